From an optimization exercise on the open Yosys and OpenROAD flow, aimed at small area; shortcuts taken in it are not production practice. At most, simulation tests tie the RTL to the original design; equivalence was not proved. Order is by start time. A run may have started before the one above it ended, and the first run may already hold edits. Not every run is shown, and edits may drop behaviour that the tests do not exercise. For run 4, only the layout was checked, not whether the RTL still works. Power and IR drop assume default switching activity.

==> design/flow/design.v <==
module dly_signal (clk, indata, outdata);
parameter WIDTH = 1;
input clk;
input [WIDTH-1:0] indata;
output [WIDTH-1:0] outdata;
reg [WIDTH-1:0] outdata, next_outdata;
always @(posedge clk) outdata <= next_outdata;
always @*
begin
  next_outdata = indata;
end
endmodule
module pipeline_stall (clk, reset, datain, dataout);
parameter WIDTH = 1;
parameter DELAY = 1;
input clk, reset;
input [WIDTH-1:0] datain;
output [WIDTH-1:0] dataout;
reg [(WIDTH*DELAY)-1:0] dly_datain, next_dly_datain;
assign dataout = dly_datain[(WIDTH*DELAY)-1 : WIDTH*(DELAY-1)];
always @ (posedge clk)
begin
  if (reset)
    dly_datain <= 0;
  else dly_datain <= next_dly_datain;
end
always @*
begin
  next_dly_datain = {dly_datain, datain};
end
endmodule
module full_synchronizer (clk, reset, datain, dataout);
parameter WIDTH = 1;
input clk, reset;
input [WIDTH-1:0] datain;
output [WIDTH-1:0] dataout;
pipeline_stall #(WIDTH,2) sync (clk, reset, datain, dataout);
endmodule
module reset_sync (clk, hardreset, reset);
input clk, hardreset;
output reset;
reg [3:0] reset_reg, next_reset_reg;
assign reset = reset_reg[3];
always @ (posedge clk)
begin
  if (hardreset)
    reset_reg <= 4'hF;
  else reset_reg <= next_reset_reg;
end
always @*
begin
  next_reset_reg = {reset_reg,1'b0};
end
endmodule
module ddr_inbuf (clk, pad, indata, indata180);
parameter WIDTH=32;
input clk;
input [WIDTH-1:0] pad;
output [WIDTH-1:0] indata;
output [WIDTH-1:0] indata180;
reg [WIDTH-1:0] indata, indata180, next_indata;
always @(posedge clk) indata <= next_indata;
always @(negedge clk) indata180 <= next_indata;
always @* begin next_indata = pad; end
endmodule
module filter (clock, indata, indata180, outdata);
input clock;
input [31:0] indata;
input [31:0] indata180;
output [31:0] outdata;
reg [31:0] dly_indata, next_dly_indata; 
reg [31:0] dly_indata180, next_dly_indata180; 
reg [31:0] outdata, next_outdata;
always @(posedge clock) 
begin
  outdata <= next_outdata;
  dly_indata <= next_dly_indata;
  dly_indata180 <= next_dly_indata180;
end
always @*
begin
  next_outdata = (outdata | dly_indata | indata) & dly_indata180;
  next_dly_indata = indata;
  next_dly_indata180 = indata180;
end
endmodule
module demux(clock, indata, indata180, outdata);
input clock;
input [15:0] indata;
input [15:0] indata180;
output [31:0] outdata;
reg [15:0] dly_indata180, next_dly_indata180;
assign outdata = {dly_indata180,indata};
always @(posedge clock) 
begin
  dly_indata180 <= next_dly_indata180;
end
always @*
begin
  next_dly_indata180 = indata180;
end
endmodule
module sync (clock, reset, indata, intTestMode, numberScheme, filter_mode, demux_mode, falling_edge, outdata);
input clock;
input reset;
input [31:0] indata;
input intTestMode;
input numberScheme;
input filter_mode;
input demux_mode;
input falling_edge;
output [31:0] outdata;
dly_signal sampled_intTestMode_reg (clock, intTestMode, sampled_intTestMode);
dly_signal sampled_numberScheme_reg (clock, numberScheme, sampled_numberScheme);
wire [31:0] sync_indata, sync_indata180;
ddr_inbuf inbuf (clock, indata, sync_indata, sync_indata180);
reg [7:0] testcount, next_testcount;
always @ (posedge clock)
  if (reset) testcount <= 0;
  else testcount <= next_testcount;
always @* begin next_testcount = testcount+1'b1; end
wire [7:0] testcount1 = {
  testcount[0],testcount[1],testcount[2],testcount[3],
  testcount[4],testcount[5],testcount[6],testcount[7]};
wire [7:0] testcount2 = {
  testcount[3],testcount[2],testcount[1],testcount[0],
  testcount[4],testcount[5],testcount[6],testcount[7]};
wire [7:0] testcount3 = {
  testcount[3],testcount[2],testcount[1],testcount[0],
  testcount[7],testcount[6],testcount[5],testcount[4]};
wire [31:0] itm_count;
dly_signal #(32) sampled_testcount_reg (clock, {testcount3,testcount2,testcount1,testcount}, itm_count);
wire [31:0] itm_indata = (sampled_intTestMode) ? itm_count : sync_indata;
wire [31:0] itm_indata180 = (sampled_intTestMode) ? ~itm_count : sync_indata180;
wire [31:0] demuxL_indata; 
demux demuxL (
  .clock(clock),
  .indata(itm_indata[15:0]), 
  .indata180(itm_indata180[15:0]), 
  .outdata(demuxL_indata));
wire [31:0] demuxH_indata; 
demux demuxH (
  .clock(clock),
  .indata(itm_indata[31:16]), 
  .indata180(itm_indata180[31:16]), 
  .outdata(demuxH_indata));
wire [31:0] demux_indata = (sampled_numberScheme) ? {demuxH_indata[15:0],demuxH_indata[31:16]} : demuxL_indata;
wire [31:0] filtered_indata; 
filter filter (
  .clock(clock), 
  .indata(itm_indata),
  .indata180(itm_indata180),
  .outdata(filtered_indata));
reg [1:0] select, next_select;
reg [31:0] selectdata, next_selectdata;
reg [31:0] outdata;
always @(posedge clock) 
begin
  select <= next_select;
  selectdata <= next_selectdata;
end
always @*
begin
  if (demux_mode)
    next_select = 2'b10;
  else if (filter_mode)
    next_select = 2'b11;
  else next_select = {1'b0,falling_edge};
  case (select) 
    2'b00 : next_selectdata = itm_indata;
    2'b01 : next_selectdata = itm_indata180;
    2'b10 : next_selectdata = demux_indata;
    2'b11 : next_selectdata = filtered_indata;
  endcase
  outdata = (sampled_numberScheme) ? {selectdata[15:0],selectdata[31:16]} : selectdata;
end
endmodule
module async_fifo (
  wrclk, wrreset, rdclk, rdreset,
  space_avail, wrenb, wrdata,
  read_req, data_avail, 
  data_valid, data_out);
parameter ASYNC_FIFO_MAXINDEX = 3;
parameter ASYNC_FIFO_MAXDATA = 31;
parameter ASYNC_FIFO_FULLTHRESHOLD = 4;		 
input wrclk, wrreset;
input rdclk, rdreset;
output space_avail;
input wrenb;
input [ASYNC_FIFO_MAXDATA:0] wrdata;
input read_req;
output data_avail, data_valid;
output [ASYNC_FIFO_MAXDATA:0] data_out;
wire [ASYNC_FIFO_MAXINDEX+1:0] stable_wrptr, stable_rdptr;
wire [ASYNC_FIFO_MAXINDEX:0] ram_wraddr, ram_rdaddr;
wire [ASYNC_FIFO_MAXDATA:0] ram_wrdata, ram_rddata;
async_fifo_ram ram (
  wrclk, rdclk, 
  ram_wrenb, ram_wraddr, ram_wrdata, 
  ram_rdenb, ram_rdaddr, ram_rddata);
defparam ram.ASYNC_FIFO_MAXINDEX = ASYNC_FIFO_MAXINDEX;
defparam ram.ASYNC_FIFO_MAXDATA = ASYNC_FIFO_MAXDATA;
async_fifo_wrpath wrpath (
  wrclk, wrreset, 
  space_avail, wrenb, wrdata,
  ram_wrenb, ram_wraddr, ram_wrdata,
  stable_wrptr, stable_rdptr);
defparam wrpath.ASYNC_FIFO_MAXINDEX = ASYNC_FIFO_MAXINDEX;
defparam wrpath.ASYNC_FIFO_MAXDATA = ASYNC_FIFO_MAXDATA;
defparam wrpath.ASYNC_FIFO_FULLTHRESHOLD = ASYNC_FIFO_FULLTHRESHOLD;
async_fifo_rdpath rdpath (
  rdclk, rdreset, 
  read_req, data_avail, 
  data_valid, data_out,
  ram_rdenb, ram_rdaddr, ram_rddata,
  stable_wrptr, stable_rdptr);
defparam rdpath.ASYNC_FIFO_MAXINDEX = ASYNC_FIFO_MAXINDEX;
defparam rdpath.ASYNC_FIFO_MAXDATA = ASYNC_FIFO_MAXDATA;
endmodule
module async_fifo_wrpath (
  clk, reset, 
  space_avail, data_valid, wrdata,
  ram_wrenb, ram_wraddr, ram_wrdata,
  stable_wrptr, stable_rdptr);
parameter ASYNC_FIFO_MAXINDEX = 3;
parameter ASYNC_FIFO_MAXDATA = 31;
parameter ASYNC_FIFO_FULLTHRESHOLD = 4;
input clk, reset;
output space_avail;
input data_valid;
input [ASYNC_FIFO_MAXDATA:0] wrdata;
output ram_wrenb;
output [ASYNC_FIFO_MAXINDEX:0] ram_wraddr;
output [ASYNC_FIFO_MAXDATA:0] ram_wrdata;
output [ASYNC_FIFO_MAXINDEX+1:0] stable_wrptr;
input [ASYNC_FIFO_MAXINDEX+1:0] stable_rdptr;
localparam WIDTH = ASYNC_FIFO_MAXINDEX+2;
function [WIDTH-1:0] gray2bin;
input [WIDTH-1:0] gray;
integer i;
begin
  gray2bin[WIDTH-1] = gray[WIDTH-1];
  for (i=WIDTH-2; i>=0; i=i-1) gray2bin[i] = gray2bin[i+1]^gray[i];
end
endfunction
function [WIDTH-1:0] bin2gray;
input [WIDTH-1:0] bin;
integer i;
begin
  for (i=0; i<WIDTH-1; i=i+1) bin2gray[i] = bin[i+1] ^ bin[i];
  bin2gray[WIDTH-1] = bin[WIDTH-1];
end
endfunction
reg [ASYNC_FIFO_MAXINDEX+1:0] stable_wrptr, next_stable_wrptr;
reg [ASYNC_FIFO_MAXINDEX+1:0] wrptr, next_wrptr;
reg [ASYNC_FIFO_MAXINDEX+1:0] rdptr, next_rdptr;
reg space_avail, next_space_avail;
wire [ASYNC_FIFO_MAXINDEX+1:0] wrptr_plus1 = wrptr+1'b1;
wire [ASYNC_FIFO_MAXINDEX+1:0] fifo_depth = wrptr-rdptr;
wire [ASYNC_FIFO_MAXINDEX+1:0] gray_rdptr;
full_synchronizer #(WIDTH) sync_gray_rdptr (clk, reset, stable_rdptr, gray_rdptr);
wire ram_wrenb = data_valid;
wire [ASYNC_FIFO_MAXINDEX:0] ram_wraddr = wrptr[ASYNC_FIFO_MAXINDEX:0];
wire [ASYNC_FIFO_MAXDATA:0] ram_wrdata = wrdata;
always @ (posedge clk)
begin
  if (reset) 
    begin
      stable_wrptr <= 0;
      rdptr <= 0;
    end
  else
    begin
      stable_wrptr <= next_stable_wrptr;
      rdptr <= next_rdptr;
    end
end
always @(*)
begin
  next_stable_wrptr = bin2gray(next_wrptr);
  next_rdptr = gray2bin(gray_rdptr);
end
always @ (posedge clk)
begin
  if (reset) 
    begin
      space_avail <= 1'b1;
      wrptr <= 0;
    end
  else
    begin
      space_avail <= next_space_avail;
      wrptr <= next_wrptr;
    end
end
always @(*)
begin
  next_space_avail = fifo_depth<((1<<(ASYNC_FIFO_MAXINDEX+1))-ASYNC_FIFO_FULLTHRESHOLD);
  next_wrptr = (data_valid && space_avail) ? wrptr_plus1 : wrptr;
end
endmodule
module async_fifo_rdpath (
  clk, reset, 
  read_req, data_avail, 
  data_valid, data_out,
  ram_rdenb, ram_rdaddr, ram_rddata,
  stable_wrptr, stable_rdptr);
parameter ASYNC_FIFO_MAXINDEX = 3;
parameter ASYNC_FIFO_MAXDATA = 31;
input clk, reset;
input read_req;
output data_avail, data_valid;
output [ASYNC_FIFO_MAXDATA:0] data_out;
output ram_rdenb;
output [ASYNC_FIFO_MAXINDEX:0] ram_rdaddr;
input [ASYNC_FIFO_MAXDATA:0] ram_rddata;
input [ASYNC_FIFO_MAXINDEX+1:0] stable_wrptr;
output [ASYNC_FIFO_MAXINDEX+1:0] stable_rdptr;
localparam WIDTH = ASYNC_FIFO_MAXINDEX+2;
function [WIDTH-1:0] gray2bin;
input [WIDTH-1:0] gray;
integer i;
begin
  gray2bin[WIDTH-1] = gray[WIDTH-1];
  for (i=WIDTH-2; i>=0; i=i-1) gray2bin[i] = gray2bin[i+1]^gray[i];
end
endfunction
function [WIDTH-1:0] bin2gray;
input [WIDTH-1:0] bin;
integer i;
begin
  for (i=0; i<WIDTH-1; i=i+1) bin2gray[i] = bin[i+1] ^ bin[i];
  bin2gray[WIDTH-1] = bin[WIDTH-1];
end
endfunction
reg [ASYNC_FIFO_MAXINDEX+1:0] stable_rdptr, next_stable_rdptr;
reg [ASYNC_FIFO_MAXINDEX+1:0] wrptr, next_wrptr;
reg data_avail, next_data_avail;
reg data_valid, next_data_valid;
reg [ASYNC_FIFO_MAXINDEX+1:0] rdptr, next_rdptr;
reg [ASYNC_FIFO_MAXDATA:0] data_out, next_data_out;
wire ram_rdenb = data_avail;
reg [ASYNC_FIFO_MAXINDEX:0] ram_rdaddr;
wire [ASYNC_FIFO_MAXINDEX+1:0] rdptr_plus1 = rdptr+1'b1;
wire [ASYNC_FIFO_MAXINDEX+1:0] gray_wrptr;
full_synchronizer #(WIDTH) sync_gray_wrptr (clk, reset, stable_wrptr, gray_wrptr);
always @ (posedge clk)
begin
  if (reset)
    begin
      stable_rdptr <= 0;
      wrptr <= 0;
    end
  else
    begin
      stable_rdptr <= next_stable_rdptr;
      wrptr <= next_wrptr;
    end
end
always @(*)
begin
  next_stable_rdptr = bin2gray(rdptr);
  next_wrptr = gray2bin(gray_wrptr);
end
always @ (posedge clk)
begin
  if (reset) 
    begin
      rdptr <= 0;
      data_avail <= 1'b0;
      data_valid <= 1'b0;
    end
  else
    begin
      rdptr <= next_rdptr;
      data_avail <= next_data_avail;
      data_valid <= next_data_valid;
    end
end
always @ (posedge clk) data_out <= next_data_out;
always @(*)
begin
  next_rdptr = rdptr;
  next_data_out = {(ASYNC_FIFO_MAXDATA+1){data_avail}} & ram_rddata;
  next_data_valid = 1'b0;
  if (read_req && data_avail)
    begin
      next_data_valid = 1'b1;
      next_rdptr = rdptr_plus1;
    end
  next_data_avail = (next_wrptr != next_rdptr);
  ram_rdaddr = next_rdptr[ASYNC_FIFO_MAXINDEX:0];
end
endmodule
module async_fifo_ram (wrclk, rdclk, wrenb, wrptr, wrdata, rdenb, rdptr, rddata);
parameter ASYNC_FIFO_MAXINDEX = 4;
parameter ASYNC_FIFO_MAXDATA = 31;
input wrclk, rdclk;
input wrenb, rdenb;
input [ASYNC_FIFO_MAXINDEX:0] wrptr, rdptr;
input [ASYNC_FIFO_MAXDATA:0] wrdata;
output [ASYNC_FIFO_MAXDATA:0] rddata;
wire dly_wrenb = wrenb;
wire [ASYNC_FIFO_MAXINDEX:0] dly_wrptr = wrptr;
wire [ASYNC_FIFO_MAXDATA:0] dly_wrdata = wrdata;
wire dly_rdenb = rdenb;
wire [ASYNC_FIFO_MAXINDEX:0] dly_rdptr = rdptr;
reg [ASYNC_FIFO_MAXDATA:0] mem[0:(1<<(ASYNC_FIFO_MAXINDEX+1))-1];
reg [ASYNC_FIFO_MAXINDEX:0] rdptr_reg;
assign rddata = mem[rdptr_reg];
always @ (posedge wrclk)
begin
  if (dly_wrenb) mem[dly_wrptr] <= dly_wrdata;
end
always @ (posedge rdclk)
begin
  rdptr_reg <= dly_rdptr;
end
endmodule
module decoder(
  clock, execute, opcode,
  wrtrigmask, wrtrigval, wrtrigcfg, wrtrigedge,
  wrspeed, wrsize, wrFlags,
  wrTrigSelect, wrTrigChain,
  finish_now,
  arm_basic, arm_adv, resetCmd);
input clock;
input execute;
input [7:0] opcode;
output [3:0] wrtrigmask;
output [3:0] wrtrigval;
output [3:0] wrtrigcfg;
output [3:0] wrtrigedge;
output wrspeed;
output wrsize;
output wrFlags;
output wrTrigSelect;
output wrTrigChain;
output finish_now;
output arm_basic;
output arm_adv;
output resetCmd;
reg resetCmd, next_resetCmd;
reg arm_basic, next_arm_basic;
reg arm_adv, next_arm_adv;
reg [3:0] wrtrigmask, next_wrtrigmask;
reg [3:0] wrtrigval, next_wrtrigval;
reg [3:0] wrtrigcfg, next_wrtrigcfg;
reg [3:0] wrtrigedge, next_wrtrigedge;
reg wrspeed, next_wrspeed;
reg wrsize, next_wrsize;
reg wrFlags, next_wrFlags;
reg finish_now, next_finish_now;
reg wrTrigSelect, next_wrTrigSelect;
reg wrTrigChain, next_wrTrigChain;
reg dly_execute, next_dly_execute;
always @(posedge clock) 
begin
  resetCmd <= next_resetCmd;
  arm_basic <= next_arm_basic;
  arm_adv <= next_arm_adv;
  wrtrigmask <= next_wrtrigmask;
  wrtrigval <= next_wrtrigval;
  wrtrigcfg <= next_wrtrigcfg;
  wrtrigedge <= next_wrtrigedge;
  wrspeed <= next_wrspeed;
  wrsize <= next_wrsize;
  wrFlags <= next_wrFlags;
  finish_now <= next_finish_now;
  wrTrigSelect <= next_wrTrigSelect;
  wrTrigChain <= next_wrTrigChain;
  dly_execute <= next_dly_execute;
end
always @*
begin
  next_resetCmd = 1'b0;
  next_arm_basic = 1'b0;
  next_arm_adv = 1'b0;
  next_wrtrigmask = 4'b0000;
  next_wrtrigval = 4'b0000;
  next_wrtrigcfg = 4'b0000;
  next_wrtrigedge = 4'b0000;
  next_wrspeed = 1'b0;
  next_wrsize = 1'b0;
  next_wrFlags = 1'b0;
  next_finish_now = 1'b0;
  next_wrTrigSelect = 1'b0;
  next_wrTrigChain = 1'b0;
  next_dly_execute = execute;
  if (execute & !dly_execute)
    case(opcode)
      8'h00 : next_resetCmd = 1'b1;
      8'h01 : next_arm_basic = 1'b1;
      8'h02 :; 
      8'h03 :; 
      8'h04 :; 
      8'h05 : next_finish_now = 1'b1;
      8'h06 :; 
      8'h0F : next_arm_adv = 1'b1;
      8'h11 :; 
      8'h13 :; 
      8'h80 : next_wrspeed = 1'b1;
      8'h81 : next_wrsize = 1'b1;
      8'h82 : next_wrFlags = 1'b1;
      8'h9E : next_wrTrigSelect = 1'b1;
      8'h9F : next_wrTrigChain = 1'b1;
      8'hC0 : next_wrtrigmask[0] = 1'b1;
      8'hC1 : next_wrtrigval[0] = 1'b1;
      8'hC2 : next_wrtrigcfg[0] = 1'b1;
      8'hC3 : next_wrtrigedge[0] = 1'b1;
      8'hC4 : next_wrtrigmask[1] = 1'b1;
      8'hC5 : next_wrtrigval[1] = 1'b1;
      8'hC6 : next_wrtrigcfg[1] = 1'b1;
      8'hC7 : next_wrtrigedge[1] = 1'b1;
      8'hC8 : next_wrtrigmask[2] = 1'b1;
      8'hC9 : next_wrtrigval[2] = 1'b1;
      8'hCA : next_wrtrigcfg[2] = 1'b1;
      8'hCB : next_wrtrigedge[2] = 1'b1;
      8'hCC : next_wrtrigmask[3] = 1'b1;
      8'hCD : next_wrtrigval[3] = 1'b1;
      8'hCE : next_wrtrigcfg[3] = 1'b1;
      8'hCF : next_wrtrigedge[3] = 1'b1;
    endcase
end
endmodule
module flags(
  clock, reset, wrFlags, config_data,
  finish_now,
  flags_reg);
input clock;
input reset;
input wrFlags;
input [31:0] config_data;
input finish_now;
output [31:0] flags_reg;
reg [31:0] flags_reg, next_flags_reg;
always @(posedge clock) 
begin
  if (reset) flags_reg <= 0;
  else flags_reg <= next_flags_reg;
end
always @*
begin
  next_flags_reg = (wrFlags) ? config_data : flags_reg;
  if (finish_now) next_flags_reg[8] = 1'b0;
end
endmodule
module sampler (
  clock, reset, extClock_mode, 
  wrDivider, config_data, 
  validIn, dataIn, 
  validOut, dataOut, ready50);
input clock; 			 
input reset;			 
input extClock_mode;		 
input wrDivider; 		 
input [23:0] config_data; 	 
input validIn;			 
input [31:0] dataIn; 		 
output validOut; 		 
output [31:0] dataOut; 		 
output ready50;
parameter TRUE = 1'b1;
parameter FALSE = 1'b0;
reg validOut, next_validOut;
reg [31:0] dataOut, next_dataOut;
reg ready50, next_ready50;  
reg [23:0] divider, next_divider; 
reg [23:0] counter, next_counter;	 
wire counter_zero = ~|counter;
always @ (posedge clock) 
begin
  if (reset)
    begin
      divider <= 0;
      counter <= 0;
      validOut <= 0;
      dataOut <= 0;
    end
  else
    begin
      divider <= next_divider;
      counter <= next_counter;
      validOut <= next_validOut;
      dataOut <= next_dataOut;
    end
end
always @*
begin
  next_divider = divider;
  next_counter = counter;
  next_validOut = FALSE;
  next_dataOut = dataOut;
  if (extClock_mode)
    begin
      next_validOut = validIn;
      next_dataOut = dataIn;
    end
  else if (validIn && counter_zero)
    begin
      next_validOut = TRUE;
      next_dataOut = dataIn;
    end
  if (wrDivider)
    begin
      next_divider = config_data[23:0];
      next_counter = next_divider;
      next_validOut = FALSE;  
    end
  else if (validIn) 
    if (counter_zero)
      next_counter = divider;
    else next_counter = counter-1'b1;
end
always @(posedge clock) 
begin
  ready50 <= next_ready50;
end
always @*
begin
  next_ready50 = ready50;
  if (wrDivider)
    next_ready50 = FALSE;  
  else if (counter_zero)
    next_ready50 = TRUE;
  else if (counter == divider[23:1])
    next_ready50 = FALSE;
end
endmodule
module stage(
  clock, reset, dataIn, validIn,
  wrMask, wrValue, wrEdge, 
  wrConfig, config_data,
  arm, demux_mode, level,
  run, match);
parameter TRUE = 1'b1;
parameter FALSE = 1'b0;
input clock, reset;
input validIn;
input [31:0] dataIn;		 
input wrMask;			 
input wrValue;		 
input wrEdge;			 
input wrConfig;			 
input [31:0] config_data;	 
input arm;
input demux_mode;
input [1:0] level;
output run;
output match;
reg [31:0] dataIn_dlyd;
reg validIn_dlyd;
reg [31:0] maskRegister, next_maskRegister;
reg [31:0] valueRegister, next_valueRegister;
reg [31:0] edgeRegister, next_edgeRegister;
reg [27:0] configRegister, next_configRegister;
reg [15:0] counter, next_counter; 
reg [31:0] shiftRegister, next_shiftRegister;
reg match32Register, next_match32Register;
reg run, next_run;
reg match, next_match;
wire cfgStart = configRegister[27];
wire cfgSerial = configRegister[26];
wire [4:0] cfgChannel = configRegister[24:20];
wire [1:0] cfgLevel = configRegister[17:16];
wire [15:0] cfgDelay = configRegister[15:0];
always @ (posedge clock)
  if (wrConfig) begin
    dataIn_dlyd <= 0;
    validIn_dlyd <= 0;
  end else begin
    dataIn_dlyd <= validIn ? dataIn : dataIn_dlyd;
    validIn_dlyd <= validIn | validIn_dlyd;
  end
always @ (posedge clock)
  if (reset) begin
    maskRegister <= 0;
    valueRegister <= 0;
    edgeRegister <= 0;
    configRegister <= 0;
  end else begin
    maskRegister <= next_maskRegister;
    valueRegister <= next_valueRegister;
    edgeRegister <= next_edgeRegister;
    configRegister <= next_configRegister;
  end
always @*
begin
  next_maskRegister = (wrMask) ? config_data : maskRegister;
  next_valueRegister = (wrValue) ? config_data : valueRegister;
  next_edgeRegister = (wrEdge) ? config_data : edgeRegister;
  next_configRegister = (wrConfig) ? config_data[27:0] : configRegister;
end
wire [31:0] testValue = (cfgSerial) ? shiftRegister : dataIn;
wire [31:0] edgeMatch, bitMatch;
genvar i;
generate
  for(i = 0 ; i < 32 ; i = i + 1)
    begin: bitgen
      assign edgeMatch[i] = validIn_dlyd & (valueRegister[i] ? (dataIn[i] & ~dataIn_dlyd[i]) : (~dataIn[i] & dataIn_dlyd[i]));
      assign bitMatch[i] = ~maskRegister[i] | ((edgeRegister[i] & ~cfgSerial) ? edgeMatch[i] : (~testValue[i] ^ valueRegister[i]));
    end
endgenerate
wire matchL16 = &bitMatch[15:0];
wire matchH16 = &bitMatch[31:16];
always @(posedge clock) 
begin
  match32Register <= next_match32Register;
end
always @*
begin
  if (demux_mode) 
    next_match32Register = matchL16 | matchH16;
  else next_match32Register = matchL16 & matchH16;
end
wire serialChannelL16 = dataIn[{1'b0,cfgChannel[3:0]}];
wire serialChannelH16 = dataIn[{1'b1,cfgChannel[3:0]}];
always @(posedge clock) 
begin
  shiftRegister <= next_shiftRegister;
end
always @*
begin
  next_shiftRegister = shiftRegister;
  if (validIn)
    if (demux_mode)  
      next_shiftRegister = {shiftRegister,serialChannelH16,serialChannelL16};
    else next_shiftRegister = {shiftRegister, (cfgChannel[4]) ? serialChannelH16 : serialChannelL16};
end
parameter [1:0]
  OFF = 2'h0,
  ARMED = 2'h1,
  MATCHED = 2'h2;
reg [1:0] state, next_state;
always @(posedge clock) 
begin
  if (reset) 
    begin
      state <= OFF;
      counter <= 0;
      match <= FALSE;
      run <= FALSE;
    end
  else 
    begin
      state <= next_state;
      counter <= next_counter;
      match <= next_match;
      run <= next_run;
    end
end
always @*
begin
  next_state = state;
  next_counter = counter;
  next_match = FALSE;
  next_run = FALSE;
  case (state)  
    OFF : 
      begin
        if (arm) next_state = ARMED;
      end
    ARMED : 
      begin
        next_counter = cfgDelay;
        if (match32Register && (level >= cfgLevel)) 
          next_state = MATCHED;
      end
    MATCHED : 
      begin
        if (validIn)
	  begin
            next_counter = counter-1'b1;
            if (~|counter)
	      begin
                next_run = cfgStart;
                next_match = ~cfgStart;
                next_state = OFF;
              end
	  end
      end
  endcase
end
endmodule
module trigger(
  clock, reset, 
  dataIn, validIn, 
  wrMask, wrValue,
  wrConfig, wrEdge,
  config_data,
  arm, demux_mode, 
  capture, run);
input clock, reset;
input validIn;
input [31:0] dataIn;		 
input [3:0] wrMask;		 
input [3:0] wrValue;		 
input [3:0] wrConfig;		 
input [3:0] wrEdge;		 
input [31:0] config_data;	 
input arm;
input demux_mode;
output capture;			 
output run;			 
reg capture, next_capture;
reg [1:0] levelReg, next_levelReg;
wire [3:0] stageRun;
wire run = |stageRun;
wire [3:0] stageMatch;
stage stage0 (
  .clock(clock), .reset(reset), .dataIn(dataIn), .validIn(validIn), 
  .wrMask(wrMask[0]), .wrValue(wrValue[0]), .wrEdge(wrEdge[0]), 
  .wrConfig(wrConfig[0]), .config_data(config_data),
  .arm(arm), .level(levelReg), .demux_mode(demux_mode),
  .run(stageRun[0]), .match(stageMatch[0]));
stage stage1 (
  .clock(clock), .reset(reset), .dataIn(dataIn), .validIn(validIn), 
  .wrMask(wrMask[1]), .wrValue(wrValue[1]), .wrEdge(wrEdge[1]), 
  .wrConfig(wrConfig[1]), .config_data(config_data),
  .arm(arm), .level(levelReg), .demux_mode(demux_mode),
  .run(stageRun[1]), .match(stageMatch[1]));
stage stage2 (
  .clock(clock), .reset(reset), .dataIn(dataIn), .validIn(validIn), 
  .wrMask(wrMask[2]), .wrValue(wrValue[2]), .wrEdge(wrEdge[2]), 
  .wrConfig(wrConfig[2]), .config_data(config_data),
  .arm(arm), .level(levelReg), .demux_mode(demux_mode),
  .run(stageRun[2]), .match(stageMatch[2]));
stage stage3 (
  .clock(clock), .reset(reset), .dataIn(dataIn), .validIn(validIn), 
  .wrMask(wrMask[3]), .wrValue(wrValue[3]), .wrEdge(wrEdge[3]), 
  .wrConfig(wrConfig[3]), .config_data(config_data),
  .arm(arm), .level(levelReg), .demux_mode(demux_mode),
  .run(stageRun[3]), .match(stageMatch[3]));
always @(posedge clock) 
begin : P2
  if (reset) 
    begin
      capture <= 1'b0;
      levelReg <= 2'b00;
    end
  else 
    begin
      capture <= next_capture;
      levelReg <= next_levelReg;
    end
end
always @*
begin
  next_capture = arm | capture;
  next_levelReg = levelReg;
  if (|stageMatch) next_levelReg = levelReg + 1;
end
endmodule
module delay_fifo (
  clock, 
  validIn, dataIn,
  validOut, dataOut);
parameter DELAY = 3;	 
parameter WIDTH = 32;
input clock;
input validIn;
input [WIDTH-1:0] dataIn;
output validOut;
output [WIDTH-1:0] dataOut;
reg [WIDTH:0] shift [0:DELAY-1];
integer k;
always @(posedge clock)
begin
  shift[0] <= {validIn, dataIn};
  for (k=1; k<DELAY; k=k+1) shift[k] <= shift[k-1];
end
assign {validOut, dataOut} = shift[DELAY-1];
endmodule
module data_align(
  clock, disabledGroups, 
  validIn, dataIn, 
  validOut, dataOut);
input clock;
input [3:0] disabledGroups;
input validIn;
input [31:0] dataIn;
output validOut;
output [31:0] dataOut;
reg [1:0] insel0, next_insel0;
reg [1:0] insel1, next_insel1;
reg insel2, next_insel2;
reg [31:0] dataOut, next_dataOut;
reg validOut, next_validOut;
always @ (posedge clock)
begin
  dataOut <= next_dataOut;
  validOut <= next_validOut;
end
always @*
begin
  next_dataOut = dataIn;
  next_validOut = validIn;
  case (insel0[1:0])
    2'h1 : next_dataOut[7:0] = dataIn[15:8];
    2'h2 : next_dataOut[7:0] = dataIn[23:16];
    2'h3 : next_dataOut[7:0] = dataIn[31:24];
  endcase
  case (insel1[1:0])
    2'h1 : next_dataOut[15:8] = dataIn[23:16];
    2'h2 : next_dataOut[15:8] = dataIn[31:24];
  endcase
  case (insel2)
    1'b1 : next_dataOut[23:16] = dataIn[31:24];
  endcase
end
always @(posedge clock) 
begin
  insel0 <= next_insel0;
  insel1 <= next_insel1;
  insel2 <= next_insel2;
end
always @*
begin
  next_insel0 = 2'h0;
  next_insel1 = 2'h0;
  next_insel2 = 1'b0;
  case (disabledGroups)
    4'b0001 : begin next_insel2 = 1'b1; next_insel1=2'h1; next_insel0=2'h1; end
    4'b0010 : begin next_insel2 = 1'b1; next_insel1=2'h1; end
    4'b0100 : begin next_insel2 = 1'b1; end
    4'b0011 : begin next_insel1=2'h2; next_insel0=2'h2; end
    4'b0101 : begin next_insel1=2'h2; next_insel0=2'h1; end
    4'b1001 : begin next_insel1=2'h1; next_insel0=2'h1; end
    4'b0110 : begin next_insel1=2'h2; end
    4'b1010 : begin next_insel1=2'h1; end
    4'b1100 : begin next_insel1=2'h0; end
    4'b0111 : next_insel0 = 2'h3;
    4'b1011 : next_insel0 = 2'h2;
    4'b1101 : next_insel0 = 2'h1;
  endcase
end
endmodule
module rle_enc(
  clock, reset, 
  enable, arm, 
  rle_mode, demux_mode, disabledGroups, 
  dataIn, validIn, 
  dataOut, validOut);
input clock, reset;
input enable, arm;
input [1:0] rle_mode;
input demux_mode;
input [3:0] disabledGroups;
input [31:0] dataIn;
input validIn;
output [31:0] dataOut;
output validOut;
localparam TRUE = 1'b1;
localparam FALSE = 1'b0;
localparam RLE_COUNT = 1'b1;
reg active, next_active;
reg mask_flag, next_mask_flag;
reg [1:0] mode, next_mode;
reg [30:0] data_mask, next_data_mask;
reg [30:0] last_data, next_last_data;
reg last_valid, next_last_valid;
reg [31:0] dataOut, next_dataOut;
reg validOut, next_validOut;
reg [30:0] count, next_count;		 
reg [8:0] fieldcount, next_fieldcount;	 
reg [1:0] track, next_track;		 
wire [30:0] inc_count = count+1'b1;
wire count_zero = ~|count;
wire count_gt_one = track[1];
wire count_full = (count==data_mask);
reg demux_mismatch;
reg mismatch;
wire [30:0] masked_dataIn = dataIn & data_mask;
wire rle_repeat_mode = 0;  
always @ (posedge clock)
begin
  mode <= next_mode;
  data_mask <= next_data_mask;
end
always @*
begin
  next_mode = 2'h3;  
  case (disabledGroups)
    4'b1110,4'b1101,4'b1011,4'b0111 : next_mode = 2'h0;  
    4'b1100,4'b1010,4'b0110,4'b1001,4'b0101,4'b0011 : next_mode = 2'h1;  
    4'b1000,4'b0100,4'b0010,4'b0001 : next_mode = 2'h2;  
  endcase
  next_data_mask = demux_mode ? 32'h7FFF7FFF : 32'h7FFFFFFF;
  case (mode)
    2'h0 : next_data_mask = 32'h0000007F;
    2'h1 : next_data_mask = demux_mode ? 32'h00007F7F : 32'h00007FFF;
    2'h2 : next_data_mask = 32'h007FFFFF;
  endcase
end
always @ (posedge clock)
begin
  if (reset)
    begin
      active <= 0;
      mask_flag <= 0;
    end
  else 
    begin
      active <= next_active;
      mask_flag <= next_mask_flag;
    end
end
always @ (posedge clock)
begin
  count <= next_count;
  fieldcount <= next_fieldcount;
  track <= next_track;
  dataOut <= next_dataOut;
  validOut <= next_validOut;
  last_data <= next_last_data;
  last_valid <= next_last_valid;
end
always @*
begin
  next_active = active | (enable && arm);
  next_mask_flag = mask_flag | (enable && arm);  
  next_dataOut = (mask_flag) ? masked_dataIn : dataIn;
  next_validOut = validIn;
  next_last_data = (validIn) ? masked_dataIn : last_data; 
  next_last_valid = FALSE;
  next_count = count & {31{active}};
  next_fieldcount = fieldcount & {9{active}};
  next_track = track & {2{active}};
  mismatch = |(masked_dataIn^last_data);  
  if (demux_mode)
    begin
      case (mode)
        2'h0 : demux_mismatch = 0;  
        2'h1 : demux_mismatch = (dataIn[14:8] != dataIn[6:0]);
        2'h2 : demux_mismatch = 0;  
        2'h3 : demux_mismatch = (dataIn[30:16] != dataIn[14:0]);
      endcase
    end
  else
    demux_mismatch = 0;
  if (active)
    begin
      next_validOut = FALSE;
      next_last_valid = last_valid | validIn;
      if (validIn && last_valid)
        if (!enable || mismatch || demux_mismatch || count_full)  
          begin
	    next_active = enable;
            next_validOut = TRUE;
            next_dataOut = {RLE_COUNT,count};
            case (mode)
              2'h0 : next_dataOut = {RLE_COUNT,count[6:0]};
              2'h1 : next_dataOut = {RLE_COUNT,count[14:0]};
              2'h2 : next_dataOut = {RLE_COUNT,count[22:0]};
            endcase
            if (!count_gt_one) next_dataOut = last_data;
	    next_fieldcount = fieldcount+1'b1;  
	    next_count = (mismatch || demux_mismatch || ~rle_mode[1] || ~rle_mode[0] & fieldcount[8]) ? 0 : 1;
	    next_track = next_count[1:0];
          end
        else  
	  begin
            next_count = inc_count;
	    if (count_zero)  
	      begin
		next_fieldcount = 0;
		next_validOut = TRUE;
	      end
	    if (rle_repeat_mode && count_zero) next_count = 2;
	    next_track = {|track,1'b1};
	  end
    end
end
endmodule
module controller(
  clock, reset, run,
  wrSize, config_data,
  validIn, dataIn, busy, arm, 
  send, memoryWrData, memoryRead, 
  memoryWrite, memoryLastWrite);
input clock;
input reset;
input run;
input wrSize;
input [31:0] config_data;
input validIn;
input [31:0] dataIn;
input busy;
input arm;
output send;
output [31:0] memoryWrData;
output memoryRead;
output memoryWrite;
output memoryLastWrite;
reg [15:0] fwd, next_fwd;  
reg [15:0] bwd, next_bwd;
reg send, next_send;
reg memoryRead, next_memoryRead;
reg memoryWrite, next_memoryWrite;
reg memoryLastWrite, next_memoryLastWrite;
reg [17:0] counter, next_counter; 
wire [17:0] counter_inc = counter+1'b1;
reg [31:0] memoryWrData, next_memoryWrData;
always @(posedge clock) 
begin
  memoryWrData <= next_memoryWrData;
end
always @*
begin
  next_memoryWrData = dataIn;
end
parameter [2:0]
  IDLE =     3'h0,
  SAMPLE =   3'h1,
  DELAY =    3'h2,
  READ =     3'h3,
  READWAIT = 3'h4;
reg [2:0] state, next_state; 
always @(posedge clock) 
begin
  if (reset)
    begin
      state <= IDLE;
      memoryWrite <= 1'b0;
      memoryLastWrite <= 1'b0;
      memoryRead <= 1'b0;
    end
  else 
    begin
      state <= next_state;
      memoryWrite <= next_memoryWrite;
      memoryLastWrite <= next_memoryLastWrite;
      memoryRead <= next_memoryRead;
    end
end
always @(posedge clock)
begin
  counter <= next_counter;
  send <= next_send;
end
always @*
begin
  next_state = state;
  next_counter = counter;
  next_memoryWrite = 1'b0;
  next_memoryLastWrite = 1'b0;
  next_memoryRead = 1'b0;
  next_send = 1'b0;
  case(state)
    IDLE :
      begin
        next_counter = 0;
        next_memoryWrite = 1;
	if (run) next_state = DELAY;
	else if (arm) next_state = SAMPLE;
      end
    SAMPLE : 
      begin
        next_counter = 0;
        next_memoryWrite = validIn;
        if (run) next_state = DELAY;
      end
    DELAY : 
      begin
	if (validIn)
	  begin
	    next_memoryWrite = 1'b1;
            next_counter = counter_inc;
            if (counter == {fwd,2'b11}) 	 
	      begin				 
		next_memoryLastWrite = 1'b1;	 
		next_counter = 0;
		next_state = READ;
	      end
	  end
      end
    READ : 
      begin
        next_memoryRead = 1'b1;
        next_send = 1'b1;
        if (counter == {bwd,2'b11}) 
	  begin
            next_counter = 0;
            next_state = IDLE;
          end
        else 
	  begin
            next_counter = counter_inc;
            next_state = READWAIT;
          end
      end
    READWAIT : 
      begin
        if (!busy && !send) next_state = READ;
      end
  endcase
end
always @(posedge clock) 
begin
  fwd <= next_fwd;
  bwd <= next_bwd;
end
always @*
begin
  next_fwd = fwd;
  next_bwd = bwd;
  if (wrSize) 
    begin
      next_fwd = config_data[31:16];
      next_bwd = config_data[15:0];
    end
end
endmodule
module ols_core(
  clock, extReset, 
  extTriggerIn, 
  opcode, config_data, execute, indata, outputBusy, 
  sampleReady50, outputSend, stableInput,
  memoryWrData, memoryRead, memoryWrite, memoryLastWrite,
  extTriggerOut, armLEDnn, 
  triggerLEDnn, wrFlags, extTestMode);
input clock;
input extReset;			 
input [7:0] opcode;		 
input [31:0] config_data;
input execute;			 
input [31:0] indata;		 
input outputBusy;
input extTriggerIn;
output sampleReady50;
output outputSend;
output [31:0] stableInput;
output [31:0] memoryWrData;
output memoryRead;
output memoryWrite;
output memoryLastWrite;
output extTriggerOut;
output armLEDnn;
output triggerLEDnn;
output wrFlags;
output extTestMode;
wire [31:0] syncedInput;
wire [3:0] wrtrigmask; 
wire [3:0] wrtrigval; 
wire [3:0] wrtrigcfg;
wire [3:0] wrtrigedge;
wire wrDivider; 
wire wrsize; 
wire sample_valid;
wire [31:0] sample_data; 
wire dly_sample_valid;
wire [31:0] dly_sample_data;
wire aligned_data_valid;
wire [31:0] aligned_data;
wire rle_data_valid; 
wire [31:0] rle_data;
wire arm_basic, arm_adv;
wire arm = arm_basic | arm_adv;
wire resetCmd;
wire reset = extReset | resetCmd;
reset_sync reset_sync_core (clock, reset, reset_core); 
reset_sync reset_sync_sample (clock, reset_core, reset_sample);
wire [31:0] flags_reg;
wire demux_mode = flags_reg[0];                     
wire filter_mode = flags_reg[1];                    
wire [3:0] disabledGroups = flags_reg[5:2];         
wire extClock_mode = flags_reg[6];                  
wire falling_edge = flags_reg[7];                   
wire rleEnable = flags_reg[8];                      
wire numberScheme = flags_reg[9];                   
wire extTestMode = flags_reg[10] && !numberScheme;  
wire intTestMode = flags_reg[11];                   
wire [1:0] rle_mode = flags_reg[15:14];             
wire run_basic, run; 
dly_signal extTriggerIn_reg (clock, extTriggerIn, sampled_extTriggerIn);
dly_signal extTriggerOut_reg (clock, run, extTriggerOut);
assign run = run_basic | sampled_extTriggerIn;
reg armLEDnn, next_armLEDnn;
reg triggerLEDnn, next_triggerLEDnn;
always @(posedge clock) 
begin
  armLEDnn <= next_armLEDnn;
  triggerLEDnn <= next_triggerLEDnn;
end
always @*
begin
  next_armLEDnn = armLEDnn;
  next_triggerLEDnn = triggerLEDnn;
  if (arm) 
    begin
      next_armLEDnn = ~1'b1;
      next_triggerLEDnn = ~1'b0;
    end
  else if (run) 
    begin
      next_armLEDnn = ~1'b0;
      next_triggerLEDnn = ~1'b1;
    end
end
decoder decoder(
  .clock(clock),
  .execute(execute),
  .opcode(opcode),
  .wrtrigmask(wrtrigmask),
  .wrtrigval(wrtrigval),
  .wrtrigcfg(wrtrigcfg),
  .wrtrigedge(wrtrigedge),
  .wrspeed(wrDivider),
  .wrsize(wrsize),
  .wrFlags(wrFlags),
  .wrTrigSelect(wrTrigSelect),
  .wrTrigChain(wrTrigChain),
  .finish_now(finish_now),
  .arm_basic(arm_basic),
  .arm_adv(arm_adv),
  .resetCmd(resetCmd));
flags flags(
  .clock(clock),
  .reset(extReset),
  .wrFlags(wrFlags),
  .config_data(config_data),
  .finish_now(finish_now),
  .flags_reg(flags_reg));
sync sync(
  .clock(clock),
  .reset(extReset),
  .indata(indata),
  .intTestMode(intTestMode),
  .numberScheme(numberScheme),
  .filter_mode(filter_mode),
  .demux_mode(demux_mode),
  .falling_edge(falling_edge),
  .outdata(syncedInput));
async_fifo async_fifo(
  .wrclk(clock), .wrreset(reset_sample),
  .rdclk(clock), .rdreset(reset_core),
  .space_avail(), .wrenb(1'b1), .wrdata(syncedInput),
  .read_req(1'b1), .data_avail(), 
  .data_valid(stableValid), .data_out(stableInput));
sampler sampler(
  .clock(clock),
  .reset(extReset),
  .extClock_mode(extClock_mode),
  .wrDivider(wrDivider),
  .config_data(config_data[23:0]),
  .validIn(stableValid),
  .dataIn(stableInput),
  .validOut(sample_valid),
  .dataOut(sample_data),
  .ready50(sampleReady50));
trigger trigger(
  .clock(clock),
  .reset(reset_core),
  .validIn(sample_valid),
  .dataIn(sample_data),
  .wrMask(wrtrigmask),
  .wrValue(wrtrigval),
  .wrConfig(wrtrigcfg),
  .wrEdge(wrtrigedge),
  .config_data(config_data),
  .arm(arm_basic),
  .demux_mode(demux_mode),
  .run(run_basic),
  .capture(capture_basic));
wire capture = capture_basic;
delay_fifo #(.DELAY(3)) delay_fifo (
  .clock(clock),
  .validIn(sample_valid),
  .dataIn(sample_data),
  .validOut(dly_sample_valid),
  .dataOut(dly_sample_data));
data_align data_align (
  .clock(clock),
  .disabledGroups(disabledGroups),
  .validIn(dly_sample_valid && capture),
  .dataIn(dly_sample_data),
  .validOut(aligned_data_valid),
  .dataOut(aligned_data));
rle_enc rle_enc (
  .clock(clock),
  .reset(reset_core),
  .enable(rleEnable),
  .arm(arm),
  .rle_mode(rle_mode),
  .demux_mode(demux_mode),
  .disabledGroups(disabledGroups),
  .validIn(aligned_data_valid),
  .dataIn(aligned_data),
  .validOut(rle_data_valid),
  .dataOut(rle_data));
pipeline_stall #(.DELAY(2)) dly_arm_reg (
  .clk(clock), 
  .reset(reset_core), 
  .datain(arm), 
  .dataout(dly_arm));
pipeline_stall #(.DELAY(1)) dly_run_reg (
  .clk(clock), 
  .reset(reset_core), 
  .datain(run), 
  .dataout(dly_run));
controller controller(
  .clock(clock),
  .reset(reset_core),
  .run(dly_run),
  .wrSize(wrsize),
  .config_data(config_data),
  .validIn(rle_data_valid),
  .dataIn(rle_data),
  .arm(dly_arm),
  .busy(outputBusy),
  .send(outputSend),
  .memoryWrData(memoryWrData),
  .memoryRead(memoryRead),
  .memoryWrite(memoryWrite),
  .memoryLastWrite(memoryLastWrite));
endmodule
==> design/flow/run.sh <==
#!/bin/bash
# synth_recipe.tcl (not shown) runs the flow's synth.tcl, then flattens the netlist and writes it again
# the make line also repeats each setting of config.mk as NAME=value (left out here)
make -C /OpenROAD-flow-scripts/flow DESIGN_CONFIG=/design/flow/config.mk WORK_HOME=/design/flow/orfs CLKGATE_MAP_FILE= SYNTH_SCRIPT=/design/flow/synth_recipe.tcl finish
==> design/flow/config.mk <==
export PLATFORM = sky130hd
export DESIGN_NAME = ols_core
export DESIGN_NICKNAME = ols_core
export VERILOG_FILES = /design/flow/design.v
export SDC_FILE = /design/flow/constraint.sdc
export NUM_CORES = 4
export LEC_CHECK = 0
export CAP_MARGIN = 20
export CORE_MARGIN = 2
export CORE_UTILIZATION = 40
export SLEW_MARGIN = 20
==> design/flow/constraint.sdc <==
create_clock -name core_clock -period 10.0 [get_ports {clock}]
set_input_delay 2.0000 -clock core_clock [delete_from_list [all_inputs] [get_ports {clock}]]
set_output_delay 2.0000 -clock core_clock [all_outputs]
set_load 0.01 [all_outputs]
==> summary.txt, run 1 <==
status finished clean; largest family of logic cells by synthesized area multiplexers; Post-Synthesis Cells roughly 7.3k; max reg flops a little over 500; Cell Pwr Density 183 nW/µm²; Crit Reg-Reg Endpoint sync.selectdata[3]; CTS tree built; Crit path buffers/inverters 1; critical path required time between 5 and 6 ns; reg2reg setup slack approximately 4 ns; Worst VDD drop between 150 and 200 µV; Syn-to-layout area delta 14.0%; Core Area 210,000 µm²; initial antenna violation count 10; register bit total from synthesis 2,115; max-slew violation count 0; syn avg cell area ~12 µm²; Max H-tree Level 4; DRT iter0 DRCs 4,970; drt via density ~5.5; CP startpoint kind input port; DIE AREA 216,000 µm²; crit-path cells clkdlybuf4s50_1; crit path from indata[28]; DRC 0; FP Rows approximately 170; Ports 151; crit end category register; Setup violations, final 0; clock latency on the worst-skew pair about 0.86 ns; crit path max fanout 2; grt ovf 0; Clock transition at path regs roughly 0.06 ns; CP arrival 2.44 ns; TritonRoute pass-1 iters 6; initial core utilization about 40%; share of Yosys cell area claimed by the top area cell type between 30% and 40%; Post-CTS Resized 0; FF-to-FF Start sync.inbuf.indata180[3]; XOR/XNOR Fraction of Synth Area 3.26%; layout cell share with drive strength beyond 1 approximately an eighth; ys async rst share 0%; worst setup path endpoint sync.inbuf.indata180[28]; Slew @ Worst Pin around 1.2 ns; largest register by flop count async_fifo.ram.mem; Post-Synth Simple-Gate Area between 10% and 20%; number of global-route vias before repair ~55k; EDFF count, synth a little over 700; largest net degree at the start of global routing around 190; global-route wire length before repair roughly 360 mm; Die X ~460 µm; Synth Area in Compound Gates roughly a tenth; WL final 239 mm; Tot GR Track Use between 20% and 30%; mux share of post-synthesis cell area 14.6%; clock root buffer clkbuf_16; CTS Buffer Depth 3; relative slew slack between 20% and 30%; HPWL Detailed 149 mm; postcts setup bufs 0; Routed Antenna Nets 0; Clock Sinks 2,115; CP peak stage delay ~0.44 ns; delay-heaviest family, CP buffers and inverters; RePlAce Congestion between 0.8 and 0.9; final-stage net count 7,428; Die Height about 460 µm; Top Registers async_fifo.ram.mem: 512 flops, delay_fifo.shift: 99 flops; synth top area cells dfxtp_1 33%, edfxtp_1 26%, mux2i_1 6.4%, mux4_2 5.8%, nor2_1 3.4%; max-cap check violation count 0; adder-cell share of the synthesized area 0.800%; PortBufs 150; setup tns final 0 ns; synthesized area between 80,000 and 90,000 µm²; Final Hold Fails 0; leakage power ~32 nW; Yosys top cell by area dfxtp_1; drt wl/cell 23.2 µm; worst r2r path cells 3; Worst Hold Class register to register; cts bufs inserted about 210; Yosys warnings 38; synth unique cells 81; routed via count about 57k; sequential fraction of the synthesis area around 58%; Setup Skew between 0.07 and 0.08 ns; CTS Hold Bufs 0; Critical-path top delay cell clkdlybuf4s50_1; unrepaired setup endpoints after global routing false; Levels on crit path 1; Layout Utilization 46.0%; Crit Path Class input port to register; Synth Flop Type dfxtp_1
==> per-stage QoR <==
step                worst slack [ns]  instance area, µm²  hold slack, ns  cells  total power, mW
floorplan                       2.90               84800           0.310   7274             9.37
global placement                2.43               88900           0.310   9858             9.53
detailed placement              2.42               88900           0.312   9858             9.54
CTS                             3.25               96600           0.294  10300             17.9
global route                    3.22               96600           0.296  10300             18.3
finish                          3.20               96600           0.301  10300             17.7
==> layout by cell type, fill, tap and decap left out, types with 31 or more instances in the layout <==
cell type,netlist,routed
clkbuf_1,400,52
nor2b_1,81,81
inv_1,156,187
and2_1,69,57
clkdlybuf4s50_1,0,148
edfxtp_1,721,721
nor2_1,768,768
nand2b_1,201,201
nand4_1,52,52
o22ai_1,41,41
clkbuf_8,0,39
nand3_1,99,99
o31a_1,32,32
a211oi_1,142,142
xor2_1,234,234
o21ai_0,316,316
mux2i_1,543,543
mux4_2,217,217
dfxtp_1,1394,1358
a31oi_1,143,143
buf_4,3,126
nand2_1,440,440
ha_1,51,51
a22oi_1,82,82
a21oi_1,324,322
mux2_2,182,182
xnor2_1,82,82
nor3_1,59,59
clkbuf_16,0,220
dfxtp_2,0,31
==> layout make-up <==
cell class / instances / area, µm²
antenna: 7 / 17.5
clock buffer: 311 / 6240
clock inverter: 127 / 1410
fill: 19000 / 114000
inverter: 156 / 586
multi-input combinational: 4504 / 32800
sequential: 2115 / 49600
tap: 2805 / 3510
timing repair buffer: 278 / 2500
==> metal layers <==
metal  wire (µm)  share of wire (%)  global-route usage, %
met1      105000                 44                   29.1
met5           0                  0                      0
met2      113000                 47                   35.8
met3       12900                5.4                   3.05
met4        8140                3.4                   7.38
==> report_power, final <==
| part | switching [mW] | internal, mW | total, mW |
|---|---|---|---|
| registers | 0.0587 | 8.95 | 9.01 |
| logic | 0.221 | 0.107 | 0.328 |
| clock network | 3.57 | 4.82 | 8.38 |
| total | 3.85 | 13.9 | 17.7 |
==> cell usage after synthesis (12+ instances only) <==
library cell / instances
a221oi_1: 24
edfxtp_1: 721
a22oi_1: 82
mux4_2: 217
o21ai_1: 12
nand3_1: 99
nand4_1: 52
a21oi_1: 324
clkbuf_1: 400
nor3_1: 59
a31oi_1: 143
a222oi_1: 15
dfxtp_1: 1394
nor2_1: 768
nor4_1: 30
and3_1: 21
buf_1: 82
a211oi_1: 142
o22ai_1: 41
o31ai_1: 15
o211ai_1: 26
nand2b_1: 201
a22o_1: 23
mux2_2: 182
o31a_1: 32
ha_1: 51
and2_1: 69
o21ai_0: 316
xor2_1: 234
mux2i_1: 543
a21o_1: 14
or3_1: 15
nor2b_1: 81
xnor2_1: 82
inv_1: 156
nand2_1: 440
==> worst min-delay path by stage <==
| stage | startpoint | end | depth (start not counted) |
|---|---|---|---|
| 2_1_floorplan | rle_enc.dataOut[0] | controller.memoryWrData[0] | 0 |
| 3_5_place_dp | delay_fifo.shift[0][14] | delay_fifo.shift[1][14] | 0 |
| 5_1_grt | delay_fifo.shift[0][32] | delay_fifo.shift[1][32] | 0 |
| 6_report | delay_fifo.shift[0][32] | delay_fifo.shift[1][32] | 0 |
| 4_1_cts | delay_fifo.shift[0][32] | delay_fifo.shift[1][32] | 0 |
| 3_3_place_gp | delay_fifo.shift[1][21] | delay_fifo.shift[2][21] | 0 |
==> cell families (layout without fill, tap and decap cells) <==
| kind of cell | count (synthesis) | count (layout) |
|---|---|---|
| xor gates and xnor gates | 316 | 316 |
| and+or+nand+nor | 1902 | 1902 |
| muxes | 943 | 943 |
| buffers and inverters | 655 | 872 |
| adders and majority gates | 55 | 55 |
| other | 0 | 7 |
| DFF | 2115 | 2115 |
| AOI/OAI and AO/OA | 1288 | 1288 |
==> run 2, diff against run 1 <==
--- a/design/flow/design.v
+++ b/design/flow/design.v
@@ -175,246 +175,30 @@
   outdata = (sampled_numberScheme) ? {selectdata[15:0],selectdata[31:16]} : selectdata;
 end
 endmodule
-module async_fifo (
-  wrclk, wrreset, rdclk, rdreset,
-  space_avail, wrenb, wrdata,
-  read_req, data_avail, 
-  data_valid, data_out);
-parameter ASYNC_FIFO_MAXINDEX = 3;
-parameter ASYNC_FIFO_MAXDATA = 31;
-parameter ASYNC_FIFO_FULLTHRESHOLD = 4;		 
-input wrclk, wrreset;
-input rdclk, rdreset;
-output space_avail;
-input wrenb;
-input [ASYNC_FIFO_MAXDATA:0] wrdata;
-input read_req;
-output data_avail, data_valid;
-output [ASYNC_FIFO_MAXDATA:0] data_out;
-wire [ASYNC_FIFO_MAXINDEX+1:0] stable_wrptr, stable_rdptr;
-wire [ASYNC_FIFO_MAXINDEX:0] ram_wraddr, ram_rdaddr;
-wire [ASYNC_FIFO_MAXDATA:0] ram_wrdata, ram_rddata;
-async_fifo_ram ram (
-  wrclk, rdclk, 
-  ram_wrenb, ram_wraddr, ram_wrdata, 
-  ram_rdenb, ram_rdaddr, ram_rddata);
-defparam ram.ASYNC_FIFO_MAXINDEX = ASYNC_FIFO_MAXINDEX;
-defparam ram.ASYNC_FIFO_MAXDATA = ASYNC_FIFO_MAXDATA;
-async_fifo_wrpath wrpath (
-  wrclk, wrreset, 
-  space_avail, wrenb, wrdata,
-  ram_wrenb, ram_wraddr, ram_wrdata,
-  stable_wrptr, stable_rdptr);
-defparam wrpath.ASYNC_FIFO_MAXINDEX = ASYNC_FIFO_MAXINDEX;
-defparam wrpath.ASYNC_FIFO_MAXDATA = ASYNC_FIFO_MAXDATA;
-defparam wrpath.ASYNC_FIFO_FULLTHRESHOLD = ASYNC_FIFO_FULLTHRESHOLD;
-async_fifo_rdpath rdpath (
-  rdclk, rdreset, 
-  read_req, data_avail, 
-  data_valid, data_out,
-  ram_rdenb, ram_rdaddr, ram_rddata,
-  stable_wrptr, stable_rdptr);
-defparam rdpath.ASYNC_FIFO_MAXINDEX = ASYNC_FIFO_MAXINDEX;
-defparam rdpath.ASYNC_FIFO_MAXDATA = ASYNC_FIFO_MAXDATA;
-endmodule
-module async_fifo_wrpath (
-  clk, reset, 
-  space_avail, data_valid, wrdata,
-  ram_wrenb, ram_wraddr, ram_wrdata,
-  stable_wrptr, stable_rdptr);
-parameter ASYNC_FIFO_MAXINDEX = 3;
-parameter ASYNC_FIFO_MAXDATA = 31;
-parameter ASYNC_FIFO_FULLTHRESHOLD = 4;
-input clk, reset;
-output space_avail;
-input data_valid;
-input [ASYNC_FIFO_MAXDATA:0] wrdata;
-output ram_wrenb;
-output [ASYNC_FIFO_MAXINDEX:0] ram_wraddr;
-output [ASYNC_FIFO_MAXDATA:0] ram_wrdata;
-output [ASYNC_FIFO_MAXINDEX+1:0] stable_wrptr;
-input [ASYNC_FIFO_MAXINDEX+1:0] stable_rdptr;
-localparam WIDTH = ASYNC_FIFO_MAXINDEX+2;
-function [WIDTH-1:0] gray2bin;
-input [WIDTH-1:0] gray;
-integer i;
-begin
-  gray2bin[WIDTH-1] = gray[WIDTH-1];
-  for (i=WIDTH-2; i>=0; i=i-1) gray2bin[i] = gray2bin[i+1]^gray[i];
-end
-endfunction
-function [WIDTH-1:0] bin2gray;
-input [WIDTH-1:0] bin;
-integer i;
-begin
-  for (i=0; i<WIDTH-1; i=i+1) bin2gray[i] = bin[i+1] ^ bin[i];
-  bin2gray[WIDTH-1] = bin[WIDTH-1];
-end
-endfunction
-reg [ASYNC_FIFO_MAXINDEX+1:0] stable_wrptr, next_stable_wrptr;
-reg [ASYNC_FIFO_MAXINDEX+1:0] wrptr, next_wrptr;
-reg [ASYNC_FIFO_MAXINDEX+1:0] rdptr, next_rdptr;
-reg space_avail, next_space_avail;
-wire [ASYNC_FIFO_MAXINDEX+1:0] wrptr_plus1 = wrptr+1'b1;
-wire [ASYNC_FIFO_MAXINDEX+1:0] fifo_depth = wrptr-rdptr;
-wire [ASYNC_FIFO_MAXINDEX+1:0] gray_rdptr;
-full_synchronizer #(WIDTH) sync_gray_rdptr (clk, reset, stable_rdptr, gray_rdptr);
-wire ram_wrenb = data_valid;
-wire [ASYNC_FIFO_MAXINDEX:0] ram_wraddr = wrptr[ASYNC_FIFO_MAXINDEX:0];
-wire [ASYNC_FIFO_MAXDATA:0] ram_wrdata = wrdata;
-always @ (posedge clk)
-begin
-  if (reset) 
-    begin
-      stable_wrptr <= 0;
-      rdptr <= 0;
-    end
-  else
-    begin
-      stable_wrptr <= next_stable_wrptr;
-      rdptr <= next_rdptr;
-    end
-end
-always @(*)
-begin
-  next_stable_wrptr = bin2gray(next_wrptr);
-  next_rdptr = gray2bin(gray_rdptr);
-end
-always @ (posedge clk)
-begin
-  if (reset) 
-    begin
-      space_avail <= 1'b1;
-      wrptr <= 0;
-    end
-  else
-    begin
-      space_avail <= next_space_avail;
-      wrptr <= next_wrptr;
-    end
-end
-always @(*)
-begin
-  next_space_avail = fifo_depth<((1<<(ASYNC_FIFO_MAXINDEX+1))-ASYNC_FIFO_FULLTHRESHOLD);
-  next_wrptr = (data_valid && space_avail) ? wrptr_plus1 : wrptr;
-end
-endmodule
-module async_fifo_rdpath (
-  clk, reset, 
-  read_req, data_avail, 
-  data_valid, data_out,
-  ram_rdenb, ram_rdaddr, ram_rddata,
-  stable_wrptr, stable_rdptr);
-parameter ASYNC_FIFO_MAXINDEX = 3;
-parameter ASYNC_FIFO_MAXDATA = 31;
-input clk, reset;
-input read_req;
-output data_avail, data_valid;
-output [ASYNC_FIFO_MAXDATA:0] data_out;
-output ram_rdenb;
-output [ASYNC_FIFO_MAXINDEX:0] ram_rdaddr;
-input [ASYNC_FIFO_MAXDATA:0] ram_rddata;
-input [ASYNC_FIFO_MAXINDEX+1:0] stable_wrptr;
-output [ASYNC_FIFO_MAXINDEX+1:0] stable_rdptr;
-localparam WIDTH = ASYNC_FIFO_MAXINDEX+2;
-function [WIDTH-1:0] gray2bin;
-input [WIDTH-1:0] gray;
-integer i;
-begin
-  gray2bin[WIDTH-1] = gray[WIDTH-1];
-  for (i=WIDTH-2; i>=0; i=i-1) gray2bin[i] = gray2bin[i+1]^gray[i];
-end
-endfunction
-function [WIDTH-1:0] bin2gray;
-input [WIDTH-1:0] bin;
-integer i;
-begin
-  for (i=0; i<WIDTH-1; i=i+1) bin2gray[i] = bin[i+1] ^ bin[i];
-  bin2gray[WIDTH-1] = bin[WIDTH-1];
-end
-endfunction
-reg [ASYNC_FIFO_MAXINDEX+1:0] stable_rdptr, next_stable_rdptr;
-reg [ASYNC_FIFO_MAXINDEX+1:0] wrptr, next_wrptr;
-reg data_avail, next_data_avail;
-reg data_valid, next_data_valid;
-reg [ASYNC_FIFO_MAXINDEX+1:0] rdptr, next_rdptr;
-reg [ASYNC_FIFO_MAXDATA:0] data_out, next_data_out;
-wire ram_rdenb = data_avail;
-reg [ASYNC_FIFO_MAXINDEX:0] ram_rdaddr;
-wire [ASYNC_FIFO_MAXINDEX+1:0] rdptr_plus1 = rdptr+1'b1;
-wire [ASYNC_FIFO_MAXINDEX+1:0] gray_wrptr;
-full_synchronizer #(WIDTH) sync_gray_wrptr (clk, reset, stable_wrptr, gray_wrptr);
-always @ (posedge clk)
-begin
-  if (reset)
-    begin
-      stable_rdptr <= 0;
-      wrptr <= 0;
-    end
-  else
-    begin
-      stable_rdptr <= next_stable_rdptr;
-      wrptr <= next_wrptr;
-    end
-end
-always @(*)
-begin
-  next_stable_rdptr = bin2gray(rdptr);
-  next_wrptr = gray2bin(gray_wrptr);
-end
-always @ (posedge clk)
-begin
-  if (reset) 
-    begin
-      rdptr <= 0;
-      data_avail <= 1'b0;
-      data_valid <= 1'b0;
-    end
-  else
-    begin
-      rdptr <= next_rdptr;
-      data_avail <= next_data_avail;
-      data_valid <= next_data_valid;
-    end
-end
-always @ (posedge clk) data_out <= next_data_out;
-always @(*)
-begin
-  next_rdptr = rdptr;
-  next_data_out = {(ASYNC_FIFO_MAXDATA+1){data_avail}} & ram_rddata;
-  next_data_valid = 1'b0;
-  if (read_req && data_avail)
-    begin
-      next_data_valid = 1'b1;
-      next_rdptr = rdptr_plus1;
-    end
-  next_data_avail = (next_wrptr != next_rdptr);
-  ram_rdaddr = next_rdptr[ASYNC_FIFO_MAXINDEX:0];
-end
-endmodule
-module async_fifo_ram (wrclk, rdclk, wrenb, wrptr, wrdata, rdenb, rdptr, rddata);
-parameter ASYNC_FIFO_MAXINDEX = 4;
-parameter ASYNC_FIFO_MAXDATA = 31;
-input wrclk, rdclk;
-input wrenb, rdenb;
-input [ASYNC_FIFO_MAXINDEX:0] wrptr, rdptr;
-input [ASYNC_FIFO_MAXDATA:0] wrdata;
-output [ASYNC_FIFO_MAXDATA:0] rddata;
-wire dly_wrenb = wrenb;
-wire [ASYNC_FIFO_MAXINDEX:0] dly_wrptr = wrptr;
-wire [ASYNC_FIFO_MAXDATA:0] dly_wrdata = wrdata;
-wire dly_rdenb = rdenb;
-wire [ASYNC_FIFO_MAXINDEX:0] dly_rdptr = rdptr;
-reg [ASYNC_FIFO_MAXDATA:0] mem[0:(1<<(ASYNC_FIFO_MAXINDEX+1))-1];
-reg [ASYNC_FIFO_MAXINDEX:0] rdptr_reg;
-assign rddata = mem[rdptr_reg];
-always @ (posedge wrclk)
-begin
-  if (dly_wrenb) mem[dly_wrptr] <= dly_wrdata;
-end
-always @ (posedge rdclk)
+module async_fifo (clock, reset, reset_core, wrdata, data_valid, data_out);
+input clock;
+input reset;			 
+output reset_core;
+input [31:0] wrdata;
+output data_valid;
+output [31:0] data_out;
+reg [3:0] rst_cnt;
+reg avail;
+reg data_valid;
+reg [31:0] dly0, dly1, dly2, dly3;
+reg [31:0] data_out;
+assign reset_core = rst_cnt[3];
+always @(posedge clock)
 begin
-  rdptr_reg <= dly_rdptr;
+  if (reset) rst_cnt <= 4'd11;
+  else if (|rst_cnt) rst_cnt <= rst_cnt - 1'b1;
+  avail <= ~|rst_cnt;
+  data_valid <= avail & ~rst_cnt[3];
+  dly0 <= wrdata;
+  dly1 <= dly0;
+  dly2 <= dly1;
+  dly3 <= dly2;
+  data_out <= avail ? dly3 : 32'h0;
 end
 endmodule
 module decoder(
@@ -1258,8 +1042,7 @@
 wire arm = arm_basic | arm_adv;
 wire resetCmd;
 wire reset = extReset | resetCmd;
-reset_sync reset_sync_core (clock, reset, reset_core); 
-reset_sync reset_sync_sample (clock, reset_core, reset_sample);
+wire reset_core;
 wire [31:0] flags_reg;
 wire demux_mode = flags_reg[0];                     
 wire filter_mode = flags_reg[1];                    
@@ -1332,10 +1115,8 @@
   .falling_edge(falling_edge),
   .outdata(syncedInput));
 async_fifo async_fifo(
-  .wrclk(clock), .wrreset(reset_sample),
-  .rdclk(clock), .rdreset(reset_core),
-  .space_avail(), .wrenb(1'b1), .wrdata(syncedInput),
-  .read_req(1'b1), .data_avail(), 
+  .clock(clock), .reset(reset), .reset_core(reset_core),
+  .wrdata(syncedInput),
   .data_valid(stableValid), .data_out(stableInput));
 sampler sampler(
   .clock(clock),
==> run 2 against run 1 <==
Net effect:
- cell area shrank 22%
- largest power group unchanged
- combinational power down 2%
- flip-flop and latch count shrank 437
- highest routed layer is now met5
- utilization is 0.22 points lower
- wire length shrank 20%
- largest cell class unchanged
- critical path type unchanged
- critical endpoint is now sync.inbuf.indata180[23]
==> summary.txt, run 2 <==
Critical-path top delay cell clkdlybuf4s50_1; total power ~14 mW; DIE AREA around 170,000 µm²; FP Rows between 100 and 150; Setup Skew approximately 0.054 ns; largest register by flop count delay_fifo.shift; drt via density 5.48; cts bufs inserted ~170; Synth Flop Type dfxtp_1; Net Sw Frac between 20% and 30%; layout cell share with drive strength beyond 1 between 10 and 15%; unrepaired setup endpoints after global routing false; number of global-route vias before repair about 45k; most common cell after layout, fill and taps aside dfxtp_1; Cell Pwr Density between 150 and 200 nW/µm²; area of placed instances slightly below 70,000 µm²; routed via count just under 50k; Slew @ Worst Pin 1.16 ns; combinational power share 2.3%; CTS Buffer Depth 3; relative slew slack approximately 23%; sequential fraction of the synthesis area 54.0%; EDFF count, synth 209; Synth top cells by count 1,469 x dfxtp_1, 737 x nor2_1, 577 x mux2i_1; Tot GR Track Use between 20% and 30%; initial antenna violation count 15; adder-cell share of the synthesized area less than 1%; max-slew violation count 0; worst hold margin 0.309 ns; HPWL Detailed around 120 mm; Routed Antenna Nets 0; initial core utilization between 40% and 50%; Post-Synth Simple-Gate Area 12.3%; syn avg cell area 10.3 µm²; Int Pwr approximately 11 mW; DRT iter0 DRCs ~4.5k; Yosys top cell by area dfxtp_1; global-route wire length before repair 286 mm; Worst Hold Class register to register; crit path max fanout 2; Die Height 411 µm; register bit total from synthesis between 1.5k and 2k; postcts setup bufs 0; placed insts 8,410; share of Yosys cell area claimed by the top area cell type ~44%; clock latency on the worst-skew pair approximately 0.82 ns; WL final ~190 mm; Syn-to-layout area delta 13.9%; largest net degree at the start of global routing between 200 and 250; Max H-tree Level 4; leakage power ~26 nW; CP peak stage delay around 0.45 ns; max reg flops 99; non-filler instance count after layout approximately 8.8k; Setup violations, final 0; Post-CTS Resized 0; Core Area about 160,000 µm²; setup tns final 0 ns; final-stage net count approximately 6.5k; RePlAce Congestion between 0.8 and 0.9; DRC 0; CTS Hold Bufs 0; synth unique cells between 70 and 80; delay-heaviest family, CP buffers and inverters; Clock Sinks around 1.7k; Reg power frac about 50%; Crit Path Class input port to register; synth top area cells dfxtp_1 44%, edfxtp_1 9.5%, mux2i_1 8.7%, nor2_1 4.2%, mux2_2 3.2%; grt ovf 0; TritonRoute pass-1 iters 6; Crit path buffers/inverters 1; Synth Area in Compound Gates between 10% and 20%; synthesized area 66,100 µm²; CTS tree built; crit-path cells clkdlybuf4s50_1; critical path required time around 5.6 ns; Yosys warnings 30; commonest cells after routing, fill and taps aside 1,442 x dfxtp_1, 737 x nor2_1, 577 x mux2i_1, 428 x nand2_1, 287 x a21oi_1; largest family of logic cells by synthesized area multiplexers; Clock transition at path regs 0.06 ns; clock root buffer clkbuf_16; CP arrival approximately 2.5 ns; crit end category register; status finished clean; Worst VDD drop between 200 and 250 µV; final instance area around 75,000 µm²; drt wl/cell 21.8 µm; Sw Pwr 3.14 mW; Clock Power Share 47.2%; mux share of post-synthesis cell area between 10% and 20%; PortBufs 150; most numerous cell in the Yosys netlist dfxtp_1; max-cap check violation count 0; Ports 151; XOR/XNOR Fraction of Synth Area 4.05%; Die X roughly 410 µm; Final Hold Fails 0; ys async rst share 0%; Post-Synthesis Cells 6,421; CP startpoint kind input port
## run 2: cell count changes in the layout (fill, tap and decap cells not counted), moves of 31 or more
cell | before | now
a21oi_1 | 322 | 287
a22oi_1 | 82 | 129
buf_4 | 126 | 94
clkbuf_16 | 220 | 179
dfxtp_1 | 1358 | 1442
edfxtp_1 | 721 | 209
mux2i_1 | 543 | 577
mux4_2 | 217 | 49
nand2b_1 | 201 | 170
nor2_1 | 768 | 737
nor2b_1 | 81 | 44
o21ai_0 | 316 | 283
## run 2: worst register-to-register path, cell delays in order (launching register included)
cell and delay (ns):
dfxtp_1 0.29, inv_1 0.03, o21ai_0 0.32, mux2i_1 0.14, o21ai_0 0.22
## run 2: logic make-up after synthesis
group / after synthesis
fa+ha+maj: 47
buf+inv: 578
simple gates: 1769
compound gates: 1227
xor+xnor: 306
flops: 1678
mux: 816
## run 2: layout make-up
class                           count  area (µm²)
Fill cell                       15300       89300
Clock inverter                    117         948
Antenna cell                        1        2.50
Sequential cell                  1678       35700
Inverter                          132         495
Multi-Input combinational cell   4165       28300
Timing Repair Buffer              245        2210
Clock buffer                      238        4920
Tap cell                         2189        2740
## run 2: metrics by stage
| stage | utilization (%) | setup slack, ns |
|---|---|---|
| 5_1_grt | 45.7 | 3.22 |
| 3_3_place_gp | 42.2 | 2.41 |
| 6_report | 45.7 | 3.19 |
| 3_5_place_dp | 42.2 | 2.40 |
| 2_1_floorplan | - | 2.90 |
| 4_1_cts | 45.7 | 3.23 |
## run 2: final timing paths
path / from / endpoint / slack, ns / cells past startpoint
max reg2reg: sync.inbuf.indata180[24] / sync.selectdata[24] / 3.94 / 4
min reg2reg: async_fifo.dly1[27] / async_fifo.dly2[27] / 0.31 / 0
min: async_fifo.dly1[27] / async_fifo.dly2[27] / 0.31 / 0
max: indata[23] / sync.inbuf.indata180[23] / 3.19 / 1
## run 2: routing by layer
layer | track usage, % | vias to the layer above | part of all wire (%)
met3 | 3.83 | 307 | 6.6
met4 | 7.14 | 4 | 2.9
met5 | 0 | - | 0.013
met2 | 34.4 | 1595 | 45
li1 | - | 22700 | -
met1 | 30.7 | 23500 | 46
## run 2: power groups by stage
stage	Clock [mW]	Combinational [mW]	Sequential, mW
2_1_floorplan	0.0202	0.171	7.09
3_3_place_gp	0.0202	0.312	7.11
3_5_place_dp	0.0202	0.317	7.11
4_1_cts	6.64	0.319	6.97
5_1_grt	6.93	0.341	6.97
6_report	6.52	0.321	6.97
==> run 3, diff against run 2 <==
--- a/design/flow/design.v
+++ b/design/flow/design.v
@@ -412,7 +412,7 @@
 end
 endmodule
 module stage(
-  clock, reset, dataIn, validIn,
+  clock, reset, dataIn, validIn, dataIn_dlyd,
   wrMask, wrValue, wrEdge, 
   wrConfig, config_data,
   arm, demux_mode, level,
@@ -422,6 +422,7 @@
 input clock, reset;
 input validIn;
 input [31:0] dataIn;		 
+input [31:0] dataIn_dlyd;	 
 input wrMask;			 
 input wrValue;		 
 input wrEdge;			 
@@ -432,7 +433,6 @@
 input [1:0] level;
 output run;
 output match;
-reg [31:0] dataIn_dlyd;
 reg validIn_dlyd;
 reg [31:0] maskRegister, next_maskRegister;
 reg [31:0] valueRegister, next_valueRegister;
@@ -449,13 +449,8 @@
 wire [1:0] cfgLevel = configRegister[17:16];
 wire [15:0] cfgDelay = configRegister[15:0];
 always @ (posedge clock)
-  if (wrConfig) begin
-    dataIn_dlyd <= 0;
-    validIn_dlyd <= 0;
-  end else begin
-    dataIn_dlyd <= validIn ? dataIn : dataIn_dlyd;
-    validIn_dlyd <= validIn | validIn_dlyd;
-  end
+  if (wrConfig) validIn_dlyd <= 0;
+  else validIn_dlyd <= validIn | validIn_dlyd;
 always @ (posedge clock)
   if (reset) begin
     maskRegister <= 0;
@@ -590,27 +585,29 @@
 reg [1:0] levelReg, next_levelReg;
 wire [3:0] stageRun;
 wire run = |stageRun;
+reg [31:0] dataIn_dlyd;
+always @(posedge clock) if (validIn) dataIn_dlyd <= dataIn;
 wire [3:0] stageMatch;
 stage stage0 (
-  .clock(clock), .reset(reset), .dataIn(dataIn), .validIn(validIn), 
+  .clock(clock), .reset(reset), .dataIn(dataIn), .validIn(validIn), .dataIn_dlyd(dataIn_dlyd),
   .wrMask(wrMask[0]), .wrValue(wrValue[0]), .wrEdge(wrEdge[0]), 
   .wrConfig(wrConfig[0]), .config_data(config_data),
   .arm(arm), .level(levelReg), .demux_mode(demux_mode),
   .run(stageRun[0]), .match(stageMatch[0]));
 stage stage1 (
-  .clock(clock), .reset(reset), .dataIn(dataIn), .validIn(validIn), 
+  .clock(clock), .reset(reset), .dataIn(dataIn), .validIn(validIn), .dataIn_dlyd(dataIn_dlyd),
   .wrMask(wrMask[1]), .wrValue(wrValue[1]), .wrEdge(wrEdge[1]), 
   .wrConfig(wrConfig[1]), .config_data(config_data),
   .arm(arm), .level(levelReg), .demux_mode(demux_mode),
   .run(stageRun[1]), .match(stageMatch[1]));
 stage stage2 (
-  .clock(clock), .reset(reset), .dataIn(dataIn), .validIn(validIn), 
+  .clock(clock), .reset(reset), .dataIn(dataIn), .validIn(validIn), .dataIn_dlyd(dataIn_dlyd),
   .wrMask(wrMask[2]), .wrValue(wrValue[2]), .wrEdge(wrEdge[2]), 
   .wrConfig(wrConfig[2]), .config_data(config_data),
   .arm(arm), .level(levelReg), .demux_mode(demux_mode),
   .run(stageRun[2]), .match(stageMatch[2]));
 stage stage3 (
-  .clock(clock), .reset(reset), .dataIn(dataIn), .validIn(validIn), 
+  .clock(clock), .reset(reset), .dataIn(dataIn), .validIn(validIn), .dataIn_dlyd(dataIn_dlyd),
   .wrMask(wrMask[3]), .wrValue(wrValue[3]), .wrEdge(wrEdge[3]), 
   .wrConfig(wrConfig[3]), .config_data(config_data),
   .arm(arm), .level(levelReg), .demux_mode(demux_mode),
--- a/design/flow/config.mk
+++ b/design/flow/config.mk
@@ -8,4 +8,6 @@
 export CAP_MARGIN = 20
 export CORE_MARGIN = 2
 export CORE_UTILIZATION = 40
+export CTS_BUF_LIST = sky130_fd_sc_hd__clkbuf_4
+export CTS_CLUSTER_SIZE = 30
 export SLEW_MARGIN = 20
==> run 3 against run 2 <==
Net effect:
- largest cell class unchanged
- cell area down 1.6%
- non-clock buffer count grew 4
- synthesized cell count is 3.4% higher
- largest power group unchanged
- total power decreased by 10%
- critical path type unchanged
- sequential power down 6.0%
- critical endpoint is now sync.inbuf.indata180[14]
==> summary.txt, run 3 <==
CTS Hold Bufs 0; Tot GR Track Use roughly 22%; EDFF count, synth between 200 and 250; largest register by flop count delay_fifo.shift; grt ovf 0; DRT iter0 DRCs between 3k and 4k; most common cell after layout, fill and taps aside dfxtp_1; synth top area cells dfxtp_1 41%, edfxtp_1 11%, mux2i_1 8.7%, nor2_1 5.2%, mux2_2 3.0%; initial core utilization approximately 40%; cts bufs inserted 417; Clock transition at path regs 0.07 ns; worst hold margin roughly 0.18 ns; setup tns final 0 ns; delay-heaviest family, CP buffers and inverters; synthesized area between 60,000 and 70,000 µm²; layout cell share with drive strength beyond 1 around 15%; Yosys top cell by area dfxtp_1; wire length on met1 83.0 mm; Die X 408 µm; postcts setup bufs 0; crit end category register; Crit Path Class input port to register; crit path max fanout 2; most numerous cell in the Yosys netlist dfxtp_1; CP startpoint kind input port; crit-path cells clkdlybuf4s50_1; Die Height between 400 and 500 µm; relative slew slack between 20% and 30%; largest net degree at the start of global routing 220; syn avg cell area slightly below 10 µm²; status finished clean; Synth Flop Type dfxtp_1; initial antenna violation count 2; final-stage net count 6,976; synth unique cells slightly below 80; Post-Synthesis Cells about 6.6k; leakage power between 20 and 30 nW; sequential fraction of the synthesis area 52.1%; Synth top cells by count 1,341 x dfxtp_1, 909 x nor2_1, 568 x mux2i_1; metal2 WL 86.1 mm; Core Area ~160,000 µm²; share of Yosys cell area claimed by the top area cell type 41.0%; Setup violations, final 0; critical path required time roughly 6 ns; CTS Buffer Depth 4; Layout Utilization between 40% and 50%; WL final 185 mm; Routed Antenna Nets 0; drt via density 5.26; Setup Skew roughly 0.2 ns; Crit path buffers/inverters 1; clock latency on the worst-skew pair 1.33 ns; placed insts 8,580; TritonRoute pass-1 iters 7; Slew @ Worst Pin approximately 1.2 ns; drt wl/cell 19.8 µm; Max H-tree Level 5; final instance area about 74,000 µm²; Ports approximately 150; Worst Hold Class register to register; Cell Pwr Density between 150 and 200 nW/µm²; clock root buffer clkbuf_4; Clock Sinks 1,582; Critical-path top delay cell clkdlybuf4s50_1; Final Hold Fails 0; Syn-to-layout area delta 13.2%; register bit total from synthesis between 1.5k and 2k; number of global-route vias before repair approximately 47k; global-route wire length before repair roughly 280 mm; Yosys warnings 30; CTS tree built; max reg flops about 100; Fillers 15.6k; Worst VDD drop about 140 µV; reg2reg setup slack between 4 and 5 ns; CP peak stage delay ~0.41 ns; RePlAce Congestion around 0.85; uppermost routed layer met4; Post-CTS Resized 0; DRC 0; met3 WL 11.5 mm; DIE AREA between 150,000 and 200,000 µm²; FP Rows around 150; PortBufs 150; non-filler instance count after layout approximately 9.4k; HPWL Detailed ~120 mm; routed via count ~49k; max-cap check violation count 0; ys async rst share 0%; commonest cells after routing, fill and taps aside 1,312 x dfxtp_1, 909 x nor2_1, 619 x clkbuf_4, 568 x mux2i_1, 510 x nand2_1; CP arrival between 2 and 2.5 ns; max-slew violation count 0; unrepaired setup endpoints after global routing false; area of placed instances 68,700 µm²
[run 3: per-layer routing]
layer  vias to the layer above  track usage, %
met5                         -           0.115
met4                         0            7.62
met3                       340            4.34
met2                      1554            34.9
met1                     23700            28.6
li1                      23700               -
[run 3: per-stage QoR]
| stage | total power, mW | setup WS, ns |
|---|---|---|
| floorplan | 6.82 | 2.90 |
| global placement | 6.94 | 2.44 |
| detailed placement | 6.95 | 2.43 |
| CTS | 12.6 | 3.77 |
| global route | 12.9 | 3.69 |
| finish | 12.4 | 3.59 |
[run 3: final cells by class]
type	instances	area, µm²	share of cell area [%]
Antenna cell	7	17.5	0.0236
Clock buffer	619	4650	6.27
Clock inverter	147	698	0.943
Inverter	155	582	0.785
Multi-Input combinational cell	4420	29000	39.1
Sequential cell	1582	34100	46.1
Tap cell	2175	2720	3.67
Timing Repair Buffer	249	2290	3.09
[run 3: final timing paths]
path / cells after the start / endpoint / start
max reg2reg: 4 / sync.selectdata[5] / sync.inbuf.indata180[5]
max: 1 / sync.inbuf.indata180[14] / indata[14]
min reg2reg: 0 / async_fifo.dly1[24] / async_fifo.dly0[24]
min: 0 / async_fifo.dly1[24] / async_fifo.dly0[24]
[run 3: cells by family (layout without fill, tap and decap cells)]
family,count (synthesis),in the layout,synth area share (%)
buffers and inverters,638,1170,3.70
muxes,790,790,13.3
adders and majority gates,47,47,0.880
other,0,7,0
and+or+nand+nor,2157,2157,15.1
xor gates and xnor gates,405,405,5.42
DFF,1582,1582,52.1
AOI/OAI and AO/OA,1021,1021,9.51
[run 3: power by group]
group          internal, mW  switching (mW)  leakage (nW)
registers              6.51          0.0325          13.2
clock network          2.94            2.70          3.28
logic                0.0724           0.171          9.59
==> run 4, diff against run 3 <==
--- a/design/flow/design.v
+++ b/design/flow/design.v
@@ -112,8 +112,6 @@
 output [31:0] outdata;
 dly_signal sampled_intTestMode_reg (clock, intTestMode, sampled_intTestMode);
 dly_signal sampled_numberScheme_reg (clock, numberScheme, sampled_numberScheme);
-wire [31:0] sync_indata, sync_indata180;
-ddr_inbuf inbuf (clock, indata, sync_indata, sync_indata180);
 reg [7:0] testcount, next_testcount;
 always @ (posedge clock)
   if (reset) testcount <= 0;
@@ -128,10 +126,11 @@
 wire [7:0] testcount3 = {
   testcount[3],testcount[2],testcount[1],testcount[0],
   testcount[7],testcount[6],testcount[5],testcount[4]};
-wire [31:0] itm_count;
-dly_signal #(32) sampled_testcount_reg (clock, {testcount3,testcount2,testcount1,testcount}, itm_count);
-wire [31:0] itm_indata = (sampled_intTestMode) ? itm_count : sync_indata;
-wire [31:0] itm_indata180 = (sampled_intTestMode) ? ~itm_count : sync_indata180;
+reg [31:0] itm_indata, itm_indata180;
+always @(posedge clock)
+  itm_indata <= intTestMode ? {testcount3,testcount2,testcount1,testcount} : indata;
+always @(negedge clock)
+  itm_indata180 <= sampled_intTestMode ? ~itm_indata : indata;
 wire [31:0] demuxL_indata; 
 demux demuxL (
   .clock(clock),
@@ -224,88 +223,37 @@
 output arm_basic;
 output arm_adv;
 output resetCmd;
-reg resetCmd, next_resetCmd;
-reg arm_basic, next_arm_basic;
-reg arm_adv, next_arm_adv;
-reg [3:0] wrtrigmask, next_wrtrigmask;
-reg [3:0] wrtrigval, next_wrtrigval;
-reg [3:0] wrtrigcfg, next_wrtrigcfg;
-reg [3:0] wrtrigedge, next_wrtrigedge;
-reg wrspeed, next_wrspeed;
-reg wrsize, next_wrsize;
-reg wrFlags, next_wrFlags;
-reg finish_now, next_finish_now;
-reg wrTrigSelect, next_wrTrigSelect;
-reg wrTrigChain, next_wrTrigChain;
-reg dly_execute, next_dly_execute;
-always @(posedge clock) 
-begin
-  resetCmd <= next_resetCmd;
-  arm_basic <= next_arm_basic;
-  arm_adv <= next_arm_adv;
-  wrtrigmask <= next_wrtrigmask;
-  wrtrigval <= next_wrtrigval;
-  wrtrigcfg <= next_wrtrigcfg;
-  wrtrigedge <= next_wrtrigedge;
-  wrspeed <= next_wrspeed;
-  wrsize <= next_wrsize;
-  wrFlags <= next_wrFlags;
-  finish_now <= next_finish_now;
-  wrTrigSelect <= next_wrTrigSelect;
-  wrTrigChain <= next_wrTrigChain;
-  dly_execute <= next_dly_execute;
-end
-always @*
+reg dly_execute;
+reg cls0, cls8, clsC;		 
+reg [3:0] low;			 
+wire start = execute & !dly_execute;
+always @(posedge clock)
 begin
-  next_resetCmd = 1'b0;
-  next_arm_basic = 1'b0;
-  next_arm_adv = 1'b0;
-  next_wrtrigmask = 4'b0000;
-  next_wrtrigval = 4'b0000;
-  next_wrtrigcfg = 4'b0000;
-  next_wrtrigedge = 4'b0000;
-  next_wrspeed = 1'b0;
-  next_wrsize = 1'b0;
-  next_wrFlags = 1'b0;
-  next_finish_now = 1'b0;
-  next_wrTrigSelect = 1'b0;
-  next_wrTrigChain = 1'b0;
-  next_dly_execute = execute;
-  if (execute & !dly_execute)
-    case(opcode)
-      8'h00 : next_resetCmd = 1'b1;
-      8'h01 : next_arm_basic = 1'b1;
-      8'h02 :; 
-      8'h03 :; 
-      8'h04 :; 
-      8'h05 : next_finish_now = 1'b1;
-      8'h06 :; 
-      8'h0F : next_arm_adv = 1'b1;
-      8'h11 :; 
-      8'h13 :; 
-      8'h80 : next_wrspeed = 1'b1;
-      8'h81 : next_wrsize = 1'b1;
-      8'h82 : next_wrFlags = 1'b1;
-      8'h9E : next_wrTrigSelect = 1'b1;
-      8'h9F : next_wrTrigChain = 1'b1;
-      8'hC0 : next_wrtrigmask[0] = 1'b1;
-      8'hC1 : next_wrtrigval[0] = 1'b1;
-      8'hC2 : next_wrtrigcfg[0] = 1'b1;
-      8'hC3 : next_wrtrigedge[0] = 1'b1;
-      8'hC4 : next_wrtrigmask[1] = 1'b1;
-      8'hC5 : next_wrtrigval[1] = 1'b1;
-      8'hC6 : next_wrtrigcfg[1] = 1'b1;
-      8'hC7 : next_wrtrigedge[1] = 1'b1;
-      8'hC8 : next_wrtrigmask[2] = 1'b1;
-      8'hC9 : next_wrtrigval[2] = 1'b1;
-      8'hCA : next_wrtrigcfg[2] = 1'b1;
-      8'hCB : next_wrtrigedge[2] = 1'b1;
-      8'hCC : next_wrtrigmask[3] = 1'b1;
-      8'hCD : next_wrtrigval[3] = 1'b1;
-      8'hCE : next_wrtrigcfg[3] = 1'b1;
-      8'hCF : next_wrtrigedge[3] = 1'b1;
-    endcase
-end
+  dly_execute <= execute;
+  cls0 <= start && (opcode[7:4] == 4'h0);
+  cls8 <= start && (opcode[7:4] == 4'h8);
+  clsC <= start && (opcode[7:4] == 4'hC);
+  low <= opcode[3:0];
+end
+assign resetCmd  = cls0 && (low == 4'h0);
+assign arm_basic = cls0 && (low == 4'h1);
+assign finish_now = cls0 && (low == 4'h5);
+assign arm_adv   = cls0 && (low == 4'hF);
+assign wrspeed = cls8 && (low == 4'h0);
+assign wrsize  = cls8 && (low == 4'h1);
+assign wrFlags = cls8 && (low == 4'h2);
+assign wrTrigSelect = 1'b0;
+assign wrTrigChain = 1'b0;
+genvar n;
+generate
+  for (n = 0; n < 4; n = n + 1)
+    begin: stg
+      assign wrtrigmask[n] = clsC && (low == 4*n+0);
+      assign wrtrigval[n]  = clsC && (low == 4*n+1);
+      assign wrtrigcfg[n]  = clsC && (low == 4*n+2);
+      assign wrtrigedge[n] = clsC && (low == 4*n+3);
+    end
+endgenerate
 endmodule
 module flags(
   clock, reset, wrFlags, config_data,
@@ -434,10 +382,10 @@
 output run;
 output match;
 reg validIn_dlyd;
-reg [31:0] maskRegister, next_maskRegister;
-reg [31:0] valueRegister, next_valueRegister;
-reg [31:0] edgeRegister, next_edgeRegister;
-reg [27:0] configRegister, next_configRegister;
+reg [31:0] maskRegister;
+reg [31:0] valueRegister;
+reg [31:0] edgeRegister;
+reg [27:0] configRegister;
 reg [15:0] counter, next_counter; 
 reg [31:0] shiftRegister, next_shiftRegister;
 reg match32Register, next_match32Register;
@@ -452,23 +400,11 @@
   if (wrConfig) validIn_dlyd <= 0;
   else validIn_dlyd <= validIn | validIn_dlyd;
 always @ (posedge clock)
-  if (reset) begin
-    maskRegister <= 0;
-    valueRegister <= 0;
-    edgeRegister <= 0;
-    configRegister <= 0;
-  end else begin
-    maskRegister <= next_maskRegister;
-    valueRegister <= next_valueRegister;
-    edgeRegister <= next_edgeRegister;
-    configRegister <= next_configRegister;
-  end
-always @*
 begin
-  next_maskRegister = (wrMask) ? config_data : maskRegister;
-  next_valueRegister = (wrValue) ? config_data : valueRegister;
-  next_edgeRegister = (wrEdge) ? config_data : edgeRegister;
-  next_configRegister = (wrConfig) ? config_data[27:0] : configRegister;
+  if (reset | wrMask) maskRegister <= config_data;
+  if (reset | wrValue) valueRegister <= config_data;
+  if (reset | wrEdge) edgeRegister <= config_data;
+  if (reset | wrConfig) configRegister <= config_data[27:0];
 end
 wire [31:0] testValue = (cfgSerial) ? shiftRegister : dataIn;
 wire [31:0] edgeMatch, bitMatch;
@@ -476,8 +412,8 @@
 generate
   for(i = 0 ; i < 32 ; i = i + 1)
     begin: bitgen
-      assign edgeMatch[i] = validIn_dlyd & (valueRegister[i] ? (dataIn[i] & ~dataIn_dlyd[i]) : (~dataIn[i] & dataIn_dlyd[i]));
-      assign bitMatch[i] = ~maskRegister[i] | ((edgeRegister[i] & ~cfgSerial) ? edgeMatch[i] : (~testValue[i] ^ valueRegister[i]));
+      assign edgeMatch[i] = validIn_dlyd & (dataIn_dlyd[i] ^ valueRegister[i]);
+      assign bitMatch[i] = ~maskRegister[i] | ((~testValue[i] ^ valueRegister[i]) & (~edgeRegister[i] | cfgSerial | edgeMatch[i]));
     end
 endgenerate
 wire matchL16 = &bitMatch[15:0];
@@ -585,31 +521,32 @@
 reg [1:0] levelReg, next_levelReg;
 wire [3:0] stageRun;
 wire run = |stageRun;
+wire [31:0] cfg_data = reset ? 32'h0 : config_data;
 reg [31:0] dataIn_dlyd;
 always @(posedge clock) if (validIn) dataIn_dlyd <= dataIn;
 wire [3:0] stageMatch;
 stage stage0 (
   .clock(clock), .reset(reset), .dataIn(dataIn), .validIn(validIn), .dataIn_dlyd(dataIn_dlyd),
   .wrMask(wrMask[0]), .wrValue(wrValue[0]), .wrEdge(wrEdge[0]), 
-  .wrConfig(wrConfig[0]), .config_data(config_data),
+  .wrConfig(wrConfig[0]), .config_data(cfg_data),
   .arm(arm), .level(levelReg), .demux_mode(demux_mode),
   .run(stageRun[0]), .match(stageMatch[0]));
 stage stage1 (
   .clock(clock), .reset(reset), .dataIn(dataIn), .validIn(validIn), .dataIn_dlyd(dataIn_dlyd),
   .wrMask(wrMask[1]), .wrValue(wrValue[1]), .wrEdge(wrEdge[1]), 
-  .wrConfig(wrConfig[1]), .config_data(config_data),
+  .wrConfig(wrConfig[1]), .config_data(cfg_data),
   .arm(arm), .level(levelReg), .demux_mode(demux_mode),
   .run(stageRun[1]), .match(stageMatch[1]));
 stage stage2 (
   .clock(clock), .reset(reset), .dataIn(dataIn), .validIn(validIn), .dataIn_dlyd(dataIn_dlyd),
   .wrMask(wrMask[2]), .wrValue(wrValue[2]), .wrEdge(wrEdge[2]), 
-  .wrConfig(wrConfig[2]), .config_data(config_data),
+  .wrConfig(wrConfig[2]), .config_data(cfg_data),
   .arm(arm), .level(levelReg), .demux_mode(demux_mode),
   .run(stageRun[2]), .match(stageMatch[2]));
 stage stage3 (
   .clock(clock), .reset(reset), .dataIn(dataIn), .validIn(validIn), .dataIn_dlyd(dataIn_dlyd),
   .wrMask(wrMask[3]), .wrValue(wrValue[3]), .wrEdge(wrEdge[3]), 
-  .wrConfig(wrConfig[3]), .config_data(config_data),
+  .wrConfig(wrConfig[3]), .config_data(cfg_data),
   .arm(arm), .level(levelReg), .demux_mode(demux_mode),
   .run(stageRun[3]), .match(stageMatch[3]));
 always @(posedge clock) 
--- a/design/flow/config.mk
+++ b/design/flow/config.mk
@@ -7,7 +7,8 @@
 export LEC_CHECK = 0
 export CAP_MARGIN = 20
 export CORE_MARGIN = 2
-export CORE_UTILIZATION = 40
-export CTS_BUF_LIST = sky130_fd_sc_hd__clkbuf_4
-export CTS_CLUSTER_SIZE = 30
+export CORE_UTILIZATION = 65
+export CTS_BUF_LIST = sky130_fd_sc_hd__clkbuf_16
+export CTS_CLUSTER_DIAMETER = 100
+export CTS_CLUSTER_SIZE = 25
 export SLEW_MARGIN = 20
==> run 4 against run 3 <==
Net effect:
- still clean on timing, DRC and antenna
- count of clock-buffer cells in the layout fell by 546
- global-route usage rose by 11 points
- total power fell by 11%
- first-iteration DRC count rose by 27%
- clock skew fell by 0.18 ns
- area after synthesis fell by 5.6%
- wire length fell by 13%
- clock power fell by 39%
- flip-flop and latch count fell by 24
- worst setup slack got worse by 0.69 ns
- synthesized cell count fell by 25%
- critical path type unchanged
==> summary.txt, run 4 <==
status finished clean; most numerous cell in the Yosys netlist dfxtp_1; FF-to-FF Start sync.sampled_intTestMode_reg.outdata; Layout Utilization just over 70%; hold wc startpoint async_fifo.dly2[5]; crit path from indata[29]; Worst Hold Class register to register; reg2reg setup slack between 3 and 4 ns; initial core utilization around 65%; leakage power between 20 and 30 nW; register bit total from synthesis between 1.5k and 2k; Slew @ Worst Pin approximately 1.2 ns; Crit Reg-Reg Endpoint sync.itm_indata180[10]; initial antenna violation count 14; Setup violations, final 0; EDFF count, synth 725; synthesized area a little over 60,000 µm²; layout cell share with drive strength beyond 1 10.3%; sequential fraction of the synthesis area 62.2%; commonest cells after routing, fill and taps aside 825 x dfxtp_1, 725 x edfxtp_1, 473 x nand2_1, 462 x xor2_1, 267 x nor2_1; RePlAce Congestion 0.895; PortBufs 150; cts bufs inserted 72; drt via density about 6.2; non-filler instance count after layout approximately 6.4k; worst r2r path cells 2; Final Hold Fails 0; TritonRoute pass-1 iters 6; max-slew violation count 0; critical path required time around 5.6 ns; most common cell after layout, fill and taps aside dfxtp_1; Die Height 312 µm; DRT iter0 DRCs 4,491; CTS Hold Bufs 0; global-route wire length before repair 241 mm; HPWL Detailed roughly 110 mm; Clock Sinks about 1.6k; CP arrival ~2.7 ns; DIE AREA 97,500 µm²; # diodes 0; Ports around 150; final-stage net count roughly 5.2k; Worst VDD drop 164 µV; Core Area 94,600 µm²; WL final between 150 and 200 mm; Cell Pwr Density roughly 170 nW/µm²; Yosys warnings 28; crit path max fanout 2; Synth top cells by count 833 x dfxtp_1, 725 x edfxtp_1, 473 x nand2_1; Crit Path Class input port to register; relative slew slack 18.2%; Die X approximately 310 µm; ys async rst share 0%; largest net degree at the start of global routing 149; postcts setup bufs 0; share of Yosys cell area claimed by the top area cell type about a third; setup tns final 0 ns; Max H-tree Level 3; placed insts 6,227; synth unique cells between 70 and 80; synth top area cells edfxtp_1 35%, dfxtp_1 27%, xor2_1 6.6%, mux2_2 3.9%, mux4_2 2.9%; worst setup path endpoint sync.itm_indata180[29]; largest register by flop count delay_fifo.shift; Tot GR Track Use between 30% and 40%; CTS tree built; FP Rows about 110; CTS Buffer Depth 3; grt ovf 0; Routed Antenna Nets 0; Post-Synthesis Cells 4,995; clock root buffer clkbuf_16; Syn-to-layout area delta 8.34%; clock latency on the worst-skew pair 0.71 ns; drt wl/cell around 25 µm; Clock transition at path regs roughly 0.1 ns; crit end category register; max-cap check violation count 0; unrepaired setup endpoints after global routing false; routed via count 39.8k; Synth Flop Type dfxtp_1; syn avg cell area 12.4 µm²; Post-CTS Resized 0; Yosys top cell by area edfxtp_1; CP startpoint kind input port; max reg flops between 90 and 100; DRC 0; number of global-route vias before repair between 30k and 40k; Setup Skew 0.0260 ns
-- run 4: cell count changes in the layout (fill, tap and decap cells not counted), sizes merged, moves of 111 or more --
cell and change:
nor2 -642, clkbuf -546, o211ai -118, edfxtp +484, nor3 -111, a21oi -135, mux2i -519, xnor2 -126
dfxtp -508, a211oi +146, xor2 +263
-- run 4: per-layer routing --
layer	vias up	routed length (µm)	track usage, %	part of all wire [%]
met1	19500	66300	46.2	41
met5	-	12	0	0.0074
met3	332	13900	5.42	8.6
met2	1713	75100	52.1	46
met4	2	6390	11.5	4.0
li1	18200	-	-	-
-- run 4: power breakdown --
| part | switching, mW | internal, mW | total, mW |
|---|---|---|---|
| logic | 0.310 | 0.208 | 0.517 |
| registers | 0.191 | 6.92 | 7.11 |
| clock network | 2.04 | 1.42 | 3.46 |
| total | 2.54 | 8.55 | 11.1 |
-- run 4: stage by stage --
step / hold slack (ns) / worst slack (ns) / cell area, µm² / power, mW
after floorplan: 0.310 / 2.75 / 61800 / 7.52
after global placement: 0.310 / 2.21 / 64500 / 7.76
after detailed placement: 0.312 / 2.21 / 64600 / 7.78
after CTS: 0.324 / 2.94 / 66800 / 11.1
after global routing: 0.331 / 2.90 / 66900 / 11.4
final: 0.325 / 2.90 / 66900 / 11.1
-- run 4: logic make-up after synthesis --
logic type               share of synthesized area (%)
buffers and inverters                             2.25
AO/OA/AOI/OAI                                     9.54
multiplexers                                      7.77
adder cells (fa/ha/maj)                          0.867
flip-flops                                        62.2
AND/OR/NAND/NOR                                   9.64
XOR/XNOR                                          7.69
-- run 4: worst min-delay path by stage --
stage	endpoint	cells after the start
after floorplan	async_fifo.dly1[0]	0
after global placement	delay_fifo.shift[1][15]	0
after detailed placement	async_fifo.dly1[8]	0
after CTS	async_fifo.dly3[5]	0
after global routing	delay_fifo.shift[1][9]	0
final	async_fifo.dly3[5]	0
-- run 4: critical path, cell delays in order --
cell,delay [ns]
clkdlybuf4s50_1,0.47
nor2_1,0.13
a21oi_1,0.05
-- run 4: final cells by class --
cell class              count  area (µm²)
repair buffers            229        2140
well taps                1265        1580
multi-input cells        3077       22100
inverters                 100         375
fillers                  6721       27700
clock inverters            79         452
flip-flops and latches   1558       38500
clock buffers              73        1830
==> run 5, diff against run 4 <==
--- a/design/flow/design.v
+++ b/design/flow/design.v
@@ -360,7 +360,7 @@
 end
 endmodule
 module stage(
-  clock, reset, dataIn, validIn, dataIn_dlyd,
+  clock, reset, dataIn, validIn, dataChange,
   wrMask, wrValue, wrEdge, 
   wrConfig, config_data,
   arm, demux_mode, level,
@@ -370,7 +370,7 @@
 input clock, reset;
 input validIn;
 input [31:0] dataIn;		 
-input [31:0] dataIn_dlyd;	 
+input [31:0] dataChange;	 
 input wrMask;			 
 input wrValue;		 
 input wrEdge;			 
@@ -412,7 +412,7 @@
 generate
   for(i = 0 ; i < 32 ; i = i + 1)
     begin: bitgen
-      assign edgeMatch[i] = validIn_dlyd & (dataIn_dlyd[i] ^ valueRegister[i]);
+      assign edgeMatch[i] = validIn_dlyd & dataChange[i];
       assign bitMatch[i] = ~maskRegister[i] | ((~testValue[i] ^ valueRegister[i]) & (~edgeRegister[i] | cfgSerial | edgeMatch[i]));
     end
 endgenerate
@@ -524,27 +524,28 @@
 wire [31:0] cfg_data = reset ? 32'h0 : config_data;
 reg [31:0] dataIn_dlyd;
 always @(posedge clock) if (validIn) dataIn_dlyd <= dataIn;
+wire [31:0] dataChange = dataIn ^ dataIn_dlyd;
 wire [3:0] stageMatch;
 stage stage0 (
-  .clock(clock), .reset(reset), .dataIn(dataIn), .validIn(validIn), .dataIn_dlyd(dataIn_dlyd),
+  .clock(clock), .reset(reset), .dataIn(dataIn), .validIn(validIn), .dataChange(dataChange),
   .wrMask(wrMask[0]), .wrValue(wrValue[0]), .wrEdge(wrEdge[0]), 
   .wrConfig(wrConfig[0]), .config_data(cfg_data),
   .arm(arm), .level(levelReg), .demux_mode(demux_mode),
   .run(stageRun[0]), .match(stageMatch[0]));
 stage stage1 (
-  .clock(clock), .reset(reset), .dataIn(dataIn), .validIn(validIn), .dataIn_dlyd(dataIn_dlyd),
+  .clock(clock), .reset(reset), .dataIn(dataIn), .validIn(validIn), .dataChange(dataChange),
   .wrMask(wrMask[1]), .wrValue(wrValue[1]), .wrEdge(wrEdge[1]), 
   .wrConfig(wrConfig[1]), .config_data(cfg_data),
   .arm(arm), .level(levelReg), .demux_mode(demux_mode),
   .run(stageRun[1]), .match(stageMatch[1]));
 stage stage2 (
-  .clock(clock), .reset(reset), .dataIn(dataIn), .validIn(validIn), .dataIn_dlyd(dataIn_dlyd),
+  .clock(clock), .reset(reset), .dataIn(dataIn), .validIn(validIn), .dataChange(dataChange),
   .wrMask(wrMask[2]), .wrValue(wrValue[2]), .wrEdge(wrEdge[2]), 
   .wrConfig(wrConfig[2]), .config_data(cfg_data),
   .arm(arm), .level(levelReg), .demux_mode(demux_mode),
   .run(stageRun[2]), .match(stageMatch[2]));
 stage stage3 (
-  .clock(clock), .reset(reset), .dataIn(dataIn), .validIn(validIn), .dataIn_dlyd(dataIn_dlyd),
+  .clock(clock), .reset(reset), .dataIn(dataIn), .validIn(validIn), .dataChange(dataChange),
   .wrMask(wrMask[3]), .wrValue(wrValue[3]), .wrEdge(wrEdge[3]), 
   .wrConfig(wrConfig[3]), .config_data(cfg_data),
   .arm(arm), .level(levelReg), .demux_mode(demux_mode),
==> run 5 against run 4 <==
Net effect:
- first-iteration DRC count down 9.4%
- critical path depth stayed put
- sequential share of layout area grew 1.6 points
- utilization is 0.43 points higher
- worst hold slack worse by 0.0026 ns
- clock skew up 0.00082 ns
- final cell count down 4.5%
- clock power fell by 2%
- synthesized cell count down 4.9%
- total power fell by 1.4%
- largest cell class unchanged
==> summary.txt, run 5 <==
status finished clean; critical path required time 5.62 ns; Die X about 310 µm; postcts setup bufs 0; Layout Utilization 71.2%; HPWL Detailed approximately 100 mm; CTS tree built; WL final between 100 and 150 mm; CP peak stage delay 0.50 ns; Syn-to-layout area delta 8.51%; relative slew slack 19.5%; CTS Buffer Depth 3; drt via density about 6.2; most common cell after layout, fill and taps aside dfxtp_1; cts bufs inserted 72; Core Area just over 90,000 µm²; CP arrival 2.70 ns; Crit path buffers/inverters 1; final-stage net count 4,967; Routed Antenna Nets 0; routed via count approximately 38k; DIE AREA roughly 95,000 µm²; FP Rows about 110; Worst VDD drop 155 µV; crit end category register; max-slew violation count 0; Yosys top cell by area edfxtp_1; setup tns final 0 ns; TritonRoute pass-1 iters 6; Clock transition at path regs approximately 0.090 ns; Final Hold Fails 0; Critical-path top delay cell clkdlybuf4s50_1; initial core utilization between 60 and 70%; clock latency on the worst-skew pair approximately 0.7 ns; DRT iter0 DRCs 4,071; Setup Skew 0.0269 ns; Crit Path Class input port to register; global-route wire length before repair roughly 220 mm; max-cap check violation count 0; crit path max fanout 2; share of Yosys cell area claimed by the top area cell type 36.3%; leakage power approximately 24 nW; ys async rst share 0%; layout cell share with drive strength beyond 1 a little over a tenth; Fillers 6,484; unrepaired setup endpoints after global routing false; most numerous cell in the Yosys netlist dfxtp_1; worst hold margin around 0.32 ns; Multi-input gate area 20,300 µm²; Die Height 308 µm; register bit total from synthesis between 1.5k and 2k; Cell Pwr Density 168 nW/µm²; Synth top cells by count 833 x dfxtp_1, 725 x edfxtp_1, 456 x nand2_1; max reg flops 99; syn avg cell area roughly 13 µm²; Synth Flop Type dfxtp_1; sequential fraction of the synthesis area about 64%; RePlAce Congestion 0.952; crit-path cells clkdlybuf4s50_1, nor2_1, a21oi_1; Slew @ Worst Pin around 1.2 ns; EDFF count, synth between 700 and 800; Setup violations, final 0; Clock Sinks around 1.6k; DRC 0; Tot GR Track Use about a third; Post-CTS Resized 0; CTS Hold Bufs 0; CP startpoint kind input port; Max H-tree Level 3; delay-heaviest family, CP buffers and inverters; clock root buffer clkbuf_16; Worst Hold Class register to register; number of global-route vias before repair between 30k and 40k; largest net degree at the start of global routing between 80 and 90; grt ovf 0; largest register by flop count delay_fifo.shift; total power around 11 mW; initial antenna violation count 11; synthesized area 60,000 µm²; Post-Synthesis Cells about 4.7k; Yosys warnings 28; commonest cells after routing, fill and taps aside 826 x dfxtp_1, 725 x edfxtp_1, 456 x nand2_1, 270 x nor2_1, 219 x mux2_2; synth top area cells edfxtp_1 36%, dfxtp_1 28%, mux2_2 4.1%, mux4_2 3.0%, xnor2_1 2.9%; drt wl/cell ~24 µm; synth unique cells 84; register area 38,500 µm²; Ports roughly 150; PortBufs 150
==> run 5: per-layer routing <==
layer / vias up / share of wire, % / global-route usage [%]
met5: - / 0 / 0.207
met4: 0 / 3.8 / 11.2
met3: 257 / 8.2 / 5.52
met2: 1588 / 48 / 52.0
met1: 18700 / 40 / 41.8
li1: 17400 / - / -
==> run 5: report_power, final <==
part           switching [mW]  total, mW  internal (mW)  leakage [nW]
logic                   0.292      0.497          0.205          7.38
registers               0.127       7.05           6.92          14.9
clock network            2.00       3.40           1.39          1.38
==> run 5: stage by stage <==
stage,setup slack [ns],instances,area (µm²)
2_1_floorplan,2.75,4748,60000
3_3_place_gp,2.24,5929,62900
3_5_place_dp,2.21,5929,62900
4_1_cts,2.94,6094,65100
5_1_grt,2.89,6094,65100
6_report,2.92,6095,65100
==> run 5: final timing paths <==
check	start	to	slack (ns)	cells after the start
setup / recovery	indata[11]	sync.itm_indata180[11]	2.92	3
hold reg to reg	delay_fifo.shift[1][31]	delay_fifo.shift[2][31]	0.32	0
setup reg to reg	sync.sampled_intTestMode_reg.outdata	sync.itm_indata180[3]	3.71	3
hold / removal	delay_fifo.shift[1][31]	delay_fifo.shift[2][31]	0.32	0
==> run 5: cell families after synthesis <==
| family | count (synthesis) | share of synthesized area (%) |
|---|---|---|
| flip-flops | 1558 | 64.0 |
| XOR/XNOR | 315 | 4.60 |
| adder cells (fa/ha/maj) | 46 | 0.942 |
| buffers and inverters | 362 | 2.31 |
| AO/OA/AOI/OAI | 765 | 8.33 |
| multiplexers | 470 | 9.96 |
| AND/OR/NAND/NOR | 1232 | 9.82 |
==> run 5: area by class of cell <==
type	instances	area share (%)
Tap cell	1186	2.28
Clock inverter	94	0.693
Antenna cell	1	0.00384
Multi-Input combinational cell	2828	31.2
Clock buffer	72	2.77
Sequential cell	1558	59.0
Timing Repair Buffer	249	3.44
Inverter	107	0.617
==> run 6, diff against run 5 <==
==> design/flow/flow/run.sh (new file) <==
#!/bin/bash
# Layout: the standard flow (standard.sh, unchanged synthesis), with two
# changes to how it is made:
#  - input and output ports are buffered with buf_1 instead of the default
#    buffer_ports choice;
#  - clock tree synthesis runs without dummy loads.
# make's full output goes to flow_make.log here; ORFS keeps each step's log
# under orfs/logs/.
set -euo pipefail
bash standard.sh \
  "BUFFER_PORTS_ARGS=-buffer_cell sky130_fd_sc_hd__buf_1" \
  "CTS_ARGS=-sink_clustering_enable -repair_clock_nets -sink_clustering_size 25 -sink_clustering_max_diameter 100 -buf_list sky130_fd_sc_hd__clkbuf_16 -dont_use_dummy_load" \
  finish > flow_make.log 2>&1
==> design/flow/standard.sh (new file) <==
#!/bin/bash
# synth_recipe.tcl (not shown) runs the flow's synth.tcl, then flattens the netlist and writes it again
# the make line also repeats each setting of config.mk as NAME=value (left out here)
make -C /OpenROAD-flow-scripts/flow DESIGN_CONFIG=/design/flow/config.mk WORK_HOME=/design/flow/orfs CLKGATE_MAP_FILE= SYNTH_SCRIPT=/design/flow/synth_recipe.tcl "${@:-finish}"
removed: design/flow/run.sh
==> run 6 against run 5 <==
Net effect:
- sequential share of layout area rose by 1.2 points
- first-iteration DRC count down 4.6%
- wire length unchanged
- largest power group unchanged
- clock skew increased by 0.031 ns
- still clean
- flip-flop and latch count unchanged
- critical path type unchanged
- count of clock-buffer cells in the layout stayed put
==> summary.txt, run 6 <==
status finished clean; Final Hold Fails 0; Slew @ Worst Pin about 1.2 ns; Ports between 150 and 200; WL final 149 mm; max-cap check violation count 0; FP Rows approximately 110; Setup Skew 0.0577 ns; Tot GR Track Use a little under a third; grt ovf 0; most common cell after layout, fill and taps aside dfxtp_1; Clock Sinks 1,558; initial antenna violation count 6; CTS tree built; DRC 0; Routed Antenna Nets 0; Worst Hold Class register to register; synthesized area about 60,000 µm²; HPWL Detailed 99.5 mm; initial core utilization 65.6%; crit path max fanout 2; CP startpoint kind input port; DRT iter0 DRCs between 3k and 4k; Clock transition at path regs about 0.090 ns; Synth Area in Compound Gates 8.33%; adder-cell share of the synthesized area 0.942%; crit-path cells buf_1, nor2_1, a21oi_1; postcts setup bufs 0; clock root buffer clkbuf_16; clock latency on the worst-skew pair around 0.7 ns; Max H-tree Level 3; Final WS setup roughly 3.3 ns; max-slew violation count 0; max reg flops between 90 and 100; synth unique cells 84; register area 38,500 µm²; drt via density between 6 and 7; Crit Path Class input port to register; RePlAce Congestion about 0.95; Fillers roughly 6.6k; unrepaired setup endpoints after global routing false; drt wl/cell ~25 µm; setup tns final 0 ns; mux share of post-synthesis cell area ~10%; syn avg cell area about 13 µm²; Die X about 300 µm; global-route wire length before repair ~220 mm; Cell Pwr Density 168 nW/µm²; Core Area 91,500 µm²; largest family of logic cells by synthesized area multiplexers; # diodes 0; leakage power 22.9 nW; ys async rst share 0%; Setup violations, final 0; DIE AREA roughly 95,000 µm²; PortBufs 150; Worst VDD drop ~150 µV; Critical-path top delay cell nor2_1; Post-Synthesis Cells around 4.7k; share of Yosys cell area claimed by the top area cell type about 36%; Multi-input gate area approximately 20,000 µm²; Die Height around 310 µm; TritonRoute pass-1 iters 6; number of global-route vias before repair roughly 36k; CP arrival 2.25 ns; Syn-to-layout area delta 6.33%; Post-CTS Resized 0; cts bufs inserted approximately 70; crit end category register; register bit total from synthesis around 1.6k; relative slew slack roughly 17%; final-stage net count between 4k and 5k; Yosys warnings 28; Synth top cells by count 833 x dfxtp_1, 725 x edfxtp_1, 456 x nand2_1; CTS Hold Bufs 0; CTS Buffer Depth 3; largest register by flop count delay_fifo.shift; critical path required time about 5.5 ns; Yosys top cell by area edfxtp_1; largest net degree at the start of global routing between 100 and 150; commonest cells after routing, fill and taps aside 826 x dfxtp_1, 725 x edfxtp_1, 456 x nand2_1, 270 x nor2_1, 219 x mux2_2; synth top area cells edfxtp_1 36%, dfxtp_1 28%, mux2_2 4.1%, mux4_2 3.0%, xnor2_1 2.9%; layout cell share with drive strength beyond 1 10.7%; Post-Synth Simple-Gate Area 9.82%; EDFF count, synth around 730; CP peak stage delay ~0.11 ns; XOR/XNOR Fraction of Synth Area about 4.6%; routed via count approximately 38k; DP Worst Slack ~2.6 ns; Synth Flop Type dfxtp_1; sequential fraction of the synthesis area between 60% and 70%; most numerous cell in the Yosys netlist dfxtp_1
==> run 6: changes by cell type in the layout (fill, tap and decap cells not counted), sizes merged <==
cell / delta
buf: +138
bufinv: -2
clkbuf: +1
clkdlybuf4s50: -149
clkinv: -9
diode: -1
inv: -51
==> run 6: area by class of cell <==
type                    count  share of cell area (%)
clock buffers              72                    2.82
clock inverters            32                   0.188
inverters                 107                   0.629
multi-input cells        2828                    31.8
flip-flops and latches   1558                    60.3
well taps                1186                    2.32
repair buffers            239                    1.97
==> run 6: metal layers <==
layer	track usage [%]	share of wire, %
met2	51.2	47
met4	11.1	3.9
met3	6.36	8.6
met1	42.1	40
met5	0	0.0087
==> run 6: worst paths after layout <==
| path | startpoint | end | slack, ns | cells after the start |
|---|---|---|---|---|
| worst max-delay path | indata[17] | sync.itm_indata180[17] | 3.27 | 3 |
| worst min-delay path | delay_fifo.shift[0][4] | delay_fifo.shift[1][4] | 0.32 | 0 |
| worst max register to register | sync.sampled_intTestMode_reg.outdata | sync.itm_indata180[17] | 3.71 | 3 |
| worst min register to register | delay_fifo.shift[0][4] | delay_fifo.shift[1][4] | 0.32 | 0 |
==> run 6: through the flow <==
| step | hold slack, ns | instance area, µm² | cells | power, mW | util, % |
|---|---|---|---|---|---|
| after detailed placement | 0.312 | 61900 | 5919 | 7.68 | 67.6 |
| after floorplan | 0.310 | 60000 | 4748 | 7.47 | - |
| after global placement | 0.310 | 61900 | 5918 | 7.67 | 67.6 |
| after global routing | 0.327 | 63800 | 6022 | 11.1 | 69.7 |
| after CTS | 0.315 | 63800 | 6022 | 10.8 | 69.7 |
| final | 0.316 | 63800 | 6022 | 10.7 | 69.7 |
==> run 6: where the power goes <==
group	switching [mW]	internal, mW	leakage, nW
clock	1.90	1.31	1.06
combinational	0.296	0.187	6.96
sequential	0.123	6.92	14.9
total	2.32	8.42	22.9
==> run 6: logic make-up (layout without fill, tap and decap cells) <==
| kind of cell | after synthesis | after routing |
|---|---|---|
| mux | 470 | 470 |
| xor+xnor | 315 | 315 |
| buf+inv | 362 | 450 |
| flops | 1558 | 1558 |
| fa+ha+maj | 46 | 46 |
| simple gates | 1232 | 1232 |
| compound gates | 765 | 765 |
==> run 6: critical path: cells and delay by family <==
family | cells | cell delay (ns)
AO/OA/AOI/OAI | 1 | 0.05
buffers and inverters | 1 | 0.10
AND/OR/NAND/NOR | 1 | 0.11
==> run 7, diff against run 6 <==
==> design/flow/flow/run.sh (replaced) <==
#!/bin/bash
# Layout: the standard flow (standard.sh, unchanged synthesis), with
# changes to how it is made:
#  - input and output ports are buffered with buf_1;
#  - clock tree synthesis runs without dummy loads;
#  - after global routing the resizer downsizes gates off the critical paths
#    (RECOVER_POWER), free to change footprints.
# make's full output goes to flow_make.log here; ORFS keeps each step's log
# under orfs/logs/.
set -euo pipefail
bash standard.sh \
  "BUFFER_PORTS_ARGS=-buffer_cell sky130_fd_sc_hd__buf_1" \
  "CTS_ARGS=-sink_clustering_enable -repair_clock_nets -sink_clustering_size 25 -sink_clustering_max_diameter 100 -buf_list sky130_fd_sc_hd__clkbuf_16 -dont_use_dummy_load" \
  "RECOVER_POWER=100" "MATCH_CELL_FOOTPRINT=0" \
  finish > flow_make.log 2>&1
--- a/design/flow/config.mk
+++ b/design/flow/config.mk
@@ -5,10 +5,10 @@
 export SDC_FILE = /design/flow/constraint.sdc
 export NUM_CORES = 4
 export LEC_CHECK = 0
-export CAP_MARGIN = 20
+export CAP_MARGIN = 0
 export CORE_MARGIN = 2
 export CORE_UTILIZATION = 65
 export CTS_BUF_LIST = sky130_fd_sc_hd__clkbuf_16
 export CTS_CLUSTER_DIAMETER = 100
 export CTS_CLUSTER_SIZE = 25
-export SLEW_MARGIN = 20
+export SLEW_MARGIN = 0
==> run 7 against run 6 <==
Net effect:
- now fails the layout checks on max-capacitance violations, max-slew violations
- sequential power about the same
- synthesized cell count unchanged
- cell area down 0.58%
- count of clock-buffer cells in the layout unchanged
- critical path type is now register to register
- critical endpoint is now delay_fifo.shift[0][32]
- highest routed layer is now met4
==> summary.txt, run 7 <==
CP peak stage delay ~5.2 ns; CTS Hold Bufs 0; PortBufs 150; drt via density 6.22; Int Pwr ~8.4 mW; Syn-to-layout area delta 5.72%; CTS tree built; Final Hold Fails 0; Post-Synthesis Cells 4,748; layout cell share with drive strength beyond 1 around 8.5%; Synth Flop Type dfxtp_1; Setup Skew approximately 0.037 ns; max-cap check violation count between 40 and 50; synth top area cells edfxtp_1 36%, dfxtp_1 28%, mux2_2 4.1%, mux4_2 3.0%, xnor2_1 2.9%; Final WS setup about 2.3 ns; synthesized area roughly 60,000 µm²; Ports about 150; largest net degree at the start of global routing between 100 and 150; minimum clock period a little under 8 ns; Crit path buffers/inverters 1; share of Yosys cell area claimed by the top area cell type 36.3%; postcts setup bufs 0; mux share of post-synthesis cell area under 10%; cts bufs inserted between 70 and 80; relative slew slack -375%; Cell Pwr Density 169 nW/µm²; TritonRoute pass-1 iters 5; Slew @ Worst Pin 7.13 ns; Worst Hold Class register to register; Clock transition at path regs 0.10 ns; commonest cells after routing, fill and taps aside 830 x dfxtp_1, 725 x edfxtp_1, 456 x nand2_1, 270 x nor2_1, 218 x a21oi_1; CTS Buffer Depth 3; EDFF count, synth just over 700; largest family of logic cells by synthesized area multiplexers; HPWL Detailed 99.4 mm; Setup violations, final 0; Net Sw Frac 21.6%; crit-path cells dlymetal6s4s_1; max reg flops 99; CP startpoint kind register; Reg power frac roughly two thirds; Clock Power Share 29.9%; final-stage net count around 5.0k; Tot GR Track Use 31.3%; most numerous cell in the Yosys netlist dfxtp_1; clock root buffer clkbuf_16; routed via count 37.4k; Post-Synth Simple-Gate Area 9.82%; largest register by flop count delay_fifo.shift; Max H-tree Level 3; Worst Hold Depth 0; XOR/XNOR Fraction of Synth Area between 4 and 5%; RePlAce Congestion roughly 0.95; status failed layout checks; Yosys warnings 28; Layout Check Fail Reasons max-capacitance violations, max-slew violations; synth unique cells 84; clock latency on the worst-skew pair 0.69 ns; Core Area ~90,000 µm²; worst r2r path cells 1; Synth top cells by count 833 x dfxtp_1, 725 x edfxtp_1, 456 x nand2_1; Levels on crit path 1; combinational power share between 4 and 5%; WL final roughly 150 mm; FP Rows approximately 110; syn avg cell area 12.6 µm²; global-route wire length before repair between 200 and 250 mm; final instance area 63,500 µm²; Die X 308 µm; Clock Sinks between 1.5k and 2k; critical path required time 10.00 ns; setup tns final 0 ns; Yosys top cell by area edfxtp_1; DP Worst Slack between 2 and 3 ns; drt wl/cell approximately 25 µm; Routed Antenna Nets 0; f_max approximately 130 MHz; crit end category register; most common cell after layout, fill and taps aside dfxtp_1; grt ovf 0; Critical-path top delay cell dlymetal6s4s_1; number of global-route vias before repair ~36k; register bit total from synthesis between 1.5k and 2k; leakage power 22.6 nW; Synth Area in Compound Gates under 10%; DRC 0; crit path max fanout approximately 140; DRT iter0 DRCs ~4k; sequential fraction of the synthesis area about 64%; ys async rst share 0%; Post-CTS Resized 0; Die Height 308 µm; unrepaired setup endpoints after global routing false; Worst VDD drop between 150 and 200 µV; delay-heaviest family, CP buffers and inverters; CP arrival approximately 7.7 ns; final period utilization between 70% and 80%; initial antenna violation count 5; Sw Pwr roughly 2.3 mW; DIE AREA around 95,000 µm²; initial core utilization 65.6%; adder-cell share of the synthesized area less than 1%; max-slew violation count 1,506; Crit Path Class register to register; area of placed instances between 60,000 and 70,000 µm²
## run 7: cells by family (layout without fill, tap and decap cells)
| group | count (synthesis) | in the layout |
|---|---|---|
| muxes | 470 | 470 |
| AOI/OAI and AO/OA | 765 | 765 |
| buffers and inverters | 362 | 449 |
| adders and majority gates | 46 | 46 |
| xor gates and xnor gates | 315 | 315 |
| DFF | 1558 | 1558 |
| other | 0 | 1 |
| and+or+nand+nor | 1232 | 1232 |
## run 7: stage by stage
stage	hold slack, ns	power (mW)	std cells	utilization (%)
after global routing	0.337	11.1	6021	69.3
after detailed placement	0.312	7.68	5918	67.6
after CTS	0.328	10.8	6021	69.7
after floorplan	0.310	7.47	4748	-
final	0.325	10.7	6022	69.3
after global placement	0.310	7.67	5918	67.6
## run 7: worst paths after layout
path         slack, ns                      end                    start
max               2.30  delay_fifo.shift[0][32]         sampler.validOut
min               0.32  delay_fifo.shift[1][10]  delay_fifo.shift[0][10]
max reg2reg       2.30  delay_fifo.shift[0][32]         sampler.validOut
min reg2reg       0.32  delay_fifo.shift[1][10]  delay_fifo.shift[0][10]
## run 7: power by group through the flow
stage          sequential (mW)  clock, mW  combinational (mW)
3_5_place_dp              7.19     0.0202               0.476
2_1_floorplan             7.14     0.0202               0.313
3_3_place_gp              7.18     0.0202               0.471
4_1_cts                   7.04       3.27               0.478
6_report                  7.05       3.21               0.474
5_1_grt                   7.08       3.48               0.504
## run 7: final cells by class
cell class,instances,area (µm²)
Tap cell,1186,1480
Antenna cell,1,2.50
Multi-Input combinational cell,2828,20200
Clock buffer,72,1800
Clock inverter,32,120
Fill cell,6744,28100
Inverter,107,402
Sequential cell,1558,38500
Timing Repair Buffer,238,970
## run 7: routing by layer
metal	up-vias	GRT usage [%]	share of wire, %
li1	17300	-	-
met1	18300	40.7	39
met2	1507	50.4	46
met3	287	8.14	9.3
met4	0	12.7	4.8
met5	-	0	0
==> run 8, diff against run 7 <==
==> design/flow/flow/run.sh (replaced) <==
#!/bin/bash
# Layout: the standard flow (standard.sh, unchanged synthesis), with two
# changes to how it is made:
#  - input and output ports are buffered with buf_1 instead of the default
#    buffer_ports choice;
#  - clock tree synthesis runs without dummy loads.
# make's full output goes to flow_make.log here; ORFS keeps each step's log
# under orfs/logs/.
set -euo pipefail
bash standard.sh \
  "BUFFER_PORTS_ARGS=-buffer_cell sky130_fd_sc_hd__buf_1" \
  "CTS_ARGS=-sink_clustering_enable -repair_clock_nets -sink_clustering_size 25 -sink_clustering_max_diameter 100 -buf_list sky130_fd_sc_hd__clkbuf_16 -dont_use_dummy_load" \
  finish > flow_make.log 2>&1
==> design/flow/config.mk (replaced) <==
export PLATFORM = sky130hd
export DESIGN_NAME = ols_core
export DESIGN_NICKNAME = ols_core
export VERILOG_FILES = /design/flow/design.v
export SDC_FILE = /design/flow/constraint.sdc
export NUM_CORES = 4
export LEC_CHECK = 0
export CAP_MARGIN = 10
export CORE_MARGIN = 2
export CORE_UTILIZATION = 75
export CTS_BUF_LIST = sky130_fd_sc_hd__clkbuf_16
export CTS_CLUSTER_DIAMETER = 100
export CTS_CLUSTER_SIZE = 25
export SLEW_MARGIN = 10
==> run 8 against run 7 <==
Net effect:
- count of clock-buffer cells in the layout unchanged
- wire length increased by 0.91%
- now clean on timing, DRC and antenna
- non-clock buffer count increased by 6
- first-iteration DRC count increased by 19%
- critical endpoint is now sync.itm_indata180[0]
- critical path depth increased by 2
- final cell count decreased by 2.1%
==> summary.txt, run 8 <==
hold wc startpoint async_fifo.dly1[31]; Cell Pwr Density approximately 170 nW/µm²; Yosys warnings 28; CTS Buffer Depth 3; unrepaired setup endpoints after global routing false; Synth Flop Type dfxtp_1; max-slew violation count 0; CP startpoint kind input port; Ports about 150; worst r2r path cells 3; share of Yosys cell area claimed by the top area cell type 36.3%; max-cap check violation count 0; syn avg cell area between 10 and 15 µm²; Setup Skew about 0.077 ns; final-stage net count about 5.0k; most common cell after layout, fill and taps aside dfxtp_1; Clock transition at path regs approximately 0.090 ns; DRC 0; critical path required time around 5.5 ns; global-route wire length before repair between 200 and 250 mm; Sw Pwr 2.33 mW; DIE AREA ~82,000 µm²; combinational power share between 4 and 5%; Max H-tree Level 3; non-filler instance count after layout 5,894; grt ovf 0; largest net degree at the start of global routing 80; Die X between 200 and 300 µm; initial core utilization 75.9%; initial antenna violation count 4; EDFF count, synth 725; CTS tree built; most numerous cell in the Yosys netlist dfxtp_1; synth top area cells edfxtp_1 36%, dfxtp_1 28%, mux2_2 4.1%, mux4_2 3.0%, xnor2_1 2.9%; Post-Synthesis Cells 4,748; postcts setup bufs 0; hold path endpoint async_fifo.dly2[31]; Slew @ Worst Pin between 1 and 1.5 ns; HPWL Detailed between 90 and 100 mm; max reg flops 99; CP arrival about 2.3 ns; Die Height around 290 µm; Setup violations, final 0; Syn-to-layout area delta 5.98%; drt via density about 6.6; Clock Power Share 29.9%; Tot GR Track Use a little over a third; FP Rows approximately 100; largest register by flop count delay_fifo.shift; relative slew slack under 10%; Synth top cells by count 833 x dfxtp_1, 725 x edfxtp_1, 456 x nand2_1; routed via count just under 40k; PortBufs 150; Layout Utilization around four fifths; Final Hold Fails 0; clock root buffer clkbuf_16; placed insts 5,788; number of global-route vias before repair around 38k; drt wl/cell 25.5 µm; WL final roughly 150 mm; clock latency on the worst-skew pair ~0.68 ns; Core Area 79,100 µm²; DRT iter0 DRCs ~4.7k; register bit total from synthesis approximately 1.6k; Int Pwr between 8 and 9 mW; crit path from indata[0]; crit end category register; crit path max fanout 2; Yosys top cell by area edfxtp_1; sequential fraction of the synthesis area 64.0%; commonest cells after routing, fill and taps aside 826 x dfxtp_1, 725 x edfxtp_1, 456 x nand2_1, 270 x nor2_1, 219 x mux2_2; Worst Hold Depth 0; Reg power frac 65.6%; Worst VDD drop 156 µV; reg2reg setup slack between 3 and 4 ns; Fillers 4,632; ys async rst share 0%; Routed Antenna Nets 0; cts bufs inserted 72; Post-CTS Resized 0; Worst Hold Class register to register; Net Sw Frac about 22%; Clock Sinks 1,558; CTS Hold Bufs 0; synthesized area ~60,000 µm²; status finished clean; FF-to-FF Start sync.sampled_intTestMode_reg.outdata; layout cell share with drive strength beyond 1 10.5%; RePlAce Congestion between 0.9 and 1; Crit Path Class input port to register; TritonRoute pass-1 iters 5; Crit Reg-Reg Endpoint sync.itm_indata180[0]; synth unique cells 84; setup tns final 0 ns; leakage power ~23 nW
==> run 8: cell counts after synthesis <==
No cell type changed its count.
==> run 8: worst max-delay path by stage <==
stage / cells after the start / to
after floorplan: 2 / sync.itm_indata180[20]
after global placement: 3 / sync.itm_indata180[29]
after detailed placement: 3 / sync.itm_indata180[6]
after CTS: 3 / sync.itm_indata180[6]
after global routing: 3 / sync.itm_indata180[0]
final: 3 / sync.itm_indata180[0]
==> run 8: critical path, stage by stage <==
cell and delay [ns]:
buf_1 0.09, nor2_1 0.14, a21oi_1 0.06
==> run 8: logic make-up (layout without fill, tap and decap cells) <==
family | count (synthesis) | in the layout | share of synthesized area, %
AOI/OAI and AO/OA | 765 | 765 | 8.33
xor gates and xnor gates | 315 | 315 | 4.60
adders and majority gates | 46 | 46 | 0.942
buffers and inverters | 362 | 455 | 2.31
DFF | 1558 | 1558 | 64.0
muxes | 470 | 470 | 9.96
other | 0 | 3 | 0
and+or+nand+nor | 1232 | 1232 | 9.82
==> run 8: cell type report <==
| class | instances | area [µm²] | share of cell area [%] |
|---|---|---|---|
| Sequential cell | 1558 | 38500 | 60.5 |
| Multi-Input combinational cell | 2828 | 20200 | 31.8 |
| Clock buffer | 72 | 1800 | 2.83 |
| Tap cell | 1050 | 1310 | 2.06 |
| Timing Repair Buffer | 244 | 1270 | 2.00 |
| Inverter | 107 | 402 | 0.631 |
| Clock inverter | 32 | 120 | 0.189 |
| Antenna cell | 3 | 7.51 | 0.0118 |
==> run 8: power groups by stage <==
stage / clock [mW] / sequential [mW] / combinational, mW
4_1_cts: 3.23 / 7.05 / 0.471
3_3_place_gp: 0.0202 / 7.18 / 0.460
2_1_floorplan: 0.0202 / 7.14 / 0.313
6_report: 3.21 / 7.06 / 0.480
5_1_grt: 3.44 / 7.08 / 0.501
3_5_place_dp: 0.0202 / 7.20 / 0.468
==> run 8: routing by layer <==
layer  global-route usage, %  up-vias  wire length (µm)
met5                       0        -                11
met2                    58.5     2159             70100
met3                    7.92      387             16000
met1                    47.5    18900             56100
li1                        -    17300                 -
met4                    16.1        2              7800
==> run 8: per-stage QoR <==
step | cell area [µm²] | setup slack, ns | total power, mW | hold slack, ns
6_report | 63600 | 3.25 | 10.7 | 0.305
5_1_grt | 63600 | 3.23 | 11.0 | 0.310
4_1_cts | 63600 | 3.28 | 10.7 | 0.306
3_5_place_dp | 61700 | 2.56 | 7.68 | 0.312
3_3_place_gp | 61700 | 2.61 | 7.66 | 0.310
2_1_floorplan | 60000 | 2.75 | 7.47 | 0.310
==> run 9, diff against run 8 <==
--- a/design/flow/flow/run.sh
+++ b/design/flow/flow/run.sh
@@ -10,4 +10,5 @@
 bash standard.sh \
   "BUFFER_PORTS_ARGS=-buffer_cell sky130_fd_sc_hd__buf_1" \
   "CTS_ARGS=-sink_clustering_enable -repair_clock_nets -sink_clustering_size 25 -sink_clustering_max_diameter 100 -buf_list sky130_fd_sc_hd__clkbuf_16 -dont_use_dummy_load" \
+  "REMOVE_ABC_BUFFERS=1" \
   finish > flow_make.log 2>&1
==> design/flow/config.mk (replaced) <==
export PLATFORM = sky130hd
export DESIGN_NAME = ols_core
export DESIGN_NICKNAME = ols_core
export VERILOG_FILES = /design/flow/design.v
export SDC_FILE = /design/flow/constraint.sdc
export NUM_CORES = 4
export LEC_CHECK = 0
export CAP_MARGIN = 20
export CORE_MARGIN = 2
export CORE_UTILIZATION = 65
export CTS_BUF_LIST = sky130_fd_sc_hd__clkbuf_16
export CTS_CLUSTER_DIAMETER = 100
export CTS_CLUSTER_SIZE = 25
export GPL_TIMING_DRIVEN = 0
export SLEW_MARGIN = 20
==> run 9 against run 8 <==
Net effect:
- clock power about the same
- area after synthesis is the same
- global-route usage decreased by 5.2 points
- sequential share of layout area decreased by 0.72 points
- utilization shrank 10 points
- non-clock buffer count fell by 41
- register-to-register slack gained 0.14 ns
- sequential power about the same
- die area rose by 15%
- wire length shrank 2.0%
- via count shrank 3.5%
==> summary.txt, run 9 <==
status finished clean; register bit total from synthesis ~1.6k; cts bufs inserted 72; hold path endpoint async_fifo.dly1[17]; crit path max fanout 2; sequential fraction of the synthesis area roughly 64%; DRT iter0 DRCs between 3k and 4k; largest net degree at the start of global routing 55; Post-Synthesis Cells 4,748; Clock Sinks 1,558; hold wc startpoint async_fifo.dly0[17]; Core Area about 92,000 µm²; relative slew slack between 10% and 20%; global-route wire length before repair 221 mm; placed insts approximately 5.9k; Setup violations, final 0; setup tns final 0 ns; share of Yosys cell area claimed by the top area cell type between 30% and 40%; Tot GR Track Use ~31%; commonest cells after routing, fill and taps aside 820 x dfxtp_1, 725 x edfxtp_1, 456 x nand2_1, 269 x nor2_1, 219 x mux2_2; CTS tree built; max-slew violation count 0; syn avg cell area 12.6 µm²; crit end category register; Worst Hold Depth 0; WL final around 150 mm; leakage power ~23 nW; HPWL Detailed roughly 100 mm; synth unique cells between 80 and 90; critical path required time ~5.5 ns; drt via density about 6.2; Ports between 150 and 200; Layout Utilization between 70% and 80%; number of global-route vias before repair approximately 35k; DP Worst Slack 2.60 ns; Max H-tree Level 3; Cell Pwr Density 167 nW/µm²; Synth Flop Type dfxtp_1; RePlAce Congestion about 0.90; Crit Reg-Reg Endpoint sync.itm_indata180[28]; CP startpoint kind input port; CTS Hold Bufs 0; FP Rows 111; Die X ~300 µm; largest register by flop count delay_fifo.shift; final instance area between 60,000 and 70,000 µm²; postcts setup bufs 0; DRC 0; Worst Hold Class register to register; Die Height 308 µm; Routed Antenna Nets 0; Worst VDD drop ~150 µV; clock root buffer clkbuf_16; most numerous cell in the Yosys netlist dfxtp_1; non-filler instance count after layout approximately 6k; EDFF count, synth 725; reg2reg setup slack 3.79 ns; max reg flops 99; CTS Buffer Depth 3; Clock transition at path regs 0.09 ns; initial core utilization between 60% and 70%; Syn-to-layout area delta 7.30%; CP arrival about 2.2 ns; Final Hold Fails 0; synth top area cells edfxtp_1 36%, dfxtp_1 28%, mux2_2 4.1%, mux4_2 3.0%, xnor2_1 2.9%; layout cell share with drive strength beyond 1 ~11%; Final WS setup about 3.3 ns; Yosys warnings 28; TritonRoute pass-1 iters 8; worst r2r path cells 3; PortBufs 150; Post-CTS Resized 0; most common cell after layout, fill and taps aside dfxtp_1; clock latency on the worst-skew pair between 0.6 and 0.7 ns; area of placed instances 62,500 µm²; Crit Path Class input port to register; max-cap check violation count 0; unrepaired setup endpoints after global routing false; Yosys top cell by area edfxtp_1; drt wl/cell roughly 25 µm; Setup Skew about 0.075 ns; Slew @ Worst Pin 1.20 ns; # diodes 0; final-stage net count about 4.9k; synthesized area around 60,000 µm²; initial antenna violation count 4; grt ovf 0; Synth top cells by count 833 x dfxtp_1, 725 x edfxtp_1, 456 x nand2_1; FF-to-FF Start sync.sampled_intTestMode_reg.outdata; ys async rst share 0%; DIE AREA 94,800 µm²; routed via count ~37k
## run 9: worst max-delay path by stage
stage	start	endpoint	slack [ns]	cells past startpoint
after floorplan	indata[0]	sync.itm_indata180[0]	2.69	2
after global placement	sampler.validOut	trigger.stage2.counter[13]	-0.29	5
after detailed placement	indata[25]	sync.itm_indata180[25]	2.60	3
after CTS	indata[20]	sync.itm_indata180[20]	3.31	3
after global routing	indata[20]	sync.itm_indata180[20]	3.25	3
final	indata[20]	sync.itm_indata180[20]	3.27	3
## run 9: power by group
part | switching, mW | internal [mW]
Clock | 1.88 | 1.31
Combinational | 0.285 | 0.211
Sequential | 0.131 | 6.92
## run 9: cell families after synthesis
family / share of synthesized area [%]
flops: 64.0
mux: 9.96
fa+ha+maj: 0.942
xor+xnor: 4.60
buf+inv: 2.31
compound gates: 8.33
simple gates: 9.82
## run 9: critical path, stage by stage
cell	delay [ns]
buf_1	0.09
nor2_1	0.10
a21oi_1	0.04
## run 9: per-layer routing
metal	global-route usage, %	up-vias	share of wire (%)
met5	0	-	0
met4	9.77	0	3.4
met2	50.3	1468	47
li1	-	17300	-
met1	43.1	18400	42
met3	5.14	237	7.8
## run 9: final cells by class
class                           count  area (µm²)
Inverter                          107         402
Fill cell                        6517       27100
Multi-Input combinational cell   2828       20500
Tap cell                         1186        1480
Clock inverter                     32         120
Clock buffer                       72        1800
Sequential cell                  1558       38500
Timing Repair Buffer              203        1670
## run 9: stage by stage
stage | total power [mW] | hold slack, ns
floorplan | 7.46 | 0.310
global route | 11.1 | 0.321
finish | 10.7 | 0.312
global placement | 7.65 | 0.310
detailed placement | 7.70 | 0.312
CTS | 10.8 | 0.317
==> run 10, diff against run 9 <==
--- a/design/flow/flow/run.sh
+++ b/design/flow/flow/run.sh
@@ -9,6 +9,5 @@
 set -euo pipefail
 bash standard.sh \
   "BUFFER_PORTS_ARGS=-buffer_cell sky130_fd_sc_hd__buf_1" \
-  "CTS_ARGS=-sink_clustering_enable -repair_clock_nets -sink_clustering_size 25 -sink_clustering_max_diameter 100 -buf_list sky130_fd_sc_hd__clkbuf_16 -dont_use_dummy_load" \
-  "REMOVE_ABC_BUFFERS=1" \
+  "CTS_ARGS=-sink_clustering_enable -repair_clock_nets -sink_clustering_size 14 -sink_clustering_max_diameter 100 -buf_list sky130_fd_sc_hd__clkbuf_8 -dont_use_dummy_load" \
   finish > flow_make.log 2>&1
==> design/flow/config.mk (replaced) <==
export PLATFORM = sky130hd
export DESIGN_NAME = ols_core
export DESIGN_NICKNAME = ols_core
export VERILOG_FILES = /design/flow/design.v
export SDC_FILE = /design/flow/constraint.sdc
export NUM_CORES = 4
export LEC_CHECK = 0
export CAP_MARGIN = 20
export CORE_MARGIN = 2
export CORE_UTILIZATION = 75
export CTS_BUF_LIST = sky130_fd_sc_hd__clkbuf_8
export CTS_CLUSTER_DIAMETER = 100
export CTS_CLUSTER_SIZE = 14
export SLEW_MARGIN = 20
==> run 10 against run 9 <==
Net effect:
- synthesized cell count did not move
- combinational power fell by 4%
- die area fell by 13%
- critical path depth did not move
- non-clock buffer count rose by 42
- count of clock-buffer cells in the layout rose by 49
- utilization rose by 9.9 points
- critical path type unchanged
==> summary.txt, run 10 <==
status finished clean; Tot GR Track Use 36.2%; synth top area cells edfxtp_1 36%, dfxtp_1 28%, mux2_2 4.1%, mux4_2 3.0%, xnor2_1 2.9%; DRC 0; routed via count 38.9k; cts bufs inserted 121; drt via density ~6.5; global-route wire length before repair 224 mm; largest family of logic cells by synthesized area multiplexers; ys async rst share 0%; Post-CTS Resized 0; final-stage net count between 5k and 6k; max reg flops just under 100; TritonRoute pass-1 iters 6; Worst VDD drop ~200 µV; Post-Synth Simple-Gate Area between 9 and 10%; Setup violations, final 0; most numerous cell in the Yosys netlist dfxtp_1; crit path max fanout 2; Crit Path Class input port to register; Slew @ Worst Pin 1.20 ns; Die X between 200 and 300 µm; Yosys warnings 28; Die Height ~290 µm; Final Hold Fails 0; XOR/XNOR Fraction of Synth Area 4.60%; Critical-path top delay cell nor2_1; grt ovf 0; PortBufs 150; crit-path cells buf_1, nor2_1, a21oi_1; crit end category register; unrepaired setup endpoints after global routing false; GR Layer Usage met2 58.2%; Syn-to-layout area delta 5.79%; Worst Hold Class register to register; Synth Area in Compound Gates ~8.3%; Fillers 4,639; largest register by flop count delay_fifo.shift; Crit path buffers/inverters 1; Routed Antenna Nets 0; CP arrival 2.28 ns; initial antenna violation count 7; CP peak stage delay between 0.1 and 0.15 ns; Max H-tree Level 3; layout cell share with drive strength beyond 1 between 10% and 20%; Setup Skew 0.0838 ns; Ports between 150 and 200; commonest cells after routing, fill and taps aside 826 x dfxtp_1, 725 x edfxtp_1, 456 x nand2_1, 270 x nor2_1, 219 x mux2_2; gr busiest metal met2; Layout Utilization about four fifths; postcts setup bufs 0; DRT iter0 DRCs between 4k and 5k; initial core utilization 75.9%; WL final ~150 mm; met1 Track Usage GR 47.4%; Synth Flop Type dfxtp_1; EDFF count, synth between 700 and 800; FP Rows roughly 100; synthesized area about 60,000 µm²; most common cell after layout, fill and taps aside dfxtp_1; Synth top cells by count 833 x dfxtp_1, 725 x edfxtp_1, 456 x nand2_1; CP startpoint kind input port; Core Area roughly 80,000 µm²; max-slew violation count 0; CTS Buffer Depth 3; setup tns final 0 ns; drt wl/cell roughly 25 µm; CTS Hold Bufs 0; max-cap check violation count 0; Yosys top cell by area edfxtp_1; relative slew slack approximately a fifth; Post-Synthesis Cells around 4.7k; number of global-route vias before repair 37.8k; mux share of post-synthesis cell area between 9 and 10%; clock root buffer clkbuf_8; Cell Pwr Density between 150 and 200 nW/µm²; DIE AREA slightly above 80,000 µm²; met3 Use GR under 10%; adder-cell share of the synthesized area less than 1%; syn avg cell area 12.6 µm²; HPWL Detailed around 99 mm; synth unique cells 84; largest net degree at the start of global routing 80; CTS tree built; RePlAce Congestion between 0.9 and 1; sequential fraction of the synthesis area 64.0%; critical path required time 5.58 ns; register bit total from synthesis between 1.5k and 2k; Clock Sinks roughly 1.6k; clock latency on the worst-skew pair 0.81 ns; Clock transition at path regs ~0.08 ns; share of Yosys cell area claimed by the top area cell type 36.3%; delay-heaviest family, CP simple AND/OR/NAND/NOR gates; leakage power between 20 and 25 nW
## run 10: final cells by class
class | instances | area [µm²] | share of cell area, %
timing repair buffer | 245 | 1290 | 2.03
sequential | 1558 | 38500 | 60.6
antenna | 2 | 5.00 | 0.00788
clock buffer | 121 | 1670 | 2.62
inverter | 107 | 402 | 0.632
tap | 1050 | 1310 | 2.07
clock inverter | 32 | 120 | 0.189
multi-input combinational | 2828 | 20300 | 31.9
## run 10: per-layer routing
| layer | share of wire (%) | vias to the layer above |
|---|---|---|
| met5 | 0.0053 | - |
| met4 | 5.2 | 2 |
| met3 | 11 | 415 |
| met2 | 47 | 2216 |
| met1 | 37 | 18900 |
| li1 | - | 17400 |
## run 10: worst paths after layout
check	slack [ns]	from	endpoint	depth (start not counted)
max	3.30	indata[18]	sync.itm_indata180[18]	3
min reg2reg	0.29	async_fifo.dly0[22]	async_fifo.dly1[22]	0
max reg2reg	3.58	sync.sampled_intTestMode_reg.outdata	sync.itm_indata180[18]	3
min	0.29	async_fifo.dly0[22]	async_fifo.dly1[22]	0
## run 10: cells by family (layout without fill, tap and decap cells)
family / Yosys count / after routing
AOI/OAI and AO/OA: 765 / 765
and+or+nand+nor: 1232 / 1232
other: 0 / 2
DFF: 1558 / 1558
xor gates and xnor gates: 315 / 315
buffers and inverters: 362 / 505
muxes: 470 / 470
adders and majority gates: 46 / 46
## run 10: metrics by stage
step | setup WS (ns) | instances | hold slack, ns | cell area [µm²] | power (mW)
after floorplan | 2.75 | 4748 | 0.310 | 60000 | 7.47
after global placement | 2.61 | 5788 | 0.310 | 61700 | 7.66
after detailed placement | 2.57 | 5788 | 0.312 | 61700 | 7.68
after CTS | 3.33 | 5940 | 0.272 | 63500 | 10.6
after global routing | 3.29 | 5942 | 0.275 | 63500 | 10.9
final | 3.30 | 5943 | 0.287 | 63500 | 10.5
## run 10: power breakdown
group / leakage [nW] / total, mW / switching [mW] / internal (mW)
sequential: 14.9 / 7.06 / 0.136 / 6.92
combinational: 6.97 / 0.478 / 0.291 / 0.187
clock: 1.04 / 3.01 / 1.92 / 1.09
==> run 11, diff against run 10 <==
--- a/design/flow/flow/run.sh
+++ b/design/flow/flow/run.sh
@@ -9,5 +9,5 @@
 set -euo pipefail
 bash standard.sh \
   "BUFFER_PORTS_ARGS=-buffer_cell sky130_fd_sc_hd__buf_1" \
-  "CTS_ARGS=-sink_clustering_enable -repair_clock_nets -sink_clustering_size 14 -sink_clustering_max_diameter 100 -buf_list sky130_fd_sc_hd__clkbuf_8 -dont_use_dummy_load" \
+  "CTS_ARGS=-sink_clustering_enable -repair_clock_nets -sink_clustering_size 28 -sink_clustering_max_diameter 100 -buf_list sky130_fd_sc_hd__clkbuf_16 -dont_use_dummy_load" \
   finish > flow_make.log 2>&1
--- a/design/flow/config.mk
+++ b/design/flow/config.mk
@@ -8,7 +8,7 @@
 export CAP_MARGIN = 20
 export CORE_MARGIN = 2
 export CORE_UTILIZATION = 75
-export CTS_BUF_LIST = sky130_fd_sc_hd__clkbuf_8
+export CTS_BUF_LIST = sky130_fd_sc_hd__clkbuf_16
 export CTS_CLUSTER_DIAMETER = 100
-export CTS_CLUSTER_SIZE = 14
+export CTS_CLUSTER_SIZE = 28
 export SLEW_MARGIN = 20
==> run 11 against run 10 <==
Net effect:
- wire length decreased by 0.78%
- total power decreased by 0.50%
- cell area decreased by 0.22%
- clock power decreased by 2%
- non-clock buffer count unchanged
- via count decreased by 0.59%
- worst hold slack improved by 0.041 ns
- die area unchanged
- critical path depth unchanged
- critical endpoint is now sync.itm_indata180[6]
- largest cell class unchanged
==> summary.txt, run 11 <==
status finished clean; CTS Buffer Depth 3; relative slew slack about a fifth; cts bufs inserted 61; Max H-tree Level 2; Multi-input gate area roughly 20,000 µm²; CP startpoint kind input port; critical path required time between 5 and 6 ns; crit path from indata[6]; uppermost routed layer met5; Post-CTS Resized 0; Tot GR Track Use a little over a third; CTS Hold Bufs 0; FP Rows approximately 100; Die X between 200 and 300 µm; max reg flops around 100; Final Hold Fails 0; RePlAce Congestion ~0.97; Core Area between 70,000 and 80,000 µm²; max-slew violation count 0; Slew @ Worst Pin 1.21 ns; max-cap check violation count 0; Worst Hold Class register to register; drt via density 6.58; Setup violations, final 0; Yosys top cell by area edfxtp_1; CP arrival roughly 2.3 ns; Synth Flop Type dfxtp_1; hold wc startpoint async_fifo.dly2[8]; leakage power around 23 nW; Clock transition at path regs around 0.10 ns; largest register by flop count delay_fifo.shift; initial core utilization between 70% and 80%; routed via count about 39k; Cell Pwr Density 166 nW/µm²; Post-Synthesis Cells ~4.7k; Worst VDD drop around 170 µV; Setup Skew 0.0577 ns; synth top area cells edfxtp_1 36%, dfxtp_1 28%, mux2_2 4.1%, mux4_2 3.0%, xnor2_1 2.9%; crit path max fanout 2; EDFF count, synth 725; Ports between 150 and 200; global-route wire length before repair 222 mm; layout cell share with drive strength beyond 1 10.3%; TritonRoute pass-1 iters 5; syn avg cell area roughly 13 µm²; wire length on met1 between 50 and 60 mm; DIE AREA about 82,000 µm²; unrepaired setup endpoints after global routing false; Routed Antenna Nets 0; initial antenna violation count 5; Crit Path Class input port to register; most common cell after layout, fill and taps aside dfxtp_1; register bit total from synthesis around 1.6k; sequential fraction of the synthesis area between 60 and 70%; postcts setup bufs 0; Clock Sinks 1,558; number of global-route vias before repair between 30k and 40k; clock root buffer clkbuf_16; FF-to-FF Start sync.sampled_intTestMode_reg.outdata; most numerous cell in the Yosys netlist dfxtp_1; DRT iter0 DRCs approximately 4.7k; Synth top cells by count 833 x dfxtp_1, 725 x edfxtp_1, 456 x nand2_1; DRC 0; largest net degree at the start of global routing 80; met3 WL roughly 16 mm; PortBufs 150; Syn-to-layout area delta 5.56%; clock latency on the worst-skew pair 0.71 ns; Yosys warnings 28; Die Height about 290 µm; CTS tree built; final-stage net count between 4k and 5k; Fillers roughly 4.7k; register area approximately 38,000 µm²; HPWL Detailed ~99 mm; crit end category register; metal2 WL about 70 mm; drt wl/cell between 20 and 30 µm; setup tns final 0 ns; synth unique cells 84; synthesized area between 60,000 and 70,000 µm²; total power approximately 10 mW; ys async rst share 0%; commonest cells after routing, fill and taps aside 826 x dfxtp_1, 725 x edfxtp_1, 456 x nand2_1, 270 x nor2_1, 219 x mux2_2; share of Yosys cell area claimed by the top area cell type between 30% and 40%; grt ovf 0; WL final between 100 and 150 mm
==> run 11: cell counts after synthesis <==
No cell type changed its count.
==> run 11: path summary, 6_finish.rpt <==
path                                  to  slack, ns  cells past startpoint
setup / recovery   sync.itm_indata180[6]       3.28                      3
hold / removal        async_fifo.dly3[8]       0.33                      0
setup reg to reg  sync.itm_indata180[16]       3.65                      3
hold reg to reg       async_fifo.dly3[8]       0.33                      0
==> run 11: area by class of cell <==
type	count	area share (%)
antenna	1	0.00395
clock buffer	61	2.41
clock inverter	32	0.190
inverter	107	0.634
multi-input combinational	2828	32.0
sequential	1558	60.7
tap	1050	2.07
timing repair buffer	245	2.03
==> run 11: cell families (layout without fill, tap and decap cells) <==
logic type	count (synthesis)	count (layout)	share of synthesized area (%)
other cells	0	1	0
buf+inv	362	445	2.31
flops	1558	1558	64.0
xor+xnor	315	315	4.60
mux	470	470	9.96
compound gates	765	765	8.33
fa+ha+maj	46	46	0.942
simple gates	1232	1232	9.82
==> run 11: worst max-delay path, cell delays in order <==
cell and delay [ns]:
buf_1 0.09, nor2_1 0.14, a21oi_1 0.05
==> run 11: report_power, final <==
group | internal, mW | switching (mW) | total [mW]
sequential | 6.92 | 0.136 | 7.06
combinational | 0.187 | 0.293 | 0.479
clock | 1.11 | 1.84 | 2.96
==> run 11: stage by stage <==
step / setup WS (ns) / hold WS, ns / std cells / instance area, µm² / util, %
after global placement: 2.61 / 0.310 / 5788 / 61700 / 78.0
after CTS: 3.30 / 0.326 / 5880 / 63300 / 80.1
final: 3.28 / 0.328 / 5882 / 63400 / 80.1
after detailed placement: 2.57 / 0.312 / 5788 / 61700 / 78.0
after global routing: 3.25 / 0.329 / 5881 / 63400 / 80.1
after floorplan: 2.75 / 0.310 / 4748 / 60000 / -
==> run 11: layer usage <==
layer  vias to the layer above  GRT usage [%]
li1                      17300              -
met1                     18800           47.0
met2                      2186           57.9
met3                       375           7.66
met4                         6           15.7
met5                         -              0
==> run 12, diff against run 11 <==
--- a/design/flow/flow/run.sh
+++ b/design/flow/flow/run.sh
@@ -3,7 +3,8 @@
 # changes to how it is made:
 #  - input and output ports are buffered with buf_1 instead of the default
 #    buffer_ports choice;
-#  - clock tree synthesis runs without dummy loads.
+#  - clock tree synthesis runs without dummy loads, with clusters of up to
+#    28 flip-flops per clkbuf_16 leaf buffer.
 # make's full output goes to flow_make.log here; ORFS keeps each step's log
 # under orfs/logs/.
 set -euo pipefail
==> run 12 against run 11 <==
Net effect:
- first-iteration DRC count is the same
- area after synthesis is the same
- critical path depth is the same
- utilization is the same
- non-clock buffer count is the same
- synthesized cell count is the same
- still clean on timing, DRC and antenna
- die area is the same
- cell area is the same
- sequential power is essentially flat
- total power is the same
- clock power is essentially flat
==> summary.txt, run 12 <==
status finished clean; share of Yosys cell area claimed by the top area cell type between 30% and 40%; Clock Sinks around 1.6k; sequential fraction of the synthesis area roughly 64%; WL final roughly 150 mm; Clock Power Share ~28%; max-cap check violation count 0; placed insts a little under 6k; DP Worst Slack approximately 2.6 ns; Die Height approximately 290 µm; Synth Flop Type dfxtp_1; DIE AREA between 80,000 and 90,000 µm²; FP Rows approximately 100; Die X around 290 µm; CP startpoint kind input port; crit-path cells buf_1, nor2_1, a21oi_1; most numerous cell in the Yosys netlist dfxtp_1; synthesized area ~60,000 µm²; clock root buffer clkbuf_16; CTS Buffer Depth 3; Post-CTS Resized 0; wire length on met1 55.0 mm; initial core utilization between 70% and 80%; register bit total from synthesis 1,558; Critical-path top delay cell nor2_1; Slew @ Worst Pin around 1.2 ns; largest register by flop count delay_fifo.shift; DRC 0; Tot GR Track Use a little over a third; setup tns final 0 ns; commonest cells after routing, fill and taps aside 826 x dfxtp_1, 725 x edfxtp_1, 456 x nand2_1, 270 x nor2_1, 219 x mux2_2; Setup Skew a little under 0.06 ns; Yosys top cell by area edfxtp_1; layout cell share with drive strength beyond 1 between 10% and 20%; EDFF count, synth 725; Reg power frac 67.3%; Cell Pwr Density 166 nW/µm²; Core Area 79,100 µm²; Crit path buffers/inverters 1; Routed Antenna Nets 0; postcts setup bufs 0; final-stage net count 4,952; TritonRoute pass-1 iters 5; met3 WL about 16 mm; Setup violations, final 0; Final WS setup approximately 3.3 ns; synth top area cells edfxtp_1 36%, dfxtp_1 28%, mux2_2 4.1%, mux4_2 3.0%, xnor2_1 2.9%; cts bufs inserted 61; drt wl/cell between 20 and 30 µm; Ports about 150; crit path max fanout 2; Yosys warnings 28; Synth top cells by count 833 x dfxtp_1, 725 x edfxtp_1, 456 x nand2_1; RePlAce Congestion 0.967; CP peak stage delay 0.14 ns; Worst VDD drop 175 µV; total power between 10 and 15 mW; Syn-to-layout area delta 5.56%; CP arrival 2.29 ns; combinational power share roughly 4.6%; Crit Path Class input port to register; Multi-input gate area about 20,000 µm²; largest net degree at the start of global routing 80; critical path required time 5.57 ns; global-route wire length before repair approximately 220 mm; Worst Hold Class register to register; syn avg cell area 12.6 µm²; Fillers between 4k and 5k; uppermost routed layer met5; grt ovf 0; relative slew slack 18.7%; Int Pwr just over 8 mW; Post-Synthesis Cells approximately 4.7k; CTS tree built; crit end category register; Final Hold Fails 0; DRT iter0 DRCs around 4.7k; leakage power between 20 and 25 nW; ys async rst share 0%; metal2 WL 69.8 mm; max-slew violation count 0; clock latency on the worst-skew pair roughly 0.7 ns; number of global-route vias before repair roughly 37k; unrepaired setup endpoints after global routing false; HPWL Detailed between 90 and 100 mm; register area approximately 38,000 µm²; CTS Hold Bufs 0; non-filler instance count after layout about 5.9k; Max H-tree Level 2; Sw Pwr between 2 and 2.5 mW; Net Sw Frac 21.7%; Clock transition at path regs approximately 0.10 ns; most common cell after layout, fill and taps aside dfxtp_1; synth unique cells 84; max reg flops 99; PortBufs 150; drt via density between 6 and 7; initial antenna violation count 5; delay-heaviest family, CP simple AND/OR/NAND/NOR gates; reg2reg setup slack ~3.7 ns; routed via count slightly below 40k
==> run 12: cells by family (layout without fill, tap and decap cells) <==
group	after synthesis	in the layout	share of synthesized area (%)
adders and majority gates	46	46	0.942
xor gates and xnor gates	315	315	4.60
other	0	1	0
DFF	1558	1558	64.0
AOI/OAI and AO/OA	765	765	8.33
buffers and inverters	362	445	2.31
and+or+nand+nor	1232	1232	9.82
muxes	470	470	9.96
==> run 12: power groups by stage <==
| stage | registers [mW] | logic [mW] | clock network, mW |
|---|---|---|---|
| 6_report | 7.06 | 0.479 | 2.96 |
| 5_1_grt | 7.08 | 0.501 | 3.18 |
| 4_1_cts | 7.05 | 0.470 | 2.97 |
| 3_5_place_dp | 7.20 | 0.467 | 0.0202 |
| 3_3_place_gp | 7.18 | 0.460 | 0.0202 |
| 2_1_floorplan | 7.14 | 0.313 | 0.0202 |
==> run 12: area by class of cell <==
cell class	count	area share, %
clock buffer	61	2.41
clock inverter	32	0.190
antenna	1	0.00395
inverter	107	0.634
tap	1050	2.07
timing repair buffer	245	2.03
multi-input combinational	2828	32.0
sequential	1558	60.7
==> run 12: worst register-to-register path: cells and delay by family, from the launching register on <==
family | cells | cell delay (ns)
flip-flops | 1 | 0.52
buffers and inverters | 1 | 0.49
AND/OR/NAND/NOR | 1 | 0.13
AO/OA/AOI/OAI | 1 | 0.13
==> run 12: final timing paths <==
path / start / endpoint / cells after the start
min: async_fifo.dly2[8] / async_fifo.dly3[8] / 0
min reg2reg: async_fifo.dly2[8] / async_fifo.dly3[8] / 0
max reg2reg: sync.sampled_intTestMode_reg.outdata / sync.itm_indata180[16] / 3
max: indata[6] / sync.itm_indata180[6] / 3
==> run 12: metrics by stage <==
step / hold WS (ns) / utilization, % / area, µm²
2_1_floorplan: 0.310 / - / 60000
3_3_place_gp: 0.310 / 78.0 / 61700
3_5_place_dp: 0.312 / 78.0 / 61700
4_1_cts: 0.326 / 80.1 / 63300
5_1_grt: 0.329 / 80.1 / 63400
6_report: 0.328 / 80.1 / 63400
==> run 12: metal layers <==
layer / GRT usage [%] / vias up
met5: 0 / -
met4: 15.7 / 6
met3: 7.66 / 375
met2: 57.9 / 2186
met1: 47.0 / 18800
li1: - / 17300
